From an optimization exercise on the open Yosys and OpenROAD flow, aimed at small area and a short achievable clock period; shortcuts taken in it are not production practice.
RTL that was checked went through simulation tests only; none was proved equivalent to the original.
Order is by start time. A run may have started before the one above it ended, and the first run may already hold edits.
The series may have gaps, and a smaller design here may also do less where the tests do not look.
Function not checked in runs 1, 2, 11, 14, 15 and 18: the RTL went through the layout flow alone.

--- flow/run.sh ---
#!/bin/bash
# synth_recipe.tcl (not shown) runs the flow's synth.tcl, then flattens the netlist and writes it again
# the make line also repeats each setting of config.mk as NAME=value (left out here)
make -C /OpenROAD-flow-scripts/flow DESIGN_CONFIG=/design/flow/config.mk WORK_HOME=/design/flow/orfs CLKGATE_MAP_FILE= SYNTH_SCRIPT=/design/flow/synth_recipe.tcl finish
--- flow/config.mk ---
export PLATFORM = sky130hd
export DESIGN_NAME = CS
export DESIGN_NICKNAME = CS
export VERILOG_FILES = /design/flow/design.v
export SDC_FILE = /design/flow/constraint.sdc
export NUM_CORES = 4
export LEC_CHECK = 0
export CAP_MARGIN = 20
export CORE_MARGIN = 2
export CORE_UTILIZATION = 40
export SLEW_MARGIN = 20
--- flow/constraint.sdc ---
create_clock -name core_clock -period 70.0 [get_ports {clk}]
set_input_delay 14.0000 -clock core_clock [delete_from_list [all_inputs] [get_ports {clk}]]
set_output_delay 14.0000 -clock core_clock [all_outputs]
set_load 0.01 [all_outputs]
--- flow/design.v ---
module CS(clk, reset, X, Y);
	input clk, reset; 
	input [7:0] X;
	output [9:0] Y;
	reg [9:0] X1,X2, X3, X4, X5, X6, X7, X8, X9;
	wire[9:0] avg_w;
	reg [9:0] avg;
	reg [9:0] appr;
	wire[9:0] Y_keep_w;
	reg [9:0] Y;
	reg [12:0] avg_dividend;
	reg [12:0] Y_dividend;
	reg [12:0] total_num;
	reg [9:0] least;
	wire [12:0] avg_dis = 13'd9;
	wire [12:0] Y_dis = 13'd8;
	always @(negedge clk) begin
		if(reset) begin
			X1 <= 0; X2 <= 0; X3 <= 0; X4 <= 0; X5 <= 0; X6 <= 0; X7 <= 0; X8 <= 0; X9 <= 0;
			avg_dividend <= 0;
			total_num <= 0;
		end  
		else begin 
			if (total_num < 9)
				total_num <= total_num + 1;
			X1 <= X2;
			X2 <= X3;
			X3 <= X4;
			X4 <= X5;
			X5 <= X6;
			X6 <= X7;
			X7 <= X8;
			X8 <= X9;
			X9 <= X;
			avg_dividend <= X2+X3+X4+X5+X6+X7+X8+X9+X; 	
		end  
	end  
	calc c1(avg_dividend, avg_dis, avg_w);
	always @(*) begin
		avg = avg_w;
		appr = X1;
		least = 1000;
		if( (avg >= X1) && (avg - X1) < least) begin
			appr = X1;
			least = avg - X1;
		end
		if(avg >= X2 && (avg - X2) < least) begin
			appr = X2;
			least = avg - X2;
		end
		if(avg >= X3 && (avg - X3) < least) begin
			appr = X3;
			least = avg - X3;
		end
		if(avg >= X4 && (avg - X4) < least) begin
			appr = X4;
			least = avg - X4;
		end
		if(avg >= X5 && (avg - X5) < least) begin
			appr = X5;
			least = avg - X5;
		end
		if(avg >= X6 && (avg - X6) < least) begin
			appr = X6;
			least = avg - X6;
		end
		if(avg >= X7 && (avg - X7) < least) begin
			appr = X7;
			least = avg - X7;
		end
		if(avg >= X8 && (avg - X8) < least) begin
			appr = X8;
			least = avg - X8;
		end
		if(avg >= X9 && (avg - X9) < least) begin
			appr = X9;
			least = avg - X9;
		end
		Y_dividend = avg_dividend + avg_dis*appr;
	end  
	calc c2(Y_dividend, Y_dis, Y_keep_w);	
	always @(posedge clk) begin
		if (total_num >= 9)
			Y <= Y_keep_w;
	end 
endmodule
module  calc
    #(parameter width=13)   
	(dividend, divisor, merchant);
	input [width-1:0]       dividend;   
	input [width-1:0]       divisor;   
	output [width-1:0]      merchant;   
	reg [width-1:0]     	temp_dividend;  
	reg [width-1:0]      	temp_divisor;  
	reg [2*width-1:0]    	temp_did;
	reg [2*width-1:0]   	temp_dis;
	reg [width-1:0]      	merchant;   
	reg [width-1:0]      	remainder;   
	integer 		i;
    always @(*) begin
		temp_dividend = dividend;
		temp_divisor = divisor;	
	end
    always @(*) begin
		temp_did = {{width{1'b0}}, temp_dividend};
		temp_dis = {temp_divisor, {width{1'b0}}};
		for(i = 0; i < width; i = i +1) begin
			temp_did = temp_did << 1;
			if(temp_did >= temp_dis) 
				temp_did = temp_did - temp_dis + 1'b1;
			else 
				temp_did = temp_did;
		end  
		merchant = temp_did[width-1:0];
		remainder = temp_did[width*2-1: width];
	end  
endmodule
==> reports/results.tsv, run 1 <==
stage	metric	value	unit
synthesis	fraction of registers with async set/reset	0	%
placed_design	IO buf count	19	
sta	worst-margin pin slew	1060	ps
sta	Setup violations, final	0	
cts	H-tree depth	3	
route	routed vias	15291	
synthesis	Syn Inst Count	1987	
synthesis	synthesized area	15900	µm²
finish	Area Growth Syn to Fin	16.0	%
die	Core Footprint	38900	µm²
synthesis	Top FF cell, synth	dfxtp_1	
setup_path	Buffers & Inverters on Critical Path	14	
sta	Final Skew	46.0	ps
setup_path	Worst R2R Path Depth	162	
setup_path	Critical Path AT	68210	ps
cts	Num CTS Buffers	9	
setup_path	Crit Path Category	register to register	
cts	Clk Latency, worst-skew pair	450	ps
die	die area	41300	µm²
grt	gr ovfl total	0	
sta	hold slack	461	ps
route	final wirelength	48.7	mm
sta	fin. max-slew vios	0	
grt	initial antenna violation count	0	
synthesis	Synth Register Bits	107	
setup_path	CP Max Fanout	9	
setup_path	Top delay family on crit path	compound AO/OA/AOI/OAI gates	
cts	CTS tree	built	
sta	Max-slew headroom	29.2	%
placed_design	DP Wirelength	39.3	mm
setup_path	CP Capture Type	register	
worst_hold_path	HP Class	register to register	
sta	final hold vios	0	
synthesis	Syn. warnings	4	
route	Avg Vias per Cell	5.69	
route	DR WL/cell	18.1	µm
worst_hold_path	hold path start	total_num[6]$_SDFFE_NP0N_	
die	Starting Density	40.8	%
grt	maximum number of pins on one net before global-route repair	98	
synthesis	number of synthesized flops with an enable pin	10	
finish	nets	2433	
cts	CTS root buffer	clkbuf_16	
worst_hold_path	worst hold path depth	1	
cts	# clock sinks	107	
finish	Fillers	3908	
setup_path	startpoint class of the critical path	register	
setup_path	Reg2Reg Setup Slack	1930	ps
synthesis	post-synthesis average cell area	7.99	µm²
synthesis	synth unique cells	112	
placed_design	GPL Wtd Cong	0.953	
cts	maximum root-to-sink buffer count	2	
synthesis	Seq/Total Area, Yosys	14.1	%
route	initial DRC count	861	
route	ANT nets after route	0	
route	Remaining DRCs	0	
run	maxcap violations	0	
finish	antenna cells	0	
setup_path	Critical path origin	avg_dividend[9]$_SDFF_NP0_	
run_status	status	no timing/DRC/antenna violations	
finish	share of cells above drive strength 1	12.3	%
route	1st-pass router iterations	5	
die	I/O pins	20	
die	row count	72	
cts	clock slew at reported path FFs	100	ps
grt	Tot GR Track Use	23.5	%
setup_path	crit-path max cell delay	520	ps
die	Die Ht	203	µm
setup_path	Crit path required time	70140	ps
setup_path	RR Startpoint	avg_dividend[9]$_SDFF_NP0_	
setup_path	Worst R2R End	Y[0]$_SDFFCE_PN0P_	
die	die width	203	µm
cts	hold buffer count at cts	0	
setup_path	most used cell, CP	ha_1	
grt	first-pass GRT wire length	78.2	mm
setup_path	slowest CP cell	fa_1	
worst_hold_path	Hold Path End	total_num[6]$_SDFFE_NP0N_	
grt	vias in the first global route	15606	
## synth_stat cells (10+ instances only)
master    instances  area [µm²]
nor2_1          197         739
ha_1            192        2400
inv_1           178         668
a21oi_1         126         631
nand2_1         114         428
o21ai_0         103         515
dfxtp_1          97        1940
a21o_1           75         563
fa_1             69        1380
nor2b_1          66         413
xnor2_1          61         534
mux2i_1          53         531
xor2_1           41         359
nor3_1           37         185
nand2b_1         36         225
nand3_1          31         155
nand4_1          30         188
o211ai_1         29         218
clkbuf_1         27         101
and3_1           22         138
and2_1           21         131
a211oi_1         20         150
o21a_1           19         143
a31oi_1          17         106
mux2_2           14         158
a221oi_1         13         114
or2_2            13        81.3
or3_1            12        75.1
and4_1           11        96.3
o21ai_1          11        55.1
a211o_1          10        87.6
edfxtp_1         10         300
nor4_1           10        62.6
## worst reg2reg max path, delay by kind of cell, from the launching register on
kind | cells | cell delay [ps]
flip-flops | 1 | 360
AND/OR/NAND/NOR | 49 | 7750
XOR/XNOR | 7 | 1150
buffers and inverters | 14 | 1870
AO/OA/AOI/OAI | 61 | 13190
multiplexers | 7 | 2020
adder cells (fa/ha/maj) | 24 | 6500
## stage by stage
step,setup TNS [ps],setup slack [ps],area [µm²],std cells,utilization [%]
2_1_floorplan,0,307,15900,1991,-
3_3_place_gp,-93.2,-93.2,16900,2536,43.5
3_5_place_dp,-2000,-1110,16900,2536,43.5
4_1_cts,0,61.0,17800,2655,45.6
5_1_grt,-257,-216,18400,2685,47.3
6_report,0,1930,18400,2685,47.3
## sequential cells by signal, indices dropped and copies added (netlist names)
name          flops
avg_dividend     12
X8                8
total_num        13
X9                8
X1                8
X7                8
X5                8
Y                10
X4                8
X2                8
X3                8
X6                8
## placed cells by master, fill, tap and decap left out, types with 10 or more instances in the layout
cell	Yosys	layout
a211o_1	10	10
a211oi_1	20	17
a21o_1	75	74
a21oi_1	126	117
a21oi_2	3	11
a221oi_1	13	10
a31oi_1	17	16
and2_1	21	19
and3_1	22	20
and4_1	11	11
buf_4	4	88
clkdlybuf4s50_1	0	18
dfxtp_1	97	95
edfxtp_1	10	10
fa_1	69	69
ha_1	192	184
inv_1	178	274
mux2_2	14	14
mux2i_1	53	40
mux2i_2	2	11
nand2_1	114	114
nand2b_1	36	36
nand3_1	31	30
nand4_1	30	30
nor2_1	197	194
nor2b_1	66	65
nor3_1	37	36
nor4_1	10	10
o211ai_1	29	29
o21a_1	19	18
o21ai_0	103	92
o21ai_1	11	15
or2_2	13	13
or3_1	12	11
xnor2_1	61	56
xor2_1	41	41
## worst max-delay path by stage
stage                              end  slack (ps)  cells after the start
floorplan           Y[0]$_SDFFCE_PN0P_         310                    170
CTS                 Y[0]$_SDFFCE_PN0P_          60                    163
detailed placement  Y[0]$_SDFFCE_PN0P_       -1110                    162
global route        Y[0]$_SDFFCE_PN0P_        -220                    160
finish              Y[0]$_SDFFCE_PN0P_        1930                    162
global placement    Y[0]$_SDFFCE_PN0P_         -90                    160
## layout make-up
| cell class | instances | area (µm²) | share of cell area, % |
|---|---|---|---|
| multi-input combinational | 1650 | 13300 | 71.9 |
| clock buffer | 9 | 225 | 1.22 |
| inverter | 186 | 698 | 3.79 |
| clock inverter | 104 | 444 | 2.41 |
| sequential | 107 | 2240 | 12.2 |
| timing repair buffer | 111 | 910 | 4.94 |
| tap | 518 | 648 | 3.52 |
## routing by layer
| layer | up-vias | GRT usage (%) | wire length, µm |
|---|---|---|---|
| li1 | 7527 | - | - |
| met1 | 7269 | 28.1 | 21200 |
| met2 | 394 | 41.8 | 24000 |
| met3 | 101 | 3.80 | 1800 |
| met4 | 0 | 9.36 | 1700 |
| met5 | - | 0 | 0 |
## kinds of logic (layout without fill, tap and decap cells)
| logic type | count (synthesis) | in the layout | share of synthesized area (%) |
|---|---|---|---|
| adder cells (fa/ha/maj) | 264 | 264 | 24.0 |
| flip-flops | 107 | 107 | 14.1 |
| XOR/XNOR | 104 | 104 | 5.83 |
| AND/OR/NAND/NOR | 642 | 642 | 20.6 |
| buffers and inverters | 235 | 410 | 5.81 |
| multiplexers | 72 | 72 | 4.77 |
| AO/OA/AOI/OAI | 562 | 563 | 24.9 |
| other | 1 | 5 | 0.0236 |
## what timing repair did
| item | 4_1_cts | 5_1_grt |
|---|---|---|
| gates resized for setup | 17 | 99 |
| setup endpoints to repair | 3 | 4 |
| gates cloned | 0 | 1 |
| pin swaps | 5 | 31 |
| setup buffers | 7 | 29 |
Power of run 1 is left out: the tool's default activity adds up to more than one toggle a clock period on the data nets, which glitch-free logic cannot reach.
==> inputs of run 2 (changes only) <==
==> flow/design.v (replaced) <==
module CS(clk, reset, X, Y);
	input clk, reset;
	input [7:0] X;
	output [9:0] Y;
	reg [7:0] X1, X2, X3, X4, X5, X6, X7, X8, X9;
	reg [10:0] T;       
	reg [3:0] cnt;      
	reg [9:0] Y;
	wire full = (cnt == 4'd9);
	always @(negedge clk) begin
		X1 <= X2; X2 <= X3; X3 <= X4; X4 <= X5;
		X5 <= X6; X6 <= X7; X7 <= X8; X8 <= X9; X9 <= X;
		if (reset) begin
			T <= 11'd0;
			cnt <= 4'd0;
		end else begin
			T <= T - (full ? X1 : 8'd0) + ((cnt != 4'd0) ? X9 : 8'd0);
			if (!full)
				cnt <= cnt + 4'd1;
		end
	end
	wire [11:0] S = T + X9;
	wire [5:0] s1 = S[11:6];
	wire [6:0] v = s1 + S[5:0];
	reg [3:0] q2;
	always @(*) q2 = v / 7'd9;
	wire [7:0] avg = {s1, 3'b0} - s1 + q2;
	wire [8:0] b [0:7];
	genvar k;
	generate for (k = 0; k < 8; k = k + 1) begin : g
		assign b[k] = {X9[k], X8[k], X7[k], X6[k], X5[k], X4[k], X3[k], X2[k], X1[k]};
	end endgenerate
	wire [8:0] c7 = {X9 <= avg, X8 <= avg, X7 <= avg, X6 <= avg, X5 <= avg,
	                 X4 <= avg, X3 <= avg, X2 <= avg, X1 <= avg};
	wire a7 = |(c7 & b[7]); wire [8:0] c6 = c7 & (b[7] | {9{~a7}});
	wire a6 = |(c6 & b[6]); wire [8:0] c5 = c6 & (b[6] | {9{~a6}});
	wire a5 = |(c5 & b[5]); wire [8:0] c4 = c5 & (b[5] | {9{~a5}});
	wire a4 = |(c4 & b[4]); wire [8:0] c3 = c4 & (b[4] | {9{~a4}});
	wire a3 = |(c3 & b[3]); wire [8:0] c2 = c3 & (b[3] | {9{~a3}});
	wire a2 = |(c2 & b[2]); wire [8:0] c1 = c2 & (b[2] | {9{~a2}});
	wire a1 = |(c1 & b[1]); wire [8:0] c0 = c1 & (b[1] | {9{~a1}});
	wire a0 = |(c0 & b[0]);
	wire [7:0] appr = {a7, a6, a5, a4, a3, a2, a1, a0};
	wire [11:0] Sa = S + appr;
	wire [9:0] Yn = Sa[11:3] + appr;
	always @(posedge clk)
		Y <= Yn;
endmodule
==> reports/results.tsv, run 2 <==
stage	metric	value	unit
synthesis	Synth Register Bits	97	
route	initial DRC count	837	
synthesis	post-synth top area cell	dfxtp_1	
route	DR WL/cell	19.6	µm
synthesis	Syn Inst Count	986	
setup_path	Reg2Reg Setup Slack	16840	ps
sta	Final Skew	69.4	ps
sta	worst-margin pin slew	1090	ps
synthesis	most frequent cells after synthesis	ha_1 (122), inv_1 (113), dfxtp_1 (97)	
placed_design	Placed Area	8980	µm²
cts	Setup Buffers After CTS	0	
setup_path	slowest CP cell	nor4_2	
finish	largest register by flop count	T	
finish	largest registers	T x11, Y x10	
finish	commonest non-fill, non-tap cell in the layout	inv_1	
worst_hold_path	HP Class	register to register	
grt	gr ovfl total	0	
finish	Storage cell area	1940	µm²
synthesis	Syn. warnings	1	
setup_path	Crit Path Category	register to register	
cts	Num CTS Buffers	9	
grt	first-pass GRT wire length	42.7	mm
placed_design	DP Worst Slack	17320	ps
grt	vias in the first global route	7929	
sta	fin. max-slew vios	0	
cts	post_cts resized	0	
sta	final hold vios	0	
finish	share of cells above drive strength 1	5.69	%
die	Starting Density	40.7	%
finish	area of the multi-input gates	6080	µm²
setup_path	crit-path max cell delay	880	ps
setup_path	CP Max Fanout	21	
cts	CTS tree	built	
sta	setup slack after layout	16840	ps
synthesis	Top FF cell, synth	dfxtp_1	
synthesis	synthesized area	8560	µm²
placed_design	DP Wirelength	20.6	mm
synthesis	largest cells by area after synthesis	dfxtp_1 (23%), ha_1 (18%), inv_1 (5.0%)	
die	row count	53	
run_status	status	no timing/DRC/antenna violations	
synthesis	most frequent cell after synthesis	ha_1	
synthesis	synth unique cells	97	
setup_path	CP Capture Type	register	
finish	nets	1229	
setup_path	Critical Path AT	53420	ps
cts	CTS root buffer	clkbuf_16	
grt	Tot GR Track Use	24.4	%
route	Avg Vias per Cell	5.91	
cts	# clock sinks	97	
finish	max reg flops	11	
grt	maximum number of pins on one net before global-route repair	22	
die	die area	22600	µm²
route	ANT nets after route	0	
setup_path	most used cell, CP	a21oi_1	
finish	most frequent cells in the layout	inv_1 (201), ha_1 (122), dfxtp_1 (97), a21oi_1 (67), nand2_1 (58)	
route	final wirelength	26.7	mm
cts	H-tree depth	3	
placed_design	GPL Wtd Cong	0.958	
finish	Area Growth Syn to Fin	12.3	%
finish	Fillers	2054	
sta	RSZ-0062 raised after global routing	false	
die	Core Footprint	21000	µm²
cts	clock slew at reported path FFs	80	ps
cts	hold buffer count at cts	0	
die	die width	150	µm
run	maxcap violations	0	
die	I/O pins	20	
cts	maximum root-to-sink buffer count	2	
setup_path	startpoint class of the critical path	register	
die	Die Ht	150	µm
cts	Clk Latency, worst-skew pair	430	ps
synthesis	number of synthesized flops with an enable pin	0	
synthesis	Synth top area share	22.7	%
synthesis	fraction of registers with async set/reset	0	%
sta	Setup violations, final	0	
route	1st-pass router iterations	6	
placed_design	IO buf count	19	
synthesis	post-synthesis average cell area	8.68	µm²
finish	post-route cell area	9610	µm²
setup_path	Crit path required time	70260	ps
sta	Setup TNS	0	ps
synthesis	Seq/Total Area, Yosys	22.7	%
route	Remaining DRCs	0	
sta	Max-slew headroom	26.9	%
grt	initial antenna violation count	1	
route	routed vias	8069	
==> run 2: changes by cell type after synthesis, moves of 28 or more <==
cell,previous run,this run
xor2_1,41,8
o21ai_0,103,36
ha_1,192,122
inv_1,178,113
a21oi_1,126,67
nand2_1,114,58
nor2b_1,66,14
mux2i_1,53,2
nand2b_1,36,8
nor2_1,197,45
fa_1,69,13
a21o_1,75,17
==> run 2: worst paths after layout <==
kind	start	to	cells past startpoint
setup / recovery	X9[0]$_DFF_N_	Y[9]$_DFF_P_	73
setup reg to reg	X9[0]$_DFF_N_	Y[9]$_DFF_P_	73
hold / removal	X5[0]$_DFF_N_	X4[0]$_DFF_N_	0
hold reg to reg	X5[0]$_DFF_N_	X4[0]$_DFF_N_	0
==> run 2: cell type report <==
type | count | share of cell area (%)
Antenna cell | 1 | 0.0260
Clock buffer | 9 | 2.34
Clock inverter | 94 | 4.15
Inverter | 112 | 4.37
Multi-Input combinational cell | 757 | 63.3
Sequential cell | 97 | 20.2
Tap cell | 275 | 3.58
Timing Repair Buffer | 20 | 2.06
==> run 2: kinds of logic (layout without fill, tap and decap cells) <==
logic type               after synthesis  in the layout  share of synthesized area, %
AND/OR/NAND/NOR                      251            251                          15.6
other                                  0              1                             0
adder cells (fa/ha/maj)              136            136                          21.0
XOR/XNOR                              49             49                          5.66
multiplexers                           2              2                         0.234
buffers and inverters                132            235                          6.32
flip-flops                            97             97                          22.7
AO/OA/AOI/OAI                        319            319                          28.6
==> run 2: per-layer routing <==
| layer | global-route usage (%) | up-vias | share of wire (%) |
|---|---|---|---|
| met2 | 36.8 | 402 | 43 |
| li1 | - | 3870 | - |
| met1 | 32.4 | 3708 | 45 |
| met5 | 0 | - | 0 |
| met3 | 6.45 | 89 | 8.2 |
| met4 | 11.6 | 0 | 3.7 |
==> run 2: per-stage QoR <==
stage / util (%) / std cells / hold slack [ps]
finish: 45.7 / 1365 / 344
global route: 45.7 / 1364 / 355
CTS: 45.7 / 1364 / 343
detailed placement: 42.7 / 1262 / 336
global placement: 42.7 / 1262 / 333
floorplan: - / 986 / 329
==> run 2: worst max-delay path, delay by kind of cell, from the launching register on <==
kind | cells | cell delay (ps)
buf+inv | 2 | 110
fa+ha+maj | 10 | 2740
compound gates | 40 | 8520
flops | 1 | 370
simple gates | 17 | 4610
xor+xnor | 4 | 1650
Power of run 2 is left out for the same reason.
==> inputs of run 3 (changes only) <==
==> flow/design.v (replaced) <==
module CS(clk, reset, X, Y);
	input clk, reset;
	input [7:0] X;
	output [9:0] Y;
	reg [7:0] X9;                    
	reg rq;                          
	reg [7:0] P1, P2, P3, P4, P5, P6, P7, P8;
	reg [10:0] T;                    
	reg [3:0] cnt;                   
	reg [9:0] Y;
	always @(negedge clk) begin
		X9 <= X;
		rq <= reset;
	end
	wire [7:0] sub = (cnt[3] ? P1 : 8'd0);
	wire [10:0] Tn;
	wire [11:0] S;
	wire [10:0] Ta;
	radd #(11) u_s(T, {3'b000, X9}, 1'b0, S[10:0], S[11]);
	wire tc;
	radd #(11) u_t(S[10:0], {3'b111, ~sub}, 1'b1, Tn, tc);
	always @(posedge clk) begin
		P1 <= P2; P2 <= P3; P3 <= P4; P4 <= P5;
		P5 <= P6; P6 <= P7; P7 <= P8; P8 <= X9;
		if (rq) begin
			T <= 11'd0;
			cnt <= 4'd0;
		end else begin
			T <= Tn;
			if (cnt != 4'd9)
				cnt <= cnt + 4'd1;
		end
		Y <= Yn;
	end
	wire [5:0] s1 = S[11:6];
	wire [6:0] v;
	radd #(6) u_v(s1, S[5:0], 1'b0, v[5:0], v[6]);
	reg [3:0] q2;
	always @(*) begin
		if (v >= 7'd90) q2 = 4'd10;
		else if (v >= 7'd81) q2 = 4'd9;
		else if (v >= 7'd72) q2 = 4'd8;
		else if (v >= 7'd63) q2 = 4'd7;
		else if (v >= 7'd54) q2 = 4'd6;
		else if (v >= 7'd45) q2 = 4'd5;
		else if (v >= 7'd36) q2 = 4'd4;
		else if (v >= 7'd27) q2 = 4'd3;
		else if (v >= 7'd18) q2 = 4'd2;
		else if (v >= 7'd9) q2 = 4'd1;
		else q2 = 4'd0;
	end
	wire [6:0] dq;                   
	wire dqc;
	radd #(6) u_dq({2'b00, q2}, ~s1, 1'b1, dq[5:0], dqc);
	assign dq[6] = ~dqc;
	wire [7:0] avg;
	wire ac;
	assign avg[2:0] = dq[2:0];
	radd #(5) u_avg(s1[4:0], {dq[6], dq[6:3]}, 1'b0, avg[7:3], ac);
	wire [8:0] le;
	cmple u_c1(P1, avg, le[0]);
	cmple u_c2(P2, avg, le[1]);
	cmple u_c3(P3, avg, le[2]);
	cmple u_c4(P4, avg, le[3]);
	cmple u_c5(P5, avg, le[4]);
	cmple u_c6(P6, avg, le[5]);
	cmple u_c7(P7, avg, le[6]);
	cmple u_c8(P8, avg, le[7]);
	cmple u_c9(X9, avg, le[8]);
	wire [8:0] b7 = {X9[7], P8[7], P7[7], P6[7], P5[7], P4[7], P3[7], P2[7], P1[7]};
	wire [8:0] b6 = {X9[6], P8[6], P7[6], P6[6], P5[6], P4[6], P3[6], P2[6], P1[6]};
	wire [8:0] b5 = {X9[5], P8[5], P7[5], P6[5], P5[5], P4[5], P3[5], P2[5], P1[5]};
	wire [8:0] b4 = {X9[4], P8[4], P7[4], P6[4], P5[4], P4[4], P3[4], P2[4], P1[4]};
	wire [8:0] b3 = {X9[3], P8[3], P7[3], P6[3], P5[3], P4[3], P3[3], P2[3], P1[3]};
	wire [8:0] b2 = {X9[2], P8[2], P7[2], P6[2], P5[2], P4[2], P3[2], P2[2], P1[2]};
	wire [8:0] b1 = {X9[1], P8[1], P7[1], P6[1], P5[1], P4[1], P3[1], P2[1], P1[1]};
	wire [8:0] b0 = {X9[0], P8[0], P7[0], P6[0], P5[0], P4[0], P3[0], P2[0], P1[0]};
	wire [8:0] c7 = le;
	wire a7 = |(c7 & b7); wire [8:0] c6 = c7 & (b7 | {9{~a7}});
	wire a6 = |(c6 & b6); wire [8:0] c5 = c6 & (b6 | {9{~a6}});
	wire a5 = |(c5 & b5); wire [8:0] c4 = c5 & (b5 | {9{~a5}});
	wire a4 = |(c4 & b4); wire [8:0] c3 = c4 & (b4 | {9{~a4}});
	wire a3 = |(c3 & b3); wire [8:0] c2 = c3 & (b3 | {9{~a3}});
	wire a2 = |(c2 & b2); wire [8:0] c1 = c2 & (b2 | {9{~a2}});
	wire a1 = |(c1 & b1); wire [8:0] c0 = c1 & (b1 | {9{~a1}});
	wire a0 = |(c0 & b0);
	wire [7:0] appr = {a7, a6, a5, a4, a3, a2, a1, a0};
	wire [11:0] Sa;
	wire sac;
	radd #(12) u_sa(S, {4'b0000, appr}, 1'b0, Sa, sac);
	wire [9:0] Yn;
	wire yc;
	radd #(10) u_y({1'b0, Sa[11:3]}, {2'b00, appr}, 1'b0, Yn, yc);
endmodule
module radd #(parameter W = 8) (a, b, ci, s, co);
	input [W-1:0] a, b;
	input ci;
	output [W-1:0] s;
	output co;
	wire [W:0] c;
	assign c[0] = ci;
	genvar i;
	generate for (i = 0; i < W; i = i + 1) begin : f
		assign s[i] = a[i] ^ b[i] ^ c[i];
		assign c[i+1] = (a[i] & b[i]) | (a[i] & c[i]) | (b[i] & c[i]);
	end endgenerate
	assign co = c[W];
endmodule
module cmple(x, y, le);
	input [7:0] x, y;
	output le;
	wire [8:0] br;
	assign br[0] = 1'b0;
	genvar k;
	generate for (k = 0; k < 8; k = k + 1) begin : h
		assign br[k+1] = (~y[k] & x[k]) | (~y[k] & br[k]) | (x[k] & br[k]);
	end endgenerate
	assign le = ~br[8];
endmodule
--- a/flow/config.mk
+++ b/flow/config.mk
@@ -5,6 +5,7 @@
 export SDC_FILE = /design/flow/constraint.sdc
 export NUM_CORES = 4
 export LEC_CHECK = 0
+export ABC_AREA = 1
 export CAP_MARGIN = 20
 export CORE_MARGIN = 2
 export CORE_UTILIZATION = 40
==> reports/results.tsv, run 3 <==
stage	metric	value	unit
run	maxcap violations	0	
setup_path	slowest CP cell	fa_1	
setup_path	CP Max Fanout	15	
die	die width	130	µm
die	Core Footprint	15700	µm²
finish	largest registers	T x11, Y x10	
finish	nets	954	
setup_path	Crit path required time	70250	ps
placed_design	IO buf count	19	
route	final wirelength	15.7	mm
placed_design	GPL Wtd Cong	0.873	
synthesis	Syn Inst Count	865	
finish	max reg flops	11	
route	1st-pass router iterations	5	
die	row count	46	
finish	antenna cells	0	
synthesis	Synth top area share	30.8	%
setup_path	crit-path max cell delay	760	ps
finish	Fillers	1611	
sta	Final Skew	58.9	ps
setup_path	startpoint class of the critical path	register	
synthesis	most frequent cells after synthesis	nand2_1 (226), inv_1 (159), dfxtp_1 (98)	
die	die area	17000	µm²
die	Starting Density	40.6	%
setup_path	Worst R2R Path Depth	101	
route	DR WL/cell	14.2	µm
setup_path	Worst R2R End	Y[8]$_DFF_P_	
cts	CTS root buffer	clkbuf_16	
worst_hold_path	Hold Path End	P3[1]$_DFF_P_	
setup_path	most used cell, CP	nand2_1	
cts	# clock sinks	98	
setup_path	Critical Path AT	55020	ps
grt	gr ovfl total	0	
sta	Setup TNS	0	ps
synthesis	Synth Register Bits	98	
die	I/O pins	20	
cts	hold buffer count at cts	0	
grt	initial antenna violation count	0	
route	ANT nets after route	0	
worst_hold_path	hold path start	P4[1]$_DFF_P_	
cts	clock slew at reported path FFs	70	ps
sta	final hold vios	0	
setup_path	Reg2Reg Setup Slack	15230	ps
setup_path	Crit Path Category	register to register	
placed_design	DP Wirelength	12.6	mm
worst_hold_path	HP Class	register to register	
synthesis	synthesized area	6370	µm²
finish	most frequent cells in the layout	nand2_1 (226), inv_1 (167), dfxtp_1 (98), nand3_1 (58), nor2_1 (38)	
cts	Setup Buffers After CTS	0	
route	initial DRC count	319	
synthesis	post-synthesis average cell area	7.37	µm²
synthesis	most frequent cell after synthesis	nand2_1	
synthesis	largest cells by area after synthesis	dfxtp_1 (31%), nand2_1 (13%), fa_1 (10%)	
grt	maximum number of pins on one net before global-route repair	19	
sta	RSZ-0062 raised after global routing	false	
cts	H-tree depth	3	
route	Avg Vias per Cell	4.84	
sta	fin. max-slew vios	0	
cts	Num CTS Buffers	9	
setup_path	RR Startpoint	X9[0]$_DFF_N_	
sta	Max-slew headroom	52.6	%
route	routed vias	5372	
synthesis	synth unique cells	40	
synthesis	Top FF cell, synth	dfxtp_1	
finish	commonest non-fill, non-tap cell in the layout	nand2_1	
synthesis	number of synthesized flops with an enable pin	0	
die	Die Ht	130	µm
worst_hold_path	worst hold path depth	0	
synthesis	fraction of registers with async set/reset	0	%
setup_path	Critical path origin	X9[0]$_DFF_N_	
cts	Clk Latency, worst-skew pair	410	ps
finish	Area Growth Syn to Fin	11.4	%
cts	maximum root-to-sink buffer count	2	
route	Remaining DRCs	0	
grt	first-pass GRT wire length	26.0	mm
synthesis	Seq/Total Area, Yosys	30.8	%
cts	post_cts resized	0	
sta	worst-margin pin slew	710	ps
grt	vias in the first global route	5084	
setup_path	CP Capture Type	register	
grt	Tot GR Track Use	19.7	%
finish	largest register by flop count	T	
finish	share of cells above drive strength 1	11.4	%
run_status	status	no timing/DRC/antenna violations	
synthesis	Syn. warnings	1	
cts	CTS tree	built	
synthesis	post-synth top area cell	dfxtp_1	
sta	Setup violations, final	0	
run 3: cell types whose count changed after synthesis, moves of 20 or more:
cell      previous run  this run
nand2_2              2        36
nor3_1              24         2
xnor2_1             37         4
o21bai_1            22         0
a21oi_1             67        17
nand3_1             29        58
nand2_1             58       226
inv_1              113       159
ha_1               122        21
fa_1                13        33
run 3: kinds of logic after synthesis:
family / synth area share [%]
adders and majority gates: 14.6
DFF: 30.8
xor gates and xnor gates: 0.942
buffers and inverters: 11.4
AOI/OAI and AO/OA: 10.6
and+or+nand+nor: 31.7
run 3: routing by layer:
layer  routed length [µm]  up-vias  GRT usage, %
li1                     -     2781             -
met1                 7880     2441          27.9
met2                 6880      132          30.7
met3                  738       18          3.81
met4                  232        0          5.76
met5                    0        -             0
run 3: worst max path at each step:
stage | slack [ps] | endpoint
final | 15230 | Y[8]$_DFF_P_
after global routing | 13720 | Y[8]$_DFF_P_
after CTS | 15230 | Y[8]$_DFF_P_
after detailed placement | 15290 | Y[8]$_DFF_P_
after global placement | 15530 | Y[8]$_DFF_P_
after floorplan | 18040 | Y[8]$_DFF_P_
run 3: through the flow:
stage          instances  utilization (%)  instance area [µm²]  setup slack, ps  hold slack (ps)
3_3_place_gp        1087             43.0                 6750            15530              336
3_5_place_dp        1087             43.0                 6750            15290              349
5_1_grt             1111             45.2                 7100            13720              366
6_report            1111             45.2                 7100            15230              359
4_1_cts             1111             45.2                 7100            15230              360
2_1_floorplan        865                -                 6370            18040              331
run 3: cell type report:
cell class                      instances  area, µm²  share of cell area, %
Clock buffer                           10        250                   3.52
Clock inverter                         15        106                   1.50
Inverter                              169        634                   8.93
Multi-Input combinational cell        584       3690                   51.9
Sequential cell                        98       1960                   27.6
Tap cell                              216        270                   3.81
Timing Repair Buffer                   19        190                   2.68
run 3: worst max-delay path, delay by kind of cell, from the launching register on:
kind | cells | cell delay [ps]
simple gates | 56 | 6130
fa+ha+maj | 27 | 10530
buf+inv | 13 | 1310
flops | 1 | 400
compound gates | 5 | 1210
Power of run 3 is left out for the same reason.
==> inputs of run 4 (changes only) <==
--- a/flow/config.mk
+++ b/flow/config.mk
@@ -5,7 +5,6 @@
 export SDC_FILE = /design/flow/constraint.sdc
 export NUM_CORES = 4
 export LEC_CHECK = 0
-export ABC_AREA = 1
 export CAP_MARGIN = 20
 export CORE_MARGIN = 2
 export CORE_UTILIZATION = 40
==> reports/results.tsv, run 4 <==
stage	metric	value	unit
cts	Num CTS Buffers	9	
route	final wirelength	24.2	mm
die	I/O pins	20	
cts	Clk Latency, worst-skew pair	420	ps
finish	largest registers	T x11, Y x10	
setup_path	most used cell, CP	fa_1	
run	maxcap violations	0	
setup_path	Crit Path Category	register to register	
cts	hold buffer count at cts	0	
synthesis	number of synthesized flops with an enable pin	0	
setup_path	startpoint class of the critical path	register	
route	1st-pass router iterations	6	
placed_design	IO buf count	19	
die	Starting Density	41.0	%
synthesis	largest cells by area after synthesis	dfxtp_1 (28%), fa_1 (9.3%), inv_1 (4.1%)	
cts	clock slew at reported path FFs	70	ps
placed_design	placed insts	1046	
die	Die Ht	137	µm
setup_path	Critical Path AT	56660	ps
finish	Area Growth Syn to Fin	9.55	%
grt	maximum number of pins on one net before global-route repair	26	
cts	maximum root-to-sink buffer count	2	
die	row count	48	
cts	post_cts resized	0	
synthesis	fraction of registers with async set/reset	0	%
die	die area	18800	µm²
setup_path	RR Startpoint	X9[0]$_DFF_N_	
grt	Tot GR Track Use	26.6	%
sta	final hold vios	0	
placed_design	DP Wirelength	18.7	mm
grt	GRT Max-Usage Layer	met2	
setup_path	slowest CP cell	or4_1	
sta	Max-slew headroom	42.6	%
placed_design	Placed Area	7440	µm²
finish	most frequent cells in the layout	dfxtp_1 (98), inv_1 (85), nand2_1 (59), nor2_1 (54), a21oi_1 (44)	
finish	largest register by flop count	T	
route	DR WL/cell	22.6	µm
sta	Setup TNS	0	ps
cts	H-tree depth	3	
die	die width	137	µm
sta	Final Skew	56.0	ps
grt	GR Layer Usage met1	36.8	%
cts	# clock sinks	98	
sta	RSZ-0062 raised after global routing	false	
worst_hold_path	HP Class	register to register	
synthesis	post-synthesis average cell area	8.50	µm²
grt	vias in the first global route	6411	
synthesis	Top FF cell, synth	dfxtp_1	
cts	CTS root buffer	clkbuf_16	
synthesis	Seq/Total Area, Yosys	27.7	%
sta	Setup violations, final	0	
sta	fin. max-slew vios	0	
finish	commonest non-fill, non-tap cell in the layout	dfxtp_1	
worst_hold_path	worst hold path depth	0	
route	initial DRC count	851	
synthesis	synth unique cells	95	
synthesis	Syn. warnings	1	
setup_path	Crit path required time	70260	ps
synthesis	Syn Inst Count	834	
synthesis	Synth Register Bits	98	
synthesis	synthesized area	7090	µm²
route	Avg Vias per Cell	6.47	
grt	first-pass GRT wire length	37.4	mm
setup_path	crit-path max cell delay	720	ps
grt	GR met3 Demand/Resource	5.48	%
cts	CTS tree	built	
synthesis	post-synth top area cell	dfxtp_1	
route	Remaining DRCs	0	
route	ANT nets after route	0	
finish	Finished Layout Cells	1070	
finish	post-route cell area	7770	µm²
finish	max reg flops	11	
placed_design	GPL Wtd Cong	1.01	
setup_path	CP Capture Type	register	
grt	gr ovfl total	0	
worst_hold_path	hold path start	P8[7]$_DFF_P_	
sta	worst-margin pin slew	850	ps
finish	share of cells above drive strength 1	7.10	%
route	routed vias	6923	
setup_path	Critical path origin	X9[0]$_DFF_N_	
setup_path	CP Max Fanout	25	
finish	nets	904	
setup_path	Worst R2R Path Depth	72	
grt	initial antenna violation count	0	
run_status	status	no timing/DRC/antenna violations	
synthesis	Synth top area share	27.7	%
grt	met2 Use GR	41.0	%
synthesis	most frequent cell after synthesis	dfxtp_1	
cts	Setup Buffers After CTS	0	
synthesis	most frequent cells after synthesis	dfxtp_1 (98), inv_1 (77), nand2_1 (59)	
finish	antenna cells	0	
die	Core Footprint	17300	µm²
[run 4: worst paths after layout]
check                       end  slack (ps)
setup reg to reg   Y[8]$_DFF_P_       13600
hold / removal    P7[7]$_DFF_P_         370
hold reg to reg   P7[7]$_DFF_P_         370
setup / recovery   Y[8]$_DFF_P_       13600
[run 4: worst max-delay path, delay by kind of cell, from the launching register on]
family	cells	cell delay, ps
adder cells (fa/ha/maj)	29	11390
AND/OR/NAND/NOR	9	2320
buffers and inverters	10	1470
flip-flops	1	400
AO/OA/AOI/OAI	24	5670
[run 4: cell families (layout without fill, tap and decap cells)]
kind of cell               count (synthesis)  count (layout)  share of synthesized area, %
AOI/OAI and AO/OA                        274             274                          28.4
xor gates and xnor gates                  12              12                          1.89
adders and majority gates                 70              70                          15.3
buffers and inverters                    118             129                          6.62
DFF                                       98              98                          27.7
muxes                                      9               9                          1.39
and+or+nand+nor                          253             253                          18.7
[run 4: stage by stage]
stage               util (%)  worst slack [ps]  hold slack, ps
detailed placement      43.0             13870             363
global placement        43.0             14120             363
global route            44.9             12640             385
finish                  44.9             13600             374
CTS                     44.9             13800             373
floorplan                  -             16150             329
[run 4: layout make-up]
class	count	area [µm²]
Clock buffer	9	225
Clock inverter	16	108
Fill cell	1716	9530
Inverter	79	297
Multi-Input combinational cell	618	4660
Sequential cell	98	1960
Tap cell	225	282
Timing Repair Buffer	25	235
[run 4: per-layer routing]
| layer | share of wire [%] | wire length [µm] |
|---|---|---|
| met5 | 0 | 0 |
| met4 | 2.7 | 663 |
| met3 | 8.9 | 2150 |
| met2 | 44 | 10700 |
| met1 | 44 | 10600 |
Power of run 4 is left out for the same reason.
==> inputs of run 5 (changes only) <==
==> flow/flow/run.sh (new file) <==
#!/bin/bash
# Own flow: the standard layout (standard.sh), except that synthesis maps
# the logic with an area-oriented ABC script and does not extract full/half
# adder cells. Registers are mapped exactly as in the standard synthesis.
set -euo pipefail
here=$(pwd)
export OWN_ABC_SCRIPT=$here/flow/area.abc
bash standard.sh SYNTH_SCRIPT=$here/flow/synth.tcl ADDER_MAP_FILE= finish > $here/flow_make.log 2>&1
==> flow/flow/area.abc (new file) <==
strash
dch -f
amap
topo
==> flow/flow/synth.tcl (new file) <==
# Standard synthesis (synth_recipe.tcl) with one change: ABC maps with an
# area-oriented script (flow/area.abc) instead of ORFS's own.
proc synth {args} { yosys synth -nofsm -noshare {*}$args }
proc abc {args} {
  set i [lsearch -exact $args -script]
  if {$i >= 0} { lset args [expr {$i + 1}] $::env(OWN_ABC_SCRIPT) }
  yosys abc {*}$args
}
source $::env(SCRIPTS_DIR)/synth.tcl
# left out here: clear keep_hierarchy, flatten, clean up, hide names made inside functions, write 1_2_yosys.v
==> flow/standard.sh (new file) <==
#!/bin/bash
# synth_recipe.tcl (not shown) runs the flow's synth.tcl, then flattens the netlist and writes it again
# the make line also repeats each setting of config.mk as NAME=value (left out here)
make -C /OpenROAD-flow-scripts/flow DESIGN_CONFIG=/design/flow/config.mk WORK_HOME=/design/flow/orfs CLKGATE_MAP_FILE= SYNTH_SCRIPT=/design/flow/synth_recipe.tcl "${@:-finish}"
removed: flow/run.sh
==> reports/results.tsv, run 5 <==
stage	metric	value	unit
route	Avg Vias per Cell	5.48	
placed_design	DP Wirelength	11.1	mm
finish	commonest non-fill, non-tap cell in the layout	nor2_1	
die	Core Footprint	12600	µm²
setup_path	Crit path required time	70300	ps
cts	# clock sinks	98	
placed_design	IO buf count	19	
setup_path	most used cell, CP	nor2_1	
cts	CTS root buffer	clkbuf_16	
cts	hold buffer count at cts	0	
synthesis	fraction of registers with async set/reset	0	%
synthesis	post-synthesis average cell area	6.98	µm²
setup_path	crit-path max cell delay	770	ps
sta	Setup TNS	0	ps
grt	vias in the first global route	4845	
setup_path	Reg2Reg Setup Slack	15280	ps
die	Die Ht	117	µm
cts	maximum root-to-sink buffer count	2	
setup_path	Critical path origin	X9[0]$_DFF_N_	
setup_path	Critical Path AT	55010	ps
sta	Setup violations, final	0	
grt	initial antenna violation count	0	
sta	Max-slew headroom	36.5	%
finish	largest registers	T x11, Y x10	
finish	Area Growth Syn to Fin	15.7	%
route	initial DRC count	556	
die	I/O pins	20	
run_status	status	no timing/DRC/antenna violations	
worst_hold_path	HP Class	register to register	
synthesis	Syn Inst Count	733	
grt	gr ovfl total	0	
setup_path	CP Max Fanout	14	
route	ANT nets after route	0	
setup_path	Worst R2R End	Y[8]$_DFF_P_	
cts	Clk Latency, worst-skew pair	400	ps
finish	share of cells above drive strength 1	3.07	%
setup_path	RR Startpoint	X9[0]$_DFF_N_	
route	routed vias	5230	
sta	RSZ-0062 raised after global routing	false	
route	final wirelength	14.2	mm
sta	fin. max-slew vios	0	
finish	largest register by flop count	T	
die	Starting Density	40.7	%
synthesis	Seq/Total Area, Yosys	38.3	%
die	row count	41	
finish	nets	788	
finish	most frequent cells in the layout	nor2_1 (145), clkinv_1 (105), dfxtp_1 (98), o21ai_0 (98), a21oi_1 (88)	
setup_path	startpoint class of the critical path	register	
die	die area	13700	µm²
synthesis	largest cells by area after synthesis	dfxtp_1 (38%), nor2_1 (11%), o21ai_0 (10%)	
finish	antenna cells	0	
grt	Tot GR Track Use	21.6	%
cts	clock slew at reported path FFs	70	ps
synthesis	Syn. warnings	1	
worst_hold_path	worst hold path depth	0	
finish	final core utilization	47.1	%
cts	CTS tree	built	
synthesis	most frequent cells after synthesis	nor2_1 (145), o21ai_0 (102), dfxtp_1 (98)	
synthesis	synth unique cells	34	
finish	Fillers	1262	
synthesis	synthesized area	5120	µm²
setup_path	Worst R2R Path Depth	102	
synthesis	most frequent cell after synthesis	nor2_1	
cts	Setup Buffers After CTS	0	
synthesis	Synth top area share	38.3	%
die	die width	117	µm
setup_path	Crit Path Category	register to register	
cts	post_cts resized	0	
synthesis	post-synth top area cell	dfxtp_1	
synthesis	number of synthesized flops with an enable pin	0	
finish	max reg flops	11	
sta	Final Skew	51.9	ps
grt	first-pass GRT wire length	23.2	mm
sta	worst-margin pin slew	951	ps
setup_path	slowest CP cell	a2111oi_1	
worst_hold_path	hold path start	P8[0]$_DFF_P_	
sta	final hold vios	0	
route	DR WL/cell	14.8	µm
setup_path	CP Capture Type	register	
synthesis	Synth Register Bits	98	
route	Remaining DRCs	0	
placed_design	GPL Wtd Cong	0.918	
grt	maximum number of pins on one net before global-route repair	19	
run	maxcap violations	0	
worst_hold_path	Hold Path End	P7[0]$_DFF_P_	
cts	H-tree depth	3	
cts	Num CTS Buffers	9	
route	1st-pass router iterations	13	
sta	hold slack	357	ps
synthesis	Top FF cell, synth	dfxtp_1	
==> run 5: per-stage QoR <==
step / area (µm²) / cells / setup slack, ps
2_1_floorplan: 5120 / 733 / 16990
3_3_place_gp: 5590 / 931 / 15450
3_5_place_dp: 5590 / 931 / 15000
4_1_cts: 5920 / 955 / 14870
5_1_grt: 5920 / 955 / 12800
6_report: 5920 / 955 / 15280
==> run 5: cell type report <==
type	count	area [µm²]	share of cell area [%]
flip-flops and latches	98	1960	33.1
clock inverters	14	95.1	1.61
inverters	96	360	6.08
repair buffers	26	243	4.10
multi-input cells	538	2810	47.4
well taps	172	215	3.63
clock buffers	11	243	4.10
==> run 5: routing by layer <==
layer / share of wire (%) / global-route usage, % / up-vias
met5: 0 / 0 / -
met4: 1.7 / 7.29 / 0
met3: 5.8 / 5.97 / 22
met2: 45 / 35.1 / 171
met1: 47 / 27.9 / 2314
li1: - / - / 2723
==> run 5: worst max path at each step <==
stage / cells after the start / to / slack, ps
2_1_floorplan: 97 / Y[8]$_DFF_P_ / 16990
3_3_place_gp: 97 / Y[8]$_DFF_P_ / 15450
3_5_place_dp: 97 / Y[8]$_DFF_P_ / 15000
4_1_cts: 97 / Y[8]$_DFF_P_ / 14870
5_1_grt: 99 / Y[8]$_DFF_P_ / 12800
6_report: 102 / Y[8]$_DFF_P_ / 15280
==> run 5: critical path: cells and delay by family, from the launching register on <==
family	cells	cell delay, ps
AO/OA/AOI/OAI	51	12210
buffers and inverters	10	2440
flip-flops	1	340
AND/OR/NAND/NOR	41	4610
==> run 5: cell families after synthesis <==
family / count (synthesis) / share of synthesized area (%)
buffers and inverters: 97 / 7.11
DFF: 98 / 38.3
AOI/OAI and AO/OA: 309 / 36.8
and+or+nand+nor: 229 / 17.8
Power of run 5 is left out for the same reason.
==> inputs of run 6 (changes only) <==
--- a/flow/flow/run.sh
+++ b/flow/flow/run.sh
@@ -5,4 +5,4 @@
 set -euo pipefail
 here=$(pwd)
 export OWN_ABC_SCRIPT=$here/flow/area.abc
-bash standard.sh SYNTH_SCRIPT=$here/flow/synth.tcl ADDER_MAP_FILE= finish > $here/flow_make.log 2>&1
+bash standard.sh SYNTH_SCRIPT=$here/flow/synth.tcl ADDER_MAP_FILE= BUFFER_PORTS_ARGS="-buffer_cell sky130_fd_sc_hd__buf_1" CTS_BUF_LIST="sky130_fd_sc_hd__clkbuf_4 sky130_fd_sc_hd__clkbuf_8" finish > $here/flow_make.log 2>&1
==> reports/results.tsv, run 6 <==
stage	metric	value	unit
run_status	status	no timing/DRC/antenna violations	
setup_path	Worst R2R Path Depth	90	
setup_path	crit-path max cell delay	840	ps
setup_path	stages on the worst setup path	90	
synthesis	synthesized area	5120	µm²
synthesis	largest cells by area after synthesis	dfxtp_1 (38%), nor2_1 (11%), o21ai_0 (10%)	
route	Avg Vias per Cell	5.33	
sta	worst-margin pin slew	1060	ps
sta	Setup violations, final	0	
synthesis	Synth Register Bits	98	
finish	share of cells above drive strength 1	2.82	%
synthesis	post-synth top area cell	dfxtp_1	
synthesis	Synth top area share	38.3	%
setup_path	Buffers & Inverters on Critical Path	8	
die	Starting Density	40.7	%
grt	GR Layer Usage met1	26.9	%
worst_hold_path	worst hold path depth	0	
cts	CTS root buffer	clkbuf_8	
sta	RSZ-0062 raised after global routing	false	
grt	first-pass GRT wire length	21.8	mm
finish	largest register by flop count	T	
cts	Setup Buffers After CTS	0	
grt	vias in the first global route	4554	
worst_hold_path	hold path start	P8[0]$_DFF_P_	
route	Remaining DRCs	0	
die	Die Ht	117	µm
route	ANT nets after route	0	
synthesis	Syn. warnings	1	
placed_design	GPL Wtd Cong	0.831	
cts	post_cts resized	0	
synthesis	fraction of registers with async set/reset	0	%
synthesis	post-synthesis average cell area	6.98	µm²
setup_path	Crit path required time	70340	ps
finish	most frequent cells in the layout	nor2_1 (145), clkinv_1 (106), o21ai_0 (99), dfxtp_1 (98), a21oi_1 (88)	
finish	max reg flops	11	
grt	Tot GR Track Use	20.4	%
finish	Fillers	1324	
grt	GRT Max-Usage Layer	met2	
cts	hold buffer count at cts	0	
route	initial DRC count	498	
cts	CTS tree	built	
route	routed vias	5078	
finish	largest registers	T x11, Y x10	
setup_path	Reg2Reg Setup Slack	14580	ps
finish	antenna cells	0	
grt	initial antenna violation count	0	
setup_path	Worst R2R End	Y[8]$_DFF_P_	
grt	met2 Use GR	33.9	%
route	1st-pass router iterations	8	
sta	final hold vios	0	
worst_hold_path	HP Class	register to register	
sta	setup slack after layout	14580	ps
sta	fin. max-slew vios	0	
die	Core Footprint	12600	µm²
setup_path	Top delay family on crit path	compound AO/OA/AOI/OAI gates	
run	maxcap violations	0	
synthesis	synth unique cells	34	
grt	maximum number of pins on one net before global-route repair	19	
cts	clock slew at reported path FFs	100	ps
setup_path	CP Capture Type	register	
setup_path	RR Startpoint	X9[0]$_DFF_N_	
worst_hold_path	Hold Path End	P7[0]$_DFF_P_	
cts	Num CTS Buffers	9	
placed_design	DP Worst Slack	13980	ps
setup_path	most used cell, CP	nor2_1	
synthesis	Seq/Total Area, Yosys	38.3	%
placed_design	DP Wirelength	10.7	mm
placed_design	IO buf count	19	
die	die area	13700	µm²
cts	Clk Latency, worst-skew pair	410	ps
synthesis	most frequent cells after synthesis	nor2_1 (145), o21ai_0 (102), dfxtp_1 (98)	
die	row count	41	
setup_path	CP Max Fanout	14	
die	die width	117	µm
setup_path	startpoint class of the critical path	register	
die	I/O pins	20	
sta	Final Skew	31.9	ps
finish	commonest non-fill, non-tap cell in the layout	nor2_1	
setup_path	slowest CP cell	a2111oi_0	
cts	H-tree depth	3	
synthesis	Syn Inst Count	733	
grt	GR met3 Demand/Resource	5.15	%
finish	Area Growth Syn to Fin	11.2	%
route	DR WL/cell	14.1	µm
setup_path	Critical Path AT	55760	ps
finish	nets	785	
synthesis	most frequent cell after synthesis	nor2_1	
synthesis	number of synthesized flops with an enable pin	0	
grt	gr ovfl total	0	
setup_path	Crit Path Category	register to register	
synthesis	Top FF cell, synth	dfxtp_1	
cts	maximum root-to-sink buffer count	2	
sta	Setup TNS	0	ps
sta	Max-slew headroom	27.3	%
route	final wirelength	13.5	mm
cts	# clock sinks	98	
==> run 6: cell types whose count changed in the layout (fill, tap and decap cells not counted), moves of 2 or more <==
cell / before / now
buf_1: 0 / 19
clkbuf_16: 9 / 0
clkbuf_8: 1 / 9
clkdlybuf4s50_1: 19 / 0
buf_4: 7 / 4
a2111oi_1: 2 / 0
==> run 6: layout make-up <==
class | count | area (µm²) | share of cell area (%)
tap | 172 | 215 | 3.78
inverter | 96 | 360 | 6.33
clock inverter | 16 | 110 | 1.93
sequential | 98 | 1960 | 34.4
multi-input combinational | 538 | 2820 | 49.6
timing repair buffer | 23 | 101 | 1.78
clock buffer | 9 | 124 | 2.17
==> run 6: routing by layer <==
| layer | vias up | wire length [µm] |
|---|---|---|
| li1 | 2730 | - |
| met1 | 2220 | 6730 |
| met2 | 115 | 6040 |
| met3 | 13 | 558 |
| met4 | 0 | 127 |
| met5 | - | 0 |
==> run 6: through the flow <==
stage	instance area, µm²	hold WS (ps)	util, %	cells
floorplan	5120	338	-	733
global placement	5440	347	43.3	928
detailed placement	5440	343	43.3	928
CTS	5670	358	45.1	952
global route	5700	369	45.3	952
finish	5700	356	45.3	952
==> run 6: worst max-delay path by stage <==
stage	from	end	slack [ps]
after detailed placement	X9[0]$_DFF_N_	Y[8]$_DFF_P_	13980
after floorplan	X9[1]$_DFF_N_	Y[8]$_DFF_P_	16990
after global placement	X9[1]$_DFF_N_	Y[8]$_DFF_P_	14620
final	X9[0]$_DFF_N_	Y[8]$_DFF_P_	14580
after CTS	X9[0]$_DFF_N_	Y[8]$_DFF_P_	13880
after global routing	X9[0]$_DFF_N_	Y[8]$_DFF_P_	12170
==> run 6: kinds of logic (layout without fill, tap and decap cells) <==
kind of cell | Yosys count | after routing | synth area share [%]
flops | 98 | 98 | 38.3
compound gates | 309 | 309 | 36.8
buf+inv | 97 | 144 | 7.11
simple gates | 229 | 229 | 17.8
==> run 6: worst register-to-register path, delay by kind of cell, from the launching register on <==
| kind | cells | cell delay (ps) |
|---|---|---|
| AND/OR/NAND/NOR | 34 | 4070 |
| buffers and inverters | 8 | 2030 |
| flip-flops | 1 | 350 |
| AO/OA/AOI/OAI | 48 | 13900 |
Power of run 6 is left out for the same reason.
==> inputs of run 7 (changes only) <==
==> flow/flow/run.sh (replaced) <==
#!/bin/bash
# Own flow: the standard layout (standard.sh), except that synthesis maps
# the logic with an area-oriented ABC script and does not extract full/half
# adder cells. Registers are mapped exactly as in the standard synthesis.
set -euo pipefail
here=$(pwd)
export OWN_ABC_SCRIPT=$here/flow/area.abc
bash standard.sh SYNTH_SCRIPT=$here/flow/synth.tcl ADDER_MAP_FILE= BUFFER_PORTS_ARGS="-buffer_cell sky130_fd_sc_hd__buf_1" CTS_BUF_LIST="sky130_fd_sc_hd__clkbuf_4 sky130_fd_sc_hd__clkbuf_8" SETUP_SLACK_MARGIN=20 finish > $here/flow_make.log 2>&1
==> reports/results.tsv, run 7 <==
stage	metric	value	unit
run_status	status	no timing/DRC/antenna violations	
setup_path	CP Capture Type	register	
synthesis	post-synthesis average cell area	6.98	µm²
finish	final core utilization	58.1	%
setup_path	Critical Path AT	50600	ps
route	ANT nets after route	0	
setup_path	CP Max Fanout	8	
finish	nets	873	
route	routed vias	5875	
placed_design	DP Worst Slack	16350	ps
route	Remaining DRCs	0	
grt	first-pass GRT wire length	25.5	mm
cts	CTS tree	built	
setup_path	Crit Path Category	register to register	
grt	gr ovfl total	0	
sta	Setup violations, final	0	
sta	fin. max-slew vios	0	
synthesis	fraction of registers with async set/reset	0	%
setup_path	Reg2Reg Setup Slack	19730	ps
synthesis	Top FF cell, synth	dfxtp_1	
placed_design	IO buf count	19	
die	row count	41	
cts	CTS root buffer	clkbuf_8	
setup_path	critical path capture point	Y[8]$_DFF_P_	
synthesis	Synth Register Bits	98	
finish	largest register by flop count	T	
setup_path	Worst R2R End	Y[8]$_DFF_P_	
finish	most frequent cells in the layout	nor2_1 (114), dfxtp_1 (95), clkinv_1 (88), buf_4 (78), nand2_1 (46)	
cts	hold buffer count at cts	0	
synthesis	Syn Inst Count	733	
sta	final hold vios	0	
run	maxcap violations	0	
setup_path	crit-path max cell delay	450	ps
synthesis	synthesized area	5120	µm²
finish	commonest non-fill, non-tap cell in the layout	nor2_1	
cts	clock slew at reported path FFs	100	ps
synthesis	largest cells by area after synthesis	dfxtp_1 (38%), nor2_1 (11%), o21ai_0 (10%)	
synthesis	most frequent cell after synthesis	nor2_1	
finish	Area Growth Syn to Fin	42.7	%
grt	Tot GR Track Use	24.1	%
die	die area	13700	µm²
cts	Clk Latency, worst-skew pair	410	ps
cts	# clock sinks	98	
synthesis	Seq/Total Area, Yosys	38.3	%
synthesis	Synth top area share	38.3	%
placed_design	GPL Wtd Cong	0.852	
setup_path	Crit path required time	70330	ps
setup_path	startpoint class of the critical path	register	
setup_path	most used cell, CP	nor2_1	
die	Core Footprint	12600	µm²
setup_path	slowest CP cell	a222oi_1	
sta	setup slack after layout	19730	ps
route	DR WL/cell	16.8	µm
finish	max reg flops	11	
route	final wirelength	17.5	mm
route	1st-pass router iterations	8	
cts	H-tree depth	3	
setup_path	Critical path origin	X9[1]$_DFF_N_	
die	Starting Density	40.7	%
die	I/O pins	20	
finish	largest registers	T x11, Y x10	
sta	worst-margin pin slew	763	ps
synthesis	most frequent cells after synthesis	nor2_1 (145), o21ai_0 (102), dfxtp_1 (98)	
grt	maximum number of pins on one net before global-route repair	18	
sta	Max-slew headroom	48.6	%
die	Die Ht	117	µm
synthesis	number of synthesized flops with an enable pin	0	
setup_path	RR Startpoint	X9[1]$_DFF_N_	
synthesis	Syn. warnings	1	
setup_path	Worst R2R Path Depth	103	
sta	Final Skew	27.6	ps
route	Avg Vias per Cell	5.65	
route	initial DRC count	480	
grt	vias in the first global route	5183	
cts	Num CTS Buffers	9	
sta	Setup TNS	0	ps
worst_hold_path	HP Class	register to register	
sta	RSZ-0062 raised after global routing	true	
synthesis	post-synth top area cell	dfxtp_1	
placed_design	DP Wirelength	10.8	mm
cts	maximum root-to-sink buffer count	2	
grt	initial antenna violation count	0	
finish	antenna cells	0	
finish	share of cells above drive strength 1	32.1	%
die	die width	117	µm
synthesis	synth unique cells	34	
-- run 7: worst min path at each step --
stage	cells after the start	end	from
after floorplan	0	P2[0]$_DFF_P_	P3[0]$_DFF_P_
after global placement	0	P2[0]$_DFF_P_	P3[0]$_DFF_P_
after detailed placement	0	P2[0]$_DFF_P_	P3[0]$_DFF_P_
after CTS	0	P2[0]$_DFF_P_	P3[0]$_DFF_P_
after global routing	0	P2[0]$_DFF_P_	P3[0]$_DFF_P_
final	0	P2[0]$_DFF_P_	P3[0]$_DFF_P_
-- run 7: kinds of logic after synthesis --
kind of cell | after synthesis | share of synthesized area, %
buffers and inverters | 97 | 7.11
DFF | 98 | 38.3
and+or+nand+nor | 229 | 17.8
AOI/OAI and AO/OA | 309 | 36.8
-- run 7: timing repair --
item,in CTS,in global routing
buffers inserted,38,42
gates cloned,8,2
pin swaps,37,99
setup endpoints to repair,10,10
gates resized for setup,152,138
-- run 7: worst max-delay path, delay by kind of cell (launching register included) --
family | cells | cell delay [ps]
AO/OA/AOI/OAI | 54 | 9410
AND/OR/NAND/NOR | 36 | 3640
buffers and inverters | 13 | 1760
flip-flops | 1 | 350
-- run 7: routing by layer --
metal | share of wire, % | vias to the layer above | wire length (µm) | GRT usage, %
met5 | 0 | - | 0 | 0
met4 | 3.3 | 0 | 569 | 10.2
met3 | 4.9 | 51 | 851 | 4.89
met2 | 50 | 210 | 8680 | 41.8
met1 | 42 | 2696 | 7400 | 29.1
li1 | - | 2918 | - | -
-- run 7: final cells by class --
cell class	count	area, µm²
fill	1111	5260
timing repair inverter	4	21.3
multi-input combinational	544	3760
inverter	96	414
timing repair buffer	101	702
sequential	98	1970
clock inverter	15	98.8
tap	172	215
clock buffer	10	131
-- run 7: through the flow --
step | std cells | instance area (µm²) | hold slack [ps]
floorplan | 733 | 5200 | 338
global placement | 926 | 5500 | 347
detailed placement | 926 | 5500 | 349
CTS | 996 | 6600 | 362
global route | 1040 | 7310 | 365
finish | 1040 | 7310 | 362
Power of run 7 is left out for the same reason.
==> inputs of run 8 (changes only) <==
--- a/flow/design.v
+++ b/flow/design.v
@@ -8,6 +8,7 @@
 	reg [10:0] T;                    
 	reg [3:0] cnt;                   
 	reg [9:0] Y;
+	wire [9:0] Yn;                   
 	always @(negedge clk) begin
 		X9 <= X;
 		rq <= reset;
@@ -85,12 +86,23 @@
 	wire a1 = |(c1 & b1); wire [8:0] c0 = c1 & (b1 | {9{~a1}});
 	wire a0 = |(c0 & b0);
 	wire [7:0] appr = {a7, a6, a5, a4, a3, a2, a1, a0};
-	wire [11:0] Sa;
-	wire sac;
-	radd #(12) u_sa(S, {4'b0000, appr}, 1'b0, Sa, sac);
-	wire [9:0] Yn;
-	wire yc;
-	radd #(10) u_y({1'b0, Sa[11:3]}, {2'b00, appr}, 1'b0, Yn, yc);
+	wire [4:0] ah = appr[7:3];
+	wire [2:0] al = appr[2:0];
+	wire [9:0] W;
+	wire [9:0] W1;                    
+	wire w1c, wc;
+	radd #(9) u_w1(S[11:3], {4'b0000, ah}, 1'b0, W1[8:0], w1c);
+	assign W1[9] = w1c;
+	radd #(7) u_w(W1[9:3], {2'b00, ah}, 1'b0, W[9:3], wc);
+	assign W[2:0] = W1[2:0];
+	wire [2:0] cbs;
+	wire cb;
+	radd #(3) u_cb(S[2:0], al, 1'b0, cbs, cb);
+	wire [2:0] L;
+	wire lc;
+	radd #(3) u_l(W[2:0], al, cb, L, lc);
+	wire [6:0] Winc = W[9:3] + 7'd1;
+	assign Yn = {lc ? Winc : W[9:3], L};
 endmodule
 module radd #(parameter W = 8) (a, b, ci, s, co);
 	input [W-1:0] a, b;
==> flow/flow/run.sh (replaced) <==
#!/bin/bash
# Own flow: the standard layout (standard.sh), except that synthesis maps
# the logic with an area-oriented ABC script and does not extract full/half
# adder cells. Registers are mapped exactly as in the standard synthesis.
set -euo pipefail
here=$(pwd)
export OWN_ABC_SCRIPT=$here/flow/area.abc
bash standard.sh SYNTH_SCRIPT=$here/flow/synth.tcl ADDER_MAP_FILE= BUFFER_PORTS_ARGS="-buffer_cell sky130_fd_sc_hd__buf_1" CTS_BUF_LIST="sky130_fd_sc_hd__clkbuf_4 sky130_fd_sc_hd__clkbuf_8" finish > $here/flow_make.log 2>&1
==> flow/flow/area.abc (replaced) <==
strash
ifraig
resub -K 8 -N 2
refactor -z
rewrite -z
&get -n
&deepsyn -T 60
&put
dch -f
amap
topo
==> reports/results.tsv, run 8 <==
stage	metric	value	unit
setup_path	crit-path max cell delay	820	ps
setup_path	Top delay family on crit path	compound AO/OA/AOI/OAI gates	
setup_path	CP Capture Type	register	
setup_path	slowest CP cell	o21ai_0	
die	die area	13100	µm²
cts	# clock sinks	98	
cts	clock slew at reported path FFs	90	ps
cts	maximum root-to-sink buffer count	2	
grt	initial antenna violation count	0	
sta	Setup violations, final	0	
finish	Fillers	1186	
worst_hold_path	HP Class	register to register	
finish	area of the multi-input gates	2620	µm²
cts	H-tree depth	3	
placed_design	DP Worst Slack	13500	ps
setup_path	Buffers & Inverters on Critical Path	13	
route	initial DRC count	436	
sta	Setup TNS	0	ps
setup_path	Worst R2R End	Y[7]$_DFF_P_	
synthesis	Synth Register Bits	98	
setup_path	RR Startpoint	X9[1]$_DFF_N_	
finish	largest registers	T x11, Y x10	
worst_hold_path	worst hold path depth	0	
synthesis	Seq/Total Area, Yosys	40.1	%
run_status	status	no timing/DRC/antenna violations	
setup_path	Crit path required time	70300	ps
route	Remaining DRCs	0	
placed_design	IO buf count	19	
die	row count	40	
finish	share of cells above drive strength 1	2.63	%
placed_design	GPL Wtd Cong	0.937	
grt	vias in the first global route	4625	
die	Core Footprint	12000	µm²
cts	Num CTS Buffers	9	
die	Starting Density	40.9	%
worst_hold_path	hold path start	P7[0]$_DFF_P_	
finish	Finished Layout Cells	870	
setup_path	CP Max Fanout	15	
cts	CTS tree	built	
grt	Tot GR Track Use	22.6	%
route	final wirelength	14.2	mm
finish	Storage cell area	1960	µm²
placed_design	Placed Area	5170	µm²
finish	Area Growth Syn to Fin	10.6	%
synthesis	synthesized area	4890	µm²
synthesis	Top FF cell, synth	dfxtp_1	
sta	RSZ-0062 raised after global routing	false	
sta	Final Skew	38.3	ps
cts	hold buffer count at cts	0	
die	Die Ht	115	µm
synthesis	Synth top area share	40.1	%
setup_path	Worst R2R Path Depth	109	
route	DR WL/cell	16.3	µm
route	ANT nets after route	0	
synthesis	post-synth top area cell	dfxtp_1	
grt	gr ovfl total	0	
finish	max reg flops	11	
finish	antenna cells	0	
cts	Setup Buffers After CTS	0	
synthesis	largest cells by area after synthesis	dfxtp_1 (40%), o21ai_0 (10%), nor2_1 (8.4%)	
synthesis	Syn Inst Count	677	
cts	Clk Latency, worst-skew pair	410	ps
setup_path	startpoint class of the critical path	register	
route	Avg Vias per Cell	5.73	
sta	fin. max-slew vios	0	
synthesis	most frequent cells after synthesis	nor2_1 (109), o21ai_0 (102), dfxtp_1 (98)	
route	routed vias	4989	
finish	most frequent cells in the layout	nor2_1 (109), o21ai_0 (102), dfxtp_1 (98), clkinv_1 (90), nand2_1 (69)	
die	die width	115	µm
worst_hold_path	Hold Path End	P6[0]$_DFF_P_	
sta	final hold vios	0	
synthesis	number of synthesized flops with an enable pin	0	
cts	CTS root buffer	clkbuf_8	
setup_path	Crit Path Category	register to register	
finish	commonest non-fill, non-tap cell in the layout	nor2_1	
grt	maximum number of pins on one net before global-route repair	18	
synthesis	Syn. warnings	1	
route	1st-pass router iterations	7	
synthesis	most frequent cell after synthesis	nor2_1	
placed_design	DP Wirelength	11.3	mm
sta	worst-margin pin slew	1010	ps
finish	nets	728	
sta	setup slack after layout	12770	ps
placed_design	placed insts	846	
synthesis	post-synthesis average cell area	7.23	µm²
run	maxcap violations	0	
cts	post_cts resized	0	
die	I/O pins	20	
finish	largest register by flop count	T	
synthesis	fraction of registers with async set/reset	0	%
sta	Max-slew headroom	31.8	%
setup_path	Reg2Reg Setup Slack	12770	ps
setup_path	Critical Path AT	57530	ps
synthesis	synth unique cells	32	
finish	post-route cell area	5410	µm²
setup_path	most used cell, CP	o21ai_0	
grt	first-pass GRT wire length	23.2	mm
[run 8: cell count changes after synthesis, moves of 4 or more]
cell and change:
nor2_1 -36, a21oi_1 -23, a22oi_1 +20, a222oi_1 -15, clkinv_1 -15, o22ai_1 -13, nand2_1 +12, a221oi_1 +11
a211oi_1 -9, o211ai_1 +9, o21bai_1 -4, or2_0 +4
[run 8: kinds of logic after synthesis]
logic type | count (synthesis) | synth area share (%)
AO/OA/AOI/OAI | 290 | 36.5
buffers and inverters | 82 | 6.29
flip-flops | 98 | 40.1
AND/OR/NAND/NOR | 207 | 17.2
[run 8: worst max path at each step]
stage / from / depth (start not counted) / slack (ps) / to
CTS: X9[1]$_DFF_N_ / 109 / 13370 / Y[7]$_DFF_P_
global placement: X9[1]$_DFF_N_ / 109 / 14220 / Y[7]$_DFF_P_
detailed placement: X9[1]$_DFF_N_ / 109 / 13500 / Y[7]$_DFF_P_
finish: X9[1]$_DFF_N_ / 109 / 12770 / Y[7]$_DFF_P_
global route: X9[1]$_DFF_N_ / 111 / 10000 / Y[7]$_DFF_P_
floorplan: X9[1]$_DFF_N_ / 109 / 17770 / Y[7]$_DFF_P_
[run 8: final cells by class]
class                      count  share of cell area (%)
timing repair buffer          22                    1.73
inverter                      81                    5.62
clock buffer                  11                    2.68
sequential                    98                    36.3
multi-input combinational    497                    48.5
clock inverter                14                    1.80
tap                          147                    3.40
[run 8: stage by stage]
stage | utilization (%) | hold WS, ps
after floorplan | - | 338
after global placement | 43.2 | 347
after detailed placement | 43.2 | 347
after CTS | 45.2 | 363
after global routing | 45.2 | 367
final | 45.2 | 357
[run 8: worst register-to-register path: cells and delay by family (launching register included)]
kind / cells / cell delay (ps)
buf+inv: 13 / 3330
flops: 1 / 330
simple gates: 41 / 5160
compound gates: 55 / 13270
[run 8: layer usage]
metal / global-route usage, % / up-vias / share of wire (%)
li1: - / 2526 / -
met1: 29.4 / 2203 / 46
met2: 35.9 / 213 / 44
met3: 4.61 / 47 / 5.6
met4: 11.0 / 0 / 4.1
met5: 0 / - / 0
Power of run 8 is left out for the same reason.
==> inputs of run 9 (changes only) <==
--- a/flow/design.v
+++ b/flow/design.v
@@ -8,7 +8,6 @@
 	reg [10:0] T;                    
 	reg [3:0] cnt;                   
 	reg [9:0] Y;
-	wire [9:0] Yn;                   
 	always @(negedge clk) begin
 		X9 <= X;
 		rq <= reset;
@@ -86,23 +85,12 @@
 	wire a1 = |(c1 & b1); wire [8:0] c0 = c1 & (b1 | {9{~a1}});
 	wire a0 = |(c0 & b0);
 	wire [7:0] appr = {a7, a6, a5, a4, a3, a2, a1, a0};
-	wire [4:0] ah = appr[7:3];
-	wire [2:0] al = appr[2:0];
-	wire [9:0] W;
-	wire [9:0] W1;                    
-	wire w1c, wc;
-	radd #(9) u_w1(S[11:3], {4'b0000, ah}, 1'b0, W1[8:0], w1c);
-	assign W1[9] = w1c;
-	radd #(7) u_w(W1[9:3], {2'b00, ah}, 1'b0, W[9:3], wc);
-	assign W[2:0] = W1[2:0];
-	wire [2:0] cbs;
-	wire cb;
-	radd #(3) u_cb(S[2:0], al, 1'b0, cbs, cb);
-	wire [2:0] L;
-	wire lc;
-	radd #(3) u_l(W[2:0], al, cb, L, lc);
-	wire [6:0] Winc = W[9:3] + 7'd1;
-	assign Yn = {lc ? Winc : W[9:3], L};
+	wire [11:0] Sa;
+	wire sac;
+	radd #(12) u_sa(S, {4'b0000, appr}, 1'b0, Sa, sac);
+	wire [9:0] Yn;
+	wire yc;
+	radd #(10) u_y({1'b0, Sa[11:3]}, {2'b00, appr}, 1'b0, Yn, yc);
 endmodule
 module radd #(parameter W = 8) (a, b, ci, s, co);
 	input [W-1:0] a, b;
==> reports/results.tsv, run 9 <==
stage	metric	value	unit
run_status	status	no timing/DRC/antenna violations	
synthesis	post-synth top area cell	dfxtp_1	
synthesis	most frequent cells after synthesis	dfxtp_1 (98), o21ai_0 (93), nor2_1 (91)	
sta	worst-margin pin slew	987	ps
synthesis	number of synthesized flops with an enable pin	0	
route	ANT nets after route	0	
synthesis	Synth Register Bits	98	
setup_path	Crit Path Category	register to register	
grt	Tot GR Track Use	20.6	%
die	Core Footprint	12000	µm²
finish	max reg flops	11	
worst_hold_path	hold path start	P5[0]$_DFF_P_	
setup_path	CP Capture Type	register	
synthesis	Syn. warnings	1	
worst_hold_path	Hold Path End	P4[0]$_DFF_P_	
setup_path	slowest CP cell	a21oi_1	
sta	Setup violations, final	0	
worst_hold_path	worst hold path depth	0	
route	Remaining DRCs	0	
finish	largest registers	T x11, Y x10	
route	1st-pass router iterations	5	
synthesis	Synth top area share	40.1	%
sta	fin. max-slew vios	0	
synthesis	post-synthesis average cell area	7.22	µm²
cts	Clk Latency, worst-skew pair	400	ps
die	die width	115	µm
worst_hold_path	HP Class	register to register	
setup_path	Worst R2R Path Depth	119	
finish	share of cells above drive strength 1	3.29	%
finish	commonest non-fill, non-tap cell in the layout	dfxtp_1	
route	routed vias	4931	
setup_path	startpoint class of the critical path	register	
setup_path	CP Max Fanout	12	
synthesis	most frequent cell after synthesis	dfxtp_1	
placed_design	IO buf count	19	
die	Die Ht	115	µm
route	Avg Vias per Cell	5.63	
finish	nets	734	
sta	RSZ-0062 raised after global routing	false	
cts	H-tree depth	3	
die	I/O pins	20	
grt	maximum number of pins on one net before global-route repair	16	
setup_path	Critical Path AT	57960	ps
cts	CTS root buffer	clkbuf_8	
die	Starting Density	40.9	%
sta	final hold vios	0	
grt	vias in the first global route	4664	
run	maxcap violations	0	
finish	most frequent cells in the layout	dfxtp_1 (98), o21ai_0 (92), nor2_1 (91), clkinv_1 (89), nand2_1 (83)	
synthesis	synthesized area	4890	µm²
route	initial DRC count	314	
cts	hold buffer count at cts	0	
setup_path	Reg2Reg Setup Slack	12280	ps
synthesis	Syn Inst Count	677	
cts	Setup Buffers After CTS	0	
route	final wirelength	12.9	mm
setup_path	RR Startpoint	X9[1]$_DFF_N_	
cts	post_cts resized	0	
synthesis	synth unique cells	35	
finish	Area Growth Syn to Fin	11.1	%
sta	hold slack	360	ps
grt	gr ovfl total	0	
grt	first-pass GRT wire length	21.4	mm
placed_design	DP Wirelength	10.2	mm
die	row count	40	
sta	Final Skew	29.4	ps
cts	CTS tree	built	
grt	initial antenna violation count	0	
setup_path	Worst R2R End	Y[8]$_DFF_P_	
cts	# clock sinks	98	
synthesis	Top FF cell, synth	dfxtp_1	
setup_path	Crit path required time	70240	ps
synthesis	largest cells by area after synthesis	dfxtp_1 (40%), o21ai_0 (9.5%), a21oi_1 (8.3%)	
sta	Max-slew headroom	34.2	%
synthesis	Seq/Total Area, Yosys	40.1	%
synthesis	fraction of registers with async set/reset	0	%
finish	antenna cells	0	
die	die area	13100	µm²
route	DR WL/cell	14.7	µm
cts	maximum root-to-sink buffer count	2	
setup_path	most used cell, CP	o21ai_0	
placed_design	GPL Wtd Cong	0.871	
setup_path	crit-path max cell delay	800	ps
cts	clock slew at reported path FFs	90	ps
finish	largest register by flop count	T	
sta	Setup TNS	0	ps
cts	Num CTS Buffers	9	
run 9: changes by cell type in the layout (fill, tap and decap cells not counted), moves of 4 or more:
cell,delta
a211oi_1,+4
a21oi_1,+15
a221oi_1,-6
a222oi_1,-5
a22o_1,+5
a22oi_1,-13
buf_4,+6
nand2_1,+14
nor2_1,-18
nor3_1,+5
o21ai_0,-10
o221ai_1,+4
run 9: area by class of cell:
class / instances / area [µm²]
clock buffer: 9 / 124
timing repair buffer: 28 / 139
clock inverter: 16 / 101
inverter: 79 / 297
tap: 147 / 184
multi-input combinational: 499 / 2630
sequential: 98 / 1960
fill: 1225 / 6530
run 9: worst max-delay path by stage:
stage,from,endpoint,slack [ps],depth (start not counted)
after global placement,X9[1]$_DFF_N_,Y[8]$_DFF_P_,13020,119
after floorplan,X9[1]$_DFF_N_,Y[8]$_DFF_P_,16720,117
after global routing,X9[1]$_DFF_N_,Y[8]$_DFF_P_,9460,119
after detailed placement,X9[1]$_DFF_N_,Y[8]$_DFF_P_,12460,119
after CTS,X9[1]$_DFF_N_,Y[8]$_DFF_P_,12350,119
final,X9[1]$_DFF_N_,Y[8]$_DFF_P_,12280,119
run 9: logic make-up after synthesis:
logic type | synth area share [%]
xor gates and xnor gates | 0.179
buffers and inverters | 6.14
and+or+nand+nor | 17.5
AOI/OAI and AO/OA | 36.1
DFF | 40.1
run 9: stage by stage:
stage | instance area [µm²] | instances | setup WS (ps) | utilization (%)
3_3_place_gp | 5210 | 852 | 13020 | 43.6
6_report | 5440 | 876 | 12280 | 45.4
3_5_place_dp | 5210 | 852 | 12460 | 43.6
2_1_floorplan | 4890 | 677 | 16720 | -
5_1_grt | 5440 | 876 | 9460 | 45.4
4_1_cts | 5440 | 876 | 12350 | 45.4
run 9: worst max-delay path: cells and delay by family, from the launching register on:
kind	cells	cell delay, ps
flip-flops	1	410
AND/OR/NAND/NOR	42	6210
AO/OA/AOI/OAI	64	12930
buffers and inverters	13	2900
run 9: layer usage:
layer  GRT usage (%)  share of wire (%)
met4            8.13                2.0
met3            3.60                4.2
met1            26.9                 48
met5               0                  0
met2            34.0                 46
Power of run 9 is left out for the same reason.
==> inputs of run 10 (changes only) <==
--- a/flow/design.v
+++ b/flow/design.v
@@ -8,6 +8,7 @@
 	reg [10:0] T;                    
 	reg [3:0] cnt;                   
 	reg [9:0] Y;
+	wire [9:0] Yn;                   
 	always @(negedge clk) begin
 		X9 <= X;
 		rq <= reset;
@@ -85,12 +86,23 @@
 	wire a1 = |(c1 & b1); wire [8:0] c0 = c1 & (b1 | {9{~a1}});
 	wire a0 = |(c0 & b0);
 	wire [7:0] appr = {a7, a6, a5, a4, a3, a2, a1, a0};
-	wire [11:0] Sa;
-	wire sac;
-	radd #(12) u_sa(S, {4'b0000, appr}, 1'b0, Sa, sac);
-	wire [9:0] Yn;
-	wire yc;
-	radd #(10) u_y({1'b0, Sa[11:3]}, {2'b00, appr}, 1'b0, Yn, yc);
+	wire [4:0] ah = appr[7:3];
+	wire [2:0] al = appr[2:0];
+	wire [9:0] W;
+	wire [9:0] W1;                    
+	wire w1c, wc;
+	radd #(9) u_w1(S[11:3], {4'b0000, ah}, 1'b0, W1[8:0], w1c);
+	assign W1[9] = w1c;
+	radd #(7) u_w(W1[9:3], {2'b00, ah}, 1'b0, W[9:3], wc);
+	assign W[2:0] = W1[2:0];
+	wire [2:0] cbs;
+	wire cb;
+	radd #(3) u_cb(S[2:0], al, 1'b0, cbs, cb);
+	wire [2:0] L;
+	wire lc;
+	radd #(3) u_l(W[2:0], al, cb, L, lc);
+	wire [6:0] Winc = W[9:3] + 7'd1;
+	assign Yn = {lc ? Winc : W[9:3], L};
 endmodule
 module radd #(parameter W = 8) (a, b, ci, s, co);
 	input [W-1:0] a, b;
==> flow/flow/run.sh (replaced) <==
#!/bin/bash
# Own flow: the standard layout (standard.sh) with these changes:
# - synthesis maps the logic with an area-oriented ABC script (flow/area.abc)
#   and does not extract full/half adder cells; registers are mapped exactly
#   as in the standard synthesis (flow/synth.tcl);
# - ports are buffered with buf_1 and the clock tree uses clkbuf_4/clkbuf_8.
set -euo pipefail
here=$(pwd)
export OWN_ABC_SCRIPT=$here/flow/area.abc
bash standard.sh SYNTH_SCRIPT=$here/flow/synth.tcl ADDER_MAP_FILE= BUFFER_PORTS_ARGS="-buffer_cell sky130_fd_sc_hd__buf_1" CTS_BUF_LIST="sky130_fd_sc_hd__clkbuf_4 sky130_fd_sc_hd__clkbuf_8"  finish > $here/flow_make.log 2>&1
==> flow/flow/area.abc (replaced) <==
strash
dch -f
amap
topo
==> reports/results.tsv, run 10 <==
stage	metric	value	unit
placed_design	DP Wirelength	11.3	mm
die	I/O pins	20	
cts	hold buffer count at cts	0	
route	1st-pass router iterations	7	
synthesis	Synth top area share	37.8	%
route	routed vias	5263	
route	Avg Vias per Cell	5.44	
setup_path	CP Capture Type	register	
synthesis	Synth Register Bits	98	
die	die area	13900	µm²
synthesis	most frequent cells after synthesis	nor2_1 (168), dfxtp_1 (98), o21ai_0 (94)	
cts	maximum root-to-sink buffer count	2	
route	DR WL/cell	14.8	µm
sta	Setup TNS	0	ps
cts	Clk Latency, worst-skew pair	410	ps
synthesis	Syn. warnings	1	
finish	most frequent cells in the layout	nor2_1 (168), dfxtp_1 (98), o21ai_0 (94), clkinv_1 (90), a21oi_1 (88)	
run_status	status	no timing/DRC/antenna violations	
grt	gr ovfl total	0	
finish	max reg flops	11	
finish	commonest non-fill, non-tap cell in the layout	nor2_1	
synthesis	synthesized area	5190	µm²
finish	antenna cells	0	
grt	vias in the first global route	4895	
setup_path	Crit path required time	70330	ps
cts	Num CTS Buffers	9	
synthesis	Top FF cell, synth	dfxtp_1	
finish	share of cells above drive strength 1	2.77	%
synthesis	Seq/Total Area, Yosys	37.8	%
grt	first-pass GRT wire length	23.8	mm
cts	Setup Buffers After CTS	0	
setup_path	crit-path max cell delay	830	ps
placed_design	GPL Wtd Cong	0.903	
sta	worst-margin pin slew	1040	ps
synthesis	most frequent cell after synthesis	nor2_1	
cts	# clock sinks	98	
sta	Max-slew headroom	29.7	%
setup_path	CP Max Fanout	13	
grt	initial antenna violation count	0	
worst_hold_path	worst hold path depth	0	
setup_path	Worst R2R Path Depth	96	
die	row count	41	
die	Core Footprint	12600	µm²
route	final wirelength	14.3	mm
cts	CTS tree	built	
setup_path	Critical Path AT	54790	ps
cts	H-tree depth	3	
setup_path	slowest CP cell	o21ai_0	
route	initial DRC count	523	
synthesis	number of synthesized flops with an enable pin	0	
grt	Tot GR Track Use	21.1	%
cts	clock slew at reported path FFs	100	ps
synthesis	largest cells by area after synthesis	dfxtp_1 (38%), nor2_1 (12%), o21ai_0 (9.1%)	
setup_path	most used cell, CP	o21ai_0	
setup_path	startpoint class of the critical path	register	
synthesis	Syn Inst Count	746	
synthesis	post-synth top area cell	dfxtp_1	
finish	Area Growth Syn to Fin	10.7	%
route	ANT nets after route	0	
cts	post_cts resized	0	
sta	fin. max-slew vios	0	
synthesis	fraction of registers with async set/reset	0	%
sta	Setup violations, final	0	
synthesis	synth unique cells	35	
synthesis	post-synthesis average cell area	6.95	µm²
worst_hold_path	HP Class	register to register	
placed_design	IO buf count	19	
finish	nets	800	
die	Die Ht	118	µm
run	maxcap violations	0	
finish	largest register by flop count	T	
sta	Final Skew	39.2	ps
route	Remaining DRCs	0	
finish	Fillers	1301	
sta	RSZ-0062 raised after global routing	false	
sta	final hold vios	0	
die	die width	118	µm
die	Starting Density	41.1	%
finish	largest registers	T x11, Y x10	
setup_path	Crit Path Category	register to register	
cts	CTS root buffer	clkbuf_8	
grt	maximum number of pins on one net before global-route repair	18	
-- run 10: cell count changes in the layout (fill, tap and decap cells not counted), sizes merged, moves of 5 or more --
cell,before,now
a222oi,0,16
nand2,83,66
nor2b,7,12
a21oi,81,88
nor2,91,168
o21bai,1,9
o211ai,9,1
o21a,16,21
o221ai,15,7
-- run 10: critical path: cells and delay by family (launching register included) --
family	cells	cell delay [ps]
buffers and inverters	14	3590
AND/OR/NAND/NOR	36	4030
flip-flops	1	360
AO/OA/AOI/OAI	46	11350
-- run 10: worst paths after layout --
| kind | start | slack (ps) | endpoint |
|---|---|---|---|
| worst max-delay path | X9[0]$_DFF_N_ | 15540 | Y[8]$_DFF_P_ |
| worst max register to register | X9[0]$_DFF_N_ | 15540 | Y[8]$_DFF_P_ |
| worst min register to register | P7[6]$_DFF_P_ | 370 | P6[6]$_DFF_P_ |
| worst min-delay path | P7[6]$_DFF_P_ | 370 | P6[6]$_DFF_P_ |
-- run 10: cell type report --
cell class | count | area, µm² | area share (%)
Multi-Input combinational cell | 566 | 2920 | 50.9
Tap cell | 172 | 215 | 3.75
Sequential cell | 98 | 1960 | 34.2
Timing Repair Buffer | 25 | 116 | 2.03
Clock inverter | 16 | 100 | 1.74
Inverter | 81 | 304 | 5.30
Clock buffer | 9 | 124 | 2.16
-- run 10: through the flow --
| stage | worst slack [ps] | area, µm² | hold slack, ps | cells | util [%] |
|---|---|---|---|---|---|
| global route | 12950 | 5740 | 386 | 967 | 45.5 |
| global placement | 16510 | 5520 | 367 | 943 | 43.7 |
| detailed placement | 16030 | 5520 | 363 | 943 | 43.7 |
| floorplan | 18810 | 5190 | 346 | 746 | - |
| finish | 15540 | 5740 | 372 | 967 | 45.5 |
| CTS | 15960 | 5740 | 375 | 967 | 45.5 |
-- run 10: routing by layer --
metal  GRT usage [%]  up-vias  part of all wire (%)
met3            3.78       22                   4.2
met5               0        -                     0
met4            6.85        0                   1.8
li1                -     2752                     -
met2            34.8      139                    46
met1            27.8     2350                    48
-- run 10: logic make-up after synthesis --
group | share of synthesized area [%]
compound gates | 36.1
buf+inv | 5.93
flops | 37.8
simple gates | 20.2
Power of run 10 is left out for the same reason.
==> inputs of run 11 (changes only) <==
--- a/flow/design.v
+++ b/flow/design.v
@@ -68,24 +68,28 @@
 	cmple u_c7(P7, avg, le[6]);
 	cmple u_c8(P8, avg, le[7]);
 	cmple u_c9(X9, avg, le[8]);
-	wire [8:0] b7 = {X9[7], P8[7], P7[7], P6[7], P5[7], P4[7], P3[7], P2[7], P1[7]};
-	wire [8:0] b6 = {X9[6], P8[6], P7[6], P6[6], P5[6], P4[6], P3[6], P2[6], P1[6]};
-	wire [8:0] b5 = {X9[5], P8[5], P7[5], P6[5], P5[5], P4[5], P3[5], P2[5], P1[5]};
-	wire [8:0] b4 = {X9[4], P8[4], P7[4], P6[4], P5[4], P4[4], P3[4], P2[4], P1[4]};
-	wire [8:0] b3 = {X9[3], P8[3], P7[3], P6[3], P5[3], P4[3], P3[3], P2[3], P1[3]};
-	wire [8:0] b2 = {X9[2], P8[2], P7[2], P6[2], P5[2], P4[2], P3[2], P2[2], P1[2]};
-	wire [8:0] b1 = {X9[1], P8[1], P7[1], P6[1], P5[1], P4[1], P3[1], P2[1], P1[1]};
-	wire [8:0] b0 = {X9[0], P8[0], P7[0], P6[0], P5[0], P4[0], P3[0], P2[0], P1[0]};
-	wire [8:0] c7 = le;
-	wire a7 = |(c7 & b7); wire [8:0] c6 = c7 & (b7 | {9{~a7}});
-	wire a6 = |(c6 & b6); wire [8:0] c5 = c6 & (b6 | {9{~a6}});
-	wire a5 = |(c5 & b5); wire [8:0] c4 = c5 & (b5 | {9{~a5}});
-	wire a4 = |(c4 & b4); wire [8:0] c3 = c4 & (b4 | {9{~a4}});
-	wire a3 = |(c3 & b3); wire [8:0] c2 = c3 & (b3 | {9{~a3}});
-	wire a2 = |(c2 & b2); wire [8:0] c1 = c2 & (b2 | {9{~a2}});
-	wire a1 = |(c1 & b1); wire [8:0] c0 = c1 & (b1 | {9{~a1}});
-	wire a0 = |(c0 & b0);
-	wire [7:0] appr = {a7, a6, a5, a4, a3, a2, a1, a0};
+	wire [71:0] w = {X9, P8, P7, P6, P5, P4, P3, P2, P1};
+	reg [8:0] c, hh, x1, x0, bh, bl;
+	reg [7:0] appr;
+	reg ah_, al_;
+	integer i, m;
+	always @(*) begin
+		c = le;
+		for (m = 3; m >= 0; m = m - 1) begin
+			for (i = 0; i < 9; i = i + 1) begin
+				bh[i] = w[8*i + 2*m + 1];
+				bl[i] = w[8*i + 2*m];
+			end
+			hh = c & bh;
+			ah_ = |hh;
+			x1 = hh & bl;
+			x0 = c & bl;
+			al_ = ah_ ? |x1 : |x0;
+			appr[2*m+1] = ah_;
+			appr[2*m] = al_;
+			c = ah_ ? (al_ ? x1 : hh) : (al_ ? x0 : c);
+		end
+	end
 	wire [4:0] ah = appr[7:3];
 	wire [2:0] al = appr[2:0];
 	wire [9:0] W;
==> flow/flow/area.abc (replaced) <==
strash
ifraig
resub -K 8 -N 2
refactor -z
rewrite -z
dch -f
amap
topo
==> reports/results.tsv, run 11 <==
stage	metric	value	unit
setup_path	slowest CP cell	o21ai_0	
synthesis	most frequent cells after synthesis	nor2_1 (154), clkinv_1 (113), o21ai_0 (105)	
grt	vias in the first global route	5013	
die	Core Footprint	13100	µm²
cts	CTS root buffer	clkbuf_8	
synthesis	Syn. warnings	1	
route	initial DRC count	506	
finish	commonest non-fill, non-tap cell in the layout	nor2_1	
grt	initial antenna violation count	0	
sta	Setup TNS	0	ps
grt	gr ovfl total	0	
synthesis	synth unique cells	29	
route	Avg Vias per Cell	5.51	
setup_path	Critical path origin	X9[1]$_DFF_N_	
route	ANT nets after route	0	
sta	worst-margin pin slew	901	ps
synthesis	post-synthesis average cell area	6.76	µm²
sta	Setup violations, final	0	
die	Die Ht	120	µm
synthesis	Seq/Total Area, Yosys	36.7	%
die	row count	42	
sta	Max-slew headroom	39.3	%
setup_path	CP Capture Type	register	
route	routed vias	5607	
synthesis	Synth top area share	36.7	%
synthesis	number of synthesized flops with an enable pin	0	
setup_path	crit-path max cell delay	720	ps
placed_design	IO buf count	19	
route	Remaining DRCs	0	
die	Starting Density	40.6	%
finish	largest register by flop count	T	
route	1st-pass router iterations	5	
synthesis	Top FF cell, synth	dfxtp_1	
sta	fin. max-slew vios	0	
grt	first-pass GRT wire length	25.7	mm
cts	post_cts resized	0	
cts	clock slew at reported path FFs	100	ps
cts	CTS tree	built	
sta	final hold vios	0	
synthesis	largest cells by area after synthesis	dfxtp_1 (37%), nor2_1 (11%), o21ai_0 (9.8%)	
grt	maximum number of pins on one net before global-route repair	23	
setup_path	Critical Path AT	53720	ps
die	die width	120	µm
sta	RSZ-0062 raised after global routing	false	
placed_design	DP Wirelength	12.6	mm
cts	Clk Latency, worst-skew pair	420	ps
setup_path	startpoint class of the critical path	register	
setup_path	Crit path required time	70290	ps
setup_path	Crit Path Category	register to register	
grt	Tot GR Track Use	22.7	%
die	I/O pins	20	
cts	Num CTS Buffers	9	
placed_design	GPL Wtd Cong	0.914	
synthesis	Synth Register Bits	98	
synthesis	fraction of registers with async set/reset	0	%
synthesis	Syn Inst Count	790	
setup_path	CP Max Fanout	13	
cts	H-tree depth	3	
synthesis	post-synth top area cell	dfxtp_1	
finish	share of cells above drive strength 1	3.09	%
finish	most frequent cells in the layout	nor2_1 (154), clkinv_1 (121), o21ai_0 (103), dfxtp_1 (98), nand2_1 (97)	
cts	Setup Buffers After CTS	0	
run_status	status	no timing/DRC/antenna violations	
setup_path	RR Startpoint	X9[1]$_DFF_N_	
setup_path	most used cell, CP	o21ai_0	
finish	antenna cells	0	
worst_hold_path	HP Class	register to register	
route	DR WL/cell	15.5	µm
finish	max reg flops	11	
cts	maximum root-to-sink buffer count	2	
die	die area	14300	µm²
finish	nets	847	
worst_hold_path	hold path start	P4[4]$_DFF_P_	
finish	largest registers	T x11, Y x10	
synthesis	synthesized area	5340	µm²
synthesis	most frequent cell after synthesis	nor2_1	
finish	Area Growth Syn to Fin	11.4	%
run	maxcap violations	0	
route	final wirelength	15.8	mm
sta	Final Skew	36.0	ps
cts	hold buffer count at cts	0	
cts	# clock sinks	98	
[run 11: critical path, delay by kind of cell (launching register included)]
kind	cells	cell delay (ps)
simple gates	39	5170
compound gates	44	9670
buf+inv	12	2990
flops	1	420
[run 11: stage by stage]
step	instances	cell area [µm²]	hold slack (ps)	utilization [%]	setup slack (ps)
2_1_floorplan	790	5340	338	-	20120
3_3_place_gp	994	5700	347	43.4	17380
3_5_place_dp	994	5700	350	43.4	17010
4_1_cts	1018	5940	367	45.2	16920
5_1_grt	1018	5950	372	45.3	14150
6_report	1018	5950	363	45.3	16570
[run 11: metal layers]
metal,up-vias,wire length [µm],GRT usage (%)
li1,2894,-,-
met1,2511,7390,30.3
met2,174,7310,37.2
met3,28,794,3.85
met4,0,335,7.72
met5,-,0,0
[run 11: logic make-up (layout without fill, tap and decap cells)]
kind of cell / after synthesis / count (layout) / synth area share (%)
buffers and inverters: 113 / 165 / 7.94
AND/OR/NAND/NOR: 302 / 302 / 23.1
AO/OA/AOI/OAI: 277 / 277 / 32.2
flip-flops: 98 / 98 / 36.7
[run 11: layout make-up]
type | count | area (µm²)
Inverter | 112 | 420
Tap cell | 176 | 220
Multi-Input combinational cell | 579 | 2960
Timing Repair Buffer | 28 | 139
Clock inverter | 15 | 113
Fill cell | 1373 | 7190
Clock buffer | 10 | 138
Sequential cell | 98 | 1960
[run 11: worst paths after layout]
check / to / slack [ps] / cells after the start
hold / removal: P3[4]$_DFF_P_ / 360 / 0
hold reg to reg: P3[4]$_DFF_P_ / 360 / 0
setup reg to reg: Y[8]$_DFF_P_ / 16570 / 95
setup / recovery: Y[8]$_DFF_P_ / 16570 / 95
Power of run 11 is left out for the same reason.
==> inputs of run 12 (changes only) <==
--- a/flow/design.v
+++ b/flow/design.v
@@ -68,28 +68,24 @@
 	cmple u_c7(P7, avg, le[6]);
 	cmple u_c8(P8, avg, le[7]);
 	cmple u_c9(X9, avg, le[8]);
-	wire [71:0] w = {X9, P8, P7, P6, P5, P4, P3, P2, P1};
-	reg [8:0] c, hh, x1, x0, bh, bl;
-	reg [7:0] appr;
-	reg ah_, al_;
-	integer i, m;
-	always @(*) begin
-		c = le;
-		for (m = 3; m >= 0; m = m - 1) begin
-			for (i = 0; i < 9; i = i + 1) begin
-				bh[i] = w[8*i + 2*m + 1];
-				bl[i] = w[8*i + 2*m];
-			end
-			hh = c & bh;
-			ah_ = |hh;
-			x1 = hh & bl;
-			x0 = c & bl;
-			al_ = ah_ ? |x1 : |x0;
-			appr[2*m+1] = ah_;
-			appr[2*m] = al_;
-			c = ah_ ? (al_ ? x1 : hh) : (al_ ? x0 : c);
-		end
-	end
+	wire [8:0] b7 = {X9[7], P8[7], P7[7], P6[7], P5[7], P4[7], P3[7], P2[7], P1[7]};
+	wire [8:0] b6 = {X9[6], P8[6], P7[6], P6[6], P5[6], P4[6], P3[6], P2[6], P1[6]};
+	wire [8:0] b5 = {X9[5], P8[5], P7[5], P6[5], P5[5], P4[5], P3[5], P2[5], P1[5]};
+	wire [8:0] b4 = {X9[4], P8[4], P7[4], P6[4], P5[4], P4[4], P3[4], P2[4], P1[4]};
+	wire [8:0] b3 = {X9[3], P8[3], P7[3], P6[3], P5[3], P4[3], P3[3], P2[3], P1[3]};
+	wire [8:0] b2 = {X9[2], P8[2], P7[2], P6[2], P5[2], P4[2], P3[2], P2[2], P1[2]};
+	wire [8:0] b1 = {X9[1], P8[1], P7[1], P6[1], P5[1], P4[1], P3[1], P2[1], P1[1]};
+	wire [8:0] b0 = {X9[0], P8[0], P7[0], P6[0], P5[0], P4[0], P3[0], P2[0], P1[0]};
+	wire [8:0] c7 = le;
+	wire a7 = |(c7 & b7); wire [8:0] c6 = c7 & (b7 | {9{~a7}});
+	wire a6 = |(c6 & b6); wire [8:0] c5 = c6 & (b6 | {9{~a6}});
+	wire a5 = |(c5 & b5); wire [8:0] c4 = c5 & (b5 | {9{~a5}});
+	wire a4 = |(c4 & b4); wire [8:0] c3 = c4 & (b4 | {9{~a4}});
+	wire a3 = |(c3 & b3); wire [8:0] c2 = c3 & (b3 | {9{~a3}});
+	wire a2 = |(c2 & b2); wire [8:0] c1 = c2 & (b2 | {9{~a2}});
+	wire a1 = |(c1 & b1); wire [8:0] c0 = c1 & (b1 | {9{~a1}});
+	wire a0 = |(c0 & b0);
+	wire [7:0] appr = {a7, a6, a5, a4, a3, a2, a1, a0};
 	wire [4:0] ah = appr[7:3];
 	wire [2:0] al = appr[2:0];
 	wire [9:0] W;
--- a/flow/flow/run.sh
+++ b/flow/flow/run.sh
@@ -7,4 +7,4 @@
 set -euo pipefail
 here=$(pwd)
 export OWN_ABC_SCRIPT=$here/flow/area.abc
-bash standard.sh SYNTH_SCRIPT=$here/flow/synth.tcl ADDER_MAP_FILE= BUFFER_PORTS_ARGS="-buffer_cell sky130_fd_sc_hd__buf_1" CTS_BUF_LIST="sky130_fd_sc_hd__clkbuf_4 sky130_fd_sc_hd__clkbuf_8"  finish > $here/flow_make.log 2>&1
+bash standard.sh SYNTH_SCRIPT=$here/flow/synth.tcl ADDER_MAP_FILE= BUFFER_PORTS_ARGS="-buffer_cell sky130_fd_sc_hd__buf_1" CTS_BUF_LIST="sky130_fd_sc_hd__clkbuf_4 sky130_fd_sc_hd__clkbuf_8" CTS_CLUSTER_SIZE=30 CTS_CLUSTER_DIAMETER=100 finish > $here/flow_make.log 2>&1
==> reports/results.tsv, run 12 <==
stage	metric	value	unit
grt	GR Layer Usage met1	27.1	%
route	Remaining DRCs	0	
setup_path	most used cell, CP	o21ai_0	
route	ANT nets after route	0	
sta	worst-margin pin slew	878	ps
route	Avg Vias per Cell	5.39	
sta	Setup violations, final	0	
worst_hold_path	Hold Path End	P2[0]$_DFF_P_	
cts	CTS tree	built	
finish	largest register by flop count	T	
synthesis	synthesized area	5020	µm²
cts	Num CTS Buffers	9	
route	initial DRC count	365	
worst_hold_path	HP Class	register to register	
setup_path	startpoint class of the critical path	register	
grt	vias in the first global route	4596	
finish	share of cells above drive strength 1	3.03	%
route	final wirelength	13.3	mm
die	row count	40	
synthesis	Syn. warnings	1	
run_status	status	no timing/DRC/antenna violations	
setup_path	Crit path required time	70290	ps
die	die width	116	µm
cts	maximum root-to-sink buffer count	2	
route	routed vias	5003	
cts	Setup Buffers After CTS	0	
synthesis	Syn Inst Count	710	
finish	max reg flops	11	
setup_path	Worst R2R Path Depth	96	
synthesis	post-synthesis average cell area	7.08	µm²
grt	Tot GR Track Use	20.6	%
worst_hold_path	hold path start	P3[0]$_DFF_P_	
synthesis	number of synthesized flops with an enable pin	0	
grt	gr ovfl total	0	
sta	Max-slew headroom	41.5	%
setup_path	CP Max Fanout	14	
setup_path	crit-path max cell delay	670	ps
cts	# clock sinks	98	
grt	first-pass GRT wire length	21.8	mm
finish	antenna cells	0	
cts	CTS root buffer	clkbuf_8	
cts	clock slew at reported path FFs	100	ps
synthesis	largest cells by area after synthesis	dfxtp_1 (39%), nor2_1 (9.1%), o21ai_0 (8.1%)	
cts	H-tree depth	3	
sta	RSZ-0062 raised after global routing	false	
synthesis	most frequent cell after synthesis	nor2_1	
sta	final hold vios	0	
setup_path	Worst R2R End	Y[9]$_DFF_P_	
finish	most frequent cells in the layout	nor2_1 (122), dfxtp_1 (98), clkinv_1 (97), nand2_1 (85), o21ai_0 (80)	
die	I/O pins	20	
synthesis	Synth Register Bits	98	
grt	GR met3 Demand/Resource	5.23	%
synthesis	Top FF cell, synth	dfxtp_1	
grt	maximum number of pins on one net before global-route repair	19	
cts	Clk Latency, worst-skew pair	420	ps
synthesis	synth unique cells	29	
placed_design	IO buf count	19	
setup_path	Critical Path AT	53720	ps
cts	hold buffer count at cts	0	
route	1st-pass router iterations	5	
setup_path	Crit Path Category	register to register	
synthesis	Synth top area share	39.1	%
cts	post_cts resized	0	
finish	nets	765	
grt	met2 Use GR	33.6	%
synthesis	most frequent cells after synthesis	nor2_1 (122), dfxtp_1 (98), clkinv_1 (89)	
placed_design	DP Wirelength	10.4	mm
die	die area	13500	µm²
synthesis	fraction of registers with async set/reset	0	%
setup_path	RR Startpoint	X9[1]$_DFF_N_	
placed_design	GPL Wtd Cong	0.875	
die	Die Ht	116	µm
sta	Final Skew	29.6	ps
grt	GRT Max-Usage Layer	met2	
finish	Fillers	1271	
finish	commonest non-fill, non-tap cell in the layout	nor2_1	
run	maxcap violations	0	
worst_hold_path	worst hold path depth	0	
finish	largest registers	T x11, Y x10	
synthesis	post-synth top area cell	dfxtp_1	
setup_path	slowest CP cell	a21oi_1	
setup_path	CP Capture Type	register	
die	Starting Density	41.5	%
setup_path	Reg2Reg Setup Slack	16570	ps
sta	fin. max-slew vios	0	
sta	Setup TNS	0	ps
synthesis	Seq/Total Area, Yosys	39.1	%
route	DR WL/cell	14.3	µm
die	Core Footprint	12100	µm²
grt	initial antenna violation count	0	
finish	Area Growth Syn to Fin	11.1	%
run 12: cell count changes after synthesis, sizes merged, moves of 9 or more:
cell / change
a211oi: +9
nor3: -9
a21oi: +13
o21ai: -24
a221oi: -13
o22ai: +9
o21a: +10
nand2: -12
nor2: -32
clkinv: -24
run 12: metal layers:
| layer | part of all wire, % | vias to the layer above |
|---|---|---|
| met4 | 1.3 | 0 |
| met1 | 49 | 2235 |
| li1 | - | 2624 |
| met5 | 0 | - |
| met2 | 45 | 130 |
| met3 | 4.9 | 14 |
run 12: how the worst max path moves through the flow:
| stage | startpoint | to | slack (ps) | depth (start not counted) |
|---|---|---|---|---|
| finish | X9[1]$_DFF_N_ | Y[9]$_DFF_P_ | 16570 | 96 |
| global placement | X9[1]$_DFF_N_ | Y[8]$_DFF_P_ | 17030 | 94 |
| global route | X9[1]$_DFF_N_ | Y[8]$_DFF_P_ | 14280 | 96 |
| CTS | X9[1]$_DFF_N_ | Y[8]$_DFF_P_ | 16530 | 93 |
| detailed placement | X9[1]$_DFF_N_ | Y[8]$_DFF_P_ | 16590 | 93 |
| floorplan | X9[1]$_DFF_N_ | Y[8]$_DFF_P_ | 19870 | 88 |
run 12: cell families after synthesis:
logic type,share of synthesized area (%)
flops,39.1
buf+inv,6.65
simple gates,19.3
compound gates,35.0
run 12: stage by stage:
step	cell area [µm²]	setup slack, ps	hold slack, ps	util, %	cells
floorplan	5020	19870	338	-	710
global placement	5340	17030	346	44.1	902
detailed placement	5340	16590	346	44.1	902
CTS	5570	16530	362	46.0	926
global route	5580	14280	364	46.1	928
finish	5580	16570	361	46.1	928
run 12: area by class of cell:
type | instances | area, µm² | area share [%]
clock buffer | 9 | 124 | 2.22
clock inverter | 16 | 104 | 1.86
inverter | 88 | 330 | 5.92
multi-input combinational | 523 | 2730 | 48.9
sequential | 98 | 1960 | 35.1
tap | 168 | 210 | 3.77
timing repair buffer | 26 | 124 | 2.22
run 12: worst max-delay path: cells and delay by family (launching register included):
kind	cells	cell delay, ps
buf+inv	10	2330
flops	1	360
compound gates	51	10170
simple gates	35	5440
Power of run 12 is left out for the same reason.
==> inputs of run 13 (changes only) <==
--- a/flow/flow/run.sh
+++ b/flow/flow/run.sh
@@ -7,4 +7,4 @@
 set -euo pipefail
 here=$(pwd)
 export OWN_ABC_SCRIPT=$here/flow/area.abc
-bash standard.sh SYNTH_SCRIPT=$here/flow/synth.tcl ADDER_MAP_FILE= BUFFER_PORTS_ARGS="-buffer_cell sky130_fd_sc_hd__buf_1" CTS_BUF_LIST="sky130_fd_sc_hd__clkbuf_4 sky130_fd_sc_hd__clkbuf_8" CTS_CLUSTER_SIZE=30 CTS_CLUSTER_DIAMETER=100 finish > $here/flow_make.log 2>&1
+bash standard.sh SYNTH_SCRIPT=$here/flow/synth.tcl ADDER_MAP_FILE= BUFFER_PORTS_ARGS="-buffer_cell sky130_fd_sc_hd__buf_1" CTS_BUF_LIST="sky130_fd_sc_hd__clkbuf_4 sky130_fd_sc_hd__clkbuf_8"  finish > $here/flow_make.log 2>&1
==> reports/results.tsv, run 13 <==
stage	metric	value	unit
synthesis	most frequent cells after synthesis	nor2_1 (122), dfxtp_1 (98), clkinv_1 (89)	
route	DR WL/cell	14.3	µm
synthesis	Seq/Total Area, Yosys	39.1	%
run_status	status	no timing/DRC/antenna violations	
setup_path	slowest CP cell	a21oi_1	
synthesis	Synth top area share	39.1	%
synthesis	post-synth top area cell	dfxtp_1	
finish	share of cells above drive strength 1	3.03	%
grt	gr ovfl total	0	
route	final wirelength	13.3	mm
cts	H-tree depth	3	
die	row count	40	
synthesis	synth unique cells	29	
finish	max reg flops	11	
cts	Num CTS Buffers	9	
die	die width	116	µm
finish	nets	765	
synthesis	Syn Inst Count	710	
finish	largest register by flop count	T	
setup_path	Crit path required time	70290	ps
die	Starting Density	41.5	%
cts	Clk Latency, worst-skew pair	420	ps
setup_path	crit-path max cell delay	670	ps
grt	vias in the first global route	4596	
sta	Setup TNS	0	ps
synthesis	Top FF cell, synth	dfxtp_1	
setup_path	startpoint class of the critical path	register	
setup_path	Buffers & Inverters on Critical Path	10	
route	top layer in use	met4	
sta	fin. max-slew vios	0	
synthesis	most frequent cell after synthesis	nor2_1	
grt	maximum number of pins on one net before global-route repair	19	
placed_design	DP Wirelength	10.4	mm
sta	Max-slew headroom	41.5	%
route	WL met3	647	µm
cts	post_cts resized	0	
route	Remaining DRCs	0	
setup_path	Worst R2R End	Y[9]$_DFF_P_	
die	I/O pins	20	
worst_hold_path	HP Class	register to register	
route	Avg Vias per Cell	5.39	
worst_hold_path	Hold Path End	P2[0]$_DFF_P_	
route	met1 WL	6.52	mm
setup_path	Critical path origin	X9[1]$_DFF_N_	
setup_path	CP Max Fanout	14	
finish	Area Growth Syn to Fin	11.1	%
synthesis	largest cells by area after synthesis	dfxtp_1 (39%), nor2_1 (9.1%), o21ai_0 (8.1%)	
route	routed vias	5003	
finish	Finished Layout Cells	928	
setup_path	Crit Path Category	register to register	
route	1st-pass router iterations	5	
placed_design	GPL Wtd Cong	0.875	
sta	RSZ-0062 raised after global routing	false	
setup_path	most used cell, CP	o21ai_0	
cts	Setup Buffers After CTS	0	
placed_design	placed insts	902	
grt	first-pass GRT wire length	21.8	mm
die	die area	13500	µm²
placed_design	IO buf count	19	
finish	final core utilization	46.1	%
finish	most frequent cells in the layout	nor2_1 (122), dfxtp_1 (98), clkinv_1 (97), nand2_1 (85), o21ai_0 (80)	
die	Die Ht	116	µm
run	maxcap violations	0	
cts	CTS root buffer	clkbuf_8	
finish	largest registers	T x11, Y x10	
cts	CTS tree	built	
route	metal2 WL	5.92	mm
synthesis	fraction of registers with async set/reset	0	%
cts	# clock sinks	98	
grt	Tot GR Track Use	20.6	%
finish	commonest non-fill, non-tap cell in the layout	nor2_1	
die	Core Footprint	12100	µm²
synthesis	Syn. warnings	1	
sta	worst-margin pin slew	878	ps
synthesis	synthesized area	5020	µm²
synthesis	Synth Register Bits	98	
route	ANT nets after route	0	
setup_path	Reg2Reg Setup Slack	16570	ps
setup_path	CP Capture Type	register	
synthesis	number of synthesized flops with an enable pin	0	
finish	Fillers	1271	
route	initial DRC count	365	
worst_hold_path	hold path start	P3[0]$_DFF_P_	
setup_path	Critical Path AT	53720	ps
cts	clock slew at reported path FFs	100	ps
sta	Setup violations, final	0	
worst_hold_path	worst hold path depth	0	
finish	antenna cells	0	
grt	initial antenna violation count	0	
synthesis	post-synthesis average cell area	7.08	µm²
setup_path	Top delay family on crit path	compound AO/OA/AOI/OAI gates	
sta	final hold vios	0	
cts	maximum root-to-sink buffer count	2	
setup_path	Worst R2R Path Depth	96	
sta	Final Skew	29.6	ps
setup_path	RR Startpoint	X9[1]$_DFF_N_	
cts	hold buffer count at cts	0	
-- run 13: cell counts after synthesis --
No cell type changed its count.
-- run 13: per-layer routing --
metal  track usage [%]  vias to the layer above
li1                  -                     2624
met1              27.1                     2235
met2              33.6                      130
met3              5.23                       14
met4              5.79                        0
met5                 0                        -
-- run 13: worst max-delay path by stage --
| stage | endpoint | slack (ps) | cells after the start |
|---|---|---|---|
| 2_1_floorplan | Y[8]$_DFF_P_ | 19870 | 88 |
| 3_3_place_gp | Y[8]$_DFF_P_ | 17030 | 94 |
| 3_5_place_dp | Y[8]$_DFF_P_ | 16590 | 93 |
| 4_1_cts | Y[8]$_DFF_P_ | 16530 | 93 |
| 5_1_grt | Y[8]$_DFF_P_ | 14280 | 96 |
| 6_report | Y[9]$_DFF_P_ | 16570 | 96 |
-- run 13: final cells by class --
cell class                 count  area (µm²)  area share (%)
multi-input combinational    523        2730            48.9
sequential                    98        1960            35.1
inverter                      88         330            5.92
tap                          168         210            3.77
clock buffer                   9         124            2.22
timing repair buffer          26         124            2.22
clock inverter                16         104            1.86
-- run 13: worst register-to-register path: cells and delay by family, from the launching register on --
| family | cells | cell delay [ps] |
|---|---|---|
| flip-flops | 1 | 360 |
| AND/OR/NAND/NOR | 35 | 5440 |
| AO/OA/AOI/OAI | 51 | 10190 |
| buffers and inverters | 10 | 2330 |
-- run 13: per-stage QoR --
| stage | setup slack (ps) | cell area [µm²] | hold WS (ps) |
|---|---|---|---|
| 5_1_grt | 14280 | 5580 | 364 |
| 3_3_place_gp | 17030 | 5340 | 346 |
| 2_1_floorplan | 19870 | 5020 | 338 |
| 3_5_place_dp | 16590 | 5340 | 346 |
| 4_1_cts | 16530 | 5570 | 362 |
| 6_report | 16570 | 5580 | 361 |
-- run 13: logic make-up (layout without fill, tap and decap cells) --
group / count (synthesis) / in the layout / share of synthesized area (%)
flip-flops: 98 / 98 / 39.1
AO/OA/AOI/OAI: 284 / 284 / 35.0
buffers and inverters: 89 / 139 / 6.65
AND/OR/NAND/NOR: 239 / 239 / 19.3
Power of run 13 is left out for the same reason.
==> inputs of run 14 (changes only) <==
--- a/flow/design.v
+++ b/flow/design.v
@@ -50,14 +50,12 @@
 		else if (v >= 7'd9) q2 = 4'd1;
 		else q2 = 4'd0;
 	end
-	wire [6:0] dq;                   
-	wire dqc;
-	radd #(6) u_dq({2'b00, q2}, ~s1, 1'b1, dq[5:0], dqc);
-	assign dq[6] = ~dqc;
+	wire [7:0] s7;                   
+	wire s7c;
+	radd #(8) u_s7({s1[4:0], 3'b000}, {2'b11, ~s1}, 1'b1, s7, s7c);
 	wire [7:0] avg;
 	wire ac;
-	assign avg[2:0] = dq[2:0];
-	radd #(5) u_avg(s1[4:0], {dq[6], dq[6:3]}, 1'b0, avg[7:3], ac);
+	radd #(8) u_avg(s7, {4'b0000, q2}, 1'b0, avg, ac);
 	wire [8:0] le;
 	cmple u_c1(P1, avg, le[0]);
 	cmple u_c2(P2, avg, le[1]);
==> reports/results.tsv, run 14 <==
stage	metric	value	unit
synthesis	most frequent cell after synthesis	nor2_1	
sta	worst-margin pin slew	850	ps
placed_design	GPL Wtd Cong	0.877	
setup_path	Reg2Reg Setup Slack	14120	ps
setup_path	Crit path required time	70270	ps
die	Starting Density	41.1	%
grt	Tot GR Track Use	20.4	%
cts	CTS root buffer	clkbuf_8	
cts	Setup Buffers After CTS	0	
sta	Setup violations, final	0	
synthesis	Synth top area share	37.8	%
finish	largest register by flop count	T	
grt	vias in the first global route	5013	
synthesis	Top FF cell, synth	dfxtp_1	
synthesis	multiplexer share of the synthesized area	0	%
grt	gr ovfl total	0	
route	ANT nets after route	0	
finish	Area Growth Syn to Fin	10.9	%
setup_path	CP Capture Type	register	
synthesis	largest cells by area after synthesis	dfxtp_1 (38%), o21ai_0 (11%), nor2_1 (9.2%)	
cts	Num CTS Buffers	9	
cts	post_cts resized	0	
synthesis	Seq/Total Area, Yosys	37.8	%
sta	Max-slew headroom	42.7	%
synthesis	synthesized area	5180	µm²
cts	Clk Latency, worst-skew pair	410	ps
cts	H-tree depth	3	
route	initial DRC count	296	
route	routed vias	5329	
run_status	status	no timing/DRC/antenna violations	
placed_design	DP Wirelength	10.9	mm
synthesis	post-synthesis xor/xnor area fraction	0	%
route	Avg Vias per Cell	5.49	
finish	commonest non-fill, non-tap cell in the layout	nor2_1	
die	row count	41	
cts	# clock sinks	98	
synthesis	synth unique cells	35	
synthesis	Post-Synth Adder-Cell Area	0	%
route	1st-pass router iterations	5	
synthesis	Synth Register Bits	98	
sta	Final Skew	34.8	ps
synthesis	simple-gate area share of the yosys netlist	17.4	%
sta	final hold vios	0	
die	die area	13900	µm²
run	maxcap violations	0	
synthesis	post-synthesis average cell area	6.93	µm²
synthesis	number of synthesized flops with an enable pin	0	
finish	largest registers	T x11, Y x10	
sta	RSZ-0062 raised after global routing	false	
cts	maximum root-to-sink buffer count	2	
grt	first-pass GRT wire length	23.0	mm
grt	initial antenna violation count	0	
setup_path	crit-path max cell delay	690	ps
die	I/O pins	20	
setup_path	Crit Path Category	register to register	
finish	share of cells above drive strength 1	3.13	%
setup_path	most used cell, CP	o21ai_0	
grt	maximum number of pins on one net before global-route repair	19	
cts	hold buffer count at cts	0	
placed_design	IO buf count	19	
sta	fin. max-slew vios	0	
die	Die Ht	118	µm
synthesis	Syn. warnings	1	
finish	antenna cells	0	
finish	most frequent cells in the layout	nor2_1 (127), o21ai_0 (111), clkinv_1 (108), dfxtp_1 (98), a21oi_1 (80)	
finish	Fillers	1331	
cts	clock slew at reported path FFs	100	ps
setup_path	startpoint class of the critical path	register	
die	die width	118	µm
synthesis	most frequent cells after synthesis	nor2_1 (127), o21ai_0 (113), clkinv_1 (100)	
synthesis	largest family of logic cells by synthesized area	compound AO/OA/AOI/OAI gates	
route	DR WL/cell	14.1	µm
synthesis	Synth Area in Compound Gates	37.5	%
worst_hold_path	HP Class	register to register	
synthesis	post-synth top area cell	dfxtp_1	
setup_path	Buffers & Inverters on Critical Path	17	
synthesis	Syn Inst Count	748	
route	final wirelength	13.7	mm
setup_path	Critical Path AT	56160	ps
synthesis	fraction of registers with async set/reset	0	%
finish	nets	804	
die	Core Footprint	12600	µm²
cts	CTS tree	built	
route	Remaining DRCs	0	
setup_path	Top delay family on crit path	compound AO/OA/AOI/OAI gates	
finish	max reg flops	11	
sta	Setup TNS	0	ps
setup_path	slowest CP cell	a211oi_1	
setup_path	CP Max Fanout	11	
## run 14: cell types whose count changed in the layout (fill, tap and decap cells not counted), moves of 4 or more
| cell | before | now |
|---|---|---|
| nor2_1 | 122 | 127 |
| nand2_1 | 85 | 78 |
| o21ai_0 | 80 | 111 |
| a221oi_1 | 9 | 5 |
| a211oi_1 | 11 | 4 |
| a22oi_1 | 24 | 20 |
| nor3_1 | 7 | 11 |
| a21oi_1 | 74 | 80 |
| o22ai_1 | 26 | 22 |
| o21bai_1 | 0 | 4 |
| and3_1 | 9 | 1 |
| clkinv_1 | 97 | 108 |
## run 14: metrics by stage
step                cells  setup slack, ps  instance area [µm²]  util (%)  hold slack (ps)
floorplan             748            17250                 5180         -              338
global placement      946            14990                 5530      43.8              343
detailed placement    947            14510                 5530      43.8              342
CTS                   971            14360                 5750      45.5              359
global route          971            12040                 5750      45.6              371
finish                971            14120                 5750      45.6              358
## run 14: kinds of logic after synthesis
group,count (synthesis)
flip-flops,98
AND/OR/NAND/NOR,229
buffers and inverters,100
AO/OA/AOI/OAI,321
## run 14: worst paths after layout
kind	start	depth (start not counted)	endpoint
min reg2reg	P8[6]$_DFF_P_	0	P7[6]$_DFF_P_
min	P8[6]$_DFF_P_	0	P7[6]$_DFF_P_
max	X9[1]$_DFF_N_	103	Y[9]$_DFF_P_
max reg2reg	X9[1]$_DFF_N_	103	Y[9]$_DFF_P_
## run 14: layout make-up
| type | instances | area, µm² | area share, % |
|---|---|---|---|
| inverter | 99 | 372 | 6.46 |
| clock buffer | 9 | 124 | 2.15 |
| timing repair buffer | 27 | 129 | 2.24 |
| tap | 172 | 215 | 3.74 |
| multi-input combinational | 550 | 2850 | 49.6 |
| sequential | 98 | 1960 | 34.1 |
| clock inverter | 16 | 96.3 | 1.68 |
## run 14: layer usage
metal	vias to the layer above	routed length (µm)	part of all wire, %	track usage, %
met5	-	0	0	0
met4	0	403	2.9	8.89
met3	28	587	4.3	4.17
met2	121	6280	46	33.3
met1	2412	6460	47	26.1
li1	2768	-	-	-
Power of run 14 is left out for the same reason.
==> inputs of run 15 (changes only) <==
==> flow/flow/area.abc (replaced) <==
strash
ifraig
resub -K 8 -N 2
refactor -z
rewrite -z
&get -n
&deepsyn -T 60
&put
dch -f
amap
topo
==> reports/results.tsv, run 15 <==
stage	metric	value	unit
placed_design	GPL Wtd Cong	0.939	
die	row count	40	
die	Core Footprint	12100	µm²
synthesis	post-synthesis average cell area	7.15	µm²
sta	final hold vios	0	
route	final wirelength	13.6	mm
sta	RSZ-0062 raised after global routing	false	
sta	Setup TNS	0	ps
grt	vias in the first global route	4577	
cts	post_cts resized	0	
synthesis	post-synth top area cell	dfxtp_1	
grt	Tot GR Track Use	21.3	%
setup_path	critical path capture point	Y[7]$_DFF_P_	
setup_path	CP Capture Type	register	
finish	share of cells above drive strength 1	2.96	%
setup_path	Reg2Reg Setup Slack	13960	ps
die	Die Ht	115	µm
synthesis	largest cells by area after synthesis	dfxtp_1 (39%), o21ai_0 (9.9%), nor2_1 (8.5%)	
synthesis	Seq/Total Area, Yosys	39.5	%
setup_path	Crit Path Category	register to register	
setup_path	crit-path max cell delay	560	ps
finish	area of the multi-input gates	2650	µm²
placed_design	DP Worst Slack	14510	ps
setup_path	slowest CP cell	nor2_1	
cts	H-tree depth	3	
cts	CTS root buffer	clkbuf_8	
finish	antenna cells	0	
grt	maximum number of pins on one net before global-route repair	17	
sta	Max-slew headroom	37.9	%
placed_design	DP Wirelength	10.8	mm
cts	hold buffer count at cts	0	
sta	setup slack after layout	13960	ps
cts	maximum root-to-sink buffer count	2	
cts	# clock sinks	98	
synthesis	Synth Register Bits	98	
finish	Storage cell area	1960	µm²
route	routed vias	4995	
grt	first-pass GRT wire length	22.2	mm
placed_design	IO buf count	19	
run	maxcap violations	0	
setup_path	Critical Path AT	56370	ps
die	I/O pins	20	
synthesis	fraction of registers with async set/reset	0	%
finish	nets	749	
setup_path	RR Startpoint	X9[1]$_DFF_N_	
finish	Fillers	1252	
setup_path	startpoint class of the critical path	register	
worst_hold_path	HP Class	register to register	
die	die area	13300	µm²
grt	gr ovfl total	0	
cts	CTS tree	built	
synthesis	Syn Inst Count	695	
cts	Clk Latency, worst-skew pair	420	ps
setup_path	most used cell, CP	nand2_1	
grt	initial antenna violation count	0	
synthesis	synth unique cells	32	
route	initial DRC count	410	
route	Remaining DRCs	0	
setup_path	Crit path required time	70330	ps
synthesis	Syn. warnings	1	
setup_path	Worst R2R End	Y[7]$_DFF_P_	
sta	Final Skew	31.3	ps
sta	worst-margin pin slew	921	ps
synthesis	synthesized area	4970	µm²
route	ANT nets after route	0	
sta	Setup violations, final	0	
synthesis	Top FF cell, synth	dfxtp_1	
die	die width	115	µm
route	Avg Vias per Cell	5.48	
synthesis	Synth top area share	39.5	%
cts	clock slew at reported path FFs	100	ps
cts	Setup Buffers After CTS	0	
finish	largest register by flop count	T	
finish	commonest non-fill, non-tap cell in the layout	nor2_1	
die	Starting Density	41.2	%
cts	Num CTS Buffers	9	
finish	Area Growth Syn to Fin	11.0	%
finish	max reg flops	11	
route	1st-pass router iterations	5	
synthesis	most frequent cell after synthesis	nor2_1	
setup_path	CP Max Fanout	13	
synthesis	number of synthesized flops with an enable pin	0	
finish	most frequent cells in the layout	nor2_1 (112), clkinv_1 (103), dfxtp_1 (98), o21ai_0 (97), nand2_1 (71)	
sta	fin. max-slew vios	0	
finish	largest registers	T x11, Y x10	
setup_path	Critical path origin	X9[1]$_DFF_N_	
run_status	status	no timing/DRC/antenna violations	
route	DR WL/cell	14.9	µm
synthesis	most frequent cells after synthesis	nor2_1 (112), dfxtp_1 (98), o21ai_0 (98)	
setup_path	Worst R2R Path Depth	111	
==> run 15: changes by cell type after synthesis, sizes merged, moves of 5 or more <==
cell and delta:
a21oi -23, nor2 -15, o21ai -15, nand2 -7
nor3 +6, clkinv -5
==> run 15: worst min path at each step <==
stage                        startpoint             to  slack (ps)  cells past startpoint
after global placement    P5[0]$_DFF_P_  P4[0]$_DFF_P_         350                      0
after detailed placement  P7[0]$_DFF_P_  P6[0]$_DFF_P_         340                      0
after CTS                 P7[0]$_DFF_P_  P6[0]$_DFF_P_         360                      0
after global routing      P8[4]$_DFF_P_  P7[4]$_DFF_P_         370                      0
after floorplan           P2[0]$_DFF_P_  P1[0]$_DFF_P_         340                      0
final                     P7[0]$_DFF_P_  P6[0]$_DFF_P_         360                      0
==> run 15: worst max-delay path: cells and delay by family, from the launching register on <==
family | cells | cell delay [ps]
AO/OA/AOI/OAI | 53 | 10840
AND/OR/NAND/NOR | 45 | 6890
buffers and inverters | 13 | 2750
flip-flops | 1 | 420
==> run 15: cells by family (layout without fill, tap and decap cells) <==
kind of cell	count (synthesis)	after routing	synth area share (%)
flops	98	98	39.5
buf+inv	95	144	7.18
compound gates	286	286	35.7
simple gates	216	216	17.6
==> run 15: layout make-up <==
cell class | instances | area share, %
inverter | 94 | 6.40
tap | 168 | 3.81
clock inverter | 16 | 1.84
timing repair buffer | 25 | 2.06
multi-input combinational | 502 | 48.1
sequential | 98 | 35.6
clock buffer | 9 | 2.25
==> run 15: per-layer routing <==
metal | track usage [%] | vias up | share of wire [%]
met4 | 8.84 | 0 | 2.3
met3 | 4.81 | 22 | 5.4
met5 | 0 | - | 0
met2 | 33.6 | 132 | 45
li1 | - | 2581 | -
met1 | 28.3 | 2260 | 47
==> run 15: per-stage QoR <==
step           util [%]  cell area, µm²  cells  hold slack, ps
5_1_grt            45.7            5510    912             372
3_5_place_dp       43.8            5290    887             345
4_1_cts            45.7            5510    911             362
6_report           45.7            5510    912             359
3_3_place_gp       43.8            5290    887             349
2_1_floorplan         -            4970    695             338
Power of run 15 is left out for the same reason.
==> inputs of run 16 (changes only) <==
--- a/flow/design.v
+++ b/flow/design.v
@@ -50,12 +50,14 @@
 		else if (v >= 7'd9) q2 = 4'd1;
 		else q2 = 4'd0;
 	end
-	wire [7:0] s7;                   
-	wire s7c;
-	radd #(8) u_s7({s1[4:0], 3'b000}, {2'b11, ~s1}, 1'b1, s7, s7c);
+	wire [6:0] dq;                   
+	wire dqc;
+	radd #(6) u_dq({2'b00, q2}, ~s1, 1'b1, dq[5:0], dqc);
+	assign dq[6] = ~dqc;
 	wire [7:0] avg;
 	wire ac;
-	radd #(8) u_avg(s7, {4'b0000, q2}, 1'b0, avg, ac);
+	assign avg[2:0] = dq[2:0];
+	radd #(5) u_avg(s1[4:0], {dq[6], dq[6:3]}, 1'b0, avg[7:3], ac);
 	wire [8:0] le;
 	cmple u_c1(P1, avg, le[0]);
 	cmple u_c2(P2, avg, le[1]);
--- a/flow/flow/run.sh
+++ b/flow/flow/run.sh
@@ -7,4 +7,4 @@
 set -euo pipefail
 here=$(pwd)
 export OWN_ABC_SCRIPT=$here/flow/area.abc
-bash standard.sh SYNTH_SCRIPT=$here/flow/synth.tcl ADDER_MAP_FILE= BUFFER_PORTS_ARGS="-buffer_cell sky130_fd_sc_hd__buf_1" CTS_BUF_LIST="sky130_fd_sc_hd__clkbuf_4 sky130_fd_sc_hd__clkbuf_8"  finish > $here/flow_make.log 2>&1
+bash standard.sh SYNTH_SCRIPT=$here/flow/synth.tcl ADDER_MAP_FILE= BUFFER_PORTS_ARGS="-buffer_cell sky130_fd_sc_hd__buf_1" CTS_BUF_LIST="sky130_fd_sc_hd__clkbuf_4 sky130_fd_sc_hd__clkbuf_8" CORE_UTILIZATION=65 SLEW_MARGIN=0 CAP_MARGIN=0 finish > $here/flow_make.log 2>&1
==> flow/flow/area.abc (replaced) <==
strash
ifraig
resub -K 8 -N 2
refactor -z
rewrite -z
dch -f
amap
topo
==> reports/results.tsv, run 16 <==
stage	metric	value	unit
setup_path	slowest CP cell	o211ai_1	
cts	H-tree depth	3	
worst_hold_path	HP Class	register to register	
placed_design	IO buf count	19	
synthesis	number of synthesized flops with an enable pin	0	
run	maxcap violations	0	
die	Core Footprint	7610	µm²
die	die area	8450	µm²
synthesis	fraction of registers with async set/reset	0	%
cts	Num CTS Buffers	9	
route	Avg Vias per Cell	6.06	
sta	worst-margin pin slew	1240	ps
sta	Final Skew	44.0	ps
route	1st-pass router iterations	5	
sta	Max-slew headroom	16.6	%
route	ANT nets after route	0	
grt	gr ovfl total	0	
die	I/O pins	20	
finish	largest registers	T x11, Y x10	
setup_path	Crit Path Category	register to register	
finish	nets	762	
route	DR WL/cell	15.3	µm
cts	Clk Latency, worst-skew pair	400	ps
synthesis	Synth Register Bits	98	
sta	RSZ-0062 raised after global routing	false	
route	final wirelength	13.1	mm
synthesis	most frequent cells after synthesis	nor2_1 (122), dfxtp_1 (98), clkinv_1 (89)	
sta	fin. max-slew vios	0	
synthesis	Top FF cell, synth	dfxtp_1	
synthesis	post-synthesis average cell area	7.08	µm²
cts	CTS root buffer	clkbuf_8	
setup_path	startpoint class of the critical path	register	
finish	Area Growth Syn to Fin	9.79	%
die	Die Ht	91.9	µm
grt	Tot GR Track Use	31.7	%
finish	most frequent cells in the layout	nor2_1 (122), dfxtp_1 (98), clkinv_1 (97), nand2_1 (85), o21ai_0 (81)	
die	die width	91.9	µm
finish	area of the multi-input gates	2730	µm²
route	initial DRC count	380	
synthesis	largest cells by area after synthesis	dfxtp_1 (39%), nor2_1 (9.1%), o21ai_0 (8.1%)	
synthesis	most frequent cell after synthesis	nor2_1	
placed_design	DP Wirelength	9.97	mm
cts	hold buffer count at cts	0	
sta	Setup TNS	0	ps
finish	antenna cells	0	
finish	share of cells above drive strength 1	2.64	%
synthesis	synthesized area	5020	µm²
cts	Setup Buffers After CTS	0	
grt	first-pass GRT wire length	21.8	mm
finish	largest register by flop count	T	
setup_path	most used cell, CP	o21ai_0	
setup_path	crit-path max cell delay	940	ps
die	row count	32	
sta	Setup violations, final	0	
synthesis	Syn Inst Count	710	
placed_design	GPL Wtd Cong	0.953	
grt	vias in the first global route	4778	
synthesis	Seq/Total Area, Yosys	39.1	%
synthesis	post-synth top area cell	dfxtp_1	
cts	post_cts resized	0	
route	Remaining DRCs	0	
synthesis	Syn. warnings	1	
finish	max reg flops	11	
route	routed vias	5209	
cts	clock slew at reported path FFs	110	ps
run_status	status	no timing/DRC/antenna violations	
setup_path	Critical Path AT	54290	ps
cts	# clock sinks	98	
synthesis	Synth top area share	39.1	%
cts	maximum root-to-sink buffer count	2	
synthesis	synth unique cells	29	
grt	initial antenna violation count	0	
grt	maximum number of pins on one net before global-route repair	19	
finish	commonest non-fill, non-tap cell in the layout	nor2_1	
setup_path	CP Max Fanout	14	
setup_path	Crit path required time	70270	ps
finish	Storage cell area	1960	µm²
sta	final hold vios	0	
finish	Fillers	633	
die	Starting Density	66.0	%
setup_path	CP Capture Type	register	
cts	CTS tree	built	
## run 16: layer usage
metal	global-route usage (%)	routed length [µm]
met1	40.1	5660
met5	0	0
met3	5.42	931
met4	11.9	270
met2	54.3	6260
## run 16: layout make-up
type	count	share of cell area (%)
sequential	98	35.6
tap	102	2.31
inverter	88	5.99
multi-input combinational	523	49.5
timing repair buffer	23	1.84
clock inverter	16	2.59
clock buffer	9	2.25
## run 16: logic make-up (layout without fill, tap and decap cells)
logic type	Yosys count	count (layout)	synth area share (%)
buf+inv	89	136	6.65
simple gates	239	239	19.3
compound gates	284	284	35.0
flops	98	98	39.1
## run 16: worst max-delay path, delay by kind of cell, from the launching register on
kind            cells  cell delay (ps)
compound gates     51            10980
buf+inv             7             1360
flops               1              320
simple gates       36             6180
## run 16: through the flow
step                std cells  util, %  setup WS (ps)  cell area, µm²  hold WS [ps]
floorplan                 710        -          19870            5020           338
global placement          835     69.0          17440            5250           343
detailed placement        835     69.0          16630            5250           343
CTS                       859     72.5          16600            5520           357
global route              859     72.5          13740            5520           360
finish                    859     72.5          15980            5520           361
## run 16: final timing paths
path	start	end	slack [ps]	cells after the start
hold / removal	P8[0]$_DFF_P_	P7[0]$_DFF_P_	360	0
hold reg to reg	P8[0]$_DFF_P_	P7[0]$_DFF_P_	360	0
setup reg to reg	X9[1]$_DFF_N_	Y[8]$_DFF_P_	15980	94
setup / recovery	X9[1]$_DFF_N_	Y[8]$_DFF_P_	15980	94
Power of run 16 is left out for the same reason.
==> inputs of run 17 (changes only) <==
--- a/flow/flow/run.sh
+++ b/flow/flow/run.sh
@@ -7,4 +7,4 @@
 set -euo pipefail
 here=$(pwd)
 export OWN_ABC_SCRIPT=$here/flow/area.abc
-bash standard.sh SYNTH_SCRIPT=$here/flow/synth.tcl ADDER_MAP_FILE= BUFFER_PORTS_ARGS="-buffer_cell sky130_fd_sc_hd__buf_1" CTS_BUF_LIST="sky130_fd_sc_hd__clkbuf_4 sky130_fd_sc_hd__clkbuf_8" CORE_UTILIZATION=65 SLEW_MARGIN=0 CAP_MARGIN=0 finish > $here/flow_make.log 2>&1
+bash standard.sh SYNTH_SCRIPT=$here/flow/synth.tcl ADDER_MAP_FILE= BUFFER_PORTS_ARGS="-buffer_cell sky130_fd_sc_hd__buf_1" CTS_BUF_LIST="sky130_fd_sc_hd__clkbuf_4 sky130_fd_sc_hd__clkbuf_8"  finish > $here/flow_make.log 2>&1
==> flow/flow/area.abc (replaced) <==
strash
dch
amap
topo
==> reports/results.tsv, run 17 <==
stage	metric	value	unit
run_status	status	no timing/DRC/antenna violations	
die	Core Footprint	12600	µm²
cts	CTS tree	built	
setup_path	CP Capture Type	register	
die	Starting Density	41.0	%
synthesis	Top FF cell, synth	dfxtp_1	
finish	max reg flops	11	
synthesis	most frequent cells after synthesis	nor2_1 (142), o21ai_0 (113), clkinv_1 (102)	
synthesis	number of synthesized flops with an enable pin	0	
placed_design	GPL Wtd Cong	0.841	
sta	final hold vios	0	
finish	largest registers	T x11, Y x10	
finish	Storage cell area	1960	µm²
cts	H-tree depth	3	
finish	commonest non-fill, non-tap cell in the layout	nor2_1	
die	Die Ht	118	µm
cts	maximum root-to-sink buffer count	2	
cts	hold buffer count at cts	0	
placed_design	Placed Area	5510	µm²
finish	largest register by flop count	T	
finish	post-route cell area	5740	µm²
synthesis	post-synthesis average cell area	7.00	µm²
sta	Setup violations, final	0	
setup_path	Crit path required time	70330	ps
placed_design	IO buf count	19	
grt	gr ovfl total	0	
cts	CTS root buffer	clkbuf_8	
sta	worst-margin pin slew	1040	ps
cts	Clk Latency, worst-skew pair	420	ps
sta	Final Skew	30.2	ps
cts	# clock sinks	98	
die	row count	41	
synthesis	synthesized area	5170	µm²
die	die area	13900	µm²
die	I/O pins	20	
finish	Fillers	1331	
grt	vias in the first global route	4857	
sta	fin. max-slew vios	0	
finish	share of cells above drive strength 1	2.79	%
route	DR WL/cell	14.3	µm
setup_path	most used cell, CP	o21ai_0	
synthesis	Syn. warnings	1	
finish	antenna cells	0	
route	Remaining DRCs	0	
route	1st-pass router iterations	7	
finish	most frequent cells in the layout	nor2_1 (142), o21ai_0 (111), clkinv_1 (110), dfxtp_1 (98), a21oi_1 (80)	
setup_path	startpoint class of the critical path	register	
finish	area of the multi-input gates	2840	µm²
cts	clock slew at reported path FFs	110	ps
sta	RSZ-0062 raised after global routing	false	
setup_path	crit-path max cell delay	850	ps
sta	Max-slew headroom	30.0	%
setup_path	slowest CP cell	o21ai_0	
synthesis	largest cells by area after synthesis	dfxtp_1 (38%), o21ai_0 (11%), nor2_1 (10%)	
cts	Setup Buffers After CTS	0	
cts	post_cts resized	0	
placed_design	DP Worst Slack	13950	ps
grt	initial antenna violation count	0	
grt	Tot GR Track Use	20.3	%
worst_hold_path	HP Class	register to register	
die	die width	118	µm
setup_path	CP Max Fanout	12	
run	maxcap violations	0	
grt	first-pass GRT wire length	23.1	mm
finish	Area Growth Syn to Fin	10.9	%
synthesis	most frequent cell after synthesis	nor2_1	
finish	nets	793	
synthesis	fraction of registers with async set/reset	0	%
setup_path	Crit Path Category	register to register	
synthesis	Syn Inst Count	739	
sta	hold slack	364	ps
synthesis	Seq/Total Area, Yosys	37.9	%
synthesis	synth unique cells	32	
sta	Setup TNS	0	ps
route	final wirelength	13.7	mm
route	initial DRC count	443	
setup_path	Critical Path AT	56300	ps
route	ANT nets after route	0	
synthesis	Synth Register Bits	98	
cts	Num CTS Buffers	9	
grt	maximum number of pins on one net before global-route repair	19	
route	Avg Vias per Cell	5.39	
synthesis	Synth top area share	37.9	%
sta	setup slack after layout	14030	ps
synthesis	post-synth top area cell	dfxtp_1	
route	routed vias	5170	
placed_design	DP Wirelength	10.9	mm
## run 17: worst paths after layout
kind | slack, ps | end | from | cells past startpoint
setup / recovery | 14030 | Y[8]$_DFF_P_ | X9[0]$_DFF_N_ | 98
hold / removal | 360 | P4[4]$_DFF_P_ | P5[4]$_DFF_P_ | 0
setup reg to reg | 14030 | Y[8]$_DFF_P_ | X9[0]$_DFF_N_ | 98
hold reg to reg | 360 | P4[4]$_DFF_P_ | P5[4]$_DFF_P_ | 0
## run 17: cell families after synthesis
kind of cell    share of synthesized area [%]
compound gates                           37.6
buf+inv                                  7.40
flops                                    37.9
simple gates                             17.1
## run 17: layout make-up
class                   count  share of cell area, %
clock buffers               9                   2.16
well taps                 172                   3.75
repair buffers             25                   2.11
flip-flops and latches     98                   34.2
clock inverters            16                   1.79
inverters                 101                   6.60
multi-input cells         539                   49.4
## run 17: worst max-delay path: cells and delay by family, from the launching register on
kind,cells,cell delay (ps)
buf+inv,16,4020
flops,1,390
simple gates,23,3210
compound gates,59,13210
## run 17: through the flow
step                cells  utilization (%)
floorplan             739                -
global placement      935             43.6
detailed placement    935             43.6
CTS                   959             45.4
global route          960             45.5
finish                960             45.5
## run 17: layer usage
| metal | GRT usage, % | vias to the layer above | wire length, µm |
|---|---|---|---|
| met3 | 4.26 | 26 | 659 |
| met1 | 26.5 | 2263 | 6580 |
| li1 | - | 2749 | - |
| met2 | 33.1 | 132 | 6200 |
| met4 | 7.61 | 0 | 300 |
| met5 | 0 | - | 0 |
Power of run 17 is left out for the same reason.
==> inputs of run 18 (changes only) <==
--- a/flow/design.v
+++ b/flow/design.v
@@ -50,14 +50,12 @@
 		else if (v >= 7'd9) q2 = 4'd1;
 		else q2 = 4'd0;
 	end
-	wire [6:0] dq;                   
-	wire dqc;
-	radd #(6) u_dq({2'b00, q2}, ~s1, 1'b1, dq[5:0], dqc);
-	assign dq[6] = ~dqc;
+	wire [7:0] s7;                   
+	wire s7c;
+	radd #(8) u_s7({s1[4:0], 3'b000}, {2'b11, ~s1}, 1'b1, s7, s7c);
 	wire [7:0] avg;
 	wire ac;
-	assign avg[2:0] = dq[2:0];
-	radd #(5) u_avg(s1[4:0], {dq[6], dq[6:3]}, 1'b0, avg[7:3], ac);
+	radd #(8) u_avg(s7, {4'b0000, q2}, 1'b0, avg, ac);
 	wire [8:0] le;
 	cmple u_c1(P1, avg, le[0]);
 	cmple u_c2(P2, avg, le[1]);
==> flow/flow/area.abc (replaced) <==
strash
ifraig
resub -K 8 -N 2
refactor -z
rewrite -z
amap
topo
==> reports/results.tsv, run 18 <==
stage	metric	value	unit
cts	post_cts resized	0	
cts	H-tree depth	3	
cts	Num CTS Buffers	9	
grt	gr ovfl total	0	
route	DR WL/cell	14.4	µm
finish	largest register by flop count	T	
cts	Setup Buffers After CTS	0	
route	initial DRC count	359	
placed_design	Placed Area	5610	µm²
sta	fin. max-slew vios	0	
finish	post-route cell area	5870	µm²
die	die area	14100	µm²
finish	area of the multi-input gates	3000	µm²
synthesis	synthesized area	5270	µm²
route	Remaining DRCs	0	
cts	maximum root-to-sink buffer count	2	
die	Core Footprint	12700	µm²
setup_path	startpoint class of the critical path	register	
synthesis	Syn. warnings	1	
synthesis	synth unique cells	34	
cts	CTS tree	built	
sta	final hold vios	0	
route	Avg Vias per Cell	5.37	
route	1st-pass router iterations	5	
cts	# clock sinks	98	
setup_path	RR Startpoint	X9[1]$_DFF_N_	
finish	most frequent cells in the layout	o21ai_0 (141), nand2_1 (107), dfxtp_1 (98), clkinv_1 (93), nor2_1 (80)	
synthesis	Seq/Total Area, Yosys	37.2	%
synthesis	Post-Synth Adder-Cell Area	0	%
cts	Clk Latency, worst-skew pair	420	ps
run_status	status	no timing/DRC/antenna violations	
run	maxcap violations	0	
placed_design	DP Wirelength	11.1	mm
worst_hold_path	HP Class	register to register	
die	I/O pins	20	
synthesis	Syn Inst Count	740	
synthesis	multiplexer share of the synthesized area	0	%
grt	Tot GR Track Use	20.8	%
placed_design	GPL Wtd Cong	0.882	
finish	nets	795	
synthesis	most frequent cell after synthesis	o21ai_0	
synthesis	Synth top area share	37.2	%
grt	initial antenna violation count	0	
synthesis	most frequent cells after synthesis	o21ai_0 (141), nand2_1 (107), dfxtp_1 (98)	
setup_path	CP Capture Type	register	
synthesis	simple-gate area share of the yosys netlist	15.7	%
synthesis	Synth Area in Compound Gates	40.7	%
finish	commonest non-fill, non-tap cell in the layout	o21ai_0	
synthesis	largest family of logic cells by synthesized area	compound AO/OA/AOI/OAI gates	
sta	Final Skew	41.3	ps
synthesis	Top FF cell, synth	dfxtp_1	
sta	Max-slew headroom	35.9	%
synthesis	post-synth top area cell	dfxtp_1	
setup_path	slowest CP cell	a21oi_1	
finish	antenna cells	0	
sta	RSZ-0062 raised after global routing	false	
synthesis	Synth Register Bits	98	
setup_path	Critical Path AT	55270	ps
route	final wirelength	13.9	mm
finish	Fillers	1343	
setup_path	Crit path required time	70280	ps
synthesis	number of synthesized flops with an enable pin	0	
synthesis	post-synthesis average cell area	7.12	µm²
sta	worst-margin pin slew	952	ps
sta	Setup TNS	0	ps
finish	max reg flops	11	
die	row count	41	
synthesis	largest cells by area after synthesis	dfxtp_1 (37%), o21ai_0 (13%), nand2_1 (7.6%)	
die	Die Ht	119	µm
route	ANT nets after route	0	
cts	hold buffer count at cts	0	
cts	CTS root buffer	clkbuf_8	
sta	Setup violations, final	0	
grt	first-pass GRT wire length	23.6	mm
grt	maximum number of pins on one net before global-route repair	19	
finish	share of cells above drive strength 1	3.16	%
cts	clock slew at reported path FFs	110	ps
setup_path	Critical path origin	X9[1]$_DFF_N_	
setup_path	most used cell, CP	o21ai_0	
finish	largest registers	T x11, Y x10	
placed_design	placed insts	938	
setup_path	CP Max Fanout	12	
setup_path	crit-path max cell delay	560	ps
die	die width	119	µm
placed_design	IO buf count	19	
route	routed vias	5168	
setup_path	Crit Path Category	register to register	
worst_hold_path	hold path start	P2[0]$_DFF_P_	
grt	vias in the first global route	4837	
finish	Finished Layout Cells	962	
finish	Storage cell area	1960	µm²
finish	Area Growth Syn to Fin	11.4	%
sta	hold slack	355	ps
synthesis	post-synthesis xor/xnor area fraction	0.333	%
synthesis	fraction of registers with async set/reset	0	%
die	Starting Density	41.4	%
## run 18: changes by cell type after synthesis, moves of 16 or more
cell      delta
a22oi_1     +23
o21ai_0     +28
a222oi_1    -17
a21oi_1     -36
a21boi_0    +25
clkinv_1    -17
nor2_1      -62
o21a_1      +33
o221ai_1    -16
nand2_1     +48
## run 18: area by class of cell
class | instances | area share (%)
clock buffers | 9 | 2.11
clock inverters | 16 | 2.30
inverters | 84 | 5.37
multi-input cells | 557 | 51.0
flip-flops and latches | 98 | 33.4
well taps | 172 | 3.67
repair buffers | 26 | 2.11
## run 18: cell families after synthesis
| logic type | count (synthesis) |
|---|---|
| flops | 98 |
| compound gates | 347 |
| buf+inv | 85 |
| simple gates | 208 |
| xor+xnor | 2 |
## run 18: worst max-delay path: cells and delay by family (launching register included)
kind / cells / cell delay (ps)
buffers and inverters: 13 / 3300
AOI/OAI and AO/OA: 61 / 12500
DFF: 1 / 400
and+or+nand+nor: 28 / 3640
## run 18: worst paths after layout
kind              endpoint  slack [ps]  cells past startpoint
max           Y[4]$_DFF_P_       15010                    102
min          P1[0]$_DFF_P_         360                      0
max reg2reg   Y[4]$_DFF_P_       15010                    102
min reg2reg  P1[0]$_DFF_P_         360                      0
## run 18: through the flow
stage / util, % / worst slack, ps
floorplan: - / 19060
global placement: 44.1 / 15920
detailed placement: 44.1 / 15270
CTS: 46.1 / 15200
global route: 46.1 / 12260
finish: 46.1 / 15010
## run 18: per-layer routing
metal,wire [µm],up-vias,track usage (%)
met4,159,0,5.51
met1,6640,2274,27.2
li1,-,2744,-
met2,6380,132,34.4
met5,0,-,0
met3,720,18,4.68
Power of run 18 is left out for the same reason.
==> inputs of run 19 (changes only) <==
--- a/flow/design.v
+++ b/flow/design.v
@@ -50,12 +50,14 @@
 		else if (v >= 7'd9) q2 = 4'd1;
 		else q2 = 4'd0;
 	end
-	wire [7:0] s7;                   
-	wire s7c;
-	radd #(8) u_s7({s1[4:0], 3'b000}, {2'b11, ~s1}, 1'b1, s7, s7c);
+	wire [6:0] dq;                   
+	wire dqc;
+	radd #(6) u_dq({2'b00, q2}, ~s1, 1'b1, dq[5:0], dqc);
+	assign dq[6] = ~dqc;
 	wire [7:0] avg;
 	wire ac;
-	radd #(8) u_avg(s7, {4'b0000, q2}, 1'b0, avg, ac);
+	assign avg[2:0] = dq[2:0];
+	radd #(5) u_avg(s1[4:0], {dq[6], dq[6:3]}, 1'b0, avg[7:3], ac);
 	wire [8:0] le;
 	cmple u_c1(P1, avg, le[0]);
 	cmple u_c2(P2, avg, le[1]);
--- a/flow/flow/run.sh
+++ b/flow/flow/run.sh
@@ -7,4 +7,4 @@
 set -euo pipefail
 here=$(pwd)
 export OWN_ABC_SCRIPT=$here/flow/area.abc
-bash standard.sh SYNTH_SCRIPT=$here/flow/synth.tcl ADDER_MAP_FILE= BUFFER_PORTS_ARGS="-buffer_cell sky130_fd_sc_hd__buf_1" CTS_BUF_LIST="sky130_fd_sc_hd__clkbuf_4 sky130_fd_sc_hd__clkbuf_8"  finish > $here/flow_make.log 2>&1
+bash standard.sh SYNTH_SCRIPT=$here/flow/synth.tcl ADDER_MAP_FILE= BUFFER_PORTS_ARGS="-buffer_cell sky130_fd_sc_hd__buf_1" CTS_BUF_LIST="sky130_fd_sc_hd__clkbuf_4 sky130_fd_sc_hd__clkbuf_8" SETUP_SLACK_MARGIN=17 finish > $here/flow_make.log 2>&1
==> flow/flow/area.abc (replaced) <==
strash
ifraig
resub -K 8 -N 2
refactor -z
rewrite -z
dch -f
amap
topo
==> reports/results.tsv, run 19 <==
stage	metric	value	unit
sta	Final Skew	30.9	ps
synthesis	Top FF cell, synth	dfxtp_1	
grt	gr ovfl total	0	
finish	most frequent cells in the layout	nor2_1 (120), dfxtp_1 (98), clkinv_1 (93), nand2_1 (85), o21ai_0 (71)	
route	1st-pass router iterations	5	
synthesis	post-synth top area cell	dfxtp_1	
synthesis	synth unique cells	29	
sta	Setup violations, final	0	
route	met1 WL	6.71	mm
finish	Area Growth Syn to Fin	15.6	%
route	Avg Vias per Cell	5.46	
cts	hold buffer count at cts	0	
sta	RSZ-0062 raised after global routing	false	
finish	largest registers	T x11, Y x10	
worst_hold_path	HP Class	register to register	
run_status	status	no timing/DRC/antenna violations	
die	row count	40	
finish	Finished Layout Cells	942	
setup_path	most used cell, CP	o21ai_0	
die	die width	116	µm
cts	CTS tree	built	
die	Core Footprint	12100	µm²
synthesis	number of synthesized flops with an enable pin	0	
synthesis	Seq/Total Area, Yosys	39.1	%
cts	clock slew at reported path FFs	100	ps
setup_path	CP Capture Type	register	
setup_path	CP Max Fanout	12	
placed_design	DP Wirelength	10.4	mm
route	routed vias	5146	
synthesis	post-synthesis average cell area	7.08	µm²
finish	Fillers	1273	
route	DR WL/cell	14.6	µm
finish	share of cells above drive strength 1	7.36	%
finish	Storage cell area	1960	µm²
sta	Max-slew headroom	45.8	%
synthesis	most frequent cell after synthesis	nor2_1	
setup_path	Buffers & Inverters on Critical Path	11	
setup_path	slowest CP cell	nor4_4	
synthesis	synthesized area	5020	µm²
sta	worst-margin pin slew	804	ps
run	maxcap violations	0	
die	die area	13500	µm²
die	Starting Density	41.5	%
cts	# clock sinks	98	
finish	antenna cells	0	
finish	area of the multi-input gates	2850	µm²
synthesis	most frequent cells after synthesis	nor2_1 (122), dfxtp_1 (98), clkinv_1 (89)	
route	top layer in use	met4	
cts	CTS root buffer	clkbuf_8	
setup_path	crit-path max cell delay	380	ps
route	Remaining DRCs	0	
route	WL met3	601	µm
setup_path	Critical Path AT	51570	ps
finish	max reg flops	11	
cts	Clk Latency, worst-skew pair	420	ps
placed_design	placed insts	902	
synthesis	Synth Register Bits	98	
route	final wirelength	13.8	mm
finish	commonest non-fill, non-tap cell in the layout	nor2_1	
cts	Num CTS Buffers	9	
die	Die Ht	116	µm
finish	nets	779	
synthesis	Synth top area share	39.1	%
setup_path	Top delay family on crit path	compound AO/OA/AOI/OAI gates	
synthesis	largest cells by area after synthesis	dfxtp_1 (39%), nor2_1 (9.1%), o21ai_0 (8.1%)	
placed_design	IO buf count	19	
synthesis	fraction of registers with async set/reset	0	%
route	initial DRC count	361	
placed_design	GPL Wtd Cong	0.875	
sta	final hold vios	0	
sta	fin. max-slew vios	0	
synthesis	Syn Inst Count	710	
sta	Setup TNS	0	ps
cts	H-tree depth	3	
grt	vias in the first global route	4618	
die	I/O pins	20	
grt	maximum number of pins on one net before global-route repair	19	
synthesis	Syn. warnings	1	
setup_path	Crit path required time	70300	ps
sta	hold slack	362	ps
setup_path	Crit Path Category	register to register	
grt	initial antenna violation count	0	
grt	Tot GR Track Use	20.7	%
setup_path	startpoint class of the critical path	register	
route	ANT nets after route	0	
finish	largest register by flop count	T	
grt	first-pass GRT wire length	21.9	mm
cts	maximum root-to-sink buffer count	2	
route	metal2 WL	6.34	mm
-- run 19: cells by family (layout without fill, tap and decap cells) --
logic type | after synthesis | count (layout) | share of synthesized area (%)
AOI/OAI and AO/OA | 284 | 285 | 35.0
buffers and inverters | 89 | 151 | 6.65
DFF | 98 | 98 | 39.1
and+or+nand+nor | 239 | 240 | 19.3
-- run 19: final timing paths --
kind / startpoint / endpoint / slack [ps] / cells after the start
worst max register to register: X9[1]$_DFF_N_ / Y[8]$_DFF_P_ / 18740 / 98
worst min register to register: P3[0]$_DFF_P_ / P2[0]$_DFF_P_ / 360 / 0
worst min-delay path: P3[0]$_DFF_P_ / P2[0]$_DFF_P_ / 360 / 0
worst max-delay path: X9[1]$_DFF_N_ / Y[8]$_DFF_P_ / 18740 / 98
-- run 19: area by class of cell --
| type | instances | share of cell area (%) |
|---|---|---|
| inverter | 88 | 6.05 |
| timing repair inverter | 1 | 0.0862 |
| multi-input combinational | 525 | 49.0 |
| clock inverter | 16 | 1.79 |
| sequential | 98 | 33.8 |
| timing repair buffer | 37 | 3.55 |
| tap | 168 | 3.62 |
| clock buffer | 9 | 2.13 |
-- run 19: per-stage QoR --
stage,utilization [%],setup WS (ps),cell area [µm²]
global placement,44.1,17030,5340
finish,48.0,18740,5810
detailed placement,44.1,16590,5340
floorplan,-,19870,5020
CTS,46.1,17100,5590
global route,48.0,16880,5810
-- run 19: layer usage --
metal  track usage, %  up-vias
met3             5.23       10
met4             5.79        0
met2             33.8      138
li1                 -     2669
met1             27.1     2329
met5                0        -
-- run 19: repair_timing --
action	in CTS	in global routing
endpoints found under the setup margin	5	10
buffers inserted	2	10
cloned	0	3
resized for setup	2	37
pin swaps	1	8
endpoints found under the hold margin	0	0
Power of run 19 is left out for the same reason.
==> inputs of run 20 (changes only) <==
--- a/flow/flow/run.sh
+++ b/flow/flow/run.sh
@@ -7,4 +7,4 @@
 set -euo pipefail
 here=$(pwd)
 export OWN_ABC_SCRIPT=$here/flow/area.abc
-bash standard.sh SYNTH_SCRIPT=$here/flow/synth.tcl ADDER_MAP_FILE= BUFFER_PORTS_ARGS="-buffer_cell sky130_fd_sc_hd__buf_1" CTS_BUF_LIST="sky130_fd_sc_hd__clkbuf_4 sky130_fd_sc_hd__clkbuf_8" SETUP_SLACK_MARGIN=17 finish > $here/flow_make.log 2>&1
+bash standard.sh SYNTH_SCRIPT=$here/flow/synth.tcl ADDER_MAP_FILE= BUFFER_PORTS_ARGS="-buffer_cell sky130_fd_sc_hd__buf_1" CTS_BUF_LIST="sky130_fd_sc_hd__clkbuf_4 sky130_fd_sc_hd__clkbuf_8" SETUP_SLACK_MARGIN=18.5 finish > $here/flow_make.log 2>&1
==> reports/results.tsv, run 20 <==
stage	metric	value	unit
run_status	status	no timing/DRC/antenna violations	
worst_hold_path	Hold Path End	P2[0]$_DFF_P_	
setup_path	Worst R2R Path Depth	98	
cts	H-tree depth	3	
cts	Clk Latency, worst-skew pair	430	ps
sta	hold slack	361	ps
grt	gr ovfl total	0	
synthesis	fraction of registers with async set/reset	0	%
setup_path	Reg2Reg Setup Slack	19650	ps
synthesis	synthesized area	5020	µm²
sta	Setup TNS	0	ps
finish	most frequent cells in the layout	nor2_1 (118), dfxtp_1 (97), clkinv_1 (89), nand2_1 (84), a21oi_1 (60)	
synthesis	most frequent cells after synthesis	nor2_1 (122), dfxtp_1 (98), clkinv_1 (89)	
sta	Setup violations, final	0	
synthesis	post-synthesis average cell area	7.08	µm²
synthesis	Top FF cell, synth	dfxtp_1	
route	Avg Vias per Cell	5.49	
synthesis	largest cells by area after synthesis	dfxtp_1 (39%), nor2_1 (9.1%), o21ai_0 (8.1%)	
finish	largest registers	T x11, Y x10	
cts	maximum root-to-sink buffer count	2	
synthesis	Synth top area share	39.1	%
route	1st-pass router iterations	5	
worst_hold_path	HP Class	register to register	
sta	RSZ-0062 raised after global routing	false	
placed_design	IO buf count	19	
route	ANT nets after route	0	
placed_design	DP Wirelength	10.4	mm
synthesis	Synth Register Bits	98	
finish	Area Growth Syn to Fin	24.5	%
cts	Num CTS Buffers	9	
synthesis	post-synth top area cell	dfxtp_1	
setup_path	slowest CP cell	dfxtp_2	
finish	largest register by flop count	T	
setup_path	CP Capture Type	register	
route	initial DRC count	414	
die	Die Ht	116	µm
finish	max reg flops	11	
route	routed vias	5306	
setup_path	Crit path required time	70300	ps
setup_path	Crit Path Category	register to register	
synthesis	synth unique cells	29	
route	DR WL/cell	15.2	µm
synthesis	most frequent cell after synthesis	nor2_1	
sta	Max-slew headroom	33.1	%
finish	share of cells above drive strength 1	16.5	%
sta	final hold vios	0	
die	die width	116	µm
finish	Fillers	1235	
die	row count	40	
finish	nets	803	
synthesis	Syn. warnings	1	
grt	vias in the first global route	4664	
worst_hold_path	worst hold path depth	0	
sta	fin. max-slew vios	0	
finish	commonest non-fill, non-tap cell in the layout	nor2_1	
route	Remaining DRCs	0	
cts	clock slew at reported path FFs	110	ps
finish	antenna cells	0	
route	final wirelength	14.7	mm
run	maxcap violations	0	
cts	CTS tree	built	
worst_hold_path	hold path start	P3[0]$_DFF_P_	
cts	# clock sinks	98	
sta	worst-margin pin slew	996	ps
synthesis	Syn Inst Count	710	
synthesis	Seq/Total Area, Yosys	39.1	%
setup_path	RR Startpoint	X9[1]$_DFF_N_	
die	die area	13500	µm²
cts	hold buffer count at cts	0	
grt	initial antenna violation count	0	
die	Starting Density	41.5	%
setup_path	most used cell, CP	nand2_1	
die	Core Footprint	12100	µm²
placed_design	GPL Wtd Cong	0.875	
grt	Tot GR Track Use	20.8	%
synthesis	number of synthesized flops with an enable pin	0	
setup_path	crit-path max cell delay	350	ps
setup_path	startpoint class of the critical path	register	
sta	Final Skew	31.0	ps
die	I/O pins	20	
setup_path	Critical Path AT	50650	ps
grt	first-pass GRT wire length	22.1	mm
grt	maximum number of pins on one net before global-route repair	19	
cts	CTS root buffer	clkbuf_8	
setup_path	Worst R2R End	Y[9]$_DFF_P_	
setup_path	CP Max Fanout	10	
run 20: cell counts after synthesis:
Identical to the previous run, type by type.
run 20: timing repair:
item                                    CTS  global route
buffers inserted                          9            25
endpoints found under the setup margin   10            10
pin swaps                                 3            23
resized for setup                        13           107
cloned                                    0             6
run 20: how the worst max path moves through the flow:
stage             startpoint            to  slack [ps]  cells past startpoint
6_report       X9[1]$_DFF_N_  Y[9]$_DFF_P_       19650                     98
5_1_grt        X9[1]$_DFF_N_  Y[9]$_DFF_P_       18310                     98
3_3_place_gp   X9[1]$_DFF_N_  Y[8]$_DFF_P_       17030                     94
3_5_place_dp   X9[1]$_DFF_N_  Y[8]$_DFF_P_       16590                     93
2_1_floorplan  X9[1]$_DFF_N_  Y[8]$_DFF_P_       19870                     88
4_1_cts        X9[1]$_DFF_N_  Y[9]$_DFF_P_       18520                     96
run 20: layout make-up:
class	instances	area, µm²	area share, %
Clock inverter	16	104	1.66
Clock buffer	9	124	1.98
Tap cell	168	210	3.36
Sequential cell	98	1960	31.4
Inverter	88	343	5.48
Timing Repair inverter	2	12.5	0.200
Timing Repair Buffer	58	364	5.82
Multi-Input combinational cell	527	3140	50.1
run 20: cells by family after synthesis:
group,count (synthesis),share of synthesized area (%)
AND/OR/NAND/NOR,239,19.3
flip-flops,98,39.1
buffers and inverters,89,6.65
AO/OA/AOI/OAI,284,35.0
run 20: routing by layer:
layer / global-route usage (%) / vias up / share of wire (%)
met3: 5.23 / 19 / 5.2
met1: 27.3 / 2415 / 46
li1: - / 2719 / -
met5: 0 / - / 0
met2: 34.2 / 153 / 47
met4: 5.79 / 0 / 1.7
run 20: metrics by stage:
stage	area [µm²]	utilization (%)	setup WS (ps)	std cells
2_1_floorplan	5020	-	19870	710
3_3_place_gp	5340	44.1	17030	902
3_5_place_dp	5340	44.1	16590	902
4_1_cts	5670	46.8	18520	935
5_1_grt	6260	51.7	18310	966
6_report	6260	51.7	19650	966
run 20: critical path: cells and delay by family (launching register included):
family          cells  cell delay, ps
compound gates     49            7900
simple gates       39            5390
flops               1             350
buf+inv            10            1510
Power of run 20 is left out for the same reason.
==> inputs of run 21 (changes only) <==
==> flow/design.v (replaced) <==
module CS(clk, reset, X, Y);
	input clk, reset;
	input [7:0] X;
	output [9:0] Y;
	reg [7:0] X9;                    
	reg rq;                          
	reg [7:0] P0, P1, P2, P3, P4, P5, P6, P7, P8;
	reg [11:0] T;                    
	reg [3:0] cnt;                   
	always @(negedge clk) begin
		X9 <= X;
		rq <= reset;
	end
	wire [7:0] sub = (cnt[3] & cnt[0]) ? P0 : 8'd0;
	wire [11:0] Ta;
	wire tac;
	radd #(12) u_ta(T, {4'b0000, X9}, 1'b0, Ta, tac);
	wire [11:0] Tn;
	wire tnc;
	radd #(12) u_tn(Ta, {4'b1111, ~sub}, 1'b1, Tn, tnc);
	always @(posedge clk) begin
		P0 <= P1; P1 <= P2; P2 <= P3; P3 <= P4; P4 <= P5;
		P5 <= P6; P6 <= P7; P7 <= P8; P8 <= X9;
		if (rq) begin
			T <= 12'd0;
			cnt <= 4'd0;
		end else begin
			T <= Tn;
			if (cnt != 4'd9)
				cnt <= cnt + 4'd1;
		end
	end
	wire [5:0] s1 = T[11:6];
	wire [6:0] v;
	radd #(6) u_v(s1, T[5:0], 1'b0, v[5:0], v[6]);
	reg [3:0] q2;
	always @(*) begin
		if (v >= 7'd90) q2 = 4'd10;
		else if (v >= 7'd81) q2 = 4'd9;
		else if (v >= 7'd72) q2 = 4'd8;
		else if (v >= 7'd63) q2 = 4'd7;
		else if (v >= 7'd54) q2 = 4'd6;
		else if (v >= 7'd45) q2 = 4'd5;
		else if (v >= 7'd36) q2 = 4'd4;
		else if (v >= 7'd27) q2 = 4'd3;
		else if (v >= 7'd18) q2 = 4'd2;
		else if (v >= 7'd9) q2 = 4'd1;
		else q2 = 4'd0;
	end
	wire [6:0] dq;                   
	wire dqc;
	radd #(6) u_dq({2'b00, q2}, ~s1, 1'b1, dq[5:0], dqc);
	assign dq[6] = ~dqc;
	wire [7:0] avg;
	wire ac;
	assign avg[2:0] = dq[2:0];
	radd #(5) u_avg(s1[4:0], {dq[6], dq[6:3]}, 1'b0, avg[7:3], ac);
	wire [8:0] le;
	cmple u_c0(P0, avg, le[0]);
	cmple u_c1(P1, avg, le[1]);
	cmple u_c2(P2, avg, le[2]);
	cmple u_c3(P3, avg, le[3]);
	cmple u_c4(P4, avg, le[4]);
	cmple u_c5(P5, avg, le[5]);
	cmple u_c6(P6, avg, le[6]);
	cmple u_c7(P7, avg, le[7]);
	cmple u_c8(P8, avg, le[8]);
	wire [71:0] w = {P8, P7, P6, P5, P4, P3, P2, P1, P0};
	reg [8:0] c, hit, b;
	reg [7:0] appr;
	integer i, k;
	always @(*) begin
		c = le;
		for (k = 7; k >= 0; k = k - 1) begin
			for (i = 0; i < 9; i = i + 1)
				b[i] = w[8*i + k];
			hit = c & b;
			appr[k] = |hit;
			c = appr[k] ? hit : c;
		end
	end
	wire [11:0] Sa;
	wire sac;
	radd #(12) u_sa(T, {4'b0000, appr}, 1'b0, Sa, sac);
	wire yc;
	radd #(10) u_y({sac, Sa[11:3]}, {2'b00, appr}, 1'b0, Y, yc);
endmodule
module radd #(parameter W = 8) (a, b, ci, s, co);
	input [W-1:0] a, b;
	input ci;
	output [W-1:0] s;
	output co;
	wire [W:0] c;
	assign c[0] = ci;
	genvar i;
	generate for (i = 0; i < W; i = i + 1) begin : f
		assign s[i] = a[i] ^ b[i] ^ c[i];
		assign c[i+1] = (a[i] & b[i]) | (a[i] & c[i]) | (b[i] & c[i]);
	end endgenerate
	assign co = c[W];
endmodule
module cmple(x, y, le);
	input [7:0] x, y;
	output le;
	wire [8:0] br;
	assign br[0] = 1'b0;
	genvar k;
	generate for (k = 0; k < 8; k = k + 1) begin : h
		assign br[k+1] = (~y[k] & x[k]) | (~y[k] & br[k]) | (x[k] & br[k]);
	end endgenerate
	assign le = ~br[8];
endmodule
--- a/flow/flow/run.sh
+++ b/flow/flow/run.sh
@@ -7,4 +7,4 @@
 set -euo pipefail
 here=$(pwd)
 export OWN_ABC_SCRIPT=$here/flow/area.abc
-bash standard.sh SYNTH_SCRIPT=$here/flow/synth.tcl ADDER_MAP_FILE= BUFFER_PORTS_ARGS="-buffer_cell sky130_fd_sc_hd__buf_1" CTS_BUF_LIST="sky130_fd_sc_hd__clkbuf_4 sky130_fd_sc_hd__clkbuf_8" SETUP_SLACK_MARGIN=18.5 finish > $here/flow_make.log 2>&1
+bash standard.sh SYNTH_SCRIPT=$here/flow/synth.tcl ADDER_MAP_FILE= BUFFER_PORTS_ARGS="-buffer_cell sky130_fd_sc_hd__buf_1" CTS_BUF_LIST="sky130_fd_sc_hd__clkbuf_4 sky130_fd_sc_hd__clkbuf_8"  finish > $here/flow_make.log 2>&1
==> reports/results.tsv, run 21 <==
stage	metric	value	unit
finish	commonest non-fill, non-tap cell in the layout	o21ai_0	
cts	Num CTS Buffers	9	
setup_path	RR Startpoint	X9[1]$_DFF_N_	
finish	most frequent cells in the layout	o21ai_0 (107), nand2_1 (102), dfxtp_1 (97), clkinv_1 (94), nor2_1 (89)	
placed_design	GPL Wtd Cong	0.855	
sta	fin. max-slew vios	0	
setup_path	startpoint class of the critical path	input pin	
route	routed vias	4927	
die	row count	40	
synthesis	most frequent cell after synthesis	o21ai_0	
run	maxcap violations	0	
cts	Clk Latency, worst-skew pair	400	ps
synthesis	Seq/Total Area, Yosys	39.0	%
route	initial DRC count	211	
die	Starting Density	41.2	%
cts	CTS tree	built	
synthesis	Syn. warnings	1	
setup_path	Crit path required time	35290	ps
sta	worst-margin pin slew	755	ps
route	final wirelength	12.8	mm
synthesis	Syn Inst Count	693	
placed_design	DP Wirelength	10.2	mm
worst_hold_path	hold path start	P5[0]$_DFF_P_	
synthesis	post-synth top area cell	dfxtp_1	
route	Remaining DRCs	0	
setup_path	Buffers & Inverters on Critical Path	1	
placed_design	IO buf count	19	
synthesis	synth unique cells	30	
setup_path	CP Capture Type	register	
route	ANT nets after route	0	
synthesis	fraction of registers with async set/reset	0	%
finish	antenna cells	0	
cts	post_cts resized	0	
cts	hold buffer count at cts	0	
finish	share of cells above drive strength 1	2.96	%
die	die width	116	µm
synthesis	Top FF cell, synth	dfxtp_1	
worst_hold_path	worst hold path depth	0	
grt	gr ovfl total	0	
finish	nets	747	
setup_path	Reg2Reg Setup Slack	31640	ps
worst_hold_path	HP Class	register to register	
die	die area	13300	µm²
finish	largest register by flop count	T	
setup_path	CP Max Fanout	1	
setup_path	crit-path max cell delay	70	ps
worst_hold_path	Hold Path End	P4[0]$_DFF_P_	
cts	clock slew at reported path FFs	90	ps
cts	CTS root buffer	clkbuf_8	
grt	vias in the first global route	4525	
grt	Tot GR Track Use	19.8	%
setup_path	crit-path cells	buf_1	
setup_path	Top delay family on crit path	buffers and inverters	
sta	final hold vios	0	
finish	Area Growth Syn to Fin	11.7	%
cts	Setup Buffers After CTS	0	
setup_path	slowest CP cell	buf_1	
setup_path	Crit Path Category	input pin to register	
synthesis	largest cells by area after synthesis	dfxtp_1 (39%), o21ai_0 (11%), nand2_1 (7.7%)	
die	I/O pins	20	
grt	initial antenna violation count	0	
synthesis	number of synthesized flops with an enable pin	0	
route	Avg Vias per Cell	5.41	
setup_path	Critical Path AT	14070	ps
cts	H-tree depth	3	
die	Core Footprint	12100	µm²
cts	maximum root-to-sink buffer count	2	
route	DR WL/cell	14.0	µm
grt	maximum number of pins on one net before global-route repair	19	
sta	Setup violations, final	0	
sta	Final Skew	35.4	ps
cts	# clock sinks	97	
finish	max reg flops	12	
synthesis	post-synthesis average cell area	7.18	µm²
synthesis	Synth Register Bits	97	
setup_path	Worst R2R End	T[11]$_SDFF_PP0_	
run_status	status	no timing/DRC/antenna violations	
setup_path	Worst R2R Path Depth	24	
sta	RSZ-0062 raised after global routing	false	
synthesis	synthesized area	4970	µm²
route	1st-pass router iterations	4	
synthesis	most frequent cells after synthesis	o21ai_0 (111), nand2_1 (102), dfxtp_1 (97)	
sta	Setup TNS	0	ps
die	Die Ht	116	µm
sta	Max-slew headroom	49.4	%
synthesis	Synth top area share	39.0	%
grt	first-pass GRT wire length	20.8	mm
## run 21: cell count changes after synthesis, moves of 9 or more
cell      change
a211oi_1      +9
a21oi_1      -22
and3_1        -9
nand2_1      +17
nor2_1       -33
o21ai_0      +30
o22ai_1       -9
## run 21: worst max path at each step
stage	startpoint	endpoint	cells past startpoint
floorplan	X[0]	X9[0]$_DFF_N_	0
global placement	X[1]	X9[1]$_DFF_N_	1
detailed placement	X[0]	X9[0]$_DFF_N_	1
CTS	X[0]	X9[0]$_DFF_N_	1
global route	X[1]	X9[1]$_DFF_N_	1
finish	X[1]	X9[1]$_DFF_N_	1
## run 21: final cells by class
| class | count | area [µm²] |
|---|---|---|
| clock inverters | 16 | 134 |
| inverters | 85 | 319 |
| repair buffers | 25 | 116 |
| flip-flops and latches | 97 | 1940 |
| fillers | 1211 | 6510 |
| clock buffers | 9 | 124 |
| multi-input cells | 510 | 2710 |
| well taps | 168 | 210 |
## run 21: cell families after synthesis
logic type / Yosys count / synth area share, %
simple gates: 211 / 16.9
flops: 97 / 39.0
buf+inv: 86 / 6.49
compound gates: 299 / 37.6
## run 21: routing by layer
metal / global-route usage (%) / routed length [µm]
met4: 6.83 / 213
met5: 0 / 0
met1: 25.5 / 6130
met3: 2.82 / 361
met2: 34.0 / 6060
## run 21: metrics by stage
| stage | utilization [%] | instances | setup slack (ps) | area, µm² | hold slack, ps |
|---|---|---|---|---|---|
| floorplan | - | 693 | 20900 | 4970 | 338 |
| global placement | 44.0 | 886 | 20820 | 5300 | 344 |
| detailed placement | 44.0 | 886 | 20810 | 5300 | 342 |
| CTS | 46.1 | 910 | 21230 | 5560 | 359 |
| global route | 46.1 | 910 | 21230 | 5560 | 363 |
| finish | 46.1 | 910 | 21220 | 5560 | 357 |
Power of run 21 is left out for the same reason.
==> inputs of run 22 (changes only) <==
==> flow/flow/area.abc (replaced) <==
strash
ifraig
resub -K 8 -N 2
refactor -z
rewrite -z
&get -n
&deepsyn -T 60
&put
dch -f
amap
topo
==> reports/results.tsv, run 22 <==
stage	metric	value	unit
worst_hold_path	HP Class	register to register	
synthesis	most frequent cells after synthesis	nor2_1 (120), dfxtp_1 (97), clkinv_1 (89)	
synthesis	simple-gate area share of the yosys netlist	19.4	%
placed_design	GPL Wtd Cong	0.894	
synthesis	Syn. warnings	1	
setup_path	crit-path max cell delay	80	ps
worst_hold_path	hold path start	P7[0]$_DFF_P_	
synthesis	post-synth top area cell	dfxtp_1	
die	Core Footprint	12100	µm²
finish	antenna cells	0	
setup_path	Crit Path Category	input pin to register	
cts	Setup Buffers After CTS	0	
synthesis	synthesized area	5000	µm²
cts	H-tree depth	3	
cts	Num CTS Buffers	9	
worst_hold_path	worst hold path depth	0	
synthesis	Top FF cell, synth	dfxtp_1	
synthesis	Post-Synth Adder-Cell Area	0	%
placed_design	DP Worst Slack	20800	ps
worst_hold_path	Hold Path End	P6[0]$_DFF_P_	
synthesis	Syn Inst Count	705	
setup_path	Reg2Reg Setup Slack	30190	ps
finish	nets	755	
grt	first-pass GRT wire length	21.8	mm
setup_path	slowest CP cell	buf_1	
placed_design	IO buf count	19	
setup_path	CP Capture Type	register	
run	maxcap violations	0	
grt	gr ovfl total	0	
sta	Setup violations, final	0	
route	ANT nets after route	0	
route	initial DRC count	355	
die	die area	13400	µm²
finish	max reg flops	12	
setup_path	Critical path origin	X[7]	
finish	share of cells above drive strength 1	2.27	%
cts	CTS tree	built	
synthesis	most frequent cell after synthesis	nor2_1	
finish	commonest non-fill, non-tap cell in the layout	nor2_1	
setup_path	CP Max Fanout	1	
setup_path	Buffers & Inverters on Critical Path	1	
cts	clock slew at reported path FFs	90	ps
setup_path	RR Startpoint	X9[0]$_DFF_N_	
synthesis	Synth top area share	38.9	%
sta	RSZ-0062 raised after global routing	false	
setup_path	Critical Path AT	14080	ps
synthesis	post-synthesis xor/xnor area fraction	0	%
synthesis	Synth Area in Compound Gates	35.1	%
sta	Final Skew	25.6	ps
setup_path	startpoint class of the critical path	input pin	
synthesis	Seq/Total Area, Yosys	38.9	%
synthesis	post-synthesis average cell area	7.09	µm²
route	1st-pass router iterations	5	
die	die width	116	µm
die	Die Ht	116	µm
setup_path	Top delay family on crit path	buffers and inverters	
sta	Max-slew headroom	26.6	%
cts	hold buffer count at cts	0	
finish	Area Growth Syn to Fin	10.4	%
grt	maximum number of pins on one net before global-route repair	17	
synthesis	synth unique cells	37	
run_status	status	no timing/DRC/antenna violations	
placed_design	DP Wirelength	10.5	mm
sta	final hold vios	0	
cts	Clk Latency, worst-skew pair	400	ps
setup_path	Worst R2R End	T[11]$_SDFF_PP0_	
grt	vias in the first global route	4663	
sta	worst-margin pin slew	1090	ps
synthesis	largest family of logic cells by synthesized area	compound AO/OA/AOI/OAI gates	
cts	maximum root-to-sink buffer count	2	
route	final wirelength	13.2	mm
sta	fin. max-slew vios	0	
synthesis	largest cells by area after synthesis	dfxtp_1 (39%), nor2_1 (9.0%), o21ai_0 (8.3%)	
die	Starting Density	41.3	%
finish	largest register by flop count	T	
setup_path	Worst R2R Path Depth	33	
grt	Tot GR Track Use	20.8	%
synthesis	Synth Register Bits	97	
cts	# clock sinks	97	
setup_path	Crit path required time	35290	ps
route	Remaining DRCs	0	
route	Avg Vias per Cell	5.44	
die	I/O pins	20	
sta	Setup TNS	0	ps
grt	initial antenna violation count	0	
cts	CTS root buffer	clkbuf_8	
cts	post_cts resized	0	
die	row count	40	
route	routed vias	4994	
route	DR WL/cell	14.4	µm
setup_path	crit-path cells	buf_1	
synthesis	number of synthesized flops with an enable pin	0	
sta	setup slack after layout	21220	ps
synthesis	multiplexer share of the synthesized area	0	%
finish	most frequent cells in the layout	nor2_1 (120), clkinv_1 (98), dfxtp_1 (97), o21ai_0 (83), a21oi_1 (73)	
synthesis	fraction of registers with async set/reset	0	%
run 22: worst register-to-register path: cells and delay by family (launching register included):
kind                   cells  cell delay [ps]
buffers and inverters      2              200
AND/OR/NAND/NOR           16             1830
flip-flops                 1              330
AO/OA/AOI/OAI             15             2340
run 22: logic make-up (layout without fill, tap and decap cells):
logic type | count (synthesis) | after routing
AND/OR/NAND/NOR | 232 | 232
flip-flops | 97 | 97
AO/OA/AOI/OAI | 287 | 287
buffers and inverters | 89 | 134
run 22: area by class of cell:
class | count | area (µm²)
fillers | 1287 | 6600
multi-input cells | 519 | 2720
flip-flops and latches | 97 | 1940
inverters | 88 | 330
well taps | 168 | 210
clock buffers | 10 | 131
clock inverters | 15 | 93.8
repair buffers | 21 | 86.3
run 22: stage by stage:
step                util (%)  instances  hold slack, ps  cell area (µm²)
floorplan                  -        705             338             5000
global placement        43.7        894             340             5290
detailed placement      43.7        894             343             5290
CTS                     45.5        918             359             5520
global route            45.5        918             363             5520
finish                  45.5        918             354             5520
run 22: worst max-delay path by stage:
stage | cells after the start | to
6_report | 1 | X9[7]$_DFF_N_
5_1_grt | 1 | X9[2]$_DFF_N_
4_1_cts | 1 | X9[7]$_DFF_N_
3_5_place_dp | 1 | X9[7]$_DFF_N_
3_3_place_gp | 1 | X9[3]$_DFF_N_
2_1_floorplan | 0 | X9[0]$_DFF_N_
run 22: metal layers:
metal  routed length [µm]  track usage (%)
met1                 6290             28.0
met2                 6100             33.9
met3                  559             2.77
met4                  246             8.25
met5                    0                0
Power of run 22 is left out for the same reason.
==> inputs of run 23 (changes only) <==
==> flow/flow/run.sh (replaced) <==
#!/bin/bash
# Own flow: the standard layout (standard.sh) with these changes:
# - synthesis (flow/synth.tcl) maps the logic with an area-oriented ABC script
#   (flow/area.abc) and extracts only full adders; registers are mapped
#   exactly as in the standard synthesis;
# - ports are buffered with buf_1;
# - the clock tree uses clkbuf_4/clkbuf_8 and no dummy loads.
# make's output goes to flow_make.log, each step's own log to orfs/logs/.
set -euo pipefail
here=$(pwd)
export OWN_ABC_SCRIPT=$here/flow/area.abc
bash standard.sh SYNTH_SCRIPT=$here/flow/synth.tcl \
  BUFFER_PORTS_ARGS="-buffer_cell sky130_fd_sc_hd__buf_1" \
  CTS_ARGS="-sink_clustering_enable -repair_clock_nets -dont_use_dummy_load -sink_clustering_size 30 -sink_clustering_max_diameter 80 -buf_list {sky130_fd_sc_hd__clkbuf_4 sky130_fd_sc_hd__clkbuf_8}" \
   finish > $here/flow_make.log 2>&1
==> flow/flow/synth.tcl (replaced) <==
# Standard synthesis (synth_recipe.tcl) with two changes: ABC maps with an
# area-oriented script (flow/area.abc) instead of ORFS's own, and only full
# adders (not half adders) are extracted into adder cells.
proc synth {args} { yosys synth -nofsm -noshare {*}$args }
proc abc {args} {
  set i [lsearch -exact $args -script]
  if {$i >= 0} { lset args [expr {$i + 1}] $::env(OWN_ABC_SCRIPT) }
  yosys abc {*}$args
}
proc extract_fa {args} {
  if {[lsearch -exact $args -fa] < 0 && [lsearch -exact $args -ha] < 0} { set args [concat -fa $args] }
  yosys extract_fa {*}$args
}
source $::env(SCRIPTS_DIR)/synth.tcl
# left out here: clear keep_hierarchy, flatten, clean up, hide names made inside functions, write 1_2_yosys.v
==> reports/results.tsv, run 23 <==
stage	metric	value	unit
cts	CTS root buffer	clkbuf_8	
synthesis	post-synth top area cell	dfxtp_1	
route	initial DRC count	237	
die	Starting Density	40.9	%
finish	max reg flops	12	
setup_path	Worst R2R End	T[11]$_SDFF_PP0_	
finish	commonest non-fill, non-tap cell in the layout	clkinv_1	
synthesis	Synth Register Bits	97	
route	DR WL/cell	16.3	µm
grt	vias in the first global route	4051	
finish	most frequent cells in the layout	clkinv_1 (98), dfxtp_1 (97), nand2_1 (52), o21ai_0 (50), nor2_1 (39)	
finish	Fillers	1203	
setup_path	Worst R2R Path Depth	14	
die	die area	13200	µm²
run_status	status	no timing/DRC/antenna violations	
placed_design	DP Wirelength	9.50	mm
route	final wirelength	11.9	mm
route	Avg Vias per Cell	5.58	
setup_path	Crit path required time	35270	ps
die	row count	40	
setup_path	CP Capture Type	register	
finish	share of cells above drive strength 1	2.05	%
setup_path	startpoint class of the critical path	input pin	
worst_hold_path	Hold Path End	P3[5]$_DFF_P_	
sta	Final Skew	48.1	ps
grt	maximum number of pins on one net before global-route repair	18	
worst_hold_path	worst hold path depth	0	
finish	Area Growth Syn to Fin	8.79	%
synthesis	largest cells by area after synthesis	dfxtp_1 (40%), fa_1 (15%), clkinv_1 (6.9%)	
sta	RSZ-0062 raised after global routing	false	
run	maxcap violations	0	
synthesis	Top FF cell, synth	dfxtp_1	
grt	Tot GR Track Use	19.6	%
finish	largest register by flop count	T	
cts	Num CTS Buffers	9	
setup_path	Critical Path AT	14070	ps
cts	post_cts resized	0	
die	I/O pins	20	
sta	Setup TNS	0	ps
setup_path	Reg2Reg Setup Slack	30080	ps
synthesis	most frequent cell after synthesis	dfxtp_1	
setup_path	Crit Path Category	input pin to register	
route	routed vias	4080	
sta	fin. max-slew vios	0	
setup_path	Top delay family on crit path	buffers and inverters	
cts	maximum root-to-sink buffer count	2	
worst_hold_path	hold path start	P4[5]$_DFF_P_	
finish	nets	634	
sta	Setup violations, final	0	
synthesis	Seq/Total Area, Yosys	39.5	%
synthesis	fraction of registers with async set/reset	0	%
setup_path	Buffers & Inverters on Critical Path	1	
cts	CTS tree	built	
cts	# clock sinks	97	
synthesis	most frequent cells after synthesis	dfxtp_1 (97), clkinv_1 (90), nand2_1 (52)	
setup_path	RR Startpoint	X9[0]$_DFF_N_	
setup_path	crit-path cells	buf_1	
route	1st-pass router iterations	5	
route	ANT nets after route	0	
synthesis	Syn Inst Count	545	
cts	Clk Latency, worst-skew pair	400	ps
cts	H-tree depth	3	
cts	hold buffer count at cts	0	
worst_hold_path	HP Class	register to register	
grt	gr ovfl total	0	
cts	Setup Buffers After CTS	0	
sta	Max-slew headroom	45.2	%
setup_path	crit-path max cell delay	70	ps
setup_path	stages on the worst setup path	1	
placed_design	DP Worst Slack	20810	ps
synthesis	Syn. warnings	1	
die	Die Ht	115	µm
finish	antenna cells	0	
route	Remaining DRCs	0	
sta	setup slack after layout	21210	ps
synthesis	synthesized area	4910	µm²
die	Core Footprint	12000	µm²
sta	worst-margin pin slew	813	ps
sta	final hold vios	0	
synthesis	Synth top area share	39.5	%
setup_path	CP Max Fanout	1	
grt	initial antenna violation count	0	
die	die width	115	µm
placed_design	GPL Wtd Cong	0.922	
placed_design	IO buf count	19	
cts	clock slew at reported path FFs	90	ps
synthesis	post-synthesis average cell area	9.02	µm²
synthesis	synth unique cells	39	
grt	first-pass GRT wire length	20.0	mm
synthesis	number of synthesized flops with an enable pin	0	
setup_path	slowest CP cell	buf_1	
## run 23: cell types whose count changed in the layout (fill, tap and decap cells not counted), moves of 9 or more
cell / delta
o21bai_1: -9
nor3_1: -15
o221ai_1: +10
o22ai_1: -20
o21ai_0: -33
fa_1: +38
nand2_1: -9
nor2_1: -81
a21oi_1: -62
## run 23: kinds of logic after synthesis
logic type,Yosys count,synth area share [%]
compound gates,181,25.3
fa+ha+maj,38,15.5
buf+inv,90,6.88
flops,97,39.5
simple gates,139,12.8
## run 23: area by class of cell
class,count,area (µm²),area share [%]
Multi-Input combinational cell,358,2630,49.3
Inverter,89,334,6.25
Clock buffer,9,124,2.32
Sequential cell,97,1940,36.3
Tap cell,147,184,3.44
Timing Repair Buffer,22,93.8,1.76
Clock inverter,9,33.8,0.632
## run 23: worst max path at each step
stage,startpoint,endpoint,slack [ps]
2_1_floorplan,X[0],X9[0]$_DFF_N_,20900
3_3_place_gp,X[2],X9[2]$_DFF_N_,20820
3_5_place_dp,X[7],X9[7]$_DFF_N_,20810
4_1_cts,X[4],X9[4]$_DFF_N_,21210
5_1_grt,X[4],X9[4]$_DFF_N_,21220
6_report,X[4],X9[4]$_DFF_N_,21210
## run 23: metrics by stage
stage	cells	util (%)	instance area (µm²)	hold WS [ps]
2_1_floorplan	545	-	4910	338
3_3_place_gp	714	43.2	5190	343
3_5_place_dp	714	43.2	5190	353
4_1_cts	731	44.5	5350	361
5_1_grt	731	44.5	5350	371
6_report	731	44.5	5350	361
## run 23: metal layers
metal | global-route usage [%] | vias up | wire, µm
met5 | 0 | - | 0
li1 | - | 2009 | -
met3 | 3.22 | 22 | 650
met4 | 7.15 | 0 | 240
met2 | 32.8 | 123 | 5700
met1 | 25.8 | 1926 | 5330
Power of run 23 is left out for the same reason.
==> inputs of run 24 (changes only) <==
--- a/flow/flow/run.sh
+++ b/flow/flow/run.sh
@@ -11,5 +11,5 @@
 export OWN_ABC_SCRIPT=$here/flow/area.abc
 bash standard.sh SYNTH_SCRIPT=$here/flow/synth.tcl \
   BUFFER_PORTS_ARGS="-buffer_cell sky130_fd_sc_hd__buf_1" \
-  CTS_ARGS="-sink_clustering_enable -repair_clock_nets -dont_use_dummy_load -sink_clustering_size 30 -sink_clustering_max_diameter 80 -buf_list {sky130_fd_sc_hd__clkbuf_4 sky130_fd_sc_hd__clkbuf_8}" \
+  CTS_ARGS="-sink_clustering_enable -repair_clock_nets -dont_use_dummy_load -buf_list {sky130_fd_sc_hd__clkbuf_4 sky130_fd_sc_hd__clkbuf_8}" \
    finish > $here/flow_make.log 2>&1
==> flow/flow/area.abc (replaced) <==
strash
&get -n
&deepsyn -T 30
&put
dch -f
amap
topo
==> reports/results.tsv, run 24 <==
stage	metric	value	unit
setup_path	CP Capture Type	register	
run	maxcap violations	0	
finish	antenna cells	0	
placed_design	IO buf count	19	
cts	CTS root buffer	clkbuf_8	
worst_hold_path	HP Class	register to register	
cts	Setup Buffers After CTS	0	
synthesis	Syn Inst Count	541	
die	I/O pins	20	
setup_path	Critical path origin	X[4]	
die	Starting Density	41.0	%
finish	Area Growth Syn to Fin	8.77	%
cts	maximum root-to-sink buffer count	2	
route	Remaining DRCs	0	
route	ANT nets after route	0	
synthesis	Synth Register Bits	97	
route	initial DRC count	231	
sta	Max-slew headroom	35.2	%
grt	Tot GR Track Use	19.6	%
die	row count	40	
cts	CTS tree	built	
cts	Clk Latency, worst-skew pair	400	ps
setup_path	Critical Path AT	14080	ps
route	final wirelength	12.0	mm
synthesis	synth unique cells	35	
worst_hold_path	hold path start	P7[0]$_DFF_P_	
route	Avg Vias per Cell	5.65	
setup_path	slowest CP cell	buf_1	
cts	# clock sinks	97	
synthesis	post-synthesis average cell area	9.10	µm²
setup_path	Reg2Reg Setup Slack	30200	ps
cts	clock slew at reported path FFs	80	ps
setup_path	Crit Path Category	input pin to register	
finish	Fillers	1205	
synthesis	most frequent cell after synthesis	clkinv_1	
synthesis	number of synthesized flops with an enable pin	0	
sta	Setup violations, final	0	
setup_path	RR Startpoint	X9[0]$_DFF_N_	
synthesis	Syn. warnings	1	
setup_path	Worst R2R End	T[11]$_SDFF_PP0_	
setup_path	crit-path cells	buf_1	
placed_design	placed insts	710	
die	die width	115	µm
setup_path	critical path capture point	X9[4]$_DFF_N_	
synthesis	largest cells by area after synthesis	dfxtp_1 (39%), fa_1 (15%), clkinv_1 (7.6%)	
die	Die Ht	115	µm
placed_design	DP Wirelength	9.55	mm
grt	maximum number of pins on one net before global-route repair	16	
setup_path	stages on the worst setup path	1	
placed_design	GPL Wtd Cong	0.915	
cts	post_cts resized	0	
synthesis	fraction of registers with async set/reset	0	%
finish	most frequent cells in the layout	clkinv_1 (108), dfxtp_1 (97), o21ai_0 (53), nor2_1 (40), fa_1 (38)	
setup_path	CP Max Fanout	1	
die	Core Footprint	12000	µm²
sta	Setup TNS	0	ps
setup_path	Crit path required time	35280	ps
synthesis	Synth top area share	39.5	%
synthesis	Top FF cell, synth	dfxtp_1	
grt	gr ovfl total	0	
synthesis	most frequent cells after synthesis	clkinv_1 (100), dfxtp_1 (97), o21ai_0 (54)	
grt	initial antenna violation count	0	
finish	commonest non-fill, non-tap cell in the layout	clkinv_1	
finish	largest register by flop count	T	
route	routed vias	4108	
grt	vias in the first global route	4143	
run_status	status	no timing/DRC/antenna violations	
finish	final core utilization	44.6	%
sta	worst-margin pin slew	961	ps
finish	nets	630	
setup_path	crit-path max cell delay	80	ps
die	die area	13200	µm²
synthesis	synthesized area	4920	µm²
sta	fin. max-slew vios	0	
synthesis	post-synth top area cell	dfxtp_1	
sta	final hold vios	0	
finish	share of cells above drive strength 1	2.07	%
cts	H-tree depth	3	
setup_path	Worst R2R Path Depth	13	
grt	first-pass GRT wire length	20.2	mm
cts	Num CTS Buffers	9	
setup_path	Buffers & Inverters on Critical Path	1	
sta	Final Skew	44.9	ps
sta	hold slack	359	ps
sta	RSZ-0062 raised after global routing	false	
finish	max reg flops	12	
route	1st-pass router iterations	5	
synthesis	Seq/Total Area, Yosys	39.5	%
finish	Finished Layout Cells	727	
setup_path	startpoint class of the critical path	input pin	
cts	hold buffer count at cts	0	
setup_path	Top delay family on crit path	buffers and inverters	
route	DR WL/cell	16.4	µm
[run 24: changes by cell type in the layout (fill, tap and decap cells not counted), moves of 4 or more]
cell      delta
a221o_1      +4
clkinv_1    +10
nand3_1      -4
nand2_1     -24
o31ai_1      -4
o221ai_1    +11
o22ai_1      +5
a22oi_1     -10
a21oi_1      +8
[run 24: how the worst min path moves through the flow]
stage,end,slack (ps),cells past startpoint
finish,P6[0]$_DFF_P_,360,0
global route,P6[0]$_DFF_P_,370,0
CTS,P6[0]$_DFF_P_,360,0
detailed placement,P6[0]$_DFF_P_,350,0
global placement,P6[0]$_DFF_P_,350,0
floorplan,P0[0]$_DFF_P_,340,0
[run 24: logic make-up after synthesis]
| group | synth area share, % |
|---|---|
| AOI/OAI and AO/OA | 27.4 |
| adders and majority gates | 15.5 |
| buffers and inverters | 7.63 |
| and+or+nand+nor | 10.0 |
| DFF | 39.5 |
[run 24: area by class of cell]
type	instances	area [µm²]	share of cell area, %
multi-input cells	344	2600	48.6
well taps	147	184	3.44
inverters	99	372	6.94
clock inverters	9	33.8	0.631
repair buffers	22	93.8	1.75
clock buffers	9	124	2.31
flip-flops and latches	97	1940	36.3
[run 24: metal layers]
layer / track usage, % / up-vias / share of wire (%)
li1: - / 2012 / -
met1: 26.5 / 1991 / 47
met2: 32.2 / 90 / 48
met3: 3.11 / 15 / 3.7
met4: 6.67 / 0 / 1.6
met5: 0 / - / 0
[run 24: through the flow]
| step | area, µm² | setup WS, ps |
|---|---|---|
| finish | 5350 | 21200 |
| global route | 5350 | 21210 |
| CTS | 5350 | 21210 |
| detailed placement | 5200 | 20810 |
| global placement | 5190 | 20820 |
| floorplan | 4920 | 20900 |
Power of run 24 is left out for the same reason.
==> inputs of run 25 (changes only) <==
==> flow/flow/area.abc (replaced) <==
strash
ifraig
resub -K 8 -N 2
refactor -z
rewrite -z
&get -n
&deepsyn -T 60
&put
dch -f
amap
topo
==> reports/results.tsv, run 25 <==
stage	metric	value	unit
synthesis	fraction of registers with async set/reset	0	%
route	final wirelength	11.9	mm
finish	antenna cells	0	
run	maxcap violations	0	
sta	RSZ-0062 raised after global routing	false	
die	die area	13200	µm²
setup_path	Crit path required time	35270	ps
die	Die Ht	115	µm
grt	initial antenna violation count	0	
sta	fin. max-slew vios	0	
cts	hold buffer count at cts	0	
die	die width	115	µm
cts	CTS root buffer	clkbuf_8	
sta	final hold vios	0	
cts	Setup Buffers After CTS	0	
synthesis	number of synthesized flops with an enable pin	0	
setup_path	startpoint class of the critical path	input pin	
cts	post_cts resized	0	
finish	nets	634	
run_status	status	no timing/DRC/antenna violations	
grt	gr ovfl total	0	
finish	Fillers	1203	
synthesis	Seq/Total Area, Yosys	39.5	%
grt	vias in the first global route	4051	
grt	first-pass GRT wire length	20.0	mm
cts	H-tree depth	3	
die	Core Footprint	12000	µm²
finish	most frequent cells in the layout	clkinv_1 (98), dfxtp_1 (97), nand2_1 (52), o21ai_0 (50), nor2_1 (39)	
setup_path	slowest CP cell	buf_1	
placed_design	IO buf count	19	
finish	share of cells above drive strength 1	2.05	%
placed_design	GPL Wtd Cong	0.922	
die	row count	40	
setup_path	Top delay family on crit path	buffers and inverters	
sta	Setup TNS	0	ps
placed_design	DP Wirelength	9.50	mm
sta	Setup violations, final	0	
worst_hold_path	HP Class	register to register	
synthesis	Top FF cell, synth	dfxtp_1	
cts	Clk Latency, worst-skew pair	400	ps
synthesis	Synth Register Bits	97	
synthesis	Synth top area share	39.5	%
setup_path	CP Max Fanout	1	
setup_path	CP Capture Type	register	
sta	Max-slew headroom	45.2	%
route	1st-pass router iterations	5	
route	routed vias	4080	
synthesis	synthesized area	4910	µm²
grt	Tot GR Track Use	19.6	%
route	ANT nets after route	0	
cts	clock slew at reported path FFs	90	ps
synthesis	largest cells by area after synthesis	dfxtp_1 (40%), fa_1 (15%), clkinv_1 (6.9%)	
finish	largest register by flop count	T	
synthesis	Syn Inst Count	545	
finish	commonest non-fill, non-tap cell in the layout	clkinv_1	
synthesis	post-synth top area cell	dfxtp_1	
synthesis	Syn. warnings	1	
route	Avg Vias per Cell	5.58	
synthesis	post-synthesis average cell area	9.02	µm²
cts	Num CTS Buffers	9	
sta	hold slack	361	ps
setup_path	crit-path max cell delay	70	ps
cts	CTS tree	built	
finish	max reg flops	12	
sta	worst-margin pin slew	813	ps
route	Remaining DRCs	0	
cts	maximum root-to-sink buffer count	2	
synthesis	most frequent cells after synthesis	dfxtp_1 (97), clkinv_1 (90), nand2_1 (52)	
grt	maximum number of pins on one net before global-route repair	18	
finish	Area Growth Syn to Fin	8.79	%
die	I/O pins	20	
setup_path	Crit Path Category	input pin to register	
route	DR WL/cell	16.3	µm
synthesis	most frequent cell after synthesis	dfxtp_1	
finish	area of the multi-input gates	2630	µm²
setup_path	crit-path cells	buf_1	
route	initial DRC count	237	
die	Starting Density	40.9	%
synthesis	synth unique cells	39	
cts	# clock sinks	97	
sta	Final Skew	48.1	ps
setup_path	Buffers & Inverters on Critical Path	1	
setup_path	Critical Path AT	14070	ps
finish	Storage cell area	1940	µm²
-- run 25: final cells by class --
cell class / instances / share of cell area [%]
Clock buffer: 9 / 2.32
Clock inverter: 9 / 0.632
Inverter: 89 / 6.25
Multi-Input combinational cell: 358 / 49.3
Sequential cell: 97 / 36.3
Tap cell: 147 / 3.44
Timing Repair Buffer: 22 / 1.76
-- run 25: worst paths after layout --
path / cells after the start / slack, ps / start / to
hold reg to reg: 0 / 360 / P4[5]$_DFF_P_ / P3[5]$_DFF_P_
hold / removal: 0 / 360 / P4[5]$_DFF_P_ / P3[5]$_DFF_P_
setup / recovery: 1 / 21210 / X[4] / X9[4]$_DFF_N_
setup reg to reg: 14 / 30080 / X9[0]$_DFF_N_ / T[11]$_SDFF_PP0_
-- run 25: logic make-up after synthesis --
| kind of cell | share of synthesized area (%) |
|---|---|
| and+or+nand+nor | 12.8 |
| adders and majority gates | 15.5 |
| DFF | 39.5 |
| AOI/OAI and AO/OA | 25.3 |
| buffers and inverters | 6.88 |
-- run 25: per-layer routing --
metal / part of all wire [%] / up-vias / track usage (%)
met2: 48 / 123 / 32.8
met5: 0 / - / 0
met1: 45 / 1926 / 25.8
li1: - / 2009 / -
met4: 2.0 / 0 / 7.15
met3: 5.5 / 22 / 3.22
-- run 25: stage by stage --
stage	instance area, µm²	worst slack [ps]	std cells	utilization [%]
finish	5350	21210	731	44.5
global route	5350	21220	731	44.5
CTS	5350	21210	731	44.5
detailed placement	5190	20810	714	43.2
global placement	5190	20820	714	43.2
floorplan	4910	20900	545	-
Power of run 25 is left out for the same reason.
==> inputs of run 26 (changes only) <==
--- a/flow/flow/run.sh
+++ b/flow/flow/run.sh
@@ -11,5 +11,5 @@
 export OWN_ABC_SCRIPT=$here/flow/area.abc
 bash standard.sh SYNTH_SCRIPT=$here/flow/synth.tcl \
   BUFFER_PORTS_ARGS="-buffer_cell sky130_fd_sc_hd__buf_1" \
-  CTS_ARGS="-sink_clustering_enable -repair_clock_nets -dont_use_dummy_load -buf_list {sky130_fd_sc_hd__clkbuf_4 sky130_fd_sc_hd__clkbuf_8}" \
+  CTS_ARGS="-sink_clustering_enable -repair_clock_nets -dont_use_dummy_load -buf_list {sky130_fd_sc_hd__clkbuf_16}" \
    finish > $here/flow_make.log 2>&1
==> reports/results.tsv, run 26 <==
stage	metric	value	unit
worst_hold_path	HP Class	register to register	
setup_path	slowest CP cell	buf_1	
synthesis	most frequent cells after synthesis	dfxtp_1 (97), clkinv_1 (90), nand2_1 (52)	
finish	Area Growth Syn to Fin	10.8	%
cts	clock slew at reported path FFs	60	ps
synthesis	simple-gate area share of the yosys netlist	12.8	%
placed_design	IO buf count	19	
cts	hold buffer count at cts	0	
synthesis	fraction of registers with async set/reset	0	%
die	Starting Density	40.9	%
setup_path	Buffers & Inverters on Critical Path	1	
finish	Fillers	1189	
setup_path	crit-path max cell delay	70	ps
synthesis	Synth Register Bits	97	
route	Remaining DRCs	0	
synthesis	post-synth top area cell	dfxtp_1	
route	DR WL/cell	16.4	µm
finish	Finished Layout Cells	731	
cts	post_cts resized	0	
synthesis	synth unique cells	39	
setup_path	crit-path cells	buf_1	
synthesis	number of synthesized flops with an enable pin	0	
synthesis	largest family of logic cells by synthesized area	compound AO/OA/AOI/OAI gates	
route	ANT nets after route	0	
die	die area	13200	µm²
synthesis	Seq/Total Area, Yosys	39.5	%
route	routed vias	4056	
cts	CTS tree	built	
route	final wirelength	12.0	mm
finish	commonest non-fill, non-tap cell in the layout	clkinv_1	
cts	# clock sinks	97	
grt	gr ovfl total	0	
setup_path	Crit path required time	35270	ps
synthesis	Synth Area in Compound Gates	25.3	%
synthesis	Syn Inst Count	545	
sta	Max-slew headroom	44.5	%
synthesis	Post-Synth Adder-Cell Area	15.5	%
die	Core Footprint	12000	µm²
setup_path	Top delay family on crit path	buffers and inverters	
synthesis	Top FF cell, synth	dfxtp_1	
sta	Setup TNS	0	ps
placed_design	placed insts	714	
route	Avg Vias per Cell	5.55	
finish	nets	634	
cts	CTS root buffer	clkbuf_16	
sta	RSZ-0062 raised after global routing	false	
placed_design	DP Wirelength	9.50	mm
sta	final hold vios	0	
synthesis	post-synthesis average cell area	9.02	µm²
setup_path	startpoint class of the critical path	input pin	
synthesis	most frequent cell after synthesis	dfxtp_1	
run_status	status	no timing/DRC/antenna violations	
grt	vias in the first global route	4060	
synthesis	multiplexer share of the synthesized area	0	%
cts	maximum root-to-sink buffer count	2	
sta	Final Skew	61.9	ps
setup_path	Crit Path Category	input pin to register	
run	maxcap violations	0	
synthesis	post-synthesis xor/xnor area fraction	0	%
grt	first-pass GRT wire length	20.1	mm
cts	H-tree depth	3	
route	1st-pass router iterations	5	
grt	initial antenna violation count	0	
die	die width	115	µm
cts	Num CTS Buffers	9	
synthesis	largest cells by area after synthesis	dfxtp_1 (40%), fa_1 (15%), clkinv_1 (6.9%)	
setup_path	Critical Path AT	14070	ps
sta	worst-margin pin slew	824	ps
finish	share of cells above drive strength 1	2.05	%
grt	maximum number of pins on one net before global-route repair	18	
finish	most frequent cells in the layout	clkinv_1 (98), dfxtp_1 (97), nand2_1 (52), o21ai_0 (50), nor2_1 (39)	
placed_design	GPL Wtd Cong	0.922	
grt	Tot GR Track Use	19.7	%
finish	final core utilization	45.3	%
synthesis	synthesized area	4910	µm²
setup_path	CP Max Fanout	1	
die	I/O pins	20	
route	initial DRC count	244	
die	Die Ht	115	µm
cts	Clk Latency, worst-skew pair	390	ps
finish	antenna cells	0	
finish	Storage cell area	1940	µm²
synthesis	Syn. warnings	1	
finish	largest register by flop count	T	
finish	area of the multi-input gates	2630	µm²
finish	max reg flops	12	
die	row count	40	
sta	Setup violations, final	0	
synthesis	Synth top area share	39.5	%
cts	Setup Buffers After CTS	0	
sta	fin. max-slew vios	0	
setup_path	CP Capture Type	register	
[run 26: worst paths after layout]
path | from | endpoint | slack [ps] | depth (start not counted)
min reg2reg | P4[5]$_DFF_P_ | P3[5]$_DFF_P_ | 360 | 0
max reg2reg | X9[0]$_DFF_N_ | T[11]$_SDFF_PP0_ | 30050 | 14
min | P4[5]$_DFF_P_ | P3[5]$_DFF_P_ | 360 | 0
max | X[4] | X9[4]$_DFF_N_ | 21200 | 1
[run 26: kinds of logic (layout without fill, tap and decap cells)]
kind of cell | count (synthesis) | after routing
compound gates | 181 | 181
fa+ha+maj | 38 | 38
buf+inv | 90 | 129
flops | 97 | 97
simple gates | 139 | 139
[run 26: area by class of cell]
cell class | instances | share of cell area, %
Tap cell | 147 | 3.38
Timing Repair Buffer | 22 | 1.72
Inverter | 89 | 6.13
Multi-Input combinational cell | 358 | 48.4
Sequential cell | 97 | 35.7
Clock buffer | 9 | 4.14
Clock inverter | 9 | 0.620
[run 26: routing by layer]
layer  track usage, %  vias up  wire length (µm)
met5                0        -                 0
met4             6.43        0               214
met3             3.22       16               561
met2             33.3      105              5840
met1             25.8     1926              5390
li1                 -     2009                 -
[run 26: metrics by stage]
stage	setup WS, ps	area (µm²)	hold WS, ps
6_report	21200	5450	357
5_1_grt	21210	5450	367
4_1_cts	21200	5450	358
3_5_place_dp	20810	5190	353
3_3_place_gp	20820	5190	343
2_1_floorplan	20900	4910	338
Power of run 26 is left out for the same reason.
==> inputs of run 27 (changes only) <==
--- a/flow/design.v
+++ b/flow/design.v
@@ -5,7 +5,8 @@
 	reg [7:0] X9;                    
 	reg rq;                          
 	reg [7:0] P0, P1, P2, P3, P4, P5, P6, P7, P8;
-	reg [11:0] T;                    
+	reg [11:0] NT;                   
+	wire [11:0] T = ~NT;
 	reg [3:0] cnt;                   
 	always @(negedge clk) begin
 		X9 <= X;
@@ -22,10 +23,10 @@
 		P0 <= P1; P1 <= P2; P2 <= P3; P3 <= P4; P4 <= P5;
 		P5 <= P6; P6 <= P7; P7 <= P8; P8 <= X9;
 		if (rq) begin
-			T <= 12'd0;
+			NT <= 12'hfff;
 			cnt <= 4'd0;
 		end else begin
-			T <= Tn;
+			NT <= ~Tn;
 			if (cnt != 4'd9)
 				cnt <= cnt + 4'd1;
 		end
--- a/flow/flow/run.sh
+++ b/flow/flow/run.sh
@@ -11,5 +11,5 @@
 export OWN_ABC_SCRIPT=$here/flow/area.abc
 bash standard.sh SYNTH_SCRIPT=$here/flow/synth.tcl \
   BUFFER_PORTS_ARGS="-buffer_cell sky130_fd_sc_hd__buf_1" \
-  CTS_ARGS="-sink_clustering_enable -repair_clock_nets -dont_use_dummy_load -buf_list {sky130_fd_sc_hd__clkbuf_16}" \
+  CTS_ARGS="-sink_clustering_enable -repair_clock_nets -dont_use_dummy_load -buf_list {sky130_fd_sc_hd__clkbuf_4 sky130_fd_sc_hd__clkbuf_8}" \
    finish > $here/flow_make.log 2>&1
==> flow/flow/area.abc (replaced) <==
strash
ifraig
resub -K 8 -N 2
refactor -z
rewrite -z
dch -f
amap
topo
==> reports/results.tsv, run 27 <==
stage	metric	value	unit
synthesis	Synth Register Bits	97	
synthesis	most frequent cell after synthesis	dfxtp_1	
run_status	status	no timing/DRC/antenna violations	
setup_path	Buffers & Inverters on Critical Path	1	
cts	CTS root buffer	clkbuf_8	
cts	H-tree depth	3	
cts	# clock sinks	97	
finish	commonest non-fill, non-tap cell in the layout	clkinv_1	
synthesis	fraction of registers with async set/reset	0	%
cts	clock slew at reported path FFs	80	ps
placed_design	DP Wirelength	9.53	mm
sta	Setup violations, final	0	
sta	hold slack	356	ps
finish	Storage cell area	1940	µm²
finish	antenna cells	0	
finish	share of cells above drive strength 1	1.62	%
die	die area	13100	µm²
route	Avg Vias per Cell	5.44	
route	DR WL/cell	15.4	µm
setup_path	startpoint class of the critical path	input pin	
placed_design	GPL Wtd Cong	0.902	
grt	vias in the first global route	4065	
setup_path	Critical Path AT	14080	ps
cts	maximum root-to-sink buffer count	2	
finish	Fillers	1160	
sta	Setup TNS	0	ps
run	maxcap violations	0	
synthesis	number of synthesized flops with an enable pin	0	
die	I/O pins	20	
die	Starting Density	40.9	%
cts	post_cts resized	0	
finish	Area Growth Syn to Fin	8.51	%
route	initial DRC count	324	
worst_hold_path	HP Class	register to register	
sta	fin. max-slew vios	0	
route	1st-pass router iterations	5	
placed_design	IO buf count	19	
setup_path	crit-path max cell delay	80	ps
setup_path	CP Max Fanout	1	
finish	nets	668	
synthesis	Top FF cell, synth	dfxtp_1	
grt	Tot GR Track Use	19.5	%
route	Remaining DRCs	0	
cts	hold buffer count at cts	0	
setup_path	slowest CP cell	buf_1	
setup_path	crit-path cells	buf_1	
sta	Max-slew headroom	37.8	%
die	die width	115	µm
die	Core Footprint	12000	µm²
finish	largest register by flop count	NT	
synthesis	synthesized area	4900	µm²
cts	Setup Buffers After CTS	0	
sta	Final Skew	45.9	ps
synthesis	synth unique cells	34	
route	routed vias	4165	
grt	gr ovfl total	0	
sta	worst-margin pin slew	923	ps
setup_path	CP Capture Type	register	
cts	CTS tree	built	
route	final wirelength	11.8	mm
finish	area of the multi-input gates	2610	µm²
cts	Num CTS Buffers	9	
sta	RSZ-0062 raised after global routing	false	
die	row count	40	
cts	Clk Latency, worst-skew pair	400	ps
die	Die Ht	115	µm
synthesis	largest cells by area after synthesis	dfxtp_1 (40%), fa_1 (16%), clkinv_1 (7.1%)	
synthesis	Synth top area share	39.7	%
synthesis	post-synth top area cell	dfxtp_1	
setup_path	Top delay family on crit path	buffers and inverters	
setup_path	Crit path required time	35270	ps
finish	most frequent cells in the layout	clkinv_1 (100), dfxtp_1 (97), nor2_1 (70), nand2_1 (55), a21oi_1 (53)	
synthesis	most frequent cells after synthesis	dfxtp_1 (97), clkinv_1 (92), nor2_1 (70)	
finish	max reg flops	12	
grt	first-pass GRT wire length	19.8	mm
sta	final hold vios	0	
grt	maximum number of pins on one net before global-route repair	19	
synthesis	post-synthesis average cell area	8.43	µm²
route	ANT nets after route	0	
synthesis	Syn Inst Count	581	
setup_path	Crit Path Category	input pin to register	
synthesis	Seq/Total Area, Yosys	39.7	%
synthesis	Syn. warnings	1	
grt	initial antenna violation count	0	
## run 27: area by class of cell
cell class | instances | share of cell area, %
Timing Repair Buffer | 20 | 1.48
Tap cell | 147 | 3.46
Sequential cell | 97 | 36.5
Clock buffer | 9 | 2.33
Multi-Input combinational cell | 392 | 49.1
Inverter | 91 | 6.43
Clock inverter | 9 | 0.636
## run 27: metrics by stage
step	utilization, %	std cells	worst slack (ps)	cell area, µm²
global route	44.4	765	21190	5310
floorplan	-	581	20900	4900
global placement	43.1	748	20820	5160
detailed placement	43.1	748	20810	5160
finish	44.4	765	21200	5310
CTS	44.4	765	21200	5310
## run 27: metal layers
metal	track usage [%]	vias up	part of all wire, %
met2	32.5	95	49
met5	0	-	0
met1	25.9	1964	45
li1	-	2086	-
met3	2.54	20	4.2
met4	6.83	0	1.7
## run 27: path summary, 6_finish.rpt
kind	from	end	slack [ps]	cells past startpoint
max reg2reg	X9[0]$_DFF_N_	NT[11]$_SDFF_PP1_	30630	19
min reg2reg	P6[0]$_DFF_P_	P5[0]$_DFF_P_	360	0
min	P6[0]$_DFF_P_	P5[0]$_DFF_P_	360	0
max	X[3]	X9[3]$_DFF_N_	21200	1
## run 27: logic make-up (layout without fill, tap and decap cells)
| group | count (synthesis) | in the layout | synth area share [%] |
|---|---|---|---|
| xor gates and xnor gates | 1 | 1 | 0.179 |
| and+or+nand+nor | 166 | 166 | 14.4 |
| buffers and inverters | 92 | 129 | 7.05 |
| adders and majority gates | 38 | 38 | 15.5 |
| DFF | 97 | 97 | 39.7 |
| AOI/OAI and AO/OA | 187 | 187 | 23.2 |
Power of run 27 is left out for the same reason.
==> inputs of run 28 (changes only) <==
--- a/flow/flow/run.sh
+++ b/flow/flow/run.sh
@@ -11,5 +11,5 @@
 export OWN_ABC_SCRIPT=$here/flow/area.abc
 bash standard.sh SYNTH_SCRIPT=$here/flow/synth.tcl \
   BUFFER_PORTS_ARGS="-buffer_cell sky130_fd_sc_hd__buf_1" \
-  CTS_ARGS="-sink_clustering_enable -repair_clock_nets -dont_use_dummy_load -buf_list {sky130_fd_sc_hd__clkbuf_4 sky130_fd_sc_hd__clkbuf_8}" \
+  CTS_ARGS="-sink_clustering_enable -repair_clock_nets -dont_use_dummy_load -sink_clustering_size 48 -sink_clustering_max_diameter 300 -buf_list {sky130_fd_sc_hd__clkbuf_8 sky130_fd_sc_hd__clkbuf_16}" \
    finish > $here/flow_make.log 2>&1
==> reports/results.tsv, run 28 <==
stage	metric	value	unit
placed_design	GPL Wtd Cong	0.902	
synthesis	synth unique cells	34	
route	final wirelength	11.9	mm
synthesis	Synth Register Bits	97	
setup_path	crit-path max cell delay	80	ps
setup_path	RR Startpoint	X9[0]$_DFF_N_	
cts	hold buffer count at cts	0	
finish	max reg flops	12	
setup_path	Worst R2R Path Depth	19	
die	die width	115	µm
finish	Area Growth Syn to Fin	10.6	%
finish	largest register by flop count	NT	
placed_design	DP Wirelength	9.53	mm
sta	Max-slew headroom	37.9	%
route	Avg Vias per Cell	5.49	
die	Core Footprint	12000	µm²
setup_path	Crit Path Category	input pin to register	
finish	share of cells above drive strength 1	1.62	%
route	DR WL/cell	15.5	µm
placed_design	DP Worst Slack	20810	ps
cts	Clk Latency, worst-skew pair	390	ps
synthesis	fraction of registers with async set/reset	0	%
die	Starting Density	40.9	%
cts	Num CTS Buffers	9	
setup_path	Critical Path AT	14080	ps
grt	maximum number of pins on one net before global-route repair	19	
synthesis	Syn. warnings	1	
synthesis	number of synthesized flops with an enable pin	0	
finish	nets	668	
cts	maximum root-to-sink buffer count	2	
finish	most frequent cells in the layout	clkinv_1 (100), dfxtp_1 (97), nor2_1 (70), nand2_1 (55), a21oi_1 (53)	
setup_path	startpoint class of the critical path	input pin	
synthesis	most frequent cells after synthesis	dfxtp_1 (97), clkinv_1 (92), nor2_1 (70)	
sta	setup slack after layout	21190	ps
setup_path	slowest CP cell	buf_1	
grt	initial antenna violation count	0	
sta	Setup TNS	0	ps
cts	post_cts resized	0	
grt	Tot GR Track Use	19.7	%
synthesis	largest cells by area after synthesis	dfxtp_1 (40%), fa_1 (16%), clkinv_1 (7.1%)	
setup_path	CP Capture Type	register	
cts	Setup Buffers After CTS	0	
synthesis	synthesized area	4900	µm²
cts	clock slew at reported path FFs	60	ps
sta	Final Skew	57.9	ps
worst_hold_path	worst hold path depth	0	
worst_hold_path	Hold Path End	P5[0]$_DFF_P_	
synthesis	Top FF cell, synth	dfxtp_1	
sta	RSZ-0062 raised after global routing	false	
route	Remaining DRCs	0	
finish	antenna cells	0	
synthesis	most frequent cell after synthesis	dfxtp_1	
setup_path	Crit path required time	35270	ps
route	initial DRC count	295	
setup_path	Reg2Reg Setup Slack	30610	ps
finish	commonest non-fill, non-tap cell in the layout	clkinv_1	
die	I/O pins	20	
cts	H-tree depth	3	
synthesis	post-synth top area cell	dfxtp_1	
die	die area	13100	µm²
route	1st-pass router iterations	5	
synthesis	post-synthesis average cell area	8.43	µm²
route	routed vias	4197	
synthesis	Synth top area share	39.7	%
setup_path	Buffers & Inverters on Critical Path	1	
die	row count	40	
setup_path	Worst R2R End	NT[11]$_SDFF_PP1_	
sta	Setup violations, final	0	
setup_path	crit-path cells	buf_1	
finish	Fillers	1146	
sta	fin. max-slew vios	0	
grt	gr ovfl total	0	
worst_hold_path	HP Class	register to register	
die	Die Ht	115	µm
worst_hold_path	hold path start	P6[0]$_DFF_P_	
route	ANT nets after route	0	
synthesis	Seq/Total Area, Yosys	39.7	%
setup_path	CP Max Fanout	1	
cts	# clock sinks	97	
cts	CTS tree	built	
grt	vias in the first global route	4071	
cts	CTS root buffer	clkbuf_16	
run	maxcap violations	0	
sta	worst-margin pin slew	922	ps
synthesis	Syn Inst Count	581	
setup_path	Top delay family on crit path	buffers and inverters	
sta	final hold vios	0	
grt	first-pass GRT wire length	20.0	mm
finish	final core utilization	45.3	%
run_status	status	no timing/DRC/antenna violations	
placed_design	IO buf count	19	
run 28: cell counts after synthesis:
Identical to the previous run, type by type.
run 28: stage by stage:
stage | hold slack [ps] | cells | cell area (µm²)
after CTS | 355 | 765 | 5420
final | 353 | 765 | 5420
after global placement | 344 | 748 | 5160
after detailed placement | 344 | 748 | 5160
after global routing | 361 | 765 | 5420
after floorplan | 338 | 581 | 4900
run 28: layout make-up:
type                    instances  area [µm²]  share of cell area (%)
clock buffers                   9         225                    4.16
clock inverters                 9        33.8                   0.624
inverters                      91         342                    6.31
multi-input cells             392        2610                    48.2
flip-flops and latches         97        1940                    35.9
well taps                     147         184                    3.40
repair buffers                 20        78.8                    1.46
run 28: logic make-up after synthesis:
kind of cell             count (synthesis)  synth area share (%)
AO/OA/AOI/OAI                          187                  23.2
XOR/XNOR                                 1                 0.179
adder cells (fa/ha/maj)                 38                  15.5
buffers and inverters                   92                  7.05
flip-flops                              97                  39.7
AND/OR/NAND/NOR                        166                  14.4
run 28: how the worst max path moves through the flow:
stage / from / to / slack, ps / cells after the start
2_1_floorplan: X[0] / X9[0]$_DFF_N_ / 20900 / 0
3_3_place_gp: X[6] / X9[6]$_DFF_N_ / 20820 / 1
3_5_place_dp: X[3] / X9[3]$_DFF_N_ / 20810 / 1
4_1_cts: X[3] / X9[3]$_DFF_N_ / 21200 / 1
5_1_grt: X[3] / X9[3]$_DFF_N_ / 21190 / 1
6_report: X[3] / X9[3]$_DFF_N_ / 21190 / 1
run 28: per-layer routing:
metal	vias to the layer above	GRT usage, %	wire length (µm)
met5	-	0	0
met4	0	6.42	229
met3	19	4.02	546
met2	102	32.4	5740
met1	1993	25.9	5370
li1	2083	-	-
Power of run 28 is left out for the same reason.
==> inputs of run 29 (changes only) <==
--- a/flow/flow/run.sh
+++ b/flow/flow/run.sh
@@ -11,5 +11,5 @@
 export OWN_ABC_SCRIPT=$here/flow/area.abc
 bash standard.sh SYNTH_SCRIPT=$here/flow/synth.tcl \
   BUFFER_PORTS_ARGS="-buffer_cell sky130_fd_sc_hd__buf_1" \
-  CTS_ARGS="-sink_clustering_enable -repair_clock_nets -dont_use_dummy_load -sink_clustering_size 48 -sink_clustering_max_diameter 300 -buf_list {sky130_fd_sc_hd__clkbuf_8 sky130_fd_sc_hd__clkbuf_16}" \
+  CTS_ARGS="-repair_clock_nets -dont_use_dummy_load -buf_list {sky130_fd_sc_hd__clkbuf_8 sky130_fd_sc_hd__clkbuf_16}" \
    finish > $here/flow_make.log 2>&1
==> reports/results.tsv, run 29 <==
stage	metric	value	unit
run_status	status	no timing/DRC/antenna violations	
finish	post-route cell area	5420	µm²
synthesis	post-synthesis xor/xnor area fraction	0.179	%
die	die width	115	µm
synthesis	simple-gate area share of the yosys netlist	14.4	%
route	final wirelength	11.9	mm
synthesis	Synth Register Bits	97	
synthesis	most frequent cell after synthesis	dfxtp_1	
grt	vias in the first global route	4071	
grt	first-pass GRT wire length	20.0	mm
sta	final hold vios	0	
placed_design	Placed Area	5160	µm²
finish	antenna cells	0	
synthesis	Syn. warnings	1	
die	Core Footprint	12000	µm²
placed_design	IO buf count	19	
die	Starting Density	40.9	%
cts	CTS tree	built	
setup_path	startpoint class of the critical path	input pin	
route	Avg Vias per Cell	5.49	
setup_path	RR Startpoint	X9[0]$_DFF_N_	
route	initial DRC count	295	
setup_path	Top delay family on crit path	buffers and inverters	
finish	largest register by flop count	NT	
route	Remaining DRCs	0	
route	DR WL/cell	15.5	µm
grt	maximum number of pins on one net before global-route repair	19	
sta	Setup TNS	0	ps
finish	most frequent cells in the layout	clkinv_1 (100), dfxtp_1 (97), nor2_1 (70), nand2_1 (55), a21oi_1 (53)	
cts	H-tree depth	3	
sta	Max-slew headroom	37.9	%
synthesis	synthesized area	4900	µm²
cts	post_cts resized	0	
finish	nets	668	
grt	gr ovfl total	0	
finish	Area Growth Syn to Fin	10.6	%
cts	CTS root buffer	clkbuf_16	
synthesis	largest cells by area after synthesis	dfxtp_1 (40%), fa_1 (16%), clkinv_1 (7.1%)	
placed_design	DP Wirelength	9.53	mm
synthesis	number of synthesized flops with an enable pin	0	
die	Die Ht	115	µm
sta	RSZ-0062 raised after global routing	false	
cts	Setup Buffers After CTS	0	
synthesis	Syn Inst Count	581	
synthesis	Top FF cell, synth	dfxtp_1	
cts	Num CTS Buffers	9	
grt	Tot GR Track Use	19.7	%
setup_path	Critical Path AT	14080	ps
cts	hold buffer count at cts	0	
synthesis	fraction of registers with async set/reset	0	%
setup_path	crit-path cells	buf_1	
synthesis	Seq/Total Area, Yosys	39.7	%
grt	initial antenna violation count	0	
die	row count	40	
finish	commonest non-fill, non-tap cell in the layout	clkinv_1	
die	die area	13100	µm²
cts	maximum root-to-sink buffer count	2	
worst_hold_path	hold path start	P6[0]$_DFF_P_	
sta	Final Skew	57.9	ps
setup_path	Crit Path Category	input pin to register	
setup_path	Crit path required time	35270	ps
synthesis	multiplexer share of the synthesized area	0	%
finish	share of cells above drive strength 1	1.62	%
setup_path	CP Capture Type	register	
synthesis	Synth Area in Compound Gates	23.2	%
setup_path	Buffers & Inverters on Critical Path	1	
sta	Setup violations, final	0	
sta	worst-margin pin slew	922	ps
synthesis	Synth top area share	39.7	%
setup_path	Critical path origin	X[3]	
cts	# clock sinks	97	
route	routed vias	4197	
setup_path	slowest CP cell	buf_1	
setup_path	crit-path max cell delay	80	ps
synthesis	post-synthesis average cell area	8.43	µm²
sta	fin. max-slew vios	0	
finish	Fillers	1146	
placed_design	GPL Wtd Cong	0.902	
die	I/O pins	20	
synthesis	largest family of logic cells by synthesized area	compound AO/OA/AOI/OAI gates	
synthesis	most frequent cells after synthesis	dfxtp_1 (97), clkinv_1 (92), nor2_1 (70)	
run	maxcap violations	0	
route	1st-pass router iterations	5	
setup_path	CP Max Fanout	1	
cts	Clk Latency, worst-skew pair	390	ps
worst_hold_path	HP Class	register to register	
synthesis	synth unique cells	34	
synthesis	post-synth top area cell	dfxtp_1	
route	ANT nets after route	0	
cts	clock slew at reported path FFs	60	ps
finish	max reg flops	12	
synthesis	Post-Synth Adder-Cell Area	15.5	%
==> run 29: kinds of logic (layout without fill, tap and decap cells) <==
group | after synthesis | count (layout)
AOI/OAI and AO/OA | 187 | 187
buffers and inverters | 92 | 129
DFF | 97 | 97
adders and majority gates | 38 | 38
xor gates and xnor gates | 1 | 1
and+or+nand+nor | 166 | 166
==> run 29: final timing paths <==
kind / to / slack, ps / cells after the start
max: X9[3]$_DFF_N_ / 21190 / 1
min: P5[0]$_DFF_P_ / 350 / 0
max reg2reg: NT[11]$_SDFF_PP1_ / 30610 / 19
min reg2reg: P5[0]$_DFF_P_ / 350 / 0
==> run 29: layer usage <==
layer / vias up / global-route usage (%) / wire length [µm]
li1: 2083 / - / -
met1: 1993 / 25.9 / 5370
met2: 102 / 32.4 / 5740
met3: 19 / 4.02 / 546
met4: 0 / 6.42 / 229
met5: - / 0 / 0
==> run 29: cell type report <==
class,instances,area (µm²),area share [%]
Inverter,91,342,6.31
Tap cell,147,184,3.40
Clock inverter,9,33.8,0.624
Clock buffer,9,225,4.16
Multi-Input combinational cell,392,2610,48.2
Sequential cell,97,1940,35.9
Timing Repair Buffer,20,78.8,1.46
==> run 29: stage by stage <==
step / setup WS (ps) / hold slack [ps] / instances / util [%]
2_1_floorplan: 20900 / 338 / 581 / -
5_1_grt: 21190 / 361 / 765 / 45.3
4_1_cts: 21200 / 355 / 765 / 45.3
3_3_place_gp: 20820 / 344 / 748 / 43.1
6_report: 21190 / 353 / 765 / 45.3
3_5_place_dp: 20810 / 344 / 748 / 43.1
Power of run 29 is left out for the same reason.
==> inputs of run 30 (changes only) <==
--- a/flow/flow/run.sh
+++ b/flow/flow/run.sh
@@ -11,5 +11,5 @@
 export OWN_ABC_SCRIPT=$here/flow/area.abc
 bash standard.sh SYNTH_SCRIPT=$here/flow/synth.tcl \
   BUFFER_PORTS_ARGS="-buffer_cell sky130_fd_sc_hd__buf_1" \
-  CTS_ARGS="-repair_clock_nets -dont_use_dummy_load -buf_list {sky130_fd_sc_hd__clkbuf_8 sky130_fd_sc_hd__clkbuf_16}" \
+  CTS_ARGS="-sink_clustering_enable -repair_clock_nets -dont_use_dummy_load -buf_list {sky130_fd_sc_hd__clkbuf_4 sky130_fd_sc_hd__clkbuf_8}" \
    finish > $here/flow_make.log 2>&1
==> flow/flow/area.abc (replaced) <==
strash
ifraig
resub -K 8 -N 2
refactor -z
rewrite -z
&get -n
&deepsyn -T 60
&put
dch -f
amap
topo
==> reports/results.tsv, run 30 <==
stage	metric	value	unit
synthesis	Syn. warnings	1	
setup_path	slowest CP cell	buf_1	
cts	CTS root buffer	clkbuf_8	
sta	final hold vios	0	
setup_path	Worst R2R Path Depth	16	
setup_path	RR Startpoint	X9[1]$_DFF_N_	
cts	maximum root-to-sink buffer count	2	
finish	Fillers	1198	
route	Avg Vias per Cell	5.43	
setup_path	Worst R2R End	NT[11]$_SDFF_PP1_	
synthesis	synthesized area	4880	µm²
die	row count	40	
synthesis	number of synthesized flops with an enable pin	0	
cts	Clk Latency, worst-skew pair	400	ps
synthesis	Synth Register Bits	97	
setup_path	Top delay family on crit path	buffers and inverters	
synthesis	Top FF cell, synth	dfxtp_1	
setup_path	Critical Path AT	14070	ps
route	1st-pass router iterations	4	
route	initial DRC count	213	
worst_hold_path	HP Class	register to register	
worst_hold_path	worst hold path depth	0	
setup_path	CP Max Fanout	1	
grt	maximum number of pins on one net before global-route repair	16	
route	Remaining DRCs	0	
grt	initial antenna violation count	0	
cts	Setup Buffers After CTS	0	
die	I/O pins	20	
worst_hold_path	hold path start	P7[4]$_DFF_P_	
worst_hold_path	Hold Path End	P6[4]$_DFF_P_	
finish	antenna cells	0	
setup_path	Reg2Reg Setup Slack	30570	ps
die	Core Footprint	12000	µm²
sta	RSZ-0062 raised after global routing	false	
route	final wirelength	11.8	mm
synthesis	most frequent cell after synthesis	clkinv_1	
sta	Setup TNS	0	ps
setup_path	startpoint class of the critical path	input pin	
cts	CTS tree	built	
finish	commonest non-fill, non-tap cell in the layout	clkinv_1	
die	Die Ht	114	µm
grt	Tot GR Track Use	19.6	%
setup_path	crit-path max cell delay	70	ps
finish	nets	651	
grt	vias in the first global route	4083	
run_status	status	no timing/DRC/antenna violations	
route	DR WL/cell	15.8	µm
synthesis	Seq/Total Area, Yosys	39.8	%
finish	Area Growth Syn to Fin	8.69	%
sta	Max-slew headroom	48.1	%
cts	hold buffer count at cts	0	
placed_design	IO buf count	19	
placed_design	GPL Wtd Cong	0.842	
sta	Setup violations, final	0	
synthesis	post-synthesis average cell area	8.67	µm²
synthesis	most frequent cells after synthesis	clkinv_1 (98), dfxtp_1 (97), nor2_1 (56)	
synthesis	Synth top area share	39.8	%
synthesis	fraction of registers with async set/reset	0	%
die	die width	114	µm
cts	clock slew at reported path FFs	90	ps
finish	max reg flops	12	
finish	share of cells above drive strength 1	1.83	%
sta	worst-margin pin slew	771	ps
grt	first-pass GRT wire length	19.9	mm
synthesis	post-synth top area cell	dfxtp_1	
die	Starting Density	40.8	%
setup_path	Crit path required time	35280	ps
cts	# clock sinks	97	
finish	largest register by flop count	NT	
setup_path	crit-path cells	buf_1	
setup_path	CP Capture Type	register	
finish	most frequent cells in the layout	clkinv_1 (106), dfxtp_1 (97), nor2_1 (56), o21ai_0 (53), a21oi_1 (47)	
setup_path	Crit Path Category	input pin to register	
placed_design	DP Wirelength	9.60	mm
route	routed vias	4063	
cts	Num CTS Buffers	9	
route	ANT nets after route	0	
sta	Final Skew	44.2	ps
synthesis	largest cells by area after synthesis	dfxtp_1 (40%), fa_1 (16%), clkinv_1 (7.5%)	
sta	fin. max-slew vios	0	
synthesis	Syn Inst Count	563	
setup_path	Buffers & Inverters on Critical Path	1	
cts	post_cts resized	0	
synthesis	synth unique cells	34	
cts	H-tree depth	3	
grt	gr ovfl total	0	
run	maxcap violations	0	
die	die area	13100	µm²
run 30: cell types whose count changed after synthesis, moves of 4 or more:
cell / before / now
a221oi_1: 12 / 7
a21oi_1: 53 / 47
nor2_1: 70 / 56
nor3_1: 13 / 7
o221ai_1: 3 / 11
a31oi_1: 7 / 2
and3_1: 6 / 0
nor4_1: 5 / 9
clkinv_1: 92 / 98
o22ai_1: 27 / 23
a21o_1: 1 / 5
o221a_1: 0 / 5
nand2_1: 55 / 46
run 30: cells by family after synthesis:
logic type                 count (synthesis)  synth area share (%)
adders and majority gates                 38                  15.6
buffers and inverters                     98                  7.53
and+or+nand+nor                          139                  12.4
AOI/OAI and AO/OA                        191                  24.7
DFF                                       97                  39.8
run 30: routing by layer:
layer	vias to the layer above	global-route usage, %	wire length (µm)
met3	14	2.22	371
met4	0	7.15	212
met5	-	0	0
met2	69	33.2	5720
li1	2040	-	-
met1	1940	26.0	5480
run 30: how the worst max path moves through the flow:
stage	startpoint	endpoint	slack, ps	cells past startpoint
6_report	X[6]	X9[6]$_DFF_N_	21210	1
4_1_cts	X[6]	X9[6]$_DFF_N_	21220	1
5_1_grt	X[4]	X9[4]$_DFF_N_	21220	1
3_5_place_dp	X[6]	X9[6]$_DFF_N_	20810	1
2_1_floorplan	X[0]	X9[0]$_DFF_N_	20900	0
3_3_place_gp	X[6]	X9[6]$_DFF_N_	20820	1
run 30: layout make-up:
type                    count  area [µm²]  share of cell area [%]
clock buffers               9         124                    2.33
clock inverters             9        33.8                   0.637
inverters                  97         364                    6.86
multi-input cells         368        2570                    48.5
flip-flops and latches     97        1940                    36.6
well taps                 147         184                    3.47
repair buffers             21        86.3                    1.63
run 30: worst reg2reg max path: stages, from the launching register on:
cell and delay, ps:
dfxtp_1 320, clkinv_1 90, fa_1 510, fa_1 470, fa_1 390, fa_1 400, fa_1 410, fa_1 390
clkinv_1 70, fa_1 170, fa_1 230, clkinv_1 100, nor3_1 250, nand2b_1 130, o22ai_1 210, a21oi_1 90
o21ai_0 90
run 30: stage by stage:
stage	setup WS, ps	util, %	hold slack [ps]	area [µm²]	cells
floorplan	20900	-	338	4880	563
global placement	20820	43.1	346	5150	731
CTS	21220	44.4	351	5310	748
global route	21220	44.4	354	5310	748
finish	21210	44.4	349	5310	748
detailed placement	20810	43.1	348	5150	731
Power of run 30 is left out for the same reason.
